Context: an optimization exercise on an open-source flow, tuned for small area. The choices shown serve that exercise and are no tape-out recipe.
Where RTL was checked, it was by simulation tests only, not by an equivalence proof against the original.
Runs are listed by start time; runs that overlapped did not see each other's results, and the first one shown may already differ from the original design.
Some runs may be left out. An edit can pass the tests and still lose a function that they never use.
Only the layout flow was run in runs 10, 11 and 14 to 17; the RTL was not checked for function there.

$ cat design.v
module jt34070(
    input            rst,
    input            clk,
    input            cen,
    output reg       cen2d,      
    input            mode,
    input            dataen,
    input            dump,       
    output reg       xat,
    input      [3:0] din_a,      
    input      [3:0] din_b,      
    output reg [3:0] red,
    output reg [3:0] green,
    output reg [3:0] blue
);
reg  [13:0] pal[0:15];  
reg  [ 4:0] rdcnt;
reg  [ 7:0] dlatch;
wire [ 3:0] amux;
wire [13:0] pxl_mux;
reg         rdokl, phase;
wire        rdok;
integer     aux;
assign rdok    = !mode && !dataen;
assign amux    = phase ? dlatch[7:4] : dlatch[3:0];
assign pxl_mux = pal[ amux ];
always @(posedge clk) begin
    cen2d <= ~phase & cen;
end
always @(posedge clk) begin
    if( rst ) begin
        for( aux=0; aux<16; aux=aux+1 ) pal[aux] <= 0;
        rdcnt <= 0;
        dlatch <= 0;
        rdokl <= 0;
        phase <= 0;
        red   <= 0;
        green <= 0;
        blue  <= 0;
        xat   <= 0;
    end else if(cen) begin
        rdokl <= rdok;
        phase <= ~phase;
        if( rdok ) begin
            rdcnt <= !rdokl ? 1 : rdcnt+5'd1;
        end
        if( rdok ) begin  
            if( !rdcnt[0] )
                pal[ rdcnt[4:1] ][13:8] <= { din_a[2:1], din_b };
            else
                pal[ rdcnt[4:1] ][ 7:0] <= { din_a, din_b };
        end
        if( phase ) dlatch <= { din_a, din_b };
        if( dataen ) begin
            xat <= pxl_mux[13];
            if( !pxl_mux[12] ) begin  
                { red, green, blue } <= pxl_mux[11:0];
            end
        end else begin
            { red, green, blue } <= 0;
        end
    end
end
endmodule
$ cat run.sh
#!/bin/bash
# synth_recipe.tcl (not shown) runs the flow's synth.tcl, then flattens the netlist and writes it again
# the make line also repeats each setting of config.mk as NAME=value (left out here)
make -C /OpenROAD-flow-scripts/flow DESIGN_CONFIG=/design/flow/config.mk WORK_HOME=/design/flow/orfs CLKGATE_MAP_FILE= SYNTH_SCRIPT=/design/flow/synth_recipe.tcl finish
$ cat config.mk
export PLATFORM = sky130hd
export DESIGN_NAME = jt34070
export DESIGN_NICKNAME = jt34070
export VERILOG_FILES = /design/flow/design.v
export SDC_FILE = /design/flow/constraint.sdc
export NUM_CORES = 4
export LEC_CHECK = 0
export CAP_MARGIN = 20
export CORE_MARGIN = 2
export CORE_UTILIZATION = 40
export SLEW_MARGIN = 20
$ cat constraint.sdc
create_clock -name core_clock -period 5.0 [get_ports {clk}]
set_input_delay 1.0000 -clock core_clock [delete_from_list [all_inputs] [get_ports {clk}]]
set_output_delay 1.0000 -clock core_clock [all_outputs]
set_load 0.01 [all_outputs]
==> results.py, run 1 <==
metrics = {
    "outcome": {
        "status": "complete, no violations",
    },
    "critical_path": {
        "crit_path_end_kind": "flip-flop",
        "crit_chain": "buf_4 -> mux2i_2 -> o21ai_0 -> a31oi_1 -> a41o_1 -> mux2i_1",
        "r2r_cells": 6,
        "r2r_end": "blue[0]",
        "path_buf_inv": 1,
        "cp.required_ns": 5.45,
        "max_stage_delay_ns": 0.77,
        "r2r-start": "phase",
        "startpoint_type": "flip-flop",
        "cp_max_fo": 17,
        "worstSetupPathType": "reg2reg",
        "crit_path_top_delay_cell": "a41o_1",
        "worst_ep_arrival_time_ns": 3.71,
        "crit_family": "compound AO/OA/AOI/OAI gates",
        "r2r_slack_ns": 1.74,
    },
    "clock_network": {
        "hold_buffers": 0,
        "numClockSinks": 253,
        "path_clk_slew_ns": 0.07,
        "cts_buffer_depth": 3,
        "post_cts_buffers": 0,
        "cts_made_buffers": 26,
        "cts-root-buf": "clkbuf_16",
        "cts_tree": "yes",
        "htreeDepth": 1,
        "insertion_delay_ns": 0.53,
        "post_cts_resized": 0,
    },
    "synth": {
        "synth_top_area_cell": "edfxtp_1",
        "synth-seq-cells": 253,
        "synth_top_family_by_area": "simple AND/OR/NAND/NOR gates",
        "synthFlopType": "edfxtp_1",
        "synth_edf_count": 224,
        "synth_compound_area_frac": 0.04628,
        "ys_top_cells_by_area": "edfxtp_1 (57%), and2_1 (12%), mux4_2 (9.4%)",
        "postSynthNetCount": 867,
        "ys_types": 36,
        "async_flop_share": 0,
        "syn-cell-area_mm2": 0.01171,
        "synth_top_area_frac": 0.5746,
        "synth_xor_area_frac": 0.0007482,
        "synth_fa_ha_area_frac": 0.001069,
        "synth_seq_area_share": 0.6242,
        "synthSimpleGateAreaFrac": 0.1854,
        "synthMuxAreaShare": 0.1191,
        "syn_avg_cell_area_um2": 13.74,
        "synth_cells": 852,
        "synth_warnings": 1,
    },
    "route": {
        "via_count": 6742,
        "wl_mm": 27.24,
        "drc": 0,
        "postRouteAntennaNets": 0,
        "first_pass_iters": 5,
        "drtIter0Drc": 571,
        "wl_per_cell_um": 21.27,
        "vias_per_cell": 5.263,
    },
    "finish": {
        "synthToLayoutAreaGrowth_pct": 13.18,
        "fillers": 2525,
        "multiInputGateArea_mm2": 0.004141,
        "drive_above_1_share": 0.1695,
        "final_net_count": 892,
        "mostFrequentLayoutCells": "and2_1 (224), edfxtp_1 (224), mux4_2 (49)",
        "regArea_mm2": 0.007307,
        "diodes": 0,
    },
    "place": {
        "gp_congestion": 0.8142,
        "portBuffers": 26,
        "hpwl_mm": 16.81,
    },
    "die": {
        "die_x_um": 175.1,
        "rows": 62,
        "dieHeight_um": 175.1,
        "start_util": 0.4067,
        "die_area_mm2": 0.03065,
        "ioPinCount": 28,
        "core_area_mm2": 0.02878,
    },
    "sta": {
        "fin_skew_ns": 0.009547,
        "drv_slew": 0,
        "rsz0062_at_grt": "false",
        "tightest_slew_ns": 0.8609,
        "tns_ns": 0,
        "relSlewSlack": 0.4261,
        "max_freq_mhz": 307.0,
        "min_period_over_period": 0.6514,
        "fin_crit_ns": 3.257,
        "hold_violations": 0,
        "setup_violations": 0,
    },
    "hold_path": {
        "min_to": "dlatch[7]",
        "hold_class": "reg2reg",
        "min_from": "dlatch[7]",
        "hold_path_depth": 2,
    },
    "global_routing": {
        "grt.overflow.total": 0,
        "grt.total_usage": 0.1830,
        "grt_pass1_wl_mm": 42.39,
        "grt_max_degree": 62,
        "first_global_vias": 6995,
        "antenna_found_initial": 0,
    },
    "job": {
        "maxCapViolations": 0,
    },
}
[worst max path at each step]
| stage | from | end | slack, ns | cells after the start |
|---|---|---|---|---|
| after floorplan | dataen | pal[4][10] | 2.48 | 5 |
| after global placement | dataen | pal[5][6] | 1.49 | 6 |
| after detailed placement | dataen | pal[5][1] | 1.46 | 6 |
| after CTS | phase | green[3] | 1.72 | 6 |
| after global routing | phase | green[3] | 1.57 | 6 |
| final | phase | blue[0] | 1.74 | 6 |
[layout make-up]
class                   count  area share
clock inverters            13    0.009349
clock buffers              35     0.05477
multi-input cells         541      0.3126
repair buffers             51     0.03438
well taps                 384     0.03626
flip-flops and latches    253      0.5515
inverters                   4    0.001133
[cell usage after synthesis (all sizes together), types with 4 or more instances]
cell	n
dfxtp	29
buf	18
a22oi	5
nand2	21
mux2i	26
nor3	12
or2	33
edfxtp	224
o22ai	8
nand3	18
a21oi	12
nand2b	19
a22o	24
clkbuf	36
inv	4
mux4	49
nor2	47
and2	224
o21ai	27
[through the flow]
step | instance area (µm²) | setup slack [ns] | utilization | cells | hold WS, ns
final | 13250 | 1.743 | 0.4604 | 1281 | 0.4649
after global routing | 13250 | 1.570 | 0.4604 | 1281 | 0.4994
after CTS | 13240 | 1.719 | 0.4600 | 1281 | 0.4664
after detailed placement | 12390 | 1.457 | 0.4304 | 1233 | 0.4574
after global placement | 12390 | 1.486 | 0.4304 | 1233 | 0.4546
after floorplan | 11710 | 2.477 | - | 852 | 0.4443
[sequential cells by signal, summed over array words and instances (netlist names), 4 cells and up]
register	count
green	4
rdcnt	5
dlatch	8
red	4
pal	224
blue	4
[cells by family (layout without fill, tap and decap cells)]
kind of cell	Yosys count	count (layout)
AND/OR/NAND/NOR	380	380
flip-flops	253	253
AO/OA/AOI/OAI	82	82
multiplexers	77	77
buffers and inverters	58	103
adder cells (fa/ha/maj)	1	1
XOR/XNOR	1	1
[routing by layer]
metal | up-vias | wire length (µm) | GRT usage
met5 | - | 0 | 0
met4 | 0 | 431 | 0.03958
met3 | 33 | 1430 | 0.02567
met2 | 173 | 12950 | 0.3015
met1 | 3380 | 12430 | 0.2595
li1 | 3156 | - | -
[tightest hold or removal path: stages (launching register included)]
cell     delay [ns]
dfxtp_1        0.32
nand2_1        0.05
a21oi_1        0.05
Power of run 1 is not shown: the default activity estimate is doubtful for this run.
==> inputs of run 2 (changes only) <==
==> design.v (replaced) <==
module jt34070_aoi222(
    input  a0, b0, a1, b1, a2, b2,
    output y
);
assign y = ~((a0 & b0) | (a1 & b1) | (a2 & b2));
endmodule
module jt34070(
    input            rst,
    input            clk,
    input            cen,
    output reg       cen2d,      
    input            mode,
    input            dataen,
    input            dump,       
    output reg       xat,
    input      [3:0] din_a,      
    input      [3:0] din_b,      
    output reg [3:0] red,
    output reg [3:0] green,
    output reg [3:0] blue
);
reg  [13:0] pal[0:15];
reg  [ 4:0] rdcnt;
reg  [ 7:0] dlatch;
wire [ 3:0] amux;
reg  [13:0] pxl_mux;
reg         rdokl, phase;
wire        rdok;
wire        wr;
wire [ 7:0] wdata;
reg  [15:0] asel;
reg  [31:0] wen;
integer     k;
assign rdok  = !mode && !dataen;
assign amux  = phase ? dlatch[7:4] : dlatch[3:0];
assign wr    = cen & rdok;
assign wdata = { din_a, din_b } & {8{~rst}};
always @* begin
    for( k=0; k<32; k=k+1 )
        wen[k] = rst | ( wr && rdcnt==k );
end
always @* begin
    for( k=0; k<16; k=k+1 )
        asel[k] = amux==k;
end
genvar gb, gk;
generate
    for( gb=0; gb<14; gb=gb+1 ) begin : rd_bit
        wire [5:0] n;  
        for( gk=0; gk<5; gk=gk+1 ) begin : rd_grp
            jt34070_aoi222 u_aoi(
                .a0( asel[3*gk  ] ), .b0( pal[3*gk  ][gb] ),
                .a1( asel[3*gk+1] ), .b1( pal[3*gk+1][gb] ),
                .a2( asel[3*gk+2] ), .b2( pal[3*gk+2][gb] ),
                .y ( n[gk] )
            );
        end
        assign n[5] = ~( asel[15] & pal[15][gb] );
        always @* pxl_mux[gb] = ~&n;
    end
endgenerate
always @(posedge clk) begin
    for( k=0; k<16; k=k+1 ) begin
        if( wen[2*k] )   pal[k][13:8] <= { wdata[6:5], wdata[3:0] };
        if( wen[2*k+1] ) pal[k][ 7:0] <= wdata;
    end
end
always @(posedge clk) begin
    cen2d <= ~phase & cen;
end
always @(posedge clk) begin
    if( rst ) begin
        rdcnt <= 0;
        dlatch <= 0;
        rdokl <= 0;
        phase <= 0;
        red   <= 0;
        green <= 0;
        blue  <= 0;
        xat   <= 0;
    end else if(cen) begin
        rdokl <= rdok;
        phase <= ~phase;
        if( rdok ) begin
            rdcnt <= !rdokl ? 5'd1 : rdcnt+5'd1;
        end
        if( phase ) dlatch <= { din_a, din_b };
        if( dataen ) begin
            xat <= pxl_mux[13];
            if( !pxl_mux[12] ) begin  
                { red, green, blue } <= pxl_mux[11:0];
            end
        end else begin
            { red, green, blue } <= 0;
        end
    end
end
endmodule
--- a/config.mk
+++ b/config.mk
@@ -9,3 +9,4 @@
 export CORE_MARGIN = 2
 export CORE_UTILIZATION = 40
 export SLEW_MARGIN = 20
+export SYNTH_HIERARCHICAL = 1
==> results.py, run 2 <==
metrics = {
    "route": {
        "postRouteAntennaNets": 0,
        "drtIter0Drc": 777,
        "first_pass_iters": 5,
        "drc": 0,
        "via_count": 5599,
        "wl_per_cell_um": 22.98,
        "wl_mm": 22.00,
        "vias_per_cell": 5.851,
    },
    "synth": {
        "synth-seq-cells": 253,
        "synth_cells": 566,
        "ys_types": 41,
        "synth_top_area_cell": "edfxtp_1",
        "synth_top_area_frac": 0.7120,
        "syn_avg_cell_area_um2": 16.69,
        "synth_warnings": 9,
        "ys_top_cells_by_area": "edfxtp_1 (71%), a222oi_1 (7.4%), dfxtp_1 (6.1%)",
        "yosys-top-cells-count": "edfxtp_1 (224), a222oi_1 (70), a21oi_1 (30), o21bai_1 (30), dfxtp_1 (29)",
        "syn-cell-area_mm2": 0.009448,
        "synthFlopType": "edfxtp_1",
        "postSynthNetCount": 586,
        "async_flop_share": 0,
        "synth_seq_area_share": 0.7734,
        "synth_edf_count": 224,
        "synth.most_common_cell": "edfxtp_1",
    },
    "die": {
        "core_area_mm2": 0.02333,
        "dieHeight_um": 157.7,
        "start_util": 0.4049,
        "die_area_mm2": 0.02486,
        "rows": 56,
        "ioPinCount": 28,
        "die_x_um": 157.7,
    },
    "place": {
        "hpwl_mm": 13.66,
        "gp_congestion": 0.8178,
        "portBuffers": 26,
    },
    "sta": {
        "hold_violations": 0,
        "rsz0062_at_grt": "false",
        "max_freq_mhz": 279.5,
        "fin_crit_ns": 3.578,
        "relSlewSlack": 0.2447,
        "drv_slew": 0,
        "fin_skew_ns": 0.01208,
        "hold_ws_ns": 0.4599,
        "setup_violations": 0,
        "tightest_slew_ns": 1.133,
        "min_period_over_period": 0.7156,
        "tns_ns": 0,
    },
    "clock_network": {
        "hold_buffers": 0,
        "path_clk_slew_ns": 0.06,
        "post_cts_resized": 0,
        "insertion_delay_ns": 0.51,
        "cts_buffer_depth": 3,
        "cts_tree": "yes",
        "cts_made_buffers": 25,
        "cts-root-buf": "clkbuf_16",
        "htreeDepth": 1,
        "numClockSinks": 253,
        "post_cts_buffers": 0,
    },
    "critical_path": {
        "worst_ep_arrival_time_ns": 3.93,
        "crit_chain": "nor3b_1 -> a31oi_1 -> nor2_2 -> a222oi_1 -> nand4_1 -> o32a_1 -> a32oi_1 -> nor2_1",
        "max_stage_delay_ns": 0.79,
        "r2r_cells": 8,
        "crit_path_top_delay_cell": "dfxtp_1",
        "worstSetupPathType": "reg2reg",
        "cp.required_ns": 5.36,
        "crit_path_end_kind": "flip-flop",
        "cp_max_fo": 22,
        "startpoint_type": "flip-flop",
    },
    "finish": {
        "final_net_count": 641,
        "fin_util": 0.4681,
        "fillers": 1983,
        "synthToLayoutAreaGrowth_pct": 15.61,
        "mostFrequentLayoutCells": "edfxtp_1 (224), a222oi_1 (70), a21oi_1 (30), o21bai_1 (30), dfxtp_1 (29)",
        "largestRegisters": "pal: 224 flops, dlatch: 8 flops, rdcnt: 5 flops",
        "drive_above_1_share": 0.1097,
        "largest_reg_flops": 224,
        "diodes": 0,
        "largest_register": "pal",
        "final_common_cell": "edfxtp_1",
    },
    "global_routing": {
        "grt_pass1_wl_mm": 32.91,
        "met3_usage": 0.02874,
        "grt_busiest_layer": "met2",
        "grt_util_met1": 0.2389,
        "first_global_vias": 5435,
        "met2_usage": 0.3064,
        "antenna_found_initial": 0,
        "grt_max_degree": 62,
        "grt.overflow.total": 0,
        "grt.total_usage": 0.1783,
    },
    "hold_path": {
        "hold_path_depth": 2,
        "hold_class": "reg2reg",
    },
    "job": {
        "maxCapViolations": 0,
    },
    "outcome": {
        "status": "complete, no violations",
    },
}
run 2: area by class of cell:
type | instances | area, µm² | area share
flip-flops and latches | 253 | 7307 | 0.6690
repair buffers | 47 | 416.7 | 0.03814
well taps | 319 | 399.1 | 0.03654
inverters | 8 | 30.03 | 0.002749
clock inverters | 9 | 40.04 | 0.003666
clock buffers | 35 | 683.2 | 0.06254
multi-input cells | 286 | 2047 | 0.1874
run 2: path summary, 6_finish.rpt:
| check | startpoint | endpoint | slack [ns] |
|---|---|---|---|
| worst min register to register | blue[3] | blue[3] | 0.46 |
| worst max register to register | phase | blue[0] | 1.42 |
| worst min-delay path | blue[3] | blue[3] | 0.46 |
| worst max-delay path | phase | blue[0] | 1.42 |
run 2: routing by layer:
| layer | part of all wire | up-vias |
|---|---|---|
| li1 | - | 2496 |
| met1 | 0.41 | 2841 |
| met2 | 0.51 | 233 |
| met3 | 0.073 | 29 |
| met4 | 0.015 | 0 |
| met5 | 0 | - |
run 2: metrics by stage:
stage	instances	setup slack (ns)	cell area, µm²
6_report	957	1.422	10920
5_1_grt	957	1.241	10920
4_1_cts	957	1.379	10920
3_5_place_dp	913	1.270	10190
3_3_place_gp	911	1.338	10170
2_1_floorplan	566	2.370	9448
run 2: logic make-up after synthesis:
family	share of synthesized area
AOI/OAI and AO/OA	0.1357
xor gates and xnor gates	0.0009272
and+or+nand+nor	0.06913
adders and majority gates	0.007946
DFF	0.7734
buffers and inverters	0.01285
run 2: per-module statistics from Yosys (local to each module, per instance):
| module | cells inside | copies in the design | area (µm²) | flops+latches |
|---|---|---|---|---|
| jt34070_aoi222 | 1 | 70 | 10.01 | 0 |
| jt34070 | 496 | 1 | 8747 | 253 |
run 2: critical path: cells and delay by family, from the launching register on:
kind,cells,cell delay [ns]
and+or+nand+nor,4,0.82
AOI/OAI and AO/OA,4,1.80
DFF,1,0.79
Power of run 2 is not shown: the default activity estimate is doubtful for this run.
==> inputs of run 3 (changes only) <==
==> design.v (replaced) <==
module jt34070_aoi222(
    input  a0, b0, a1, b1, a2, b2,
    output y
);
assign y = ~((a0 & b0) | (a1 & b1) | (a2 & b2));
endmodule
module jt34070_aoi31(
    input  a, b, c, rst,
    output y
);
assign y = ~((a & b & c) | rst);
endmodule
module jt34070_nor2(
    input  a, b,
    output y
);
assign y = ~(a | b);
endmodule
module jt34070_nand2(
    input  a, b,
    output y
);
assign y = ~(a & b);
endmodule
module jt34070_rdout(
    input  [5:0] n,
    input        g,
    output       y
);
assign y = g & ~&n;
endmodule
module jt34070(
    input            rst,
    input            clk,
    input            cen,
    output reg       cen2d,      
    input            mode,
    input            dataen,
    input            dump,       
    output reg       xat,
    input      [3:0] din_a,      
    input      [3:0] din_b,      
    output reg [3:0] red,
    output reg [3:0] green,
    output reg [3:0] blue
);
reg  [13:0] pal[0:15];
reg  [ 4:0] rdcnt;
reg  [ 7:0] dlatch;
reg         rdokl, phase;
wire        rdok, wr;
wire [ 7:0] wdata;
wire [31:0] wen;
wire [ 3:0] wlo_n;           
wire [ 7:0] whi_n;
wire [ 3:0] amux, amux_n;
wire [ 3:0] plo_n, phi_n;    
wire [15:0] asel;
wire [13:0] rd_d;            
wire        g, e12;
wire        col_en, xat_en, dl_en;
wire [ 4:0] cnt_nx;
assign rdok  = !mode && !dataen;
assign wr    = cen & rdok;
assign wdata = { din_a, din_b } & {8{~rst}};
genvar gi, gj;
generate
    for( gi=0; gi<4; gi=gi+1 ) begin : wlo
        jt34070_aoi31 u( .a(wr), .b(rdcnt[0]==gi[0]), .c(rdcnt[1]==gi[1]),
            .rst(rst), .y(wlo_n[gi]) );
    end
    for( gi=0; gi<8; gi=gi+1 ) begin : whi
        jt34070_aoi31 u( .a(rdcnt[2]==gi[0]), .b(rdcnt[3]==gi[1]), .c(rdcnt[4]==gi[2]),
            .rst(rst), .y(whi_n[gi]) );
    end
    for( gi=0; gi<32; gi=gi+1 ) begin : wdec
        jt34070_nor2 u( .a(wlo_n[gi%4]), .b(whi_n[gi/4]), .y(wen[gi]) );
    end
endgenerate
assign amux   = phase ? dlatch[7:4] : dlatch[3:0];
assign amux_n = ~amux;
generate
    for( gi=0; gi<4; gi=gi+1 ) begin : rpre
        jt34070_nand2 ulo( .a(gi[0] ? amux[0] : amux_n[0]), .b(gi[1] ? amux[1] : amux_n[1]),
            .y(plo_n[gi]) );
        jt34070_nand2 uhi( .a(gi[0] ? amux[2] : amux_n[2]), .b(gi[1] ? amux[3] : amux_n[3]),
            .y(phi_n[gi]) );
    end
    for( gi=0; gi<16; gi=gi+1 ) begin : rdec
        jt34070_nor2 u( .a(plo_n[gi%4]), .b(phi_n[gi/4]), .y(asel[gi]) );
    end
endgenerate
assign g = dataen & ~rst;
generate
    for( gi=0; gi<14; gi=gi+1 ) begin : rd_bit
        wire [5:0] n;  
        for( gj=0; gj<5; gj=gj+1 ) begin : rd_grp
            jt34070_aoi222 u_aoi(
                .a0( asel[3*gj  ] ), .b0( pal[3*gj  ][gi] ),
                .a1( asel[3*gj+1] ), .b1( pal[3*gj+1][gi] ),
                .a2( asel[3*gj+2] ), .b2( pal[3*gj+2][gi] ),
                .y ( n[gj] )
            );
        end
        jt34070_nand2 u_last( .a(asel[15]), .b(pal[15][gi]), .y(n[5]) );
        if( gi==12 ) begin : rep
            assign e12 = ~&n;
        end
        jt34070_rdout u_out( .n(n), .g(g), .y(rd_d[gi]) );
    end
endgenerate
assign col_en = rst | ( cen & ~(dataen & e12) );
assign xat_en = rst | ( cen & dataen );
assign dl_en  = rst | ( cen & phase );
assign cnt_nx = rdokl ? rdcnt+5'd1 : 5'd1;
always @(posedge clk) begin : pal_wr
    integer k;
    for( k=0; k<16; k=k+1 ) begin
        if( wen[2*k] )   pal[k][13:8] <= { wdata[6:5], wdata[3:0] };
        if( wen[2*k+1] ) pal[k][ 7:0] <= wdata;
    end
end
always @(posedge clk) begin
    cen2d <= ~phase & cen;
    if( col_en ) { red, green, blue } <= rd_d[11:0];
    if( xat_en ) xat <= rd_d[13];
    if( dl_en  ) dlatch <= wdata;
end
always @(posedge clk) begin
    if( rst ) begin
        rdcnt <= 0;
        rdokl <= 0;
        phase <= 0;
    end else if(cen) begin
        rdokl <= rdok;
        phase <= ~phase;
        if( rdok ) rdcnt <= cnt_nx;
    end
end
endmodule
--- a/config.mk
+++ b/config.mk
@@ -7,6 +7,9 @@
 export LEC_CHECK = 0
 export CAP_MARGIN = 20
 export CORE_MARGIN = 2
-export CORE_UTILIZATION = 40
+export CORE_UTILIZATION = 70
+export CTS_BUF_LIST = sky130_fd_sc_hd__clkbuf_8
+export CTS_CLUSTER_DIAMETER = 50
+export CTS_CLUSTER_SIZE = 20
 export SLEW_MARGIN = 20
 export SYNTH_HIERARCHICAL = 1
==> results.py, run 3 <==
metrics = {
    "outcome": {
        "status": "complete, no violations",
    },
    "synth": {
        "synthFlopType": "edfxtp_1",
        "yosys-top-cells-count": "edfxtp_1 (245), a222oi_1 (70), nor2_1 (50)",
        "synth_seq_area_share": 0.8249,
        "ys_types": 25,
        "ys_top_cells_by_area": "edfxtp_1 (81%), a222oi_1 (7.7%), nor2_1 (2.1%)",
        "synth_cells": 500,
        "syn-cell-area_mm2": 0.009112,
        "postSynthNetCount": 515,
        "synth.most_common_cell": "edfxtp_1",
        "syn_avg_cell_area_um2": 18.22,
        "synth-seq-cells": 253,
        "synth_warnings": 9,
        "async_flop_share": 0,
        "synth_top_area_cell": "edfxtp_1",
        "synth_top_area_frac": 0.8074,
        "synth_edf_count": 245,
    },
    "clock_network": {
        "htreeDepth": 1,
        "cts_buffer_depth": 3,
        "post_cts_resized": 0,
        "cts_tree": "yes",
        "hold_buffers": 0,
        "numClockSinks": 253,
        "path_clk_slew_ns": 0.11,
        "post_cts_buffers": 0,
        "cts_made_buffers": 17,
        "insertion_delay_ns": 0.50,
        "cts-root-buf": "clkbuf_8",
    },
    "sta": {
        "fin_crit_ns": 3.371,
        "max_freq_mhz": 296.7,
        "fin_skew_ns": 0.02060,
        "min_period_over_period": 0.6742,
        "relSlewSlack": 0.2842,
        "tightest_slew_ns": 1.069,
        "drv_slew": 0,
        "setup_violations": 0,
        "tns_ns": 0,
        "hold_violations": 0,
        "rsz0062_at_grt": "false",
    },
    "route": {
        "wl_mm": 18.89,
        "drtIter0Drc": 898,
        "postRouteAntennaNets": 0,
        "drc": 0,
        "vias_per_cell": 6.957,
        "first_pass_iters": 6,
        "wl_per_cell_um": 25.46,
        "via_count": 5162,
    },
    "critical_path": {
        "cp_max_fo": 9,
        "crit_chain": "clkdlybuf4s50_1 -> or3b_1 -> inv_1 -> a31oi_1 -> nor2_1",
        "crit_path_end_kind": "flip-flop",
        "cp.required_ns": 5.14,
        "crit_family": "simple AND/OR/NAND/NOR gates",
        "worstSetupPathType": "in2reg",
        "startpoint_type": "input port",
        "r2r_slack_ns": 2.05,
        "path_buf_inv": 2,
        "max_stage_delay_ns": 0.75,
        "worst_ep_arrival_time_ns": 3.51,
        "crit_path_top_delay_cell": "nor2_1",
    },
    "finish": {
        "largest_reg_flops": 224,
        "final_common_cell": "edfxtp_1",
        "mostFrequentLayoutCells": "edfxtp_1 (245), a222oi_1 (70), nor2_1 (46)",
        "drive_above_1_share": 0.09649,
        "largestRegisters": "pal: 224 flops, dlatch: 8 flops, rdcnt: 5 flops",
        "largest_register": "pal",
        "diodes": 0,
        "final_net_count": 579,
        "synthToLayoutAreaGrowth_pct": 10.50,
    },
    "die": {
        "ioPinCount": 28,
        "dieHeight_um": 118.1,
        "die_x_um": 118.1,
        "start_util": 0.7192,
        "die_area_mm2": 0.01395,
        "core_area_mm2": 0.01267,
        "rows": 41,
    },
    "global_routing": {
        "grt.total_usage": 0.2778,
        "antenna_found_initial": 0,
        "grt_pass1_wl_mm": 28.80,
        "grt.overflow.total": 0,
        "grt_busiest_layer": "met2",
        "grt_util_met1": 0.4050,
        "grt_max_degree": 22,
        "first_global_vias": 5083,
        "met2_usage": 0.4411,
        "met3_usage": 0.04215,
    },
    "hold_path": {
        "hold_class": "reg2reg",
    },
    "place": {
        "hpwl_mm": 12.48,
        "portBuffers": 26,
        "gp_congestion": 0.8010,
    },
    "job": {
        "maxCapViolations": 0,
    },
}
## run 3: cell types whose count changed in the layout (fill, tap and decap cells not counted), sizes merged, moves of 21 or more
cell    previous run  this run
o21bai            30         1
nor2              26        50
a21oi             30         7
dfxtp             29         8
edfxtp           224       245
## run 3: cell type report
class	count	area [µm²]
clock inverter	6	40.04
clock buffer	19	261.5
inverter	10	37.54
fill	690	2601
timing repair buffer	48	425.4
sequential	253	7517
multi-input combinational	234	1573
tap	172	215.2
## run 3: per-layer routing
| layer | vias up | share of wire |
|---|---|---|
| li1 | 2240 | - |
| met1 | 2555 | 0.38 |
| met3 | 46 | 0.11 |
| met2 | 321 | 0.47 |
| met4 | 0 | 0.033 |
| met5 | - | 0 |
## run 3: worst paths after layout
check	cells past startpoint	from	endpoint
worst max-delay path	5	cen	pal[11][3]
worst min-delay path	2	rdokl	rdokl
worst max register to register	10	phase	blue[3]
worst min register to register	2	rdokl	rdokl
## run 3: cells by family after synthesis
logic type | count (synthesis) | synth area share
compound gates | 109 | 0.1050
mux | 4 | 0.004394
xor+xnor | 1 | 0.0009613
fa+ha+maj | 1 | 0.001373
flops | 253 | 0.8249
simple gates | 119 | 0.05781
buf+inv | 13 | 0.005492
## run 3: worst min-delay path, cell delays in order (launching register included)
cell      delay [ns]
dfxtp_1         0.34
nand2b_1        0.07
a21oi_1         0.06
## run 3: through the flow
| stage | setup slack, ns | hold slack [ns] | instance area [µm²] | util | cells |
|---|---|---|---|---|---|
| after floorplan | 2.129 | 0.4630 | 9112 | - | 500 |
| after global placement | 1.215 | 0.4832 | 9748 | 0.7693 | 716 |
| after detailed placement | 1.159 | 0.4835 | 9748 | 0.7693 | 716 |
| after CTS | 1.699 | 0.5003 | 10050 | 0.7931 | 741 |
| after global routing | 1.516 | 0.5371 | 10070 | 0.7947 | 742 |
| final | 1.629 | 0.4986 | 10070 | 0.7947 | 742 |
## run 3: modules after synthesis (local to each module, per instance)
module,cells,cell area [µm²],copies in the design,flops+latches
jt34070,309,7846,1,253
jt34070_aoi222,1,10.01,70,0
jt34070_aoi31,1,6.256,12,0
jt34070_nand2,1,3.754,22,0
jt34070_nor2,1,3.754,48,0
jt34070_rdout,3,17.52,13,0
Power of run 3 is not shown: the default activity estimate is doubtful for this run.
==> inputs of run 4 (changes only) <==
--- a/config.mk
+++ b/config.mk
@@ -8,8 +8,8 @@
 export CAP_MARGIN = 20
 export CORE_MARGIN = 2
 export CORE_UTILIZATION = 70
-export CTS_BUF_LIST = sky130_fd_sc_hd__clkbuf_8
-export CTS_CLUSTER_DIAMETER = 50
-export CTS_CLUSTER_SIZE = 20
+export CTS_BUF_LIST = sky130_fd_sc_hd__clkbuf_16
+export CTS_CLUSTER_DIAMETER = 60
+export CTS_CLUSTER_SIZE = 30
 export SLEW_MARGIN = 20
 export SYNTH_HIERARCHICAL = 1
==> results.py, run 4 <==
metrics = {
    "outcome": {
        "status": "complete, no violations",
    },
    "die": {
        "core_area_mm2": 0.01267,
        "dieHeight_um": 118.1,
        "ioPinCount": 28,
        "die_area_mm2": 0.01395,
        "rows": 41,
        "start_util": 0.7192,
        "die_x_um": 118.1,
    },
    "synth": {
        "ys_top_cells_by_area": "edfxtp_1 (81%), a222oi_1 (7.7%), nor2_1 (2.1%)",
        "synth_warnings": 9,
        "synth_top_area_cell": "edfxtp_1",
        "synth_cells": 500,
        "synth_seq_area_share": 0.8249,
        "synth-seq-cells": 253,
        "ys_types": 25,
        "async_flop_share": 0,
        "postSynthNetCount": 515,
        "syn_avg_cell_area_um2": 18.22,
        "synth_top_area_frac": 0.8074,
        "syn-cell-area_mm2": 0.009112,
        "synth_edf_count": 245,
        "synth.most_common_cell": "edfxtp_1",
        "synthFlopType": "edfxtp_1",
        "yosys-top-cells-count": "edfxtp_1 (245), a222oi_1 (70), nor2_1 (50)",
    },
    "clock_network": {
        "cts_buffer_depth": 3,
        "cts_made_buffers": 13,
        "path_clk_slew_ns": 0.10,
        "cts_tree": "yes",
        "post_cts_buffers": 0,
        "numClockSinks": 253,
        "post_cts_resized": 0,
        "insertion_delay_ns": 0.47,
        "cts-root-buf": "clkbuf_16",
        "hold_buffers": 0,
        "htreeDepth": 1,
    },
    "sta": {
        "min_period_over_period": 0.6861,
        "tns_ns": 0,
        "rsz0062_at_grt": "false",
        "fin_crit_ns": 3.430,
        "fin_skew_ns": 0.01512,
        "hold_violations": 0,
        "setup_violations": 0,
        "relSlewSlack": 0.1993,
        "drv_slew": 0,
        "max_freq_mhz": 291.5,
        "tightest_slew_ns": 1.195,
    },
    "route": {
        "via_count": 5142,
        "wl_per_cell_um": 26.23,
        "drc": 0,
        "postRouteAntennaNets": 0,
        "first_pass_iters": 6,
        "vias_per_cell": 6.996,
        "wl_mm": 19.28,
        "drtIter0Drc": 936,
    },
    "finish": {
        "final_net_count": 574,
        "synthToLayoutAreaGrowth_pct": 11.41,
        "largestRegisters": "pal: 224 flops, dlatch: 8 flops, rdcnt: 5 flops",
        "final_common_cell": "edfxtp_1",
        "regArea_mm2": 0.007517,
        "diodes": 0,
        "mostFrequentLayoutCells": "edfxtp_1 (245), a222oi_1 (70), nor2_1 (45)",
        "fillers": 676,
        "drive_above_1_share": 0.09414,
        "largest_register": "pal",
        "multiInputGateArea_mm2": 0.001575,
        "largest_reg_flops": 224,
    },
    "critical_path": {
        "cp_max_fo": 9,
        "worst_ep_arrival_time_ns": 3.54,
        "crit_path_end_kind": "flip-flop",
        "worstSetupPathType": "in2reg",
        "startpoint_type": "input port",
        "cp.required_ns": 5.11,
    },
    "global_routing": {
        "grt.overflow.total": 0,
        "grt_pass1_wl_mm": 28.97,
        "grt_max_degree": 31,
        "grt.total_usage": 0.2802,
        "antenna_found_initial": 0,
        "first_global_vias": 5033,
    },
    "job": {
        "maxCapViolations": 0,
    },
    "place": {
        "gp_congestion": 0.8010,
        "portBuffers": 26,
        "hpwl_mm": 12.48,
    },
    "hold_path": {
        "hold_class": "reg2reg",
    },
}
run 4: per-module statistics from Yosys (local to each module, per instance):
| module | cell area (µm²) | flip-flops and latches |
|---|---|---|
| jt34070 | 7846 | 253 |
| jt34070_aoi222 | 10.01 | 0 |
| jt34070_aoi31 | 6.256 | 0 |
| jt34070_nand2 | 3.754 | 0 |
| jt34070_nor2 | 3.754 | 0 |
| jt34070_rdout | 17.52 | 0 |
run 4: layer usage:
metal | vias up | share of wire | global-route usage
met5 | - | 0 | 0
met3 | 37 | 0.11 | 0.03828
met1 | 2534 | 0.38 | 0.4070
met2 | 334 | 0.48 | 0.4505
li1 | 2237 | - | -
met4 | 0 | 0.028 | 0.09187
run 4: final cells by class:
class | count | area share
repair buffers | 47 | 0.04116
multi-input cells | 234 | 0.1552
inverters | 10 | 0.003697
clock inverters | 6 | 0.006285
clock buffers | 13 | 0.03204
flip-flops and latches | 253 | 0.7405
well taps | 172 | 0.02120
run 4: path summary, 6_finish.rpt:
kind,endpoint,depth (start not counted),from,slack (ns)
min,rdokl,2,rdokl,0.50
max reg2reg,red[2],10,phase,2.05
min reg2reg,rdokl,2,rdokl,0.50
max,pal[4][1],5,cen,1.57
run 4: logic make-up after synthesis:
group                      count (synthesis)  share of synthesized area
muxes                                      4                   0.004394
AOI/OAI and AO/OA                        109                     0.1050
DFF                                      253                     0.8249
buffers and inverters                     13                   0.005492
adders and majority gates                  1                   0.001373
and+or+nand+nor                          119                    0.05781
xor gates and xnor gates                   1                  0.0009613
run 4: per-stage QoR:
stage	setup slack, ns	util	instances	area, µm²	hold WS [ns]
2_1_floorplan	2.129	-	500	9112	0.4630
3_3_place_gp	1.215	0.7693	716	9748	0.4832
3_5_place_dp	1.159	0.7693	716	9748	0.4835
4_1_cts	1.643	0.8000	735	10140	0.4987
5_1_grt	1.463	0.8012	735	10150	0.5355
6_report	1.570	0.8012	735	10150	0.4977
run 4: critical path: stages:
cell	delay [ns]
clkdlybuf4s50_1	0.60
or3b_1	0.50
inv_1	0.24
a31oi_1	0.45
nor2_1	0.74
Power of run 4 is not shown: the default activity estimate is doubtful for this run.
==> inputs of run 5 (changes only) <==
==> config.mk (replaced) <==
export PLATFORM = sky130hd
export DESIGN_NAME = jt34070
export DESIGN_NICKNAME = jt34070
export VERILOG_FILES = /design/flow/design.v
export SDC_FILE = /design/flow/constraint.sdc
export NUM_CORES = 4
export LEC_CHECK = 0
export CAP_MARGIN = 0
export CORE_MARGIN = 2
export CORE_UTILIZATION = 80
export CTS_BUF_LIST = sky130_fd_sc_hd__clkbuf_8
export CTS_CLUSTER_DIAMETER = 50
export CTS_CLUSTER_SIZE = 20
export GPL_TIMING_DRIVEN = 0
export SLEW_MARGIN = 0
export SYNTH_HIERARCHICAL = 1
==> results.py, run 5 <==
metrics = {
    "outcome": {
        "status": "complete, no violations",
    },
    "critical_path": {
        "crit_family": "compound AO/OA/AOI/OAI gates",
        "r2r_end": "green[0]",
        "max_stage_delay_ns": 1.15,
        "path_buf_inv": 2,
        "crit_path_end_kind": "flip-flop",
        "cp.required_ns": 5.12,
        "worstSetupPathType": "reg2reg",
        "crit_path_top_delay_cell": "a21oi_1",
        "startpoint_type": "flip-flop",
        "r2r_slack_ns": 0.72,
        "worst_ep_arrival_time_ns": 4.41,
        "r2r_cells": 9,
        "r2r-start": "phase",
        "crit_chain": "clkbuf_1 -> mux2i_1 -> inv_1 -> nand2_1 -> nor2_1 -> a222oi_1 -> and4_1 -> nand3_1 -> a21oi_1",
        "cp_max_fo": 14,
    },
    "global_routing": {
        "first_global_vias": 5378,
        "grt.total_usage": 0.3523,
        "grt.overflow.total": 0,
        "grt_pass1_wl_mm": 32.06,
        "grt_max_degree": 22,
        "antenna_found_initial": 0,
    },
    "sta": {
        "tns_ns": 0,
        "relSlewSlack": 0.03338,
        "fin_crit_ns": 4.284,
        "setup_violations": 0,
        "min_period_over_period": 0.8567,
        "hold_violations": 0,
        "max_freq_mhz": 233.4,
        "fin_skew_ns": 0.01587,
        "rsz0062_at_grt": "false",
        "drv_slew": 0,
        "tightest_slew_ns": 1.450,
    },
    "synth": {
        "syn_avg_cell_area_um2": 18.22,
        "syn-cell-area_mm2": 0.009112,
        "synth.most_common_cell": "edfxtp_1",
        "ys_types": 25,
        "synth_top_area_cell": "edfxtp_1",
        "synth_top_area_frac": 0.8074,
        "yosys-top-cells-count": "edfxtp_1 (245), a222oi_1 (70), nor2_1 (50)",
        "async_flop_share": 0,
        "postSynthNetCount": 515,
        "synth_warnings": 9,
        "synth_edf_count": 245,
        "synth_cells": 500,
        "synth_seq_area_share": 0.8249,
        "synthFlopType": "edfxtp_1",
        "ys_top_cells_by_area": "edfxtp_1 (81%), a222oi_1 (7.7%), nor2_1 (2.1%)",
        "synth-seq-cells": 253,
    },
    "finish": {
        "fillers": 349,
        "synthToLayoutAreaGrowth_pct": 9.227,
        "final_common_cell": "edfxtp_1",
        "regArea_mm2": 0.007517,
        "diodes": 0,
        "mostFrequentLayoutCells": "edfxtp_1 (245), a222oi_1 (70), nor2_1 (50)",
        "largest_reg_flops": 224,
        "final_net_count": 565,
        "largest_register": "pal",
        "drive_above_1_share": 0.05925,
        "multiInputGateArea_mm2": 0.001560,
        "largestRegisters": "pal: 224 flops, dlatch: 8 flops, rdcnt: 5 flops",
    },
    "hold_path": {
        "min_to": "rdokl",
        "hold_path_depth": 2,
        "hold_class": "reg2reg",
        "min_from": "rdokl",
    },
    "route": {
        "drc": 0,
        "postRouteAntennaNets": 0,
        "wl_mm": 21.03,
        "first_pass_iters": 10,
        "via_count": 5494,
        "drtIter0Drc": 1374,
        "wl_per_cell_um": 30.17,
        "vias_per_cell": 7.882,
    },
    "place": {
        "gp_congestion": 0.8477,
        "portBuffers": 26,
        "hpwl_mm": 13.20,
    },
    "clock_network": {
        "cts-root-buf": "clkbuf_8",
        "htreeDepth": 1,
        "cts_tree": "yes",
        "post_cts_buffers": 0,
        "post_cts_resized": 0,
        "insertion_delay_ns": 0.52,
        "numClockSinks": 253,
        "cts_made_buffers": 16,
        "cts_buffer_depth": 3,
        "path_clk_slew_ns": 0.11,
        "hold_buffers": 0,
    },
    "die": {
        "dieHeight_um": 110.7,
        "ioPinCount": 28,
        "start_util": 0.8297,
        "die_area_mm2": 0.01226,
        "rows": 38,
        "die_x_um": 110.7,
        "core_area_mm2": 0.01098,
    },
    "job": {
        "maxCapViolations": 0,
    },
}
## run 5: changes by cell type in the layout (fill, tap and decap cells not counted), sizes merged
cell and change:
buf -14, clkbuf +6, clkinv -2, inv +4
## run 5: metal layers
layer  vias up  routed length [µm]  global-route usage
met4         0                 957              0.1367
met3        79                2991             0.05577
li1       2229                   -                   -
met5         -                   0                   0
met2       590               10370              0.5685
met1      2596                6713              0.5027
## run 5: how the worst max path moves through the flow
stage               start         end  slack (ns)  cells past startpoint
CTS                 phase     blue[0]        0.90                      9
global placement      rst  pal[15][3]        0.63                      3
detailed placement    rst     blue[3]        0.89                      3
finish              phase    green[0]        0.72                      9
floorplan           phase     blue[0]        2.13                      9
global route        phase    green[0]        0.69                      9
## run 5: area by class of cell
cell class | count | area share
Buffer | 3 | 0.001257
Clock buffer | 17 | 0.02351
Clock inverter | 8 | 0.003268
Inverter | 10 | 0.003771
Multi-Input combinational cell | 234 | 0.1568
Sequential cell | 253 | 0.7552
Tap cell | 140 | 0.01760
Timing Repair Buffer | 32 | 0.03859
## run 5: logic make-up (layout without fill, tap and decap cells)
logic type,Yosys count,after routing,share of synthesized area
AOI/OAI and AO/OA,109,109,0.1050
xor gates and xnor gates,1,1,0.0009613
adders and majority gates,1,1,0.001373
buffers and inverters,13,70,0.005492
DFF,253,253,0.8249
muxes,4,4,0.004394
and+or+nand+nor,119,119,0.05781
## run 5: worst min-delay path, delay by kind of cell, from the launching register on
kind | cells | cell delay (ns)
AO/OA/AOI/OAI | 1 | 0.06
AND/OR/NAND/NOR | 1 | 0.08
flip-flops | 1 | 0.35
## run 5: modules after synthesis, one instance, submodules excluded
module | cells inside | area, µm²
jt34070 | 309 | 7846
jt34070_rdout | 3 | 17.52
jt34070_aoi222 | 1 | 10.01
jt34070_aoi31 | 1 | 6.256
jt34070_nand2 | 1 | 3.754
jt34070_nor2 | 1 | 3.754
## run 5: metrics by stage
stage | instances | setup slack, ns | util | instance area (µm²) | hold WS, ns
finish | 697 | 0.7163 | 0.9062 | 9953 | 0.5273
global route | 697 | 0.6950 | 0.9062 | 9953 | 0.5634
floorplan | 500 | 2.129 | - | 9112 | 0.4630
global placement | 666 | 0.6285 | 0.8693 | 9548 | 0.4806
detailed placement | 672 | 0.8880 | 0.8820 | 9687 | 0.5063
CTS | 697 | 0.9038 | 0.9062 | 9953 | 0.5198
Power of run 5 is not shown: the default activity estimate is doubtful for this run.
==> inputs of run 6 (changes only) <==
==> config.mk (replaced) <==
export PLATFORM = sky130hd
export DESIGN_NAME = jt34070
export DESIGN_NICKNAME = jt34070
export VERILOG_FILES = /design/flow/design.v
export SDC_FILE = /design/flow/constraint.sdc
export NUM_CORES = 4
export LEC_CHECK = 0
export CAP_MARGIN = 20
export CORE_MARGIN = 2
export CORE_UTILIZATION = 70
export CTS_BUF_LIST = sky130_fd_sc_hd__clkbuf_8
export CTS_CLUSTER_DIAMETER = 50
export CTS_CLUSTER_SIZE = 20
export GPL_TIMING_DRIVEN = 0
export SLEW_MARGIN = 20
export SYNTH_HIERARCHICAL = 1
==> results.py, run 6 <==
metrics = {
    "global_routing": {
        "grt_util_met1": 0.3994,
        "met3_usage": 0.03440,
        "antenna_found_initial": 0,
        "grt_max_degree": 34,
        "grt.total_usage": 0.2728,
        "grt_busiest_layer": "met2",
        "grt.overflow.total": 0,
        "grt_pass1_wl_mm": 28.12,
        "first_global_vias": 4780,
        "met2_usage": 0.4444,
    },
    "sta": {
        "fin_crit_ns": 3.502,
        "max_freq_mhz": 285.6,
        "fin_skew_ns": 0.01568,
        "min_period_over_period": 0.7004,
        "drv_slew": 0,
        "tns_ns": 0,
        "relSlewSlack": 0.2299,
        "hold_violations": 0,
        "rsz0062_at_grt": "false",
        "setup_violations": 0,
        "tightest_slew_ns": 1.150,
    },
    "outcome": {
        "status": "complete, no violations",
    },
    "critical_path": {
        "r2r_cells": 9,
        "crit_family": "compound AO/OA/AOI/OAI gates",
        "critPathCapture": "blue[3]",
        "crit_chain": "clkbuf_1 -> mux2i_1 -> inv_1 -> nand2_1 -> nor2_1 -> a222oi_1 -> and4_1 -> nand3_1 -> a21oi_2",
        "crit_path_top_delay_cell": "a21oi_2",
        "r2r_slack_ns": 1.50,
        "max_stage_delay_ns": 0.64,
        "cp_max_fo": 14,
        "worst-path-stages": 9,
        "path_buf_inv": 2,
        "cp.required_ns": 5.14,
        "crit_path_end_kind": "flip-flop",
        "r2r-start": "phase",
        "worst_ep_arrival_time_ns": 3.64,
        "r2r_end": "blue[3]",
        "startpoint_type": "flip-flop",
        "critPathLaunch": "phase",
        "worstSetupPathType": "reg2reg",
    },
    "synth": {
        "synth.most_common_cell": "edfxtp_1",
        "syn-cell-area_mm2": 0.009112,
        "synth_cells": 500,
        "async_flop_share": 0,
        "synth_top_area_frac": 0.8074,
        "synth_edf_count": 245,
        "syn_avg_cell_area_um2": 18.22,
        "synth_top_area_cell": "edfxtp_1",
        "synth-seq-cells": 253,
        "ys_top_cells_by_area": "edfxtp_1 (81%), a222oi_1 (7.7%), nor2_1 (2.1%)",
        "synth_seq_area_share": 0.8249,
        "postSynthNetCount": 515,
        "synth_warnings": 9,
        "synthFlopType": "edfxtp_1",
        "ys_types": 25,
        "yosys-top-cells-count": "edfxtp_1 (245), a222oi_1 (70), nor2_1 (50)",
    },
    "route": {
        "drtIter0Drc": 923,
        "first_pass_iters": 9,
        "vias_per_cell": 7.008,
        "wl_mm": 18.76,
        "drc": 0,
        "wl_per_cell_um": 25.80,
        "postRouteAntennaNets": 0,
        "via_count": 5095,
    },
    "die": {
        "ioPinCount": 28,
        "core_area_mm2": 0.01267,
        "die_x_um": 118.1,
        "dieHeight_um": 118.1,
        "die_area_mm2": 0.01395,
        "rows": 41,
        "start_util": 0.7192,
    },
    "clock_network": {
        "cts_made_buffers": 17,
        "cts_buffer_depth": 3,
        "numClockSinks": 253,
        "htreeDepth": 1,
        "cts_tree": "yes",
        "cts-root-buf": "clkbuf_8",
        "path_clk_slew_ns": 0.11,
        "insertion_delay_ns": 0.50,
        "post_cts_resized": 0,
        "hold_buffers": 0,
        "post_cts_buffers": 0,
    },
    "finish": {
        "final_net_count": 564,
        "largest_reg_flops": 224,
        "fillers": 698,
        "drive_above_1_share": 0.08829,
        "largest_register": "pal",
        "synthToLayoutAreaGrowth_pct": 10.37,
        "mostFrequentLayoutCells": "edfxtp_1 (245), a222oi_1 (70), nor2_1 (40)",
        "final_common_cell": "edfxtp_1",
        "largestRegisters": "pal: 224 flops, dlatch: 8 flops, rdcnt: 5 flops",
        "diodes": 0,
    },
    "place": {
        "hpwl_mm": 11.89,
        "gp_congestion": 0.8120,
        "portBuffers": 26,
    },
    "hold_path": {
        "hold_class": "reg2reg",
        "hold_path_depth": 2,
    },
    "job": {
        "maxCapViolations": 0,
    },
}
## run 6: cell counts after synthesis
No cell type changed its count.
## run 6: per-module statistics from Yosys, one instance, submodules excluded
module,area (µm²),flops+latches
jt34070,7846,253
jt34070_rdout,17.52,0
jt34070_aoi222,10.01,0
jt34070_aoi31,6.256,0
jt34070_nand2,3.754,0
jt34070_nor2,3.754,0
## run 6: cell families after synthesis
logic type / count (synthesis) / synth area share
flip-flops: 253 / 0.8249
AND/OR/NAND/NOR: 119 / 0.05781
AO/OA/AOI/OAI: 109 / 0.1050
buffers and inverters: 13 / 0.005492
multiplexers: 4 / 0.004394
XOR/XNOR: 1 / 0.0009613
adder cells (fa/ha/maj): 1 / 0.001373
## run 6: final cells by class
class                   count  area (µm²)  share of cell area
flip-flops and latches    253        7517              0.7475
well taps                 172       215.2             0.02140
clock buffers              17       234.0             0.02326
plain buffers               3       12.51            0.001244
clock inverters             8       93.84            0.009331
multi-input cells         234        1622              0.1612
inverters                  10       37.54            0.003732
repair buffers             30       325.3             0.03235
## run 6: metrics by stage
step	cell area, µm²	utilization	setup slack, ns	hold WS [ns]	instances
3_3_place_gp	9588	0.7567	0.6834	0.4837	698
5_1_grt	10060	0.7937	1.249	0.5444	727
4_1_cts	10030	0.7914	1.587	0.5131	727
3_5_place_dp	9699	0.7655	1.140	0.4968	702
6_report	10060	0.7937	1.498	0.5304	727
2_1_floorplan	9112	-	2.129	0.4630	500
## run 6: worst min-delay path by stage
stage / from / endpoint
floorplan: rdokl / rdokl
global placement: rdokl / rdokl
detailed placement: rdokl / rdokl
CTS: rdokl / rdokl
global route: rdokl / rdokl
finish: rdokl / rdokl
## run 6: routing by layer
layer | wire length [µm] | up-vias
li1 | - | 2218
met1 | 7193 | 2557
met2 | 9316 | 286
met3 | 1804 | 34
met4 | 446 | 0
met5 | 0 | -
## run 6: worst reg2reg max path: stages (launching register included)
cell and delay [ns]:
dfxtp_1 0.33, clkbuf_1 0.40, mux2i_1 0.35, inv_1 0.10, nand2_1 0.16, nor2_1 0.26
a222oi_1 0.54, and4_1 0.26, nand3_1 0.10, a21oi_2 0.64
Power of run 6 is not shown: the default activity estimate is doubtful for this run.
==> inputs of run 7 (changes only) <==
==> flow/run.sh (new file) <==
#!/bin/bash
set -euo pipefail
export BUFFER_PORTS_ARGS="-buffer_cell sky130_fd_sc_hd__buf_1"
export CTS_ARGS="-sink_clustering_enable -repair_clock_nets -sink_clustering_size 20 -sink_clustering_max_diameter 50 -buf_list sky130_fd_sc_hd__clkbuf_8 -dont_use_dummy_load"
bash standard.sh finish > make_finish.log 2>&1
==> standard.sh (new file) <==
#!/bin/bash
# synth_recipe.tcl (not shown) runs the flow's synth.tcl, then flattens the netlist and writes it again
# the make line also repeats each setting of config.mk as NAME=value (left out here)
make -C /OpenROAD-flow-scripts/flow DESIGN_CONFIG=/design/flow/config.mk WORK_HOME=/design/flow/orfs CLKGATE_MAP_FILE= SYNTH_SCRIPT=/design/flow/synth_recipe.tcl "${@:-finish}"
removed: run.sh
==> results.py, run 7 <==
metrics = {
    "sta": {
        "setup_violations": 0,
        "max_freq_mhz": 281.4,
        "fin_crit_ns": 3.553,
        "fin_skew_ns": 0.04012,
        "hold_violations": 0,
        "min_period_over_period": 0.7106,
        "tns_ns": 0,
        "tightest_slew_ns": 1.139,
        "drv_slew": 0,
        "relSlewSlack": 0.2374,
        "rsz0062_at_grt": "false",
    },
    "critical_path": {
        "cp.required_ns": 5.14,
        "crit_chain": "clkbuf_1 -> mux2i_1 -> inv_1 -> nand2_1 -> nor2_1 -> buf_4 -> a222oi_1 -> and4_1 -> nand3_1 -> a21oi_2",
        "cp_max_fo": 12,
        "worstSetupPathType": "reg2reg",
        "r2r-start": "phase",
        "critPathLaunch": "phase",
        "crit_path_top_delay_cell": "a21oi_2",
        "worst_ep_arrival_time_ns": 3.69,
        "startpoint_type": "flip-flop",
        "crit_path_end_kind": "flip-flop",
        "max_stage_delay_ns": 0.63,
    },
    "route": {
        "drtIter0Drc": 880,
        "vias_per_cell": 7.131,
        "wl_mm": 19.25,
        "drc": 0,
        "via_count": 5120,
        "first_pass_iters": 6,
        "postRouteAntennaNets": 0,
        "wl_per_cell_um": 26.81,
    },
    "outcome": {
        "status": "complete, no violations",
    },
    "finish": {
        "largestRegisters": "pal: 224 flops, dlatch: 8 flops, rdcnt: 5 flops",
        "largest_reg_flops": 224,
        "mostFrequentLayoutCells": "edfxtp_1 (245), a222oi_1 (70), nor2_1 (39)",
        "synthToLayoutAreaGrowth_pct": 7.675,
        "final_net_count": 563,
        "final_common_cell": "edfxtp_1",
        "drive_above_1_share": 0.08059,
        "diodes": 0,
        "fin_util": 0.7744,
        "largest_register": "pal",
    },
    "synth": {
        "synth_top_area_frac": 0.8074,
        "synth_edf_count": 245,
        "yosys-top-cells-count": "edfxtp_1 (245), a222oi_1 (70), nor2_1 (50)",
        "synthFlopType": "edfxtp_1",
        "postSynthNetCount": 515,
        "async_flop_share": 0,
        "synth.most_common_cell": "edfxtp_1",
        "ys_top_cells_by_area": "edfxtp_1 (81%), a222oi_1 (7.7%), nor2_1 (2.1%)",
        "synth_cells": 500,
        "synth-seq-cells": 253,
        "syn-cell-area_mm2": 0.009112,
        "syn_avg_cell_area_um2": 18.22,
        "synth_warnings": 9,
        "synth_seq_area_share": 0.8249,
        "ys_types": 25,
        "synth_top_area_cell": "edfxtp_1",
    },
    "clock_network": {
        "cts_tree": "yes",
        "htreeDepth": 1,
        "cts_buffer_depth": 3,
        "numClockSinks": 253,
        "insertion_delay_ns": 0.50,
        "post_cts_resized": 0,
        "cts_made_buffers": 17,
        "post_cts_buffers": 0,
        "path_clk_slew_ns": 0.11,
        "hold_buffers": 0,
        "cts-root-buf": "clkbuf_8",
    },
    "hold_path": {
        "min_from": "rdokl",
        "hold_class": "reg2reg",
    },
    "global_routing": {
        "antenna_found_initial": 0,
        "grt.total_usage": 0.2813,
        "grt_pass1_wl_mm": 29.02,
        "grt.overflow.total": 0,
        "first_global_vias": 4941,
        "grt_max_degree": 34,
    },
    "die": {
        "die_area_mm2": 0.01395,
        "start_util": 0.7192,
        "die_x_um": 118.1,
        "rows": 41,
        "ioPinCount": 28,
        "dieHeight_um": 118.1,
        "core_area_mm2": 0.01267,
    },
    "place": {
        "hpwl_mm": 12.29,
        "portBuffers": 26,
        "gp_congestion": 0.7551,
    },
    "job": {
        "maxCapViolations": 0,
    },
}
[run 7: layout make-up]
cell class / count / area [µm²]
clock buffers: 17 / 234.0
inverters: 10 / 37.54
fillers: 719 / 2859
multi-input cells: 234 / 1635
flip-flops and latches: 253 / 7517
well taps: 172 / 215.2
plain buffers: 3 / 12.51
repair buffers: 29 / 160.2
[run 7: through the flow]
| stage | instance area [µm²] | worst slack (ns) | instances | hold slack, ns |
|---|---|---|---|---|
| finish | 9812 | 1.447 | 718 | 0.5280 |
| global route | 9812 | 1.265 | 718 | 0.5410 |
| CTS | 9768 | 1.477 | 717 | 0.5299 |
| detailed placement | 9534 | 1.419 | 700 | 0.5133 |
| global placement | 9425 | 1.181 | 698 | 0.4848 |
| floorplan | 9112 | 2.129 | 500 | 0.4630 |
[run 7: worst max-delay path: cells and delay by family (launching register included)]
kind                   cells  cell delay (ns)
muxes                      1             0.36
AOI/OAI and AO/OA          2             1.07
buffers and inverters      3             0.73
and+or+nand+nor            4             0.70
DFF                        1             0.33
[run 7: cells by family (layout without fill, tap and decap cells)]
kind of cell / count (synthesis) / after routing / share of synthesized area
buffers and inverters: 13 / 59 / 0.005492
adders and majority gates: 1 / 1 / 0.001373
muxes: 4 / 4 / 0.004394
and+or+nand+nor: 119 / 119 / 0.05781
DFF: 253 / 253 / 0.8249
xor gates and xnor gates: 1 / 1 / 0.0009613
AOI/OAI and AO/OA: 109 / 109 / 0.1050
[run 7: path summary, 6_finish.rpt]
path | endpoint | slack, ns | cells after the start
setup / recovery | red[0] | 1.45 | 10
hold / removal | rdokl | 0.53 | 2
setup reg to reg | red[0] | 1.45 | 10
hold reg to reg | rdokl | 0.53 | 2
[run 7: layer usage]
layer | part of all wire | wire length, µm | track usage | up-vias
li1 | - | - | - | 2203
met1 | 0.39 | 7506 | 0.4176 | 2561
met2 | 0.49 | 9496 | 0.4632 | 328
met3 | 0.10 | 1950 | 0.03973 | 28
met4 | 0.015 | 292 | 0.04970 | 0
met5 | 0 | 0 | 0 | -
[run 7: modules after synthesis (local to each module, per instance)]
module / area (µm²) / cells / flip-flops and latches / times used
jt34070: 7846 / 309 / 253 / 1
jt34070_rdout: 17.52 / 3 / 0 / 13
jt34070_aoi222: 10.01 / 1 / 0 / 70
jt34070_aoi31: 6.256 / 1 / 0 / 12
jt34070_nand2: 3.754 / 1 / 0 / 22
jt34070_nor2: 3.754 / 1 / 0 / 48
Power of run 7 is not shown: the default activity estimate is doubtful for this run.
==> inputs of run 8 (changes only) <==
--- a/design.v
+++ b/design.v
@@ -21,6 +21,12 @@
     output y
 );
 assign y = ~(a & b);
+endmodule
+module jt34070_gate(
+    input  a, rst,
+    output y
+);
+assign y = a & ~rst;
 endmodule
 module jt34070_rdout(
     input  [5:0] n,
@@ -49,7 +55,8 @@
 reg  [ 7:0] dlatch;
 reg         rdokl, phase;
 wire        rdok, wr;
-wire [ 7:0] wdata;
+wire [ 7:0] wdata;           
+wire [ 5:0] wdath;           
 wire [31:0] wen;
 wire [ 3:0] wlo_n;           
 wire [ 7:0] whi_n;
@@ -62,8 +69,15 @@
 wire [ 4:0] cnt_nx;
 assign rdok  = !mode && !dataen;
 assign wr    = cen & rdok;
-assign wdata = { din_a, din_b } & {8{~rst}};
 genvar gi, gj;
+generate
+    for( gi=0; gi<8; gi=gi+1 ) begin : wdl
+        jt34070_gate u( .a( gi<4 ? din_b[gi%4] : din_a[gi%4] ), .rst(rst), .y(wdata[gi]) );
+    end
+    for( gi=0; gi<6; gi=gi+1 ) begin : wdh
+        jt34070_gate u( .a( gi<4 ? din_b[gi%4] : din_a[gi-3] ), .rst(rst), .y(wdath[gi]) );
+    end
+endgenerate
 generate
     for( gi=0; gi<4; gi=gi+1 ) begin : wlo
         jt34070_aoi31 u( .a(wr), .b(rdcnt[0]==gi[0]), .c(rdcnt[1]==gi[1]),
@@ -116,7 +130,7 @@
 always @(posedge clk) begin : pal_wr
     integer k;
     for( k=0; k<16; k=k+1 ) begin
-        if( wen[2*k] )   pal[k][13:8] <= { wdata[6:5], wdata[3:0] };
+        if( wen[2*k] )   pal[k][13:8] <= wdath;
         if( wen[2*k+1] ) pal[k][ 7:0] <= wdata;
     end
 end
==> config.mk (replaced) <==
export PLATFORM = sky130hd
export DESIGN_NAME = jt34070
export DESIGN_NICKNAME = jt34070
export VERILOG_FILES = /design/flow/design.v
export SDC_FILE = /design/flow/constraint.sdc
export NUM_CORES = 4
export LEC_CHECK = 0
export CAP_MARGIN = 0
export CORE_MARGIN = 2
export CORE_UTILIZATION = 80
export CTS_BUF_LIST = sky130_fd_sc_hd__clkbuf_8
export CTS_CLUSTER_DIAMETER = 50
export CTS_CLUSTER_SIZE = 20
export GPL_TIMING_DRIVEN = 0
export SLEW_MARGIN = 0
export SYNTH_HIERARCHICAL = 1
==> results.py, run 8 <==
metrics = {
    "place": {
        "pre_cts_slack_ns": 1.129,
        "hpwl_mm": 12.43,
        "gp_congestion": 0.8843,
        "portBuffers": 26,
        "dp_cells": 674,
    },
    "clock_network": {
        "path_clk_slew_ns": 0.12,
        "cts_tree": "yes",
        "htreeDepth": 1,
        "cts_made_buffers": 16,
        "numClockSinks": 253,
        "post_cts_buffers": 0,
        "insertion_delay_ns": 0.52,
        "hold_buffers": 0,
        "cts-root-buf": "clkbuf_8",
        "cts_buffer_depth": 3,
        "post_cts_resized": 0,
    },
    "synth": {
        "postSynthNetCount": 520,
        "syn_avg_cell_area_um2": 18.32,
        "synth.most_common_cell": "edfxtp_1",
        "synth_edf_count": 245,
        "async_flop_share": 0,
        "synth_warnings": 9,
        "yosys-top-cells-count": "edfxtp_1 (245), a222oi_1 (70), nor2_1 (50)",
        "ys_types": 26,
        "synth_cells": 505,
        "synth_top_area_frac": 0.7952,
        "syn-cell-area_mm2": 0.009251,
        "ys_top_cells_by_area": "edfxtp_1 (80%), a222oi_1 (7.6%), nor2b_4 (2.1%)",
        "synthFlopType": "edfxtp_1",
        "synth_seq_area_share": 0.8126,
        "synth-seq-cells": 253,
        "synth_top_area_cell": "edfxtp_1",
    },
    "route": {
        "via_count": 5357,
        "drc": 0,
        "wl_mm": 19.57,
        "first_pass_iters": 9,
        "wl_per_cell_um": 28.36,
        "drtIter0Drc": 1061,
        "vias_per_cell": 7.764,
        "postRouteAntennaNets": 0,
    },
    "sta": {
        "finalWorstSetupSlack_ns": 1.047,
        "min_period_over_period": 0.7905,
        "fin_skew_ns": 0.03192,
        "drv_slew": 0,
        "relSlewSlack": 0.03864,
        "max_freq_mhz": 253.0,
        "fin_crit_ns": 3.953,
        "tightest_slew_ns": 1.442,
        "setup_violations": 0,
        "hold_violations": 0,
        "rsz0062_at_grt": "false",
        "tns_ns": 0,
    },
    "critical_path": {
        "r2r_end": "green[1]",
        "cp_max_fo": 14,
        "critPathLaunch": "phase",
        "worstSetupPathType": "reg2reg",
        "r2r_cells": 9,
        "worst_ep_arrival_time_ns": 4.07,
        "critPathCapture": "green[1]",
        "startpoint_type": "flip-flop",
        "crit_path_end_kind": "flip-flop",
        "r2r_slack_ns": 1.05,
        "cp.required_ns": 5.12,
        "r2r-start": "phase",
    },
    "finish": {
        "mostFrequentLayoutCells": "edfxtp_1 (245), a222oi_1 (70), nor2_1 (50)",
        "drive_above_1_share": 0.06033,
        "largest_register": "pal",
        "largestRegisters": "pal: 224 flops, dlatch: 8 flops, rdcnt: 5 flops",
        "largest_reg_flops": 224,
        "final_cells": 690,
        "diodes": 0,
        "final_common_cell": "edfxtp_1",
        "final_net_count": 564,
        "synthToLayoutAreaGrowth_pct": 5.383,
    },
    "die": {
        "start_util": 0.8137,
        "die_x_um": 111.5,
        "die_area_mm2": 0.01244,
        "core_area_mm2": 0.01137,
        "ioPinCount": 28,
        "rows": 39,
        "dieHeight_um": 111.5,
    },
    "global_routing": {
        "met3_usage": 0.04845,
        "grt_util_met1": 0.4552,
        "grt.overflow.total": 0,
        "grt_busiest_layer": "met2",
        "first_global_vias": 5321,
        "grt_max_degree": 35,
        "grt.total_usage": 0.3277,
        "met2_usage": 0.5455,
        "grt_pass1_wl_mm": 30.33,
        "antenna_found_initial": 0,
    },
    "job": {
        "maxCapViolations": 0,
    },
    "outcome": {
        "status": "complete, no violations",
    },
    "hold_path": {
        "min_from": "rdokl",
        "hold_class": "reg2reg",
    },
}
[run 8: cell type report]
cell class / instances / area (µm²)
fillers: 462 / 1620
flip-flops and latches: 253 / 7517
inverters: 10 / 37.54
clock buffers: 16 / 220.2
plain buffers: 2 / 8.758
well taps: 143 / 178.9
repair buffers: 26 / 98.84
multi-input cells: 240 / 1688
[run 8: critical path: stages, from the launching register on]
cell	delay, ns
dfxtp_1	0.33
clkbuf_1	0.40
mux2i_1	0.35
inv_1	0.11
nand2_1	0.17
nor2_1	0.26
a222oi_1	0.48
and4_1	0.24
nand3_1	0.08
a21oi_1	1.13
[run 8: worst min path at each step]
stage	end	cells after the start	slack (ns)
floorplan	rdokl	2	0.46
global placement	rdokl	2	0.48
detailed placement	rdokl	2	0.50
CTS	rdokl	2	0.51
global route	rdokl	2	0.54
finish	rdokl	2	0.52
[run 8: per-module statistics from Yosys, one instance, submodules excluded]
module	cells inside	area [µm²]	times used
jt34070	300	7792	1
jt34070_aoi222	1	10.01	70
jt34070_aoi31	1	6.256	12
jt34070_gate	1	13.76	14
jt34070_nand2	1	3.754	22
jt34070_nor2	1	3.754	48
jt34070_rdout	3	17.52	13
[run 8: cell families after synthesis]
| group | after synthesis | synth area share |
|---|---|---|
| AOI/OAI and AO/OA | 109 | 0.1035 |
| xor gates and xnor gates | 1 | 0.0009469 |
| adders and majority gates | 1 | 0.001352 |
| buffers and inverters | 12 | 0.005004 |
| DFF | 253 | 0.8126 |
| muxes | 4 | 0.004328 |
| and+or+nand+nor | 125 | 0.07236 |
[run 8: per-stage QoR]
step           utilization  hold slack (ns)  instance area [µm²]
2_1_floorplan            -           0.4569                 9251
3_3_place_gp        0.8380           0.4753                 9528
3_5_place_dp        0.8381           0.4951                 9529
4_1_cts             0.8575           0.5147                 9749
5_1_grt             0.8575           0.5432                 9749
6_report            0.8575           0.5167                 9749
[run 8: per-layer routing]
layer	part of all wire	wire length, µm
met1	0.34	6681
met2	0.49	9569
met3	0.13	2496
met4	0.042	822
met5	0	0
Power of run 8 is not shown: the default activity estimate is doubtful for this run.
==> inputs of run 9 (changes only) <==
==> flow/run.sh (replaced) <==
#!/bin/bash
set -euo pipefail
export BUFFER_PORTS_ARGS="-buffer_cell sky130_fd_sc_hd__buf_1"
export CTS_ARGS="-sink_clustering_enable -repair_clock_nets -sink_clustering_size 20 -sink_clustering_max_diameter 50 -buf_list sky130_fd_sc_hd__clkbuf_8 -dont_use_dummy_load"
RES=orfs/results/${FLOW_PLATFORM}/jt34070/base
bash standard.sh synth > make_synth.log 2>&1
cp $RES/1_2_yosys.v $RES/1_2_yosys.orig.v
python3 flow/downsize.py ${FLOW_HOME}/platforms/${FLOW_PLATFORM}/lib/sky130_fd_sc_hd__tt_025C_1v80.lib $RES/1_2_yosys.v > downsize.log 2>&1
touch $RES/1_2_yosys.v
bash standard.sh finish > make_finish.log 2>&1
==> flow/downsize.py (new file) <==
#!/usr/bin/env python3
"""Swap each combinational cell of a synthesized netlist for the smallest-area
cell of the same family (same function and pins, other drive strength).
Registers and clock cells are left as synthesis made them.
usage: downsize.py LIBERTY NETLIST"""
import re
import sys

lib_path, net_path = sys.argv[1], sys.argv[2]
lib = open(lib_path).read()
cells = {}
for m in re.finditer(r'\n\s*cell\s*\(\s*"?(\w+)"?\s*\)\s*\{', lib):
    name = m.group(1)
    end = lib.find('\n    cell (', m.end())
    body = lib[m.end():end if end > 0 else len(lib)]
    area = float(re.search(r'area\s*:\s*([\d.]+)', body).group(1))
    pins = tuple(sorted(set(re.findall(r'\bpin\s*\(\s*"?(\w+)"?\s*\)', body))))
    seq = ' ff ' in body or 'ff (' in body or 'latch (' in body or 'statetable' in body
    cells[name] = (area, pins, seq)

keep = re.compile(r'__(clk|dly|tap|fill|decap|conb|probe|lpflow|diode|mux2i)')
fam = {}
for name, (area, pins, seq) in cells.items():
    m = re.match(r'(sky130_fd_sc_hd__\w+?)_(\d+)$', name)
    if m and not seq and not keep.search(name):
        fam.setdefault((m.group(1), pins), []).append((area, name))

def best(name):
    if name not in cells:
        return name
    area, pins, seq = cells[name]
    m = re.match(r'(sky130_fd_sc_hd__\w+?)_(\d+)$', name)
    if seq or not m or keep.search(name):
        return name
    cands = fam.get((m.group(1), pins), [])
    a, n = min(cands, default=(area, name))
    return n if a < area else name

net = open(net_path).read()
count = 0
def sub(m):
    global count
    new = best(m.group(2))
    if new != m.group(2):
        count += 1
    return m.group(1) + new + m.group(3)
net = re.sub(r'(^\s*)(sky130_fd_sc_hd__\w+)(\s)', sub, net, flags=re.M)
open(net_path, 'w').write(net)
print(f"downsized {count} cells")
==> results.py, run 9 <==
metrics = {
    "global_routing": {
        "first_global_vias": 5157,
        "grt_max_degree": 35,
        "grt.total_usage": 0.3194,
        "grt.overflow.total": 0,
        "grt_pass1_wl_mm": 29.41,
        "antenna_found_initial": 0,
    },
    "sta": {
        "hold_ws_ns": 0.5351,
        "finalWorstSetupSlack_ns": 1.063,
        "tns_ns": 0,
        "rsz0062_at_grt": "false",
        "drv_slew": 0,
        "tightest_slew_ns": 1.364,
        "setup_violations": 0,
        "relSlewSlack": 0.08723,
        "hold_violations": 0,
        "fin_crit_ns": 3.937,
        "fin_skew_ns": 0.03215,
        "min_period_over_period": 0.7874,
        "max_freq_mhz": 254.0,
    },
    "synth": {
        "synth_warnings": 9,
        "syn-cell-area_mm2": 0.009145,
        "postSynthNetCount": 520,
        "syn_avg_cell_area_um2": 18.11,
        "synth_cells": 505,
    },
    "route": {
        "drc": 0,
        "wl_per_cell_um": 27.84,
        "postRouteAntennaNets": 0,
        "drtIter0Drc": 1069,
        "vias_per_cell": 7.634,
        "wl_mm": 19.24,
        "first_pass_iters": 6,
        "via_count": 5275,
    },
    "critical_path": {
        "startpoint_type": "flip-flop",
        "r2r-start": "phase",
        "max_stage_delay_ns": 1.02,
        "cp_max_fo": 14,
        "crit_chain": "clkbuf_1 -> mux2i_1 -> inv_1 -> nand2_1 -> nor2_1 -> a222oi_1 -> and4_1 -> nand3_1 -> a21oi_1",
        "r2r_slack_ns": 1.06,
        "crit_path_top_delay_cell": "a21oi_1",
        "r2r_cells": 9,
        "path_buf_inv": 2,
        "crit_path_end_kind": "flip-flop",
        "r2r_end": "blue[0]",
        "crit_family": "compound AO/OA/AOI/OAI gates",
        "cp.required_ns": 5.09,
        "worst_ep_arrival_time_ns": 4.03,
        "worstSetupPathType": "reg2reg",
    },
    "finish": {
        "largestRegisters": "pal: 224 flops, dlatch: 8 flops, rdcnt: 5 flops",
        "final_net_count": 565,
        "final_common_cell": "edfxtp_1",
        "diodes": 0,
        "mostFrequentLayoutCells": "edfxtp_1 (245), a222oi_1 (70), nor2_1 (50)",
        "synthToLayoutAreaGrowth_pct": 5.664,
        "largest_register": "pal",
        "drive_above_1_share": 0.03832,
        "final_cells": 691,
        "largest_reg_flops": 224,
    },
    "die": {
        "rows": 39,
        "die_area_mm2": 0.01230,
        "start_util": 0.8113,
        "core_area_mm2": 0.01127,
        "ioPinCount": 28,
        "die_x_um": 110.9,
        "dieHeight_um": 110.9,
    },
    "outcome": {
        "status": "complete, no violations",
    },
    "place": {
        "gp_congestion": 0.8407,
        "dp_cells": 674,
        "portBuffers": 26,
        "pre_cts_slack_ns": 1.041,
        "hpwl_mm": 12.11,
    },
    "hold_path": {
        "min_to": "rdcnt[1]",
        "min_from": "rdcnt[1]",
        "hold_class": "reg2reg",
        "hold_path_depth": 2,
    },
    "clock_network": {
        "cts_buffer_depth": 3,
        "hold_buffers": 0,
        "htreeDepth": 1,
        "post_cts_resized": 0,
        "cts_made_buffers": 17,
        "post_cts_buffers": 0,
        "cts_tree": "yes",
        "cts-root-buf": "clkbuf_8",
        "insertion_delay_ns": 0.50,
        "numClockSinks": 253,
        "path_clk_slew_ns": 0.12,
    },
    "job": {
        "maxCapViolations": 0,
    },
}
[run 9: stage by stage]
| stage | utilization | instance area, µm² |
|---|---|---|
| 3_3_place_gp | 0.8358 | 9422 |
| 5_1_grt | 0.8573 | 9663 |
| 2_1_floorplan | - | 9145 |
| 6_report | 0.8573 | 9663 |
| 4_1_cts | 0.8566 | 9656 |
| 3_5_place_dp | 0.8358 | 9422 |
[run 9: final cells by class]
cell class	instances	area, µm²
buffer	2	7.507
clock buffer	17	234.0
fill	471	1609
inverter	10	37.54
multi-input combinational	240	1590
sequential	253	7517
tap	143	178.9
timing repair buffer	26	97.59
[run 9: worst max path at each step]
stage	from	end	slack (ns)	cells past startpoint
after floorplan	phase	blue[0]	2.13	9
after global placement	rst	green[3]	1.16	3
after detailed placement	rst	green[0]	1.04	3
after CTS	phase	blue[1]	1.18	9
after global routing	phase	blue[2]	0.95	9
final	phase	blue[0]	1.06	9
[run 9: tightest hold or removal path, delay by kind of cell (launching register included)]
kind | cells | cell delay, ns
compound gates | 1 | 0.06
flops | 1 | 0.36
simple gates | 1 | 0.07
[run 9: metal layers]
metal | wire length (µm) | track usage | up-vias
met5 | 0 | 0 | -
met4 | 649 | 0.1375 | 0
met3 | 2199 | 0.03663 | 52
met2 | 9763 | 0.5231 | 472
met1 | 6625 | 0.4517 | 2534
li1 | - | - | 2217
Power of run 9 is not shown: the default activity estimate is doubtful for this run.
==> inputs of run 10 (changes only) <==
==> design.v (replaced) <==
module jt34070_aoi222(
    input  a0, b0, a1, b1, a2, b2,
    output y
);
assign y = ~((a0 & b0) | (a1 & b1) | (a2 & b2));
endmodule
module jt34070_nand3(
    input  a, b, c,
    output y
);
assign y = ~(a & b & c);
endmodule
module jt34070_nor2(
    input  a, b,
    output y
);
assign y = ~(a | b);
endmodule
module jt34070_nand2(
    input  a, b,
    output y
);
assign y = ~(a & b);
endmodule
module jt34070_hold(
    input  en, hold, d, q,
    output y
);
assign y = (en & d) | (hold & q);
endmodule
module jt34070_colbit(
    input  [5:0] n,
    input        en, hold, q,
    output       y
);
assign y = (en & ~&n) | (hold & q);
endmodule
module jt34070(
    input            rst,
    input            clk,
    input            cen,
    output reg       cen2d,      
    input            mode,
    input            dataen,
    input            dump,       
    output reg       xat,
    input      [3:0] din_a,      
    input      [3:0] din_b,      
    output reg [3:0] red,
    output reg [3:0] green,
    output reg [3:0] blue
);
reg  [223:0] pal;            
reg  [ 4:0] rdcnt;
reg  [ 7:0] dlatch;
reg         rdokl, phase;
wire        rdok, wr;
wire [ 7:0] wdata;           
wire [ 5:0] wdath;           
wire [31:0] wen, whold;
wire [ 3:0] wlo_n;           
wire [ 7:0] whi_n;
wire [ 3:0] amux, amux_n;
wire [ 3:0] plo_n, phi_n;    
wire [15:0] asel;
wire [13:0] rd_n0;           
wire        e12;
wire        col_en, col_hold, xat_en, xat_hold, dl_en, dl_hold;
wire [223:0] pal_nx;
wire [ 7:0] dl_nx;
wire [11:0] col_nx;
wire        xat_nx;
wire [ 4:0] cnt_nx;
assign rdok  = !mode && !dataen;
assign wr    = cen & rdok & ~rst;
assign wdata = { din_a, din_b };
assign wdath = { din_a[2:1], din_b };
genvar gi, gj;
generate
    for( gi=0; gi<4; gi=gi+1 ) begin : wlo
        jt34070_nand3 u( .a(wr), .b(rdcnt[0]==gi[0]), .c(rdcnt[1]==gi[1]), .y(wlo_n[gi]) );
    end
    for( gi=0; gi<8; gi=gi+1 ) begin : whi
        jt34070_nand3 u( .a(rdcnt[2]==gi[0]), .b(rdcnt[3]==gi[1]), .c(rdcnt[4]==gi[2]),
            .y(whi_n[gi]) );
    end
    for( gi=0; gi<32; gi=gi+1 ) begin : wdec
        jt34070_nor2 u( .a(wlo_n[gi%4]), .b(whi_n[gi/4]), .y(wen[gi]) );
        jt34070_nor2 v( .a(wen[gi]), .b(rst), .y(whold[gi]) );
    end
endgenerate
generate
    for( gi=0; gi<16; gi=gi+1 ) begin : pent
        for( gj=0; gj<14; gj=gj+1 ) begin : pbit
            if( gj<8 ) begin : lo
                jt34070_hold u( .en(wen[2*gi+1]), .hold(whold[2*gi+1]), .d(wdata[gj]),
                    .q(pal[14*gi+gj]), .y(pal_nx[14*gi+gj]) );
            end else begin : hi
                jt34070_hold u( .en(wen[2*gi]), .hold(whold[2*gi]), .d(wdath[gj-8]),
                    .q(pal[14*gi+gj]), .y(pal_nx[14*gi+gj]) );
            end
        end
    end
endgenerate
always @(posedge clk) pal <= pal_nx;
assign amux   = phase ? dlatch[7:4] : dlatch[3:0];
assign amux_n = ~amux;
generate
    for( gi=0; gi<4; gi=gi+1 ) begin : rpre
        jt34070_nand2 ulo( .a(gi[0] ? amux[0] : amux_n[0]), .b(gi[1] ? amux[1] : amux_n[1]),
            .y(plo_n[gi]) );
        jt34070_nand2 uhi( .a(gi[0] ? amux[2] : amux_n[2]), .b(gi[1] ? amux[3] : amux_n[3]),
            .y(phi_n[gi]) );
    end
    for( gi=0; gi<16; gi=gi+1 ) begin : rdec
        jt34070_nor2 u( .a(plo_n[gi%4]), .b(phi_n[gi/4]), .y(asel[gi]) );
    end
endgenerate
assign col_en   = ~rst & cen & dataen & ~e12;
assign col_hold = ~rst & ( ~cen | (dataen & e12) );
assign xat_en   = ~rst & cen & dataen;
assign xat_hold = ~rst & ~( cen & dataen );
assign dl_en    = ~rst & cen & phase;
assign dl_hold  = ~rst & ~( cen & phase );
generate
    for( gi=0; gi<14; gi=gi+1 ) begin : rd_bit
        wire [5:0] n;  
        for( gj=0; gj<5; gj=gj+1 ) begin : rd_grp
            jt34070_aoi222 u_aoi(
                .a0( asel[3*gj  ] ), .b0( pal[14*(3*gj  )+gi] ),
                .a1( asel[3*gj+1] ), .b1( pal[14*(3*gj+1)+gi] ),
                .a2( asel[3*gj+2] ), .b2( pal[14*(3*gj+2)+gi] ),
                .y ( n[gj] )
            );
        end
        jt34070_nand2 u_last( .a(asel[15]), .b(pal[14*15+gi]), .y(n[5]) );
        if( gi<12 ) begin : col
            jt34070_colbit u( .n(n), .en(col_en), .hold(col_hold),
                .q( gi<4 ? blue[gi%4] : gi<8 ? green[gi%4] : red[gi%4] ), .y(col_nx[gi]) );
        end
        if( gi==12 ) begin : rep
            assign e12 = ~&n;
        end
        if( gi==13 ) begin : xa
            jt34070_colbit u( .n(n), .en(xat_en), .hold(xat_hold), .q(xat), .y(xat_nx) );
        end
    end
    for( gi=0; gi<8; gi=gi+1 ) begin : dl
        jt34070_hold u( .en(dl_en), .hold(dl_hold), .d(wdata[gi]), .q(dlatch[gi]), .y(dl_nx[gi]) );
    end
endgenerate
assign cnt_nx = rdokl ? rdcnt+5'd1 : 5'd1;
always @(posedge clk) begin
    cen2d <= ~phase & cen;
    { red, green, blue } <= col_nx;
    xat    <= xat_nx;
    dlatch <= dl_nx;
end
always @(posedge clk) begin
    if( rst ) begin
        rdcnt <= 0;
        rdokl <= 0;
        phase <= 0;
    end else if(cen) begin
        rdokl <= rdok;
        phase <= ~phase;
        if( rdok ) rdcnt <= cnt_nx;
    end
end
endmodule
--- a/config.mk
+++ b/config.mk
@@ -5,12 +5,12 @@
 export SDC_FILE = /design/flow/constraint.sdc
 export NUM_CORES = 4
 export LEC_CHECK = 0
-export CAP_MARGIN = 0
+export CAP_MARGIN = 20
 export CORE_MARGIN = 2
 export CORE_UTILIZATION = 80
 export CTS_BUF_LIST = sky130_fd_sc_hd__clkbuf_8
 export CTS_CLUSTER_DIAMETER = 50
 export CTS_CLUSTER_SIZE = 20
 export GPL_TIMING_DRIVEN = 0
-export SLEW_MARGIN = 0
+export SLEW_MARGIN = 20
 export SYNTH_HIERARCHICAL = 1
==> results.py, run 10 <==
metrics = {
    "finish": {
        "diodes": 0,
        "largestRegisters": "pal: 224 flops, dlatch: 8 flops, rdcnt: 5 flops",
        "fin_util": 0.8712,
        "mostFrequentLayoutCells": "dfxtp_1 (253), a22o_1 (232), nor2_1 (82)",
        "drive_above_1_share": 0.03663,
        "largest_reg_flops": 224,
        "largest_register": "pal",
        "final_common_cell": "dfxtp_1",
        "synthToLayoutAreaGrowth_pct": 6.250,
        "final_net_count": 836,
    },
    "global_routing": {
        "grt.overflow.total": 0,
        "grt_max_degree": 35,
        "first_global_vias": 7145,
        "grt.total_usage": 0.4094,
        "antenna_found_initial": 0,
        "grt_pass1_wl_mm": 38.05,
    },
    "job": {
        "maxCapViolations": 0,
    },
    "die": {
        "dieHeight_um": 109.4,
        "ioPinCount": 28,
        "die_x_um": 109.4,
        "start_util": 0.8199,
        "core_area_mm2": 0.01084,
        "die_area_mm2": 0.01197,
        "rows": 38,
    },
    "critical_path": {
        "max_stage_delay_ns": 0.84,
        "cp.required_ns": 5.42,
        "crit_path_end_kind": "flip-flop",
        "startpoint_type": "flip-flop",
        "r2r_slack_ns": 1.13,
        "r2r-start": "phase",
        "worstSetupPathType": "reg2reg",
        "crit_chain": "clkbuf_1 -> mux2i_1 -> nand2_1 -> nor2_1 -> a222oi_1 -> nand4_1 -> o21ai_0 -> a21oi_2 -> buf_8 -> a21oi_1 -> a41oi_1",
        "crit_path_top_delay_cell": "nor2_1",
        "cp_max_fo": 16,
        "worst_ep_arrival_time_ns": 4.29,
        "r2r_cells": 11,
        "r2r_end": "blue[1]",
    },
    "clock_network": {
        "hold_buffers": 0,
        "post_cts_buffers": 0,
        "post_cts_resized": 0,
        "htreeDepth": 1,
        "cts_made_buffers": 17,
        "cts_tree": "yes",
        "numClockSinks": 253,
        "insertion_delay_ns": 0.51,
        "cts-root-buf": "clkbuf_8",
        "path_clk_slew_ns": 0.11,
        "cts_buffer_depth": 3,
    },
    "sta": {
        "tightest_slew_ns": 1.153,
        "max_freq_mhz": 258.3,
        "min_period_over_period": 0.7743,
        "relSlewSlack": 0.2283,
        "tns_ns": 0,
        "fin_crit_ns": 3.871,
        "fin_skew_ns": 0.06787,
        "setup_violations": 0,
        "rsz0062_at_grt": "false",
        "hold_violations": 0,
        "drv_slew": 0,
    },
    "route": {
        "first_pass_iters": 7,
        "via_count": 7738,
        "postRouteAntennaNets": 0,
        "drtIter0Drc": 1504,
        "vias_per_cell": 8.069,
        "wl_per_cell_um": 26.29,
        "wl_mm": 25.21,
        "drc": 0,
    },
    "hold_path": {
        "min_from": "pal[100]",
        "hold_path_depth": 1,
        "hold_class": "reg2reg",
        "min_to": "pal[100]",
    },
    "synth": {
        "synth_warnings": 7,
        "postSynthNetCount": 789,
        "syn_avg_cell_area_um2": 11.48,
        "synth_cells": 774,
        "syn-cell-area_mm2": 0.008889,
    },
    "place": {
        "hpwl_mm": 16.12,
        "gp_congestion": 0.8782,
        "portBuffers": 25,
    },
    "outcome": {
        "status": "complete, no violations",
    },
}
-- run 10: cell types whose count changed in the layout (fill, tap and decap cells not counted), sizes merged, moves of 12 or more --
cell    previous run  this run
nand4             13         1
a22o               0       232
a21oi              7        22
nor2b             16         1
nor2              50        83
a41oi              0        13
dfxtp              8       253
edfxtp           245         0
and4               1        13
a31oi             12         0
o21a              13         0
-- run 10: per-layer routing --
metal | track usage | wire (µm)
met4 | 0.1600 | 919
met3 | 0.06995 | 3235
met2 | 0.6459 | 11440
met1 | 0.5655 | 9619
met5 | 0 | 0
-- run 10: worst max-delay path by stage --
stage | from | end | slack [ns]
after floorplan | phase | blue[0] | 1.78
after global placement | phase | green[0] | 0.50
after detailed placement | cen | pal[84] | 1.07
after CTS | phase | green[0] | 1.31
after global routing | phase | green[0] | 0.92
final | phase | blue[1] | 1.13
-- run 10: cell type report --
type                    count  area [µm²]
plain buffers               4       15.01
clock buffers              17       234.0
fillers                   546        1396
inverters                   9       33.78
multi-input cells         508        3781
flip-flops and latches    253        5065
well taps                 140       175.2
repair buffers             28       140.1
-- run 10: critical path, delay by kind of cell (launching register included) --
kind                   cells  cell delay, ns
multiplexers               1            0.33
AO/OA/AOI/OAI              5            1.28
flip-flops                 1            0.32
buffers and inverters      2            0.62
AND/OR/NAND/NOR            3            1.22
-- run 10: stage by stage --
stage	hold WS [ns]	cells	cell area (µm²)	setup WS [ns]
global route	0.4988	959	9444	0.9166
CTS	0.4821	959	9442	1.313
detailed placement	0.4522	942	9208	1.072
floorplan	0.4383	774	8889	1.782
finish	0.4826	959	9444	1.129
global placement	0.4507	939	9158	0.4970
Power of run 10 is not shown: the default activity estimate is doubtful for this run.
==> inputs of run 11 (changes only) <==
==> design.v (replaced) <==
module jt34070_aoi222(
    input  a0, b0, a1, b1, a2, b2,
    output y
);
assign y = ~((a0 & b0) | (a1 & b1) | (a2 & b2));
endmodule
module jt34070_aoi31(
    input  a, b, c, rst,
    output y
);
assign y = ~((a & b & c) | rst);
endmodule
module jt34070_nor2(
    input  a, b,
    output y
);
assign y = ~(a | b);
endmodule
module jt34070_nand2(
    input  a, b,
    output y
);
assign y = ~(a & b);
endmodule
module jt34070_inv(
    input  a,
    output y
);
assign y = ~a;
endmodule
module jt34070_gate(
    input  a, rst,
    output y
);
assign y = a & ~rst;
endmodule
module jt34070_hold(
    input  en, en_n, d, q,
    output y
);
assign y = (en & d) | (en_n & q);
endmodule
module jt34070_rdout(
    input  [5:0] n,
    input        g,
    output       y
);
assign y = g & ~&n;
endmodule
module jt34070(
    input            rst,
    input            clk,
    input            cen,
    output reg       cen2d,      
    input            mode,
    input            dataen,
    input            dump,       
    output reg       xat,
    input      [3:0] din_a,      
    input      [3:0] din_b,      
    output reg [3:0] red,
    output reg [3:0] green,
    output reg [3:0] blue
);
reg  [223:0] pal;            
reg  [ 4:0] rdcnt;
reg  [ 7:0] dlatch;
reg         rdokl, phase;
wire        rdok, wr;
wire [ 7:0] wdata;           
wire [ 5:0] wdath;           
wire [31:0] wen, wen_n;
wire [ 3:0] wlo_n;           
wire [ 7:0] whi_n;
wire [ 3:0] amux, amux_n;
wire [ 3:0] plo_n, phi_n;    
wire [15:0] asel;
wire [13:0] rd_d;            
wire        g, e12;
wire        col_en, xat_en, dl_en;
wire        col_en_n, xat_en_n, dl_en_n;
wire [223:0] pal_nx;
wire [ 7:0] dl_nx;
wire [11:0] col_nx;
wire        xat_nx;
wire [ 4:0] cnt_nx;
assign rdok  = !mode && !dataen;
assign wr    = cen & rdok;
genvar gi, gj;
generate
    for( gi=0; gi<8; gi=gi+1 ) begin : wdl
        jt34070_gate u( .a( gi<4 ? din_b[gi%4] : din_a[gi%4] ), .rst(rst), .y(wdata[gi]) );
    end
    for( gi=0; gi<6; gi=gi+1 ) begin : wdh
        jt34070_gate u( .a( gi<4 ? din_b[gi%4] : din_a[gi-3] ), .rst(rst), .y(wdath[gi]) );
    end
endgenerate
generate
    for( gi=0; gi<4; gi=gi+1 ) begin : wlo
        jt34070_aoi31 u( .a(wr), .b(rdcnt[0]==gi[0]), .c(rdcnt[1]==gi[1]),
            .rst(rst), .y(wlo_n[gi]) );
    end
    for( gi=0; gi<8; gi=gi+1 ) begin : whi
        jt34070_aoi31 u( .a(rdcnt[2]==gi[0]), .b(rdcnt[3]==gi[1]), .c(rdcnt[4]==gi[2]),
            .rst(rst), .y(whi_n[gi]) );
    end
    for( gi=0; gi<32; gi=gi+1 ) begin : wdec
        jt34070_nor2 u( .a(wlo_n[gi%4]), .b(whi_n[gi/4]), .y(wen[gi]) );
        jt34070_inv  v( .a(wen[gi]), .y(wen_n[gi]) );
    end
endgenerate
generate
    for( gi=0; gi<16; gi=gi+1 ) begin : pent
        for( gj=0; gj<14; gj=gj+1 ) begin : pbit
            if( gj<8 ) begin : lo
                jt34070_hold u( .en(wen[2*gi+1]), .en_n(wen_n[2*gi+1]), .d(wdata[gj]),
                    .q(pal[14*gi+gj]), .y(pal_nx[14*gi+gj]) );
            end else begin : hi
                jt34070_hold u( .en(wen[2*gi]), .en_n(wen_n[2*gi]), .d(wdath[gj-8]),
                    .q(pal[14*gi+gj]), .y(pal_nx[14*gi+gj]) );
            end
        end
    end
endgenerate
always @(posedge clk) pal <= pal_nx;
assign amux   = phase ? dlatch[7:4] : dlatch[3:0];
assign amux_n = ~amux;
generate
    for( gi=0; gi<4; gi=gi+1 ) begin : rpre
        jt34070_nand2 ulo( .a(gi[0] ? amux[0] : amux_n[0]), .b(gi[1] ? amux[1] : amux_n[1]),
            .y(plo_n[gi]) );
        jt34070_nand2 uhi( .a(gi[0] ? amux[2] : amux_n[2]), .b(gi[1] ? amux[3] : amux_n[3]),
            .y(phi_n[gi]) );
    end
    for( gi=0; gi<16; gi=gi+1 ) begin : rdec
        jt34070_nor2 u( .a(plo_n[gi%4]), .b(phi_n[gi/4]), .y(asel[gi]) );
    end
endgenerate
assign g = dataen & ~rst;
generate
    for( gi=0; gi<14; gi=gi+1 ) begin : rd_bit
        wire [5:0] n;  
        for( gj=0; gj<5; gj=gj+1 ) begin : rd_grp
            jt34070_aoi222 u_aoi(
                .a0( asel[3*gj  ] ), .b0( pal[14*(3*gj  )+gi] ),
                .a1( asel[3*gj+1] ), .b1( pal[14*(3*gj+1)+gi] ),
                .a2( asel[3*gj+2] ), .b2( pal[14*(3*gj+2)+gi] ),
                .y ( n[gj] )
            );
        end
        jt34070_nand2 u_last( .a(asel[15]), .b(pal[14*15+gi]), .y(n[5]) );
        if( gi==12 ) begin : rep
            assign e12 = ~&n;
        end
        jt34070_rdout u_out( .n(n), .g(g), .y(rd_d[gi]) );
    end
endgenerate
assign col_en = rst | ( cen & ~(dataen & e12) );
assign xat_en = rst | ( cen & dataen );
assign dl_en  = rst | ( cen & phase );
jt34070_inv u_col_n( .a(col_en), .y(col_en_n) );
jt34070_inv u_xat_n( .a(xat_en), .y(xat_en_n) );
jt34070_inv u_dl_n ( .a(dl_en ), .y(dl_en_n ) );
generate
    for( gi=0; gi<12; gi=gi+1 ) begin : col
        jt34070_hold u( .en(col_en), .en_n(col_en_n), .d(rd_d[gi]),
            .q( gi<4 ? blue[gi%4] : gi<8 ? green[gi%4] : red[gi%4] ), .y(col_nx[gi]) );
    end
    for( gi=0; gi<8; gi=gi+1 ) begin : dl
        jt34070_hold u( .en(dl_en), .en_n(dl_en_n), .d(wdata[gi]), .q(dlatch[gi]), .y(dl_nx[gi]) );
    end
endgenerate
jt34070_hold u_xat( .en(xat_en), .en_n(xat_en_n), .d(rd_d[13]), .q(xat), .y(xat_nx) );
assign cnt_nx = rdokl ? rdcnt+5'd1 : 5'd1;
always @(posedge clk) begin
    cen2d <= ~phase & cen;
    { red, green, blue } <= col_nx;
    xat    <= xat_nx;
    dlatch <= dl_nx;
end
always @(posedge clk) begin
    if( rst ) begin
        rdcnt <= 0;
        rdokl <= 0;
        phase <= 0;
    end else if(cen) begin
        rdokl <= rdok;
        phase <= ~phase;
        if( rdok ) rdcnt <= cnt_nx;
    end
end
endmodule
==> results.py, run 11 <==
metrics = {
    "finish": {
        "fillers": 529,
        "drive_above_1_share": 0.05187,
        "mostFrequentLayoutCells": "dfxtp_1 (253), a22o_1 (245), a222oi_1 (70)",
        "final_net_count": 846,
        "fin_util": 0.8766,
        "regArea_mm2": 0.005065,
        "largestRegisters": "pal: 224 flops, dlatch: 8 flops, rdcnt: 5 flops",
        "final_cells": 969,
        "diodes": 0,
        "synthToLayoutAreaGrowth_pct": 6.403,
        "largest_register": "pal",
        "final_common_cell": "dfxtp_1",
        "largest_reg_flops": 224,
        "multiInputGateArea_mm2": 0.003787,
    },
    "clock_network": {
        "path_clk_slew_ns": 0.10,
        "insertion_delay_ns": 0.52,
        "cts_tree": "yes",
        "htreeDepth": 1,
        "post_cts_resized": 0,
        "cts-root-buf": "clkbuf_8",
        "numClockSinks": 253,
        "cts_made_buffers": 17,
        "post_cts_buffers": 0,
        "cts_buffer_depth": 3,
        "hold_buffers": 0,
    },
    "sta": {
        "max_freq_mhz": 232.2,
        "tns_ns": 0,
        "rsz0062_at_grt": "false",
        "finalWorstSetupSlack_ns": 0.6939,
        "relSlewSlack": 0.1723,
        "fin_crit_ns": 4.306,
        "setup_violations": 0,
        "drv_slew": 0,
        "hold_violations": 0,
        "fin_skew_ns": 0.03366,
        "tightest_slew_ns": 1.236,
        "min_period_over_period": 0.8612,
    },
    "die": {
        "rows": 38,
        "die_x_um": 109.9,
        "die_area_mm2": 0.01208,
        "start_util": 0.8238,
        "core_area_mm2": 0.01089,
        "dieHeight_um": 109.9,
        "ioPinCount": 28,
    },
    "global_routing": {
        "grt_pass1_wl_mm": 37.78,
        "first_global_vias": 7226,
        "grt.total_usage": 0.4060,
        "grt.overflow.total": 0,
        "grt_max_degree": 35,
        "antenna_found_initial": 0,
    },
    "route": {
        "wl_per_cell_um": 26.08,
        "via_count": 7820,
        "wl_mm": 25.27,
        "first_pass_iters": 9,
        "vias_per_cell": 8.070,
        "postRouteAntennaNets": 0,
        "drtIter0Drc": 1362,
        "drc": 0,
    },
    "place": {
        "dp_cells": 951,
        "portBuffers": 26,
        "gp_congestion": 0.9575,
        "pre_cts_slack_ns": 0.5887,
        "hpwl_mm": 16.47,
    },
    "synth": {
        "syn-cell-area_mm2": 0.008970,
        "synth_cells": 785,
        "postSynthNetCount": 800,
        "synth_warnings": 7,
        "syn_avg_cell_area_um2": 11.43,
    },
    "critical_path": {
        "r2r_cells": 11,
        "path_buf_inv": 3,
        "cp.required_ns": 5.39,
        "crit_family": "compound AO/OA/AOI/OAI gates",
        "worst_ep_arrival_time_ns": 4.69,
        "startpoint_type": "flip-flop",
        "crit_path_top_delay_cell": "a21oi_2",
        "worst-path-stages": 11,
        "crit_path_end_kind": "flip-flop",
        "crit_path_frequent_cell": "inv_1",
        "cp_max_fo": 14,
        "max_stage_delay_ns": 0.70,
        "crit_chain": "clkbuf_1 -> mux2i_1 -> inv_1 -> nand2_1 -> nor2_1 -> a222oi_1 -> and4_1 -> nand3_1 -> a21oi_2 -> inv_1 -> a22o_1",
        "worstSetupPathType": "reg2reg",
    },
    "hold_path": {
        "hold_path_depth": 1,
        "hold_class": "reg2reg",
    },
    "outcome": {
        "status": "complete, no violations",
    },
    "job": {
        "maxCapViolations": 0,
    },
}
-- run 11: area by class of cell --
| cell class | count | share of cell area |
|---|---|---|
| tap | 140 | 0.01835 |
| sequential | 253 | 0.5307 |
| inverter | 45 | 0.01770 |
| clock buffer | 17 | 0.02451 |
| timing repair buffer | 27 | 0.01114 |
| multi-input combinational | 485 | 0.3968 |
| buffer | 2 | 0.0007866 |
-- run 11: worst register-to-register path: stages (launching register included) --
cell and delay, ns:
dfxtp_1 0.32, clkbuf_1 0.33, mux2i_1 0.41, inv_1 0.12
nand2_1 0.23, nor2_1 0.30, a222oi_1 0.55, and4_1 0.28
nand3_1 0.10, a21oi_2 0.70, inv_1 0.51, a22o_1 0.34
-- run 11: metal layers --
| metal | up-vias | wire length, µm | global-route usage |
|---|---|---|---|
| li1 | 3274 | - | - |
| met1 | 3721 | 9155 | 0.5354 |
| met2 | 682 | 11550 | 0.6543 |
| met3 | 143 | 3240 | 0.06995 |
| met4 | 0 | 1328 | 0.1844 |
| met5 | - | 0 | 0 |
-- run 11: through the flow --
| step | cell area [µm²] | hold WS (ns) |
|---|---|---|
| floorplan | 8970 | 0.4383 |
| global placement | 9243 | 0.4504 |
| detailed placement | 9279 | 0.4531 |
| CTS | 9513 | 0.4776 |
| global route | 9544 | 0.4966 |
| finish | 9544 | 0.4788 |
-- run 11: path summary, 6_finish.rpt --
kind              endpoint  startpoint  slack [ns]
setup / recovery   blue[1]       phase        0.69
hold / removal    pal[108]    pal[108]        0.48
setup reg to reg   blue[1]       phase        0.69
hold reg to reg   pal[108]    pal[108]        0.48
Power of run 11 is not shown: the default activity estimate is doubtful for this run.
==> inputs of run 12 (changes only) <==
==> design.v (replaced) <==
module jt34070_aoi222(
    input  a0, b0, a1, b1, a2, b2,
    output y
);
assign y = ~((a0 & b0) | (a1 & b1) | (a2 & b2));
endmodule
module jt34070_nand3(
    input  a, b, c,
    output y
);
assign y = ~(a & b & c);
endmodule
module jt34070_nor2(
    input  a, b,
    output y
);
assign y = ~(a | b);
endmodule
module jt34070_nand2(
    input  a, b,
    output y
);
assign y = ~(a & b);
endmodule
module jt34070_hold(
    input  en, hold, d, q,
    output y
);
assign y = (en & d) | (hold & q);
endmodule
module jt34070_inv(
    input  a,
    output y
);
assign y = ~a;
endmodule
module jt34070_colbit(
    input  [5:0] n,
    input        en, hold, q,
    output       y
);
wire x0, x1, y_n;
jt34070_nand3  u_x0( .a(n[0]), .b(n[1]), .c(n[2]), .y(x0) );
jt34070_nand3  u_x1( .a(n[3]), .b(n[4]), .c(n[5]), .y(x1) );
jt34070_aoi222 u_ao( .a0(en), .b0(x0), .a1(en), .b1(x1), .a2(hold), .b2(q), .y(y_n) );
jt34070_inv    u_y ( .a(y_n), .y(y) );
endmodule
module jt34070_cnt0(
    input  one, en, f, hold, q,
    output y
);
assign y = one | (en & f) | (hold & q);
endmodule
module jt34070(
    input            rst,
    input            clk,
    input            cen,
    output reg       cen2d,      
    input            mode,
    input            dataen,
    input            dump,       
    output reg       xat,
    input      [3:0] din_a,      
    input      [3:0] din_b,      
    output reg [3:0] red,
    output reg [3:0] green,
    output reg [3:0] blue
);
reg  [223:0] pal;            
reg  [ 4:0] ldst;            
reg  [ 7:0] dlatch;
reg         rdokl, phase;
wire        rdok, wr;
wire [ 7:0] wdata;           
wire [ 5:0] wdath;           
wire [31:0] wen, whold;
wire [ 3:0] wlo_n;           
wire [ 7:0] whi_n;
wire [ 3:0] amux, amux_n;
wire [ 3:0] plo_n, phi_n;    
wire [15:0] asel;
wire [13:0] rd_n0;           
wire        e12;
wire        col_en, col_hold, xat_en, xat_hold, dl_en, dl_hold;
wire [223:0] pal_nx;
wire [ 7:0] dl_nx;
wire [11:0] col_nx;
wire        xat_nx;
wire [ 4:0] ldst_nx;
wire        ld_fb, wr_inc, wr_one, ld_hold;
assign rdok  = !mode && !dataen;
assign wr    = cen & rdok & ~rst;
assign wdata = { din_a, din_b };
assign wdath = { din_a[2:1], din_b };
function [4:0] ld_state;
    input integer k;
    integer i;
    reg [4:0] s;
    begin
        s = 5'd0;
        for( i=0; i<k; i=i+1 )
            s = { s[3:0], s[4] ^ s[2] ^ (s[3:0]==4'd0) };
        ld_state = s;
    end
endfunction
genvar gi, gj;
generate
    for( gi=0; gi<4; gi=gi+1 ) begin : wlo
        jt34070_nand3 u( .a(wr), .b(ldst[0]==gi[0]), .c(ldst[1]==gi[1]), .y(wlo_n[gi]) );
    end
    for( gi=0; gi<8; gi=gi+1 ) begin : whi
        jt34070_nand3 u( .a(ldst[2]==gi[0]), .b(ldst[3]==gi[1]), .c(ldst[4]==gi[2]),
            .y(whi_n[gi]) );
    end
    for( gi=0; gi<32; gi=gi+1 ) begin : wdec
        localparam [4:0] S = ld_state(gi);
        jt34070_nor2 u( .a(wlo_n[S[1:0]]), .b(whi_n[S[4:2]]), .y(wen[gi]) );
        jt34070_nor2 v( .a(wen[gi]), .b(rst), .y(whold[gi]) );
    end
endgenerate
generate
    for( gi=0; gi<16; gi=gi+1 ) begin : pent
        for( gj=0; gj<14; gj=gj+1 ) begin : pbit
            if( gj<8 ) begin : lo
                jt34070_hold u( .en(wen[2*gi+1]), .hold(whold[2*gi+1]), .d(wdata[gj]),
                    .q(pal[14*gi+gj]), .y(pal_nx[14*gi+gj]) );
            end else begin : hi
                jt34070_hold u( .en(wen[2*gi]), .hold(whold[2*gi]), .d(wdath[gj-8]),
                    .q(pal[14*gi+gj]), .y(pal_nx[14*gi+gj]) );
            end
        end
    end
endgenerate
always @(posedge clk) pal <= pal_nx;
assign amux   = phase ? dlatch[7:4] : dlatch[3:0];
assign amux_n = ~amux;
generate
    for( gi=0; gi<4; gi=gi+1 ) begin : rpre
        jt34070_nand2 ulo( .a(gi[0] ? amux[0] : amux_n[0]), .b(gi[1] ? amux[1] : amux_n[1]),
            .y(plo_n[gi]) );
        jt34070_nand2 uhi( .a(gi[0] ? amux[2] : amux_n[2]), .b(gi[1] ? amux[3] : amux_n[3]),
            .y(phi_n[gi]) );
    end
    for( gi=0; gi<16; gi=gi+1 ) begin : rdec
        jt34070_nor2 u( .a(plo_n[gi%4]), .b(phi_n[gi/4]), .y(asel[gi]) );
    end
endgenerate
assign col_en   = ~rst & cen & dataen & ~e12;
assign col_hold = ~rst & ( ~cen | (dataen & e12) );
assign xat_en   = ~rst & cen & dataen;
assign xat_hold = ~rst & ~( cen & dataen );
assign dl_en    = ~rst & cen & phase;
assign dl_hold  = ~rst & ~( cen & phase );
generate
    for( gi=0; gi<14; gi=gi+1 ) begin : rd_bit
        wire [5:0] n;  
        for( gj=0; gj<5; gj=gj+1 ) begin : rd_grp
            jt34070_aoi222 u_aoi(
                .a0( asel[3*gj  ] ), .b0( pal[14*(3*gj  )+gi] ),
                .a1( asel[3*gj+1] ), .b1( pal[14*(3*gj+1)+gi] ),
                .a2( asel[3*gj+2] ), .b2( pal[14*(3*gj+2)+gi] ),
                .y ( n[gj] )
            );
        end
        jt34070_nand2 u_last( .a(asel[15]), .b(pal[14*15+gi]), .y(n[5]) );
        if( gi<12 ) begin : col
            jt34070_colbit u( .n(n), .en(col_en), .hold(col_hold),
                .q( gi<4 ? blue[gi%4] : gi<8 ? green[gi%4] : red[gi%4] ), .y(col_nx[gi]) );
        end
        if( gi==12 ) begin : rep
            assign e12 = ~&n;
        end
        if( gi==13 ) begin : xa
            jt34070_colbit u( .n(n), .en(xat_en), .hold(xat_hold), .q(xat), .y(xat_nx) );
        end
    end
    for( gi=0; gi<8; gi=gi+1 ) begin : dl
        jt34070_hold u( .en(dl_en), .hold(dl_hold), .d(wdata[gi]), .q(dlatch[gi]), .y(dl_nx[gi]) );
    end
endgenerate
assign wr_inc  = wr & rdokl;
assign wr_one  = wr & ~rdokl;
assign ld_hold = ~( wr | rst );
assign ld_fb   = ldst[4] ^ ldst[2] ^ ( ldst[3:0]==4'd0 );
jt34070_cnt0 u_cnt0( .one(wr_one), .en(wr_inc), .f(ld_fb), .hold(ld_hold), .q(ldst[0]),
    .y(ldst_nx[0]) );
generate
    for( gi=1; gi<5; gi=gi+1 ) begin : cnt
        jt34070_hold u( .en(wr_inc), .hold(ld_hold), .d(ldst[gi-1]), .q(ldst[gi]),
            .y(ldst_nx[gi]) );
    end
endgenerate
always @(posedge clk) begin
    cen2d <= ~phase & cen;
    { red, green, blue } <= col_nx;
    xat    <= xat_nx;
    dlatch <= dl_nx;
    ldst   <= ldst_nx;
end
always @(posedge clk) begin
    if( rst ) begin
        rdokl <= 0;
        phase <= 0;
    end else if(cen) begin
        rdokl <= rdok;
        phase <= ~phase;
    end
end
endmodule
==> flow/run.sh (replaced) <==
#!/bin/bash
set -euo pipefail
export BUFFER_PORTS_ARGS="-buffer_cell sky130_fd_sc_hd__buf_1"
export CTS_ARGS="-sink_clustering_enable -repair_clock_nets -sink_clustering_size 36 -sink_clustering_max_diameter 60 -buf_list sky130_fd_sc_hd__clkbuf_16 -dont_use_dummy_load"
RES=orfs/results/${FLOW_PLATFORM}/jt34070/base
bash standard.sh synth > make_synth.log 2>&1
cp $RES/1_2_yosys.v $RES/1_2_yosys.orig.v
python3 flow/downsize.py ${FLOW_HOME}/platforms/${FLOW_PLATFORM}/lib/sky130_fd_sc_hd__tt_025C_1v80.lib $RES/1_2_yosys.v > downsize.log 2>&1
touch $RES/1_2_yosys.v
bash standard.sh finish > make_finish.log 2>&1
==> results.py, run 12 <==
metrics = {
    "hold_path": {
        "hold_class": "reg2reg",
        "min_from": "pal[59]",
    },
    "route": {
        "drtIter0Drc": 1470,
        "wl_per_cell_um": 26.23,
        "vias_per_cell": 8.027,
        "drc": 0,
        "wl_mm": 24.82,
        "first_pass_iters": 6,
        "postRouteAntennaNets": 0,
        "via_count": 7594,
    },
    "global_routing": {
        "grt_util_met1": 0.5438,
        "antenna_found_initial": 0,
        "grt_pass1_wl_mm": 38.05,
        "met2_usage": 0.6677,
        "met3_usage": 0.07233,
        "grt.total_usage": 0.4110,
        "grt_busiest_layer": "met2",
        "grt.overflow.total": 0,
        "grt_max_degree": 40,
        "first_global_vias": 7148,
    },
    "die": {
        "ioPinCount": 28,
        "rows": 38,
        "die_area_mm2": 0.01190,
        "start_util": 0.8182,
        "core_area_mm2": 0.01079,
        "dieHeight_um": 109.1,
        "die_x_um": 109.1,
    },
    "critical_path": {
        "startpoint_type": "flip-flop",
        "crit_path_end_kind": "flip-flop",
        "worstSetupPathType": "reg2reg",
        "crit_path_top_delay_cell": "nor2_1",
        "cp.required_ns": 5.34,
        "crit_chain": "buf_1 -> mux2i_1 -> nand2_1 -> nor2_1 -> a222oi_1 -> nand4_1 -> nor3_2 -> buf_4 -> a222oi_1 -> inv_1",
        "critPathLaunch": "phase",
        "worst_ep_arrival_time_ns": 4.02,
        "r2r-start": "phase",
        "max_stage_delay_ns": 0.89,
        "cp_max_fo": 16,
        "crit_path_frequent_cell": "a222oi_1",
    },
    "synth": {
        "ys_top_cells_by_area": "dfxtp_1 (57%), a22o_1 (23%), a222oi_1 (9.4%)",
        "synth.most_common_cell": "dfxtp_1",
        "synthFlopType": "dfxtp_1",
        "async_flop_share": 0,
        "synth_top_area_frac": 0.5724,
        "synth_edf_count": 0,
        "synth-seq-cells": 253,
        "synth_top_area_cell": "dfxtp_1",
        "synth_cells": 767,
        "ys_types": 24,
        "synth_seq_area_share": 0.5724,
        "yosysChipArea_mm2": 0.008848,
        "synth_warnings": 7,
        "syn-cell-area_mm2": 0.008831,
        "postSynthNetCount": 781,
        "syn_avg_cell_area_um2": 11.51,
        "yosys-top-cells-count": "dfxtp_1 (253), a22o_1 (236), nor2_1 (84)",
    },
    "sta": {
        "tns_ns": 0,
        "fin_skew_ns": 0.06407,
        "rsz0062_at_grt": "false",
        "drv_slew": 0,
        "hold_ws_ns": 0.4788,
        "fin_crit_ns": 3.678,
        "relSlewSlack": 0.2425,
        "min_period_over_period": 0.7356,
        "tightest_slew_ns": 1.132,
        "setup_violations": 0,
        "max_freq_mhz": 271.9,
        "hold_violations": 0,
    },
    "finish": {
        "mostFrequentLayoutCells": "dfxtp_1 (253), a22o_1 (236), nor2_1 (83), a222oi_1 (83), nand3_1 (39)",
        "drive_above_1_share": 0.03226,
        "largest_reg_flops": 224,
        "synthToLayoutAreaGrowth_pct": 7.070,
        "final_net_count": 822,
        "final_common_cell": "dfxtp_1",
        "largest_register": "pal",
        "largestRegisters": "pal: 224 flops, dlatch: 8 flops, ldst: 5 flops",
        "diodes": 0,
    },
    "place": {
        "portBuffers": 25,
        "hpwl_mm": 15.77,
        "gp_congestion": 0.9171,
    },
    "clock_network": {
        "cts_buffer_depth": 3,
        "cts-root-buf": "clkbuf_16",
        "hold_buffers": 0,
        "numClockSinks": 253,
        "htreeDepth": 1,
        "cts_made_buffers": 13,
        "post_cts_resized": 0,
        "insertion_delay_ns": 0.49,
        "cts_tree": "yes",
        "post_cts_buffers": 0,
        "path_clk_slew_ns": 0.09,
    },
    "outcome": {
        "status": "complete, no violations",
    },
    "job": {
        "maxCapViolations": 0,
    },
}
-- run 12: path summary, 6_finish.rpt --
check,to,slack [ns],depth (start not counted)
max,green[0],1.32,10
min,pal[59],0.48,1
max reg2reg,green[0],1.32,10
min reg2reg,pal[59],0.48,1
-- run 12: per-stage QoR --
stage	util	worst slack, ns	instance area [µm²]	instances
5_1_grt	0.8761	1.117	9455	946
3_5_place_dp	0.8451	0.5898	9121	933
4_1_cts	0.8753	1.070	9447	946
6_report	0.8761	1.322	9455	946
2_1_floorplan	-	1.574	8831	767
3_3_place_gp	0.8431	0.3530	9100	932
-- run 12: Yosys stat by module, one instance, submodules excluded, a selection --
module	flip-flops and latches	cells
jt34070_nand2	0	1
jt34070_inv	0	1
jt34070_nor2	0	1
jt34070	253	294
jt34070_hold	0	1
jt34070_cnt0	0	1
jt34070_nand3	0	1
jt34070_aoi222	0	1
-- run 12: cell families after synthesis --
| group | Yosys count | share of synthesized area |
|---|---|---|
| flops | 253 | 0.5724 |
| mux | 4 | 0.004525 |
| simple gates | 156 | 0.07692 |
| buf+inv | 27 | 0.01174 |
| xor+xnor | 1 | 0.0009900 |
| compound gates | 326 | 0.3334 |
-- run 12: area by class of cell --
type                    instances  area [µm²]
clock buffers                  13       325.3
plain buffers                   2       7.507
inverters                      25       93.84
repair buffers                 26       110.1
multi-input cells             487        3679
well taps                     140       175.2
fillers                       531        1338
flip-flops and latches        253        5065
-- run 12: critical path, delay by kind of cell, from the launching register on --
family | cells | cell delay (ns)
multiplexers | 1 | 0.36
flip-flops | 1 | 0.32
AND/OR/NAND/NOR | 4 | 1.45
buffers and inverters | 3 | 0.71
AO/OA/AOI/OAI | 2 | 0.70
-- run 12: routing by layer --
layer,up-vias,routed length [µm]
met2,596,11470
met4,0,1181
met1,3634,9178
met3,107,2982
met5,-,0
li1,3257,-
Power of run 12 is not shown: the default activity estimate is doubtful for this run.
==> inputs of run 13 (changes only) <==
==> flow/run.sh (replaced) <==
#!/bin/bash
set -euo pipefail
export BUFFER_PORTS_ARGS="-buffer_cell sky130_fd_sc_hd__buf_1"
export CTS_ARGS="-sink_clustering_enable -repair_clock_nets -sink_clustering_size 20 -sink_clustering_max_diameter 50 -buf_list sky130_fd_sc_hd__clkbuf_8 -dont_use_dummy_load"
RES=orfs/results/${FLOW_PLATFORM}/jt34070/base
bash standard.sh synth > make_synth.log 2>&1
cp $RES/1_2_yosys.v $RES/1_2_yosys.orig.v
python3 flow/downsize.py ${FLOW_HOME}/platforms/${FLOW_PLATFORM}/lib/sky130_fd_sc_hd__tt_025C_1v80.lib $RES/1_2_yosys.v > downsize.log 2>&1
touch $RES/1_2_yosys.v
bash standard.sh finish > make_finish.log 2>&1
==> results.py, run 13 <==
metrics = {
    "outcome": {
        "status": "complete, no violations",
    },
    "critical_path": {
        "crit_chain": "buf_2 -> nor4b_1 -> nand3_1 -> nor2_1 -> nor2_1 -> a22o_1",
        "worstSetupPathType": "in2reg",
        "crit_path_top_delay_cell": "nor4b_1",
        "crit_path_end_kind": "flip-flop",
        "startpoint_type": "input port",
        "r2r_cells": 10,
        "r2r-start": "phase",
        "crit_path_frequent_cell": "nor2_1",
        "max_stage_delay_ns": 1.05,
        "r2r_slack_ns": 1.26,
        "cp_max_fo": 39,
        "cp.required_ns": 5.43,
        "r2r_end": "blue[2]",
        "worst_ep_arrival_time_ns": 4.53,
    },
    "synth": {
        "syn-cell-area_mm2": 0.008831,
        "synth_top_area_frac": 0.5724,
        "ys_types": 24,
        "yosys-top-cells-count": "dfxtp_1 (253), a22o_1 (236), nor2_1 (84)",
        "synth.most_common_cell": "dfxtp_1",
        "synthFlopType": "dfxtp_1",
        "synth_seq_area_share": 0.5724,
        "synth_top_area_cell": "dfxtp_1",
        "postSynthNetCount": 781,
        "synth-seq-cells": 253,
        "synth_warnings": 7,
        "yosysChipArea_mm2": 0.008848,
        "ys_top_cells_by_area": "dfxtp_1 (57%), a22o_1 (23%), a222oi_1 (9.4%)",
        "synth_edf_count": 0,
        "synth_cells": 767,
        "syn_avg_cell_area_um2": 11.51,
        "async_flop_share": 0,
    },
    "clock_network": {
        "numClockSinks": 253,
        "cts_tree": "yes",
        "path_clk_slew_ns": 0.12,
        "post_cts_resized": 0,
        "cts_made_buffers": 17,
        "cts_buffer_depth": 3,
        "post_cts_buffers": 0,
        "hold_buffers": 0,
        "htreeDepth": 1,
        "insertion_delay_ns": 0.52,
        "cts-root-buf": "clkbuf_8",
    },
    "sta": {
        "fin_skew_ns": 0.03211,
        "drv_slew": 0,
        "max_freq_mhz": 243.7,
        "hold_violations": 0,
        "min_period_over_period": 0.8207,
        "tightest_slew_ns": 1.242,
        "rsz0062_at_grt": "false",
        "fin_crit_ns": 4.104,
        "setup_violations": 0,
        "relSlewSlack": 0.1686,
        "tns_ns": 0,
    },
    "global_routing": {
        "grt_busiest_layer": "met2",
        "grt_max_degree": 40,
        "grt.total_usage": 0.4114,
        "grt.overflow.total": 0,
        "met2_usage": 0.6460,
        "met3_usage": 0.07770,
        "grt_pass1_wl_mm": 37.98,
        "first_global_vias": 7274,
        "antenna_found_initial": 0,
        "grt_util_met1": 0.5486,
    },
    "place": {
        "hpwl_mm": 15.77,
        "portBuffers": 25,
        "dp_cells": 933,
        "gp_congestion": 0.9171,
    },
    "finish": {
        "largest_reg_flops": 224,
        "fillers": 571,
        "drive_above_1_share": 0.03818,
        "diodes": 0,
        "regArea_mm2": 0.005065,
        "mostFrequentLayoutCells": "dfxtp_1 (253), a22o_1 (236), nor2_1 (83), a222oi_1 (83), nand3_1 (39)",
        "final_net_count": 828,
        "final_common_cell": "dfxtp_1",
        "largest_register": "pal",
        "largestRegisters": "pal: 224 flops, dlatch: 8 flops, ldst: 5 flops",
        "synthToLayoutAreaGrowth_pct": 6.135,
        "final_cells": 952,
        "multiInputGateArea_mm2": 0.003672,
    },
    "route": {
        "via_count": 7660,
        "first_pass_iters": 9,
        "postRouteAntennaNets": 0,
        "wl_per_cell_um": 26.11,
        "wl_mm": 24.86,
        "drc": 0,
        "vias_per_cell": 8.046,
        "drtIter0Drc": 1522,
    },
    "hold_path": {
        "hold_path_depth": 1,
        "min_from": "pal[96]",
        "hold_class": "reg2reg",
        "min_to": "pal[96]",
    },
    "die": {
        "die_area_mm2": 0.01190,
        "start_util": 0.8182,
        "core_area_mm2": 0.01079,
        "die_x_um": 109.1,
        "rows": 38,
        "ioPinCount": 28,
        "dieHeight_um": 109.1,
    },
    "job": {
        "maxCapViolations": 0,
    },
}
-- run 13: cell counts after synthesis --
Identical to the previous run, type by type.
-- run 13: worst max-delay path: cells and delay by family --
kind | cells | cell delay [ns]
AO/OA/AOI/OAI | 1 | 0.30
AND/OR/NAND/NOR | 4 | 2.87
buffers and inverters | 1 | 0.35
-- run 13: final cells by class --
| type | instances | share of cell area |
|---|---|---|
| plain buffers | 2 | 0.0008010 |
| clock buffers | 17 | 0.02496 |
| inverters | 25 | 0.01001 |
| flip-flops and latches | 253 | 0.5404 |
| well taps | 140 | 0.01869 |
| multi-input cells | 487 | 0.3918 |
| repair buffers | 28 | 0.01335 |
-- run 13: worst max-delay path by stage --
stage	cells past startpoint	slack (ns)	endpoint	start
final	6	0.90	pal[126]	rst
after global routing	6	0.87	pal[130]	rst
after CTS	6	1.11	pal[160]	rst
after detailed placement	6	0.59	pal[160]	rst
after global placement	6	0.35	pal[132]	rst
after floorplan	10	1.57	blue[0]	phase
-- run 13: logic make-up (layout without fill, tap and decap cells) --
| logic type | count (synthesis) | after routing | synth area share |
|---|---|---|---|
| flip-flops | 253 | 253 | 0.5724 |
| AO/OA/AOI/OAI | 326 | 326 | 0.3334 |
| AND/OR/NAND/NOR | 156 | 156 | 0.07692 |
| XOR/XNOR | 1 | 1 | 0.0009900 |
| buffers and inverters | 27 | 72 | 0.01174 |
| multiplexers | 4 | 4 | 0.004525 |
-- run 13: per-module statistics from Yosys (local to each module, per instance), excerpt --
module | copies in the design | flops+latches | cells inside | cell area [µm²]
jt34070 | 1 | 253 | 294 | 5319
jt34070_aoi222 | 83 | 0 | 1 | 10.01
jt34070_cnt0 | 1 | 0 | 1 | 10.01
jt34070_hold | 236 | 0 | 1 | 8.758
jt34070_nand3 | 38 | 0 | 1 | 5.005
jt34070_inv | 13 | 0 | 1 | 3.754
jt34070_nand2 | 22 | 0 | 1 | 3.754
jt34070_nor2 | 80 | 0 | 1 | 3.754
-- run 13: layer usage --
metal	vias to the layer above	wire (µm)
met1	3664	9352
met2	622	11430
met3	104	2992
met5	-	0
met4	0	1079
li1	3270	-
-- run 13: metrics by stage --
stage,setup WS (ns),utilization,hold WS [ns],instance area [µm²]
after floorplan,1.574,-,0.4383,8831
after global placement,0.3530,0.8431,0.4507,9100
after detailed placement,0.5898,0.8451,0.4521,9121
after CTS,1.109,0.8668,0.4772,9355
after global routing,0.8674,0.8684,0.4940,9373
final,0.8964,0.8684,0.4807,9373
Power of run 13 is not shown: the default activity estimate is doubtful for this run.
==> inputs of run 14 (changes only) <==
--- a/design.v
+++ b/design.v
@@ -43,6 +43,14 @@
 jt34070_nand3  u_x0( .a(n[0]), .b(n[1]), .c(n[2]), .y(x0) );
 jt34070_nand3  u_x1( .a(n[3]), .b(n[4]), .c(n[5]), .y(x1) );
 jt34070_aoi222 u_ao( .a0(en), .b0(x0), .a1(en), .b1(x1), .a2(hold), .b2(q), .y(y_n) );
+jt34070_inv    u_y ( .a(y_n), .y(y) );
+endmodule
+module jt34070_hold3(
+    input  ea, a, eb, b, hold, q,
+    output y
+);
+wire y_n;
+jt34070_aoi222 u_ao( .a0(ea), .b0(a), .a1(eb), .b1(b), .a2(hold), .b2(q), .y(y_n) );
 jt34070_inv    u_y ( .a(y_n), .y(y) );
 endmodule
 module jt34070_cnt0(
@@ -68,7 +76,8 @@
 );
 reg  [223:0] pal;            
 reg  [ 4:0] ldst;            
-reg  [ 7:0] dlatch;
+reg  [ 3:0] dlhi;            
+reg  [ 3:0] amux;            
 reg         rdokl, phase;
 wire        rdok, wr;
 wire [ 7:0] wdata;           
@@ -76,14 +85,15 @@
 wire [31:0] wen, whold;
 wire [ 3:0] wlo_n;           
 wire [ 7:0] whi_n;
-wire [ 3:0] amux, amux_n;
+wire [ 3:0] amux_n;
 wire [ 3:0] plo_n, phi_n;    
 wire [15:0] asel;
 wire [13:0] rd_n0;           
 wire        e12;
 wire        col_en, col_hold, xat_en, xat_hold, dl_en, dl_hold;
+wire        am_ea, am_eb, am_hold;
 wire [223:0] pal_nx;
-wire [ 7:0] dl_nx;
+wire [ 3:0] dlhi_nx, amux_nx;
 wire [11:0] col_nx;
 wire        xat_nx;
 wire [ 4:0] ldst_nx;
@@ -132,7 +142,6 @@
     end
 endgenerate
 always @(posedge clk) pal <= pal_nx;
-assign amux   = phase ? dlatch[7:4] : dlatch[3:0];
 assign amux_n = ~amux;
 generate
     for( gi=0; gi<4; gi=gi+1 ) begin : rpre
@@ -151,6 +160,9 @@
 assign xat_hold = ~rst & ~( cen & dataen );
 assign dl_en    = ~rst & cen & phase;
 assign dl_hold  = ~rst & ~( cen & phase );
+assign am_ea    = dl_en;
+assign am_eb    = ~rst & cen & ~phase;
+assign am_hold  = ~rst & ~cen;
 generate
     for( gi=0; gi<14; gi=gi+1 ) begin : rd_bit
         wire [5:0] n;  
@@ -174,8 +186,10 @@
             jt34070_colbit u( .n(n), .en(xat_en), .hold(xat_hold), .q(xat), .y(xat_nx) );
         end
     end
-    for( gi=0; gi<8; gi=gi+1 ) begin : dl
-        jt34070_hold u( .en(dl_en), .hold(dl_hold), .d(wdata[gi]), .q(dlatch[gi]), .y(dl_nx[gi]) );
+    for( gi=0; gi<4; gi=gi+1 ) begin : dl
+        jt34070_hold u( .en(dl_en), .hold(dl_hold), .d(din_a[gi]), .q(dlhi[gi]), .y(dlhi_nx[gi]) );
+        jt34070_hold3 v( .ea(am_ea), .a(din_b[gi]), .eb(am_eb), .b(dlhi[gi]), .hold(am_hold),
+            .q(amux[gi]), .y(amux_nx[gi]) );
     end
 endgenerate
 assign wr_inc  = wr & rdokl;
@@ -194,7 +208,8 @@
     cen2d <= ~phase & cen;
     { red, green, blue } <= col_nx;
     xat    <= xat_nx;
-    dlatch <= dl_nx;
+    dlhi   <= dlhi_nx;
+    amux   <= amux_nx;
     ldst   <= ldst_nx;
 end
 always @(posedge clk) begin
==> results.py, run 14 <==
metrics = {
    "synth": {
        "synth_cells": 769,
        "synth_top_area_cell": "dfxtp_1",
        "ys_top_cells_by_area": "dfxtp_1 (57%), a22o_1 (23%), a222oi_1 (9.9%)",
        "postSynthNetCount": 783,
        "synth.most_common_cell": "dfxtp_1",
        "synth_warnings": 7,
        "syn_avg_cell_area_um2": 11.47,
        "synth_top_area_frac": 0.5730,
        "synth_seq_area_share": 0.5730,
        "yosys-top-cells-count": "dfxtp_1 (253), a22o_1 (232), a222oi_1 (87)",
        "yosysChipArea_mm2": 0.008838,
        "synthFlopType": "dfxtp_1",
        "synth_edf_count": 0,
        "synth-seq-cells": 253,
        "ys_types": 24,
        "syn-cell-area_mm2": 0.008818,
        "async_flop_share": 0,
    },
    "sta": {
        "setup_violations": 0,
        "tns_ns": 0,
        "hold_violations": 0,
        "min_period_over_period": 0.8424,
        "rsz0062_at_grt": "false",
        "fin_skew_ns": 0.03126,
        "tightest_slew_ns": 1.251,
        "drv_slew": 0,
        "relSlewSlack": 0.1626,
        "fin_crit_ns": 4.212,
        "max_freq_mhz": 237.4,
    },
    "route": {
        "first_pass_iters": 8,
        "vias_per_cell": 7.911,
        "drc": 0,
        "postRouteAntennaNets": 0,
        "drtIter0Drc": 1610,
        "wl_per_cell_um": 25.59,
        "wl_mm": 24.38,
        "via_count": 7539,
    },
    "critical_path": {
        "crit_path_frequent_cell": "nor2_1",
        "r2r_cells": 9,
        "r2r_slack_ns": 1.86,
        "crit_family": "simple AND/OR/NAND/NOR gates",
        "crit_path_end_kind": "flip-flop",
        "worst-path-stages": 7,
        "worst_ep_arrival_time_ns": 4.61,
        "path_buf_inv": 2,
        "critPathLaunch": "rst",
        "r2r_end": "green[0]",
        "cp.required_ns": 5.40,
        "max_stage_delay_ns": 0.95,
        "startpoint_type": "input port",
        "critPathCapture": "pal[113]",
        "cp_max_fo": 33,
        "crit_chain": "buf_2 -> buf_1 -> nor4b_1 -> nand3_1 -> nor2_1 -> nor2_1 -> a22o_1",
        "worstSetupPathType": "in2reg",
        "crit_path_top_delay_cell": "nor4b_1",
        "r2r-start": "amux[1]",
    },
    "clock_network": {
        "insertion_delay_ns": 0.51,
        "hold_buffers": 0,
        "numClockSinks": 253,
        "cts_buffer_depth": 3,
        "post_cts_buffers": 0,
        "cts-root-buf": "clkbuf_8",
        "htreeDepth": 1,
        "cts_tree": "yes",
        "post_cts_resized": 0,
        "cts_made_buffers": 17,
        "path_clk_slew_ns": 0.10,
    },
    "place": {
        "hpwl_mm": 15.63,
        "portBuffers": 25,
        "gp_congestion": 0.9581,
    },
    "global_routing": {
        "first_global_vias": 7101,
        "antenna_found_initial": 0,
        "grt.overflow.total": 0,
        "grt_pass1_wl_mm": 37.54,
        "grt.total_usage": 0.4050,
        "grt_max_degree": 34,
    },
    "finish": {
        "synthToLayoutAreaGrowth_pct": 6.087,
        "multiInputGateArea_mm2": 0.003647,
        "diodes": 0,
        "final_common_cell": "dfxtp_1",
        "largest_reg_flops": 224,
        "regArea_mm2": 0.005065,
        "drive_above_1_share": 0.03690,
        "mostFrequentLayoutCells": "dfxtp_1 (253), a22o_1 (232), a222oi_1 (87)",
        "fillers": 543,
        "final_net_count": 829,
        "largestRegisters": "pal: 224 flops, ldst: 5 flops",
        "largest_register": "pal",
    },
    "die": {
        "start_util": 0.8171,
        "dieHeight_um": 109.0,
        "rows": 38,
        "die_area_mm2": 0.01188,
        "ioPinCount": 28,
        "core_area_mm2": 0.01079,
        "die_x_um": 109.0,
    },
    "hold_path": {
        "min_from": "rdokl",
        "hold_class": "reg2reg",
    },
    "job": {
        "maxCapViolations": 0,
    },
    "outcome": {
        "status": "complete, no violations",
    },
}
==> run 14: changes by cell type in the layout (fill, tap and decap cells not counted) <==
cell      previous run  this run
a222oi_1            83        87
a22o_1             236       232
inv_1               25        29
mux2i_1              4         0
a21o_1               0         1
a31o_2               1         0
buf_4                3         2
nor2_2               1         2
nor3_1               0         1
==> run 14: cells by family after synthesis <==
logic type,Yosys count,share of synthesized area
AND/OR/NAND/NOR,158,0.07800
buffers and inverters,31,0.01373
XOR/XNOR,1,0.0009911
AO/OA/AOI/OAI,326,0.3342
flip-flops,253,0.5730
==> run 14: worst register-to-register path: stages, from the launching register on <==
cell	delay [ns]
dfxtp_1	0.36
inv_1	0.11
nand2_1	0.17
nor2_1	0.98
a222oi_1	0.36
nand4_1	0.26
nor3_2	0.12
buf_4	0.21
a222oi_1	0.37
inv_1	0.09
==> run 14: routing by layer <==
metal / part of all wire / wire, µm / vias up / GRT usage
met2: 0.46 / 11100 / 634 / 0.6460
met4: 0.040 / 966 / 0 / 0.1557
met1: 0.38 / 9225 / 3540 / 0.5557
met3: 0.13 / 3094 / 101 / 0.06635
met5: 0 / 0 / - / 0
li1: - / - / 3264 / -
==> run 14: Yosys stat by module, one instance, submodules excluded, excerpt <==
module          cells inside  times used  flip-flops and latches  cell area, µm²
jt34070                  292           1                     253            5289
jt34070_aoi222             1          87                       0           10.01
jt34070_cnt0               1           1                       0           10.01
jt34070_hold               1         232                       0           8.758
jt34070_nand3              1          38                       0           5.005
jt34070_inv                1          17                       0           3.754
jt34070_nand2              1          22                       0           3.754
jt34070_nor2               1          80                       0           3.754
==> run 14: how the worst min path moves through the flow <==
stage	to	slack, ns	cells after the start
floorplan	cen2d	0.43	1
global placement	rdokl	0.44	1
detailed placement	pal[141]	0.45	1
CTS	rdokl	0.48	1
global route	rdokl	0.49	1
finish	rdokl	0.48	1
==> run 14: area by class of cell <==
| cell class | instances | share of cell area |
|---|---|---|
| Multi-Input combinational cell | 485 | 0.3899 |
| Sequential cell | 253 | 0.5414 |
| Buffer | 2 | 0.0008025 |
| Timing Repair Buffer | 27 | 0.01257 |
| Tap cell | 140 | 0.01872 |
| Clock buffer | 17 | 0.02501 |
| Inverter | 29 | 0.01164 |
==> run 14: metrics by stage <==
step	util	hold slack (ns)	area, µm²	setup slack [ns]	std cells
after floorplan	-	0.4298	8818	1.833	769
after global placement	0.8420	0.4409	9087	0.3087	934
after detailed placement	0.8440	0.4528	9109	0.4821	935
after CTS	0.8656	0.4789	9343	0.9833	952
after global routing	0.8668	0.4899	9355	0.7077	953
final	0.8668	0.4791	9355	0.7881	953
Power of run 14 is not shown: the default activity estimate is doubtful for this run.
==> inputs of run 15 (changes only) <==
==> flow/run.sh (replaced) <==
#!/bin/bash
set -euo pipefail
export BUFFER_PORTS_ARGS="-buffer_cell sky130_fd_sc_hd__buf_1"
export CTS_ARGS="-sink_clustering_enable -repair_clock_nets -sink_clustering_size 20 -sink_clustering_max_diameter 50 -buf_list sky130_fd_sc_hd__clkbuf_8 -root_buf sky130_fd_sc_hd__clkbuf_4 -tree_buf sky130_fd_sc_hd__clkbuf_4 -dont_use_dummy_load"
RES=orfs/results/${FLOW_PLATFORM}/jt34070/base
bash standard.sh synth > make_synth.log 2>&1
cp $RES/1_2_yosys.v $RES/1_2_yosys.orig.v
python3 flow/downsize.py ${FLOW_HOME}/platforms/${FLOW_PLATFORM}/lib/sky130_fd_sc_hd__tt_025C_1v80.lib $RES/1_2_yosys.v > downsize.log 2>&1
touch $RES/1_2_yosys.v
bash standard.sh finish > make_finish.log 2>&1
==> results.py, run 15 <==
metrics = {
    "hold_path": {
        "hold_class": "reg2reg",
        "min_from": "pal[34]",
    },
    "clock_network": {
        "cts-root-buf": "clkbuf_4",
        "path_clk_slew_ns": 0.10,
        "hold_buffers": 0,
        "htreeDepth": 1,
        "numClockSinks": 253,
        "post_cts_resized": 0,
        "insertion_delay_ns": 0.62,
        "cts_tree": "yes",
        "post_cts_buffers": 0,
        "cts_made_buffers": 17,
        "cts_buffer_depth": 3,
    },
    "finish": {
        "fin_util": 0.8651,
        "fillers": 550,
        "final_net_count": 829,
        "largest_reg_flops": 224,
        "largest_register": "pal",
        "drive_above_1_share": 0.03690,
        "largestRegisters": "pal: 224 flops, ldst: 5 flops",
        "mostFrequentLayoutCells": "dfxtp_1 (253), a22o_1 (232), a222oi_1 (87)",
        "final_area_mm2": 0.009336,
        "final_common_cell": "dfxtp_1",
        "synthToLayoutAreaGrowth_pct": 5.874,
        "diodes": 0,
    },
    "die": {
        "dieHeight_um": 109.0,
        "rows": 38,
        "die_area_mm2": 0.01188,
        "core_area_mm2": 0.01079,
        "die_x_um": 109.0,
        "ioPinCount": 28,
        "start_util": 0.8171,
    },
    "global_routing": {
        "first_global_vias": 7078,
        "grt.total_usage": 0.4044,
        "grt.overflow.total": 0,
        "antenna_found_initial": 0,
        "grt_pass1_wl_mm": 37.47,
        "grt_max_degree": 34,
    },
    "synth": {
        "synth_top_area_cell": "dfxtp_1",
        "ys_types": 24,
        "synth-seq-cells": 253,
        "async_flop_share": 0,
        "ys_top_cells_by_area": "dfxtp_1 (57%), a22o_1 (23%), a222oi_1 (9.9%)",
        "postSynthNetCount": 783,
        "syn-cell-area_mm2": 0.008818,
        "synth_cells": 769,
        "yosys-top-cells-count": "dfxtp_1 (253), a22o_1 (232), a222oi_1 (87)",
        "synth_seq_area_share": 0.5730,
        "synthFlopType": "dfxtp_1",
        "synth_top_area_frac": 0.5730,
        "yosysChipArea_mm2": 0.008838,
        "syn_avg_cell_area_um2": 11.47,
        "synth_warnings": 7,
        "synth.most_common_cell": "dfxtp_1",
        "synth_edf_count": 0,
    },
    "critical_path": {
        "crit_path_frequent_cell": "nor2_1",
        "crit_path_end_kind": "flip-flop",
        "crit_family": "simple AND/OR/NAND/NOR gates",
        "worstSetupPathType": "in2reg",
        "max_stage_delay_ns": 0.95,
        "critPathLaunch": "rst",
        "worst_ep_arrival_time_ns": 4.60,
        "crit_chain": "buf_2 -> buf_1 -> nor4b_1 -> nand3_1 -> nor2_1 -> nor2_1 -> a22o_1",
        "cp_max_fo": 33,
        "r2r-start": "amux[1]",
        "cp.required_ns": 5.50,
        "crit_path_top_delay_cell": "nor4b_1",
        "startpoint_type": "input port",
        "path_buf_inv": 2,
    },
    "route": {
        "wl_mm": 24.32,
        "vias_per_cell": 7.954,
        "wl_per_cell_um": 25.52,
        "via_count": 7580,
        "drc": 0,
        "first_pass_iters": 9,
        "drtIter0Drc": 1629,
        "postRouteAntennaNets": 0,
    },
    "outcome": {
        "status": "complete, no violations",
    },
    "place": {
        "portBuffers": 25,
        "gp_congestion": 0.9581,
        "placed_area_mm2": 0.009109,
        "hpwl_mm": 15.63,
    },
    "sta": {
        "tightest_slew_ns": 1.240,
        "fin_crit_ns": 4.107,
        "min_period_over_period": 0.8213,
        "hold_violations": 0,
        "relSlewSlack": 0.1700,
        "max_freq_mhz": 243.5,
        "drv_slew": 0,
        "setup_violations": 0,
        "rsz0062_at_grt": "false",
        "tns_ns": 0,
        "fin_skew_ns": 0.03021,
    },
    "job": {
        "maxCapViolations": 0,
    },
}
run 15: cell count changes in the layout (fill, tap and decap cells not counted):
cell      before  now
clkbuf_8      17   14
clkbuf_4       0    3
run 15: stage by stage:
| step | instances | hold slack, ns | worst slack, ns |
|---|---|---|---|
| floorplan | 769 | 0.4298 | 1.833 |
| global placement | 934 | 0.4409 | 0.3087 |
| detailed placement | 935 | 0.4528 | 0.4821 |
| CTS | 952 | 0.4792 | 1.088 |
| global route | 953 | 0.4901 | 0.8082 |
| finish | 953 | 0.4806 | 0.8934 |
run 15: cell type report:
type                    instances  area [µm²]  share of cell area
flip-flops and latches        253        5065              0.5425
repair buffers                 27       117.6             0.01260
plain buffers                   2       7.507           0.0008041
multi-input cells             485        3647              0.3906
inverters                      29       108.9             0.01166
well taps                     140       175.2             0.01876
clock buffers                  17       215.2             0.02305
run 15: cell families (layout without fill, tap and decap cells):
logic type | count (synthesis) | count (layout) | share of synthesized area
xor gates and xnor gates | 1 | 1 | 0.0009911
and+or+nand+nor | 158 | 158 | 0.07800
buffers and inverters | 31 | 75 | 0.01373
DFF | 253 | 253 | 0.5730
AOI/OAI and AO/OA | 326 | 326 | 0.3342
run 15: per-module statistics from Yosys, one instance, submodules excluded, excerpt:
module          copies in the design  cells inside
jt34070                            1           292
jt34070_aoi222                    87             1
jt34070_cnt0                       1             1
jt34070_hold                     232             1
jt34070_inv                       17             1
jt34070_nand2                     22             1
jt34070_nand3                     38             1
jt34070_nor2                      80             1
run 15: metal layers:
layer	GRT usage	vias to the layer above	part of all wire
met2	0.6415	628	0.46
met5	0	-	0
met1	0.5534	3577	0.38
met3	0.07352	110	0.13
met4	0.1548	0	0.037
li1	-	3265	-
run 15: path summary, 6_finish.rpt:
kind         cells past startpoint       end  slack, ns
min reg2reg                      1   pal[34]       0.48
min                              1   pal[34]       0.48
max                              7  pal[113]       0.89
max reg2reg                      9  green[0]       1.89
run 15: worst register-to-register path, delay by kind of cell (launching register included):
family	cells	cell delay [ns]
AOI/OAI and AO/OA	2	0.73
buffers and inverters	3	0.41
DFF	1	0.36
and+or+nand+nor	4	1.51
Power of run 15 is not shown: the default activity estimate is doubtful for this run.
==> inputs of run 16 (changes only) <==
==> flow/run.sh (replaced) <==
#!/bin/bash
set -euo pipefail
export BUFFER_PORTS_ARGS="-buffer_cell sky130_fd_sc_hd__buf_1"
export CTS_ARGS="-sink_clustering_enable -repair_clock_nets -sink_clustering_size 22 -sink_clustering_max_diameter 40 -buf_list sky130_fd_sc_hd__clkbuf_8 -dont_use_dummy_load"
RES=orfs/results/${FLOW_PLATFORM}/jt34070/base
bash standard.sh synth > make_synth.log 2>&1
cp $RES/1_2_yosys.v $RES/1_2_yosys.orig.v
python3 flow/downsize.py ${FLOW_HOME}/platforms/${FLOW_PLATFORM}/lib/sky130_fd_sc_hd__tt_025C_1v80.lib $RES/1_2_yosys.v > downsize.log 2>&1
touch $RES/1_2_yosys.v
bash standard.sh finish > make_finish.log 2>&1
==> results.py, run 16 <==
metrics = {
    "sta": {
        "drv_slew": 0,
        "rsz0062_at_grt": "false",
        "fin_crit_ns": 4.203,
        "hold_violations": 0,
        "hold_ws_ns": 0.4720,
        "setup_violations": 0,
        "min_period_over_period": 0.8407,
        "finalWorstSetupSlack_ns": 0.7965,
        "relSlewSlack": 0.1872,
        "tightest_slew_ns": 1.215,
        "fin_skew_ns": 0.05835,
        "tns_ns": 0,
        "max_freq_mhz": 237.9,
    },
    "clock_network": {
        "post_cts_resized": 0,
        "cts_tree": "yes",
        "htreeDepth": 1,
        "numClockSinks": 253,
        "cts_buffer_depth": 3,
        "post_cts_buffers": 0,
        "cts-root-buf": "clkbuf_8",
        "hold_buffers": 0,
        "path_clk_slew_ns": 0.06,
        "cts_made_buffers": 28,
        "insertion_delay_ns": 0.56,
    },
    "critical_path": {
        "startpoint_type": "input port",
        "cp_max_fo": 33,
        "crit_family": "simple AND/OR/NAND/NOR gates",
        "worstSetupPathType": "in2reg",
        "cp.required_ns": 5.42,
        "crit_path_end_kind": "flip-flop",
        "crit_chain": "buf_2 -> buf_1 -> nor4b_1 -> nand3_1 -> nor2_1 -> nor2_1 -> a22o_1",
        "max_stage_delay_ns": 0.93,
        "path_buf_inv": 2,
        "worst_ep_arrival_time_ns": 4.62,
        "r2r_slack_ns": 2.04,
        "crit_path_frequent_cell": "nor2_1",
        "crit_path_top_delay_cell": "nor4b_1",
    },
    "synth": {
        "synth_warnings": 7,
        "syn-cell-area_mm2": 0.008818,
        "synth_cells": 769,
        "synth-seq-cells": 253,
        "postSynthNetCount": 783,
        "synth_top_area_cell": "dfxtp_1",
        "ys_top_cells_by_area": "dfxtp_1 (57%), a22o_1 (23%), a222oi_1 (9.9%)",
        "ys_types": 24,
        "synth_top_area_frac": 0.5730,
        "yosysChipArea_mm2": 0.008838,
        "synthFlopType": "dfxtp_1",
        "syn_avg_cell_area_um2": 11.47,
        "synth.most_common_cell": "dfxtp_1",
        "yosys-top-cells-count": "dfxtp_1 (253), a22o_1 (232), a222oi_1 (87)",
        "synth_edf_count": 0,
        "synth_seq_area_share": 0.5730,
        "async_flop_share": 0,
    },
    "route": {
        "postRouteAntennaNets": 0,
        "vias_per_cell": 7.977,
        "wl_mm": 25.07,
        "drc": 0,
        "wl_per_cell_um": 25.98,
        "first_pass_iters": 8,
        "via_count": 7698,
        "drtIter0Drc": 1764,
    },
    "finish": {
        "largest_register": "pal",
        "mostFrequentLayoutCells": "dfxtp_1 (253), a22o_1 (232), a222oi_1 (87)",
        "final_common_cell": "dfxtp_1",
        "largestRegisters": "pal: 224 flops, ldst: 5 flops",
        "largest_reg_flops": 224,
        "diodes": 0,
        "final_cells": 965,
        "synthToLayoutAreaGrowth_pct": 7.832,
        "drive_above_1_share": 0.04848,
        "final_net_count": 841,
    },
    "die": {
        "die_area_mm2": 0.01188,
        "ioPinCount": 28,
        "rows": 38,
        "core_area_mm2": 0.01079,
        "dieHeight_um": 109.0,
        "start_util": 0.8171,
        "die_x_um": 109.0,
    },
    "global_routing": {
        "grt_pass1_wl_mm": 38.54,
        "grt.total_usage": 0.4176,
        "first_global_vias": 7275,
        "grt.overflow.total": 0,
        "antenna_found_initial": 0,
        "grt_max_degree": 34,
    },
    "place": {
        "hpwl_mm": 15.63,
        "dp_cells": 935,
        "gp_congestion": 0.9581,
        "pre_cts_slack_ns": 0.4821,
        "portBuffers": 25,
    },
    "hold_path": {
        "hold_class": "reg2reg",
    },
    "job": {
        "maxCapViolations": 0,
    },
    "outcome": {
        "status": "complete, no violations",
    },
}
-- run 16: layout make-up --
| cell class | count | area (µm²) |
|---|---|---|
| sequential | 253 | 5065 |
| multi-input combinational | 485 | 3642 |
| fill | 512 | 1284 |
| clock buffer | 28 | 385.4 |
| tap | 140 | 175.2 |
| timing repair buffer | 28 | 125.1 |
| inverter | 29 | 108.9 |
| buffer | 2 | 7.507 |
-- run 16: metal layers --
| layer | vias to the layer above | global-route usage | wire (µm) |
|---|---|---|---|
| met1 | 3640 | 0.5569 | 9368 |
| met5 | - | 0 | 0 |
| li1 | 3284 | - | - |
| met4 | 0 | 0.1639 | 1031 |
| met2 | 667 | 0.6619 | 11340 |
| met3 | 107 | 0.09623 | 3328 |
-- run 16: worst reg2reg max path: cells and delay by family, from the launching register on --
kind,cells,cell delay (ns)
and+or+nand+nor,4,1.46
AOI/OAI and AO/OA,2,0.61
buffers and inverters,3,0.37
DFF,1,0.36
-- run 16: cell families after synthesis --
kind of cell	synth area share
AO/OA/AOI/OAI	0.3342
XOR/XNOR	0.0009911
buffers and inverters	0.01373
flip-flops	0.5730
AND/OR/NAND/NOR	0.07800
-- run 16: metrics by stage --
stage | instance area [µm²] | util
floorplan | 8818 | -
global placement | 9087 | 0.8420
detailed placement | 9109 | 0.8440
CTS | 9494 | 0.8797
global route | 9509 | 0.8811
finish | 9509 | 0.8811
-- run 16: Yosys stat by module, one instance, submodules excluded, excerpt --
module / copies in the design / area [µm²]
jt34070_aoi222: 87 / 10.01
jt34070_nand3: 38 / 5.005
jt34070_hold: 232 / 8.758
jt34070_cnt0: 1 / 10.01
jt34070_inv: 17 / 3.754
jt34070: 1 / 5289
jt34070_nor2: 80 / 3.754
jt34070_nand2: 22 / 3.754
-- run 16: final timing paths --
kind | depth (start not counted) | to | startpoint
min reg2reg | 1 | pal[141] | pal[141]
min | 1 | pal[141] | pal[141]
max | 7 | pal[146] | rst
max reg2reg | 9 | green[1] | amux[0]
Power of run 16 is not shown: the default activity estimate is doubtful for this run.
==> inputs of run 17 (changes only) <==
==> flow/run.sh (replaced) <==
#!/bin/bash
set -euo pipefail
export BUFFER_PORTS_ARGS="-buffer_cell sky130_fd_sc_hd__buf_1"
export CTS_ARGS="-sink_clustering_enable -repair_clock_nets -sink_clustering_size 20 -sink_clustering_max_diameter 70 -buf_list sky130_fd_sc_hd__clkbuf_8 -root_buf sky130_fd_sc_hd__clkbuf_4 -tree_buf sky130_fd_sc_hd__clkbuf_4 -dont_use_dummy_load"
RES=orfs/results/${FLOW_PLATFORM}/jt34070/base
bash standard.sh synth > make_synth.log 2>&1
cp $RES/1_2_yosys.v $RES/1_2_yosys.orig.v
python3 flow/downsize.py ${FLOW_HOME}/platforms/${FLOW_PLATFORM}/lib/sky130_fd_sc_hd__tt_025C_1v80.lib $RES/1_2_yosys.v > downsize.log 2>&1
touch $RES/1_2_yosys.v
bash standard.sh finish > make_finish.log 2>&1
==> results.py, run 17 <==
metrics = {
    "finish": {
        "drive_above_1_share": 0.03686,
        "diodes": 0,
        "largest_register": "pal",
        "largest_reg_flops": 224,
        "fillers": 560,
        "regArea_mm2": 0.005065,
        "largestRegisters": "pal: 224 flops, ldst: 5 flops",
        "synthToLayoutAreaGrowth_pct": 5.860,
        "final_net_count": 830,
        "mostFrequentLayoutCells": "dfxtp_1 (253), a22o_1 (232), a222oi_1 (87)",
        "multiInputGateArea_mm2": 0.003645,
        "final_common_cell": "dfxtp_1",
    },
    "route": {
        "postRouteAntennaNets": 0,
        "vias_per_cell": 7.980,
        "drtIter0Drc": 1463,
        "wl_per_cell_um": 25.77,
        "drc": 0,
        "wl_mm": 24.58,
        "first_pass_iters": 12,
        "via_count": 7613,
    },
    "hold_path": {
        "hold_class": "reg2reg",
        "hold_path_depth": 1,
        "min_from": "pal[152]",
        "min_to": "pal[152]",
    },
    "place": {
        "hpwl_mm": 15.63,
        "gp_congestion": 0.9581,
        "portBuffers": 25,
    },
    "critical_path": {
        "crit_path_end_kind": "flip-flop",
        "r2r_end": "green[0]",
        "crit_path_top_delay_cell": "nor4b_1",
        "r2r_slack_ns": 2.04,
        "crit_chain": "buf_2 -> buf_1 -> nor4b_1 -> nand3_1 -> nor2_1 -> nor2_1 -> a22o_1",
        "worstSetupPathType": "in2reg",
        "r2r-start": "amux[0]",
        "worst_ep_arrival_time_ns": 4.49,
        "crit_path_frequent_cell": "nor2_1",
        "r2r_cells": 9,
        "cp.required_ns": 5.51,
        "startpoint_type": "input port",
        "cp_max_fo": 33,
        "max_stage_delay_ns": 0.86,
    },
    "sta": {
        "fin_crit_ns": 3.977,
        "tns_ns": 0,
        "hold_ws_ns": 0.4854,
        "fin_skew_ns": 0.03172,
        "setup_violations": 0,
        "max_freq_mhz": 251.4,
        "hold_violations": 0,
        "tightest_slew_ns": 1.253,
        "drv_slew": 0,
        "rsz0062_at_grt": "false",
        "relSlewSlack": 0.1618,
        "min_period_over_period": 0.7954,
    },
    "synth": {
        "yosys-top-cells-count": "dfxtp_1 (253), a22o_1 (232), a222oi_1 (87)",
        "postSynthNetCount": 783,
        "synth_seq_area_share": 0.5730,
        "async_flop_share": 0,
        "synth_warnings": 7,
        "ys_top_cells_by_area": "dfxtp_1 (57%), a22o_1 (23%), a222oi_1 (9.9%)",
        "yosysChipArea_mm2": 0.008838,
        "ys_types": 24,
        "synth_top_area_frac": 0.5730,
        "synthFlopType": "dfxtp_1",
        "synth.most_common_cell": "dfxtp_1",
        "synth-seq-cells": 253,
        "synth_top_area_cell": "dfxtp_1",
        "syn_avg_cell_area_um2": 11.47,
        "syn-cell-area_mm2": 0.008818,
        "synth_edf_count": 0,
        "synth_cells": 769,
    },
    "die": {
        "dieHeight_um": 109.0,
        "die_x_um": 109.0,
        "rows": 38,
        "start_util": 0.8171,
        "core_area_mm2": 0.01079,
        "die_area_mm2": 0.01188,
        "ioPinCount": 28,
    },
    "clock_network": {
        "htreeDepth": 1,
        "post_cts_buffers": 0,
        "cts-root-buf": "clkbuf_4",
        "cts_made_buffers": 16,
        "cts_tree": "yes",
        "insertion_delay_ns": 0.61,
        "hold_buffers": 0,
        "post_cts_resized": 0,
        "numClockSinks": 253,
        "path_clk_slew_ns": 0.11,
        "cts_buffer_depth": 3,
    },
    "global_routing": {
        "grt.overflow.total": 0,
        "grt_pass1_wl_mm": 38.02,
        "first_global_vias": 7173,
        "grt_max_degree": 34,
        "antenna_found_initial": 0,
        "grt.total_usage": 0.4103,
    },
    "job": {
        "maxCapViolations": 0,
    },
    "outcome": {
        "status": "complete, no violations",
    },
}
==> run 17: worst max-delay path by stage <==
stage / start / to / slack, ns / cells after the start
2_1_floorplan: cen / pal[0] / 1.83 / 6
3_3_place_gp: rst / pal[126] / 0.31 / 7
3_5_place_dp: rst / pal[113] / 0.48 / 7
4_1_cts: rst / pal[113] / 1.10 / 7
5_1_grt: rst / pal[114] / 0.74 / 7
6_report: rst / pal[131] / 1.02 / 7
==> run 17: critical path, delay by kind of cell <==
family	cells	cell delay (ns)
and+or+nand+nor	4	2.59
buffers and inverters	2	0.58
AOI/OAI and AO/OA	1	0.30
==> run 17: kinds of logic after synthesis <==
| family | synth area share |
|---|---|
| compound gates | 0.3342 |
| flops | 0.5730 |
| simple gates | 0.07800 |
| buf+inv | 0.01373 |
| xor+xnor | 0.0009911 |
==> run 17: layout make-up <==
type | instances | share of cell area
sequential | 253 | 0.5426
timing repair buffer | 29 | 0.01421
clock buffer | 16 | 0.02158
multi-input combinational | 485 | 0.3904
tap | 140 | 0.01876
buffer | 2 | 0.0008042
inverter | 29 | 0.01166
==> run 17: routing by layer <==
metal  part of all wire  wire length, µm  GRT usage  vias up
met5                  0                0          0        -
met4              0.047             1144     0.1722        0
met1               0.37             9191     0.5500     3595
li1                   -                -          -     3256
met2               0.45            11010     0.6531      639
met3               0.13             3231    0.07890      123
==> run 17: per-stage QoR <==
step | cells | util | setup WS [ns] | cell area [µm²]
2_1_floorplan | 769 | - | 1.833 | 8818
3_3_place_gp | 934 | 0.8420 | 0.3087 | 9087
3_5_place_dp | 935 | 0.8440 | 0.4821 | 9109
4_1_cts | 951 | 0.8626 | 1.098 | 9310
5_1_grt | 954 | 0.8649 | 0.7431 | 9335
6_report | 954 | 0.8649 | 1.023 | 9335
==> run 17: Yosys stat by module (local to each module, per instance), excerpt <==
| module | cells | flip-flops and latches | copies in the design |
|---|---|---|---|
| jt34070 | 292 | 253 | 1 |
| jt34070_aoi222 | 1 | 0 | 87 |
| jt34070_cnt0 | 1 | 0 | 1 |
| jt34070_hold | 1 | 0 | 232 |
| jt34070_nand3 | 1 | 0 | 38 |
| jt34070_inv | 1 | 0 | 17 |
| jt34070_nand2 | 1 | 0 | 22 |
| jt34070_nor2 | 1 | 0 | 80 |
Power of run 17 is not shown: the default activity estimate is doubtful for this run.
==> inputs of run 18 (changes only) <==
--- a/design.v
+++ b/design.v
@@ -27,6 +27,12 @@
     output y
 );
 assign y = (en & d) | (hold & q);
+endmodule
+module jt34070_oai21(
+    input  a, b, c,
+    output y
+);
+assign y = ~((a | b) & c);
 endmodule
 module jt34070_inv(
     input  a,
@@ -39,11 +45,12 @@
     input        en, hold, q,
     output       y
 );
-wire x0, x1, y_n;
+wire x0, x1, ld_n, hd_n;
 jt34070_nand3  u_x0( .a(n[0]), .b(n[1]), .c(n[2]), .y(x0) );
 jt34070_nand3  u_x1( .a(n[3]), .b(n[4]), .c(n[5]), .y(x1) );
-jt34070_aoi222 u_ao( .a0(en), .b0(x0), .a1(en), .b1(x1), .a2(hold), .b2(q), .y(y_n) );
-jt34070_inv    u_y ( .a(y_n), .y(y) );
+jt34070_oai21  u_ld( .a(x0), .b(x1), .c(en), .y(ld_n) );
+jt34070_nand2  u_hd( .a(hold), .b(q), .y(hd_n) );
+jt34070_nand2  u_y ( .a(ld_n), .b(hd_n), .y(y) );
 endmodule
 module jt34070_hold3(
     input  ea, a, eb, b, hold, q,
==> flow/run.sh (replaced) <==
#!/bin/bash
set -euo pipefail
export BUFFER_PORTS_ARGS="-buffer_cell sky130_fd_sc_hd__buf_1"
export CTS_ARGS="-sink_clustering_enable -repair_clock_nets -sink_clustering_size 20 -sink_clustering_max_diameter 50 -buf_list sky130_fd_sc_hd__clkbuf_8 -root_buf sky130_fd_sc_hd__clkbuf_4 -tree_buf sky130_fd_sc_hd__clkbuf_4 -dont_use_dummy_load"
RES=orfs/results/${FLOW_PLATFORM}/jt34070/base
bash standard.sh synth > make_synth.log 2>&1
cp $RES/1_2_yosys.v $RES/1_2_yosys.orig.v
python3 flow/downsize.py ${FLOW_HOME}/platforms/${FLOW_PLATFORM}/lib/sky130_fd_sc_hd__tt_025C_1v80.lib $RES/1_2_yosys.v > downsize.log 2>&1
touch $RES/1_2_yosys.v
bash standard.sh finish > make_finish.log 2>&1
==> results.py, run 18 <==
metrics = {
    "clock_network": {
        "numClockSinks": 253,
        "cts-root-buf": "clkbuf_4",
        "post_cts_resized": 0,
        "cts_made_buffers": 17,
        "cts_tree": "yes",
        "hold_buffers": 0,
        "htreeDepth": 1,
        "insertion_delay_ns": 0.62,
        "cts_buffer_depth": 3,
        "path_clk_slew_ns": 0.10,
        "post_cts_buffers": 0,
    },
    "synth": {
        "synth.most_common_cell": "dfxtp_1",
        "yosysChipArea_mm2": 0.008822,
        "synth-seq-cells": 253,
        "ys_types": 25,
        "async_flop_share": 0,
        "yosys-top-cells-count": "dfxtp_1 (253), a22o_1 (232), nor2_1 (85)",
        "synth_top_area_frac": 0.5741,
        "ys_top_cells_by_area": "dfxtp_1 (57%), a22o_1 (23%), a222oi_1 (8.4%)",
        "synth_edf_count": 0,
        "synth_warnings": 7,
        "syn_avg_cell_area_um2": 11.26,
        "synth_cells": 782,
        "synthFlopType": "dfxtp_1",
        "postSynthNetCount": 796,
        "synth_top_area_cell": "dfxtp_1",
        "syn-cell-area_mm2": 0.008802,
        "synth_seq_area_share": 0.5741,
    },
    "sta": {
        "max_freq_mhz": 250.3,
        "setup_violations": 0,
        "tns_ns": 0,
        "rsz0062_at_grt": "false",
        "min_period_over_period": 0.7991,
        "drv_slew": 0,
        "fin_skew_ns": 0.03459,
        "tightest_slew_ns": 1.154,
        "fin_crit_ns": 3.996,
        "hold_violations": 0,
        "relSlewSlack": 0.2277,
    },
    "critical_path": {
        "path_buf_inv": 2,
        "cp.required_ns": 5.50,
        "worst_ep_arrival_time_ns": 4.50,
        "crit_path_frequent_cell": "nor2_1",
        "r2r_cells": 8,
        "crit_family": "simple AND/OR/NAND/NOR gates",
        "crit_path_end_kind": "flip-flop",
        "startpoint_type": "input port",
        "cp_max_fo": 33,
        "crit_path_top_delay_cell": "nor4b_1",
        "worst-path-stages": 7,
        "crit_chain": "buf_2 -> buf_1 -> nor4b_1 -> nand3_1 -> nor2_1 -> nor2_1 -> a22o_1",
        "max_stage_delay_ns": 0.82,
        "worstSetupPathType": "in2reg",
    },
    "finish": {
        "mostFrequentLayoutCells": "dfxtp_1 (253), a22o_1 (232), nor2_1 (85)",
        "diodes": 0,
        "largest_register": "pal",
        "largest_reg_flops": 224,
        "largestRegisters": "pal: 224 flops, ldst: 5 flops",
        "fin_util": 0.8617,
        "final_net_count": 840,
        "drive_above_1_share": 0.03155,
        "synthToLayoutAreaGrowth_pct": 5.657,
        "final_common_cell": "dfxtp_1",
        "fillers": 572,
    },
    "die": {
        "ioPinCount": 28,
        "die_area_mm2": 0.01186,
        "rows": 38,
        "dieHeight_um": 108.9,
        "die_x_um": 108.9,
        "start_util": 0.8156,
        "core_area_mm2": 0.01079,
    },
    "place": {
        "hpwl_mm": 15.67,
        "gp_congestion": 0.9527,
        "portBuffers": 25,
    },
    "route": {
        "first_pass_iters": 12,
        "postRouteAntennaNets": 0,
        "via_count": 7694,
        "drc": 0,
        "drtIter0Drc": 1193,
        "wl_per_cell_um": 25.14,
        "vias_per_cell": 7.981,
        "wl_mm": 24.23,
    },
    "global_routing": {
        "grt_max_degree": 34,
        "antenna_found_initial": 0,
        "first_global_vias": 7174,
        "grt_pass1_wl_mm": 36.89,
        "grt.total_usage": 0.3962,
        "grt.overflow.total": 0,
    },
    "hold_path": {
        "hold_path_depth": 2,
        "hold_class": "reg2reg",
    },
    "job": {
        "maxCapViolations": 0,
    },
    "outcome": {
        "status": "complete, no violations",
    },
}
-- run 18: cell count changes after synthesis --
cell,before,now
inv_1,29,16
nand2_1,23,49
a222oi_1,87,74
o21ai_1,0,13
-- run 18: per-module statistics from Yosys (local to each module, per instance), excerpt --
module | copies in the design | cells | cell area (µm²)
jt34070 | 1 | 292 | 5289
jt34070_aoi222 | 74 | 1 | 10.01
jt34070_cnt0 | 1 | 1 | 10.01
jt34070_hold | 232 | 1 | 8.758
jt34070_nand3 | 38 | 1 | 5.005
jt34070_oai21 | 13 | 1 | 5.005
jt34070_inv | 4 | 1 | 3.754
jt34070_nand2 | 48 | 1 | 3.754
jt34070_nor2 | 80 | 1 | 3.754
-- run 18: area by class of cell --
class	count	area, µm²	share of cell area
well taps	140	175.2	0.01883
plain buffers	2	7.507	0.0008072
flip-flops and latches	253	5065	0.5446
clock buffers	17	215.2	0.02314
repair buffers	25	102.6	0.01103
inverters	16	60.06	0.006458
multi-input cells	511	3675	0.3951
-- run 18: kinds of logic (layout without fill, tap and decap cells) --
| kind of cell | Yosys count | after routing | synth area share |
|---|---|---|---|
| flops | 253 | 253 | 0.5741 |
| buf+inv | 18 | 60 | 0.008226 |
| xor+xnor | 1 | 1 | 0.0009929 |
| compound gates | 326 | 326 | 0.3275 |
| simple gates | 184 | 184 | 0.08921 |
-- run 18: final timing paths --
path / slack [ns] / to / startpoint
max: 1.00 / pal[45] / rst
min: 0.44 / green[0] / green[0]
max reg2reg: 2.21 / red[3] / amux[1]
min reg2reg: 0.44 / green[0] / green[0]
-- run 18: metal layers --
layer / global-route usage / up-vias / part of all wire
met2: 0.6318 / 649 / 0.45
met5: 0 / - / 0
met3: 0.07173 / 119 / 0.12
met4: 0.1749 / 0 / 0.046
li1: - / 3286 / -
met1: 0.5289 / 3640 / 0.38
-- run 18: per-stage QoR --
step                      area, µm²  std cells  setup WS (ns)  hold WS (ns)
after CTS                      9295        964          1.186        0.4444
after detailed placement       9080        947         0.5445        0.4293
final                          9300        964          1.004        0.4408
after global routing           9300        964         0.8010        0.4617
after global placement         9071        947         0.2952        0.4246
after floorplan                8802        782          1.833        0.4298
-- run 18: worst register-to-register path, cell delays in order (launching register included) --
cell and delay (ns):
dfxtp_1 0.39, inv_1 0.08, nand2_1 0.17, nor2_1 0.28, a222oi_1 0.59, nand4_1 0.23, nor3_2 0.62, o21ai_1 0.25
nand2_1 0.12
Power of run 18 is not shown: the default activity estimate is doubtful for this run.
==> inputs of run 19 (changes only) <==
--- a/config.mk
+++ b/config.mk
@@ -7,7 +7,7 @@
 export LEC_CHECK = 0
 export CAP_MARGIN = 20
 export CORE_MARGIN = 2
-export CORE_UTILIZATION = 80
+export CORE_UTILIZATION = 88
 export CTS_BUF_LIST = sky130_fd_sc_hd__clkbuf_8
 export CTS_CLUSTER_DIAMETER = 50
 export CTS_CLUSTER_SIZE = 20
==> results.py, run 19 <==
metrics = {
    "synth": {
        "synth_edf_count": 0,
        "syn-cell-area_mm2": 0.008802,
        "synthFlopType": "dfxtp_1",
        "synth_warnings": 7,
        "ys_top_cells_by_area": "dfxtp_1 (57%), a22o_1 (23%), a222oi_1 (8.4%)",
        "yosys-top-cells-count": "dfxtp_1 (253), a22o_1 (232), nor2_1 (85)",
        "ys_types": 25,
        "synth_cells": 782,
        "synth-seq-cells": 253,
        "async_flop_share": 0,
        "synth_seq_area_share": 0.5741,
        "syn_avg_cell_area_um2": 11.26,
        "synthMuxAreaShare": 0,
        "synthSimpleGateAreaFrac": 0.08921,
        "synth.most_common_cell": "dfxtp_1",
        "synth_top_area_cell": "dfxtp_1",
        "synth_xor_area_frac": 0.0009928,
        "synth_top_area_frac": 0.5741,
        "postSynthNetCount": 796,
        "yosysChipArea_mm2": 0.008822,
        "synth_compound_area_frac": 0.3275,
        "synth_top_family_by_area": "compound AO/OA/AOI/OAI gates",
        "synth_fa_ha_area_frac": 0,
    },
    "outcome": {
        "status": "did not finish",
        "haltStage": "global placement without I/O",
        "tool.error": "[ERROR GPL-0301] Utilization 103.682 % exceeds 100%.",
    },
    "die": {
        "die_x_um": 104.0,
        "start_util": 0.9047,
        "rows": 36,
        "dieHeight_um": 104.0,
    },
}
run 19: cell counts after synthesis:
No cell type changed its count.
run 19: Yosys stat by module, one instance, submodules excluded, excerpt:
module	flops+latches	times used	cell area (µm²)	cells
jt34070_cnt0	0	1	10.01	1
jt34070_nor2	0	80	3.754	1
jt34070_nand3	0	38	5.005	1
jt34070_inv	0	4	3.754	1
jt34070_nand2	0	48	3.754	1
jt34070_aoi222	0	74	10.01	1
run 19: cells by family after synthesis:
group           after synthesis
compound gates              326
flops                       253
simple gates                184
xor+xnor                      1
buf+inv                      18
==> inputs of run 20 (changes only) <==
--- a/design.v
+++ b/design.v
@@ -51,14 +51,6 @@
 jt34070_oai21  u_ld( .a(x0), .b(x1), .c(en), .y(ld_n) );
 jt34070_nand2  u_hd( .a(hold), .b(q), .y(hd_n) );
 jt34070_nand2  u_y ( .a(ld_n), .b(hd_n), .y(y) );
-endmodule
-module jt34070_hold3(
-    input  ea, a, eb, b, hold, q,
-    output y
-);
-wire y_n;
-jt34070_aoi222 u_ao( .a0(ea), .b0(a), .a1(eb), .b1(b), .a2(hold), .b2(q), .y(y_n) );
-jt34070_inv    u_y ( .a(y_n), .y(y) );
 endmodule
 module jt34070_cnt0(
     input  one, en, f, hold, q,
@@ -84,7 +76,7 @@
 reg  [223:0] pal;            
 reg  [ 4:0] ldst;            
 reg  [ 3:0] dlhi;            
-reg  [ 3:0] amux;            
+reg  [ 3:0] amux_n;          
 reg         rdokl, phase;
 wire        rdok, wr;
 wire [ 7:0] wdata;           
@@ -92,7 +84,7 @@
 wire [31:0] wen, whold;
 wire [ 3:0] wlo_n;           
 wire [ 7:0] whi_n;
-wire [ 3:0] amux_n;
+wire [ 3:0] amux;
 wire [ 3:0] plo_n, phi_n;    
 wire [15:0] asel;
 wire [13:0] rd_n0;           
@@ -100,7 +92,7 @@
 wire        col_en, col_hold, xat_en, xat_hold, dl_en, dl_hold;
 wire        am_ea, am_eb, am_hold;
 wire [223:0] pal_nx;
-wire [ 3:0] dlhi_nx, amux_nx;
+wire [ 3:0] dlhi_nx, amux_n_nx;
 wire [11:0] col_nx;
 wire        xat_nx;
 wire [ 4:0] ldst_nx;
@@ -149,7 +141,7 @@
     end
 endgenerate
 always @(posedge clk) pal <= pal_nx;
-assign amux_n = ~amux;
+assign amux = ~amux_n;
 generate
     for( gi=0; gi<4; gi=gi+1 ) begin : rpre
         jt34070_nand2 ulo( .a(gi[0] ? amux[0] : amux_n[0]), .b(gi[1] ? amux[1] : amux_n[1]),
@@ -195,8 +187,8 @@
     end
     for( gi=0; gi<4; gi=gi+1 ) begin : dl
         jt34070_hold u( .en(dl_en), .hold(dl_hold), .d(din_a[gi]), .q(dlhi[gi]), .y(dlhi_nx[gi]) );
-        jt34070_hold3 v( .ea(am_ea), .a(din_b[gi]), .eb(am_eb), .b(dlhi[gi]), .hold(am_hold),
-            .q(amux[gi]), .y(amux_nx[gi]) );
+        jt34070_aoi222 v( .a0(am_ea), .b0(din_b[gi]), .a1(am_eb), .b1(dlhi[gi]),
+            .a2(am_hold), .b2(amux[gi]), .y(amux_n_nx[gi]) );
     end
 endgenerate
 assign wr_inc  = wr & rdokl;
@@ -216,7 +208,7 @@
     { red, green, blue } <= col_nx;
     xat    <= xat_nx;
     dlhi   <= dlhi_nx;
-    amux   <= amux_nx;
+    amux_n <= amux_n_nx;
     ldst   <= ldst_nx;
 end
 always @(posedge clk) begin
--- a/config.mk
+++ b/config.mk
@@ -7,7 +7,7 @@
 export LEC_CHECK = 0
 export CAP_MARGIN = 20
 export CORE_MARGIN = 2
-export CORE_UTILIZATION = 88
+export CORE_UTILIZATION = 80
 export CTS_BUF_LIST = sky130_fd_sc_hd__clkbuf_8
 export CTS_CLUSTER_DIAMETER = 50
 export CTS_CLUSTER_SIZE = 20
==> results.py, run 20 <==
metrics = {
    "critical_path": {
        "path_buf_inv": 2,
        "worstSetupPathType": "in2reg",
        "crit_family": "simple AND/OR/NAND/NOR gates",
        "crit_path_top_delay_cell": "nor4b_1",
        "max_stage_delay_ns": 0.86,
        "cp.required_ns": 5.46,
        "crit_chain": "buf_2 -> buf_1 -> nor4b_1 -> nand3_1 -> nor2_1 -> nor2_1 -> a22o_1",
        "crit_path_end_kind": "flip-flop",
        "cp_max_fo": 33,
        "crit_path_frequent_cell": "nor2_1",
        "worst_ep_arrival_time_ns": 4.54,
        "startpoint_type": "input port",
    },
    "synth": {
        "async_flop_share": 0,
        "ys_types": 25,
        "synth_top_area_frac": 0.5751,
        "yosys-top-cells-count": "dfxtp_1 (253), a22o_1 (232), nor2_1 (85)",
        "synth-seq-cells": 253,
        "synthFlopType": "dfxtp_1",
        "syn_avg_cell_area_um2": 11.29,
        "synth.most_common_cell": "dfxtp_1",
        "synth_seq_area_share": 0.5751,
        "postSynthNetCount": 792,
        "syn-cell-area_mm2": 0.008787,
        "synth_top_area_cell": "dfxtp_1",
        "yosysChipArea_mm2": 0.008807,
        "synth_edf_count": 0,
        "synth_warnings": 7,
        "synth_cells": 778,
        "ys_top_cells_by_area": "dfxtp_1 (58%), a22o_1 (23%), a222oi_1 (8.4%)",
    },
    "finish": {
        "synthToLayoutAreaGrowth_pct": 5.681,
        "mostFrequentLayoutCells": "dfxtp_1 (253), a22o_1 (232), nor2_1 (82)",
        "largest_reg_flops": 224,
        "largestRegisters": "pal: 224 flops, ldst: 5 flops",
        "largest_register": "pal",
        "final_net_count": 836,
        "fin_util": 0.8604,
        "drive_above_1_share": 0.03537,
        "diodes": 0,
        "final_common_cell": "dfxtp_1",
    },
    "sta": {
        "fin_crit_ns": 4.078,
        "tns_ns": 0,
        "hold_violations": 0,
        "tightest_slew_ns": 1.184,
        "min_period_over_period": 0.8156,
        "max_freq_mhz": 245.2,
        "setup_violations": 0,
        "relSlewSlack": 0.2079,
        "finalWorstSetupSlack_ns": 0.9222,
        "rsz0062_at_grt": "false",
        "drv_slew": 0,
        "fin_skew_ns": 0.05962,
    },
    "die": {
        "dieHeight_um": 108.8,
        "die_area_mm2": 0.01184,
        "core_area_mm2": 0.01079,
        "ioPinCount": 28,
        "start_util": 0.8142,
        "rows": 38,
        "die_x_um": 108.8,
    },
    "clock_network": {
        "htreeDepth": 1,
        "numClockSinks": 253,
        "cts_made_buffers": 16,
        "cts_tree": "yes",
        "post_cts_resized": 0,
        "path_clk_slew_ns": 0.11,
        "insertion_delay_ns": 0.62,
        "post_cts_buffers": 0,
        "cts-root-buf": "clkbuf_4",
        "cts_buffer_depth": 3,
        "hold_buffers": 0,
    },
    "route": {
        "drc": 0,
        "drtIter0Drc": 1402,
        "postRouteAntennaNets": 0,
        "vias_per_cell": 7.929,
        "wl_per_cell_um": 25.16,
        "via_count": 7612,
        "wl_mm": 24.15,
        "first_pass_iters": 8,
    },
    "hold_path": {
        "hold_class": "reg2reg",
    },
    "global_routing": {
        "grt_max_degree": 34,
        "first_global_vias": 6987,
        "met2_usage": 0.6451,
        "grt.overflow.total": 0,
        "antenna_found_initial": 0,
        "grt.total_usage": 0.4017,
        "grt_util_met1": 0.5560,
        "grt_busiest_layer": "met2",
        "met3_usage": 0.05559,
        "grt_pass1_wl_mm": 37.08,
    },
    "place": {
        "gp_congestion": 0.9249,
        "portBuffers": 25,
        "pre_cts_slack_ns": 0.5960,
        "hpwl_mm": 15.50,
    },
    "outcome": {
        "status": "complete, no violations",
    },
    "job": {
        "maxCapViolations": 0,
    },
}
[run 20: path summary, 6_finish.rpt]
kind	from	end	slack, ns	cells after the start
worst max-delay path	rst	pal[132]	0.92	7
worst min-delay path	dlhi[0]	amux_n[0]	0.44	1
worst min register to register	dlhi[0]	amux_n[0]	0.44	1
worst max register to register	amux_n[3]	red[2]	2.25	8
[run 20: cell families (layout without fill, tap and decap cells)]
family | after synthesis | after routing | share of synthesized area
buf+inv | 14 | 56 | 0.006534
simple gates | 184 | 184 | 0.08936
flops | 253 | 253 | 0.5751
compound gates | 326 | 326 | 0.3280
xor+xnor | 1 | 1 | 0.0009946
[run 20: Yosys stat by module (local to each module, per instance), excerpt]
module          flops+latches  copies in the design
jt34070                   253                     1
jt34070_oai21               0                    13
jt34070_nand2               0                    48
jt34070_aoi222              0                    74
jt34070_nor2                0                    80
jt34070_cnt0                0                     1
jt34070_hold                0                   232
jt34070_nand3               0                    38
[run 20: cell type report]
class,count,area [µm²]
buffer,2,7.507
tap,140,175.2
sequential,253,5065
fill,554,1506
inverter,12,45.04
timing repair buffer,26,110.1
clock buffer,16,201.4
multi-input combinational,511,3682
[run 20: metrics by stage]
step / instances / hold WS, ns / cell area, µm²
6_report: 960 / 0.4428 / 9286
5_1_grt: 960 / 0.4548 / 9286
4_1_cts: 959 / 0.4301 / 9266
3_5_place_dp: 943 / 0.4342 / 9065
3_3_place_gp: 943 / 0.4229 / 9056
2_1_floorplan: 778 / 0.4180 / 8787
[run 20: worst register-to-register path: stages, from the launching register on]
cell	delay (ns)
dfxtp_1	0.37
inv_1	0.07
nand2_1	0.18
nor2_1	0.29
a222oi_1	0.50
nand4_1	0.25
nor3_2	0.68
o21ai_1	0.22
nand2_1	0.14
[run 20: layer usage]
layer | part of all wire | vias to the layer above
li1 | - | 3268
met1 | 0.39 | 3677
met2 | 0.47 | 573
met3 | 0.11 | 94
met4 | 0.039 | 0
met5 | 0 | -
Power of run 20 is not shown: the default activity estimate is doubtful for this run.
==> inputs of run 21 (changes only) <==
--- a/design.v
+++ b/design.v
@@ -33,12 +33,6 @@
     output y
 );
 assign y = ~((a | b) & c);
-endmodule
-module jt34070_inv(
-    input  a,
-    output y
-);
-assign y = ~a;
 endmodule
 module jt34070_colbit(
     input  [5:0] n,
@@ -52,11 +46,17 @@
 jt34070_nand2  u_hd( .a(hold), .b(q), .y(hd_n) );
 jt34070_nand2  u_y ( .a(ld_n), .b(hd_n), .y(y) );
 endmodule
-module jt34070_cnt0(
+module jt34070_hold_n(
+    input  en, hold, d, q,
+    output y
+);
+assign y = ~((en & d) | (hold & q));
+endmodule
+module jt34070_cnt0_n(
     input  one, en, f, hold, q,
     output y
 );
-assign y = one | (en & f) | (hold & q);
+assign y = ~(one | (en & f) | (hold & q));
 endmodule
 module jt34070(
     input            rst,
@@ -74,7 +74,7 @@
     output reg [3:0] blue
 );
 reg  [223:0] pal;            
-reg  [ 4:0] ldst;            
+reg  [ 4:0] ldst_n;          
 reg  [ 3:0] dlhi;            
 reg  [ 3:0] amux_n;          
 reg         rdokl, phase;
@@ -95,7 +95,7 @@
 wire [ 3:0] dlhi_nx, amux_n_nx;
 wire [11:0] col_nx;
 wire        xat_nx;
-wire [ 4:0] ldst_nx;
+wire [ 4:0] ldst, ldst_n_nx;
 wire        ld_fb, wr_inc, wr_one, ld_hold;
 assign rdok  = !mode && !dataen;
 assign wr    = cen & rdok & ~rst;
@@ -195,12 +195,13 @@
 assign wr_one  = wr & ~rdokl;
 assign ld_hold = ~( wr | rst );
 assign ld_fb   = ldst[4] ^ ldst[2] ^ ( ldst[3:0]==4'd0 );
-jt34070_cnt0 u_cnt0( .one(wr_one), .en(wr_inc), .f(ld_fb), .hold(ld_hold), .q(ldst[0]),
-    .y(ldst_nx[0]) );
+assign ldst    = ~ldst_n;
+jt34070_cnt0_n u_cnt0( .one(wr_one), .en(wr_inc), .f(ld_fb), .hold(ld_hold), .q(ldst[0]),
+    .y(ldst_n_nx[0]) );
 generate
     for( gi=1; gi<5; gi=gi+1 ) begin : cnt
-        jt34070_hold u( .en(wr_inc), .hold(ld_hold), .d(ldst[gi-1]), .q(ldst[gi]),
-            .y(ldst_nx[gi]) );
+        jt34070_hold_n u( .en(wr_inc), .hold(ld_hold), .d(ldst[gi-1]), .q(ldst[gi]),
+            .y(ldst_n_nx[gi]) );
     end
 endgenerate
 always @(posedge clk) begin
@@ -209,7 +210,7 @@
     xat    <= xat_nx;
     dlhi   <= dlhi_nx;
     amux_n <= amux_n_nx;
-    ldst   <= ldst_nx;
+    ldst_n <= ldst_n_nx;
 end
 always @(posedge clk) begin
     if( rst ) begin
==> results.py, run 21 <==
metrics = {
    "critical_path": {
        "crit_chain": "buf_2 -> buf_1 -> nor4b_2 -> nand3_1 -> nor2_1 -> nor2_1 -> a22o_1",
        "max_stage_delay_ns": 0.75,
        "path_buf_inv": 2,
        "worstSetupPathType": "in2reg",
        "cp_max_fo": 33,
        "crit_family": "simple AND/OR/NAND/NOR gates",
        "crit_path_frequent_cell": "nor2_1",
        "crit_path_end_kind": "flip-flop",
        "r2r_slack_ns": 2.20,
        "startpoint_type": "input port",
        "worst_ep_arrival_time_ns": 4.24,
        "crit_path_top_delay_cell": "nor2_1",
        "cp.required_ns": 5.47,
    },
    "synth": {
        "synth.most_common_cell": "dfxtp_1",
        "synth_xor_area_frac": 0.0009909,
        "synthFlopType": "dfxtp_1",
        "synth_top_area_cell": "dfxtp_1",
        "ys_top_cells_by_area": "dfxtp_1 (57%), a22o_1 (23%), a222oi_1 (8.4%)",
        "synth_fa_ha_area_frac": 0,
        "synthMuxAreaShare": 0,
        "postSynthNetCount": 792,
        "syn_avg_cell_area_um2": 11.29,
        "ys_types": 24,
        "synthSimpleGateAreaFrac": 0.08904,
        "synth_top_area_frac": 0.5730,
        "synth_edf_count": 0,
        "synth_warnings": 7,
        "yosysChipArea_mm2": 0.008838,
        "synth-seq-cells": 253,
        "async_flop_share": 0,
        "synth_top_family_by_area": "compound AO/OA/AOI/OAI gates",
        "synth_seq_area_share": 0.5730,
        "syn-cell-area_mm2": 0.008781,
        "synth_compound_area_frac": 0.3293,
        "yosys-top-cells-count": "dfxtp_1 (253), a22o_1 (228), nor2_1 (84)",
        "synth_cells": 778,
    },
    "outcome": {
        "status": "complete, no violations",
    },
    "finish": {
        "largest_register": "pal",
        "mostFrequentLayoutCells": "dfxtp_1 (253), a22o_1 (228), nor2_1 (84)",
        "largest_reg_flops": 224,
        "drive_above_1_share": 0.03410,
        "largestRegisters": "pal: 224 flops, ldst_n: 5 flops",
        "fin_util": 0.8612,
        "final_common_cell": "dfxtp_1",
        "final_cells": 962,
        "final_net_count": 837,
        "synthToLayoutAreaGrowth_pct": 5.856,
    },
    "global_routing": {
        "grt.total_usage": 0.4061,
        "grt_pass1_wl_mm": 37.40,
        "antenna_found_initial": 1,
        "first_global_vias": 7123,
        "grt_max_degree": 34,
        "grt.overflow.total": 0,
    },
    "die": {
        "core_area_mm2": 0.01079,
        "start_util": 0.8136,
        "die_x_um": 108.8,
        "die_area_mm2": 0.01183,
        "dieHeight_um": 108.8,
        "rows": 38,
        "ioPinCount": 28,
    },
    "clock_network": {
        "cts_tree": "yes",
        "post_cts_buffers": 0,
        "htreeDepth": 1,
        "cts_made_buffers": 17,
        "path_clk_slew_ns": 0.09,
        "hold_buffers": 0,
        "insertion_delay_ns": 0.64,
        "post_cts_resized": 0,
        "cts_buffer_depth": 3,
        "numClockSinks": 253,
        "cts-root-buf": "clkbuf_4",
    },
    "route": {
        "via_count": 7656,
        "drc": 0,
        "wl_per_cell_um": 25.47,
        "vias_per_cell": 7.958,
        "wl_mm": 24.50,
        "postRouteAntennaNets": 0,
        "first_pass_iters": 9,
        "drtIter0Drc": 1317,
    },
    "hold_path": {
        "hold_class": "reg2reg",
    },
    "sta": {
        "hold_violations": 0,
        "rsz0062_at_grt": "false",
        "min_period_over_period": 0.7539,
        "tns_ns": 0,
        "setup_violations": 0,
        "drv_slew": 0,
        "max_freq_mhz": 265.3,
        "fin_crit_ns": 3.769,
        "fin_skew_ns": 0.06678,
        "tightest_slew_ns": 1.240,
        "relSlewSlack": 0.1702,
    },
    "place": {
        "gp_congestion": 0.9746,
        "portBuffers": 25,
        "dp_cells": 943,
        "hpwl_mm": 15.69,
    },
    "job": {
        "maxCapViolations": 0,
    },
}
run 21: final timing paths:
kind,depth (start not counted),start,end
setup reg to reg,8,amux_n[0],green[3]
hold / removal,2,green[1],green[1]
hold reg to reg,2,green[1],green[1]
setup / recovery,7,rst,pal[116]
run 21: modules after synthesis (local to each module, per instance), excerpt:
module / copies in the design / area [µm²]
jt34070_aoi222: 74 / 10.01
jt34070_cnt0_n: 1 / 15.01
jt34070_hold: 228 / 8.758
jt34070_hold_n: 4 / 12.51
jt34070_nor2: 80 / 3.754
jt34070_oai21: 13 / 5.005
run 21: cell type report:
type	count	area [µm²]
Tap cell	140	175.2
Fill cell	575	1498
Inverter	12	45.04
Clock buffer	17	215.2
Antenna cell	1	2.502
Buffer	2	7.507
Sequential cell	253	5065
Timing Repair Buffer	26	110.1
Multi-Input combinational cell	511	3675
run 21: routing by layer:
layer	GRT usage	vias to the layer above	wire length (µm)
met5	0	-	0
met3	0.06396	125	2977
met1	0.5487	3650	9148
met2	0.6464	618	11080
met4	0.1850	0	1296
li1	-	3263	-
run 21: cells by family (layout without fill, tap and decap cells):
group | Yosys count | count (layout)
AO/OA/AOI/OAI | 326 | 326
flip-flops | 253 | 253
AND/OR/NAND/NOR | 184 | 184
buffers and inverters | 14 | 57
XOR/XNOR | 1 | 1
other | 0 | 1
run 21: tightest hold or removal path: stages (launching register included):
cell and delay [ns]:
dfxtp_1 0.32, nand2_1 0.05, nand2_1 0.04
run 21: metrics by stage:
step | hold slack, ns | setup WS [ns] | instance area [µm²]
2_1_floorplan | 0.4180 | 1.833 | 8781
3_3_place_gp | 0.4251 | 0.3142 | 9050
3_5_place_dp | 0.4319 | 0.5396 | 9059
4_1_cts | 0.4459 | 1.052 | 9274
5_1_grt | 0.4695 | 1.260 | 9295
6_report | 0.4422 | 1.231 | 9295
Power of run 21 is not shown: the default activity estimate is doubtful for this run.
==> inputs of run 22 (changes only) <==
==> flow/run.sh (replaced) <==
#!/bin/bash
set -euo pipefail
export BUFFER_PORTS_ARGS="-buffer_cell sky130_fd_sc_hd__buf_1"
export CTS_ARGS="-sink_clustering_enable -repair_clock_nets -sink_clustering_size 20 -sink_clustering_max_diameter 50 -buf_list {sky130_fd_sc_hd__clkbuf_4 sky130_fd_sc_hd__clkbuf_8} -root_buf sky130_fd_sc_hd__clkbuf_4 -tree_buf sky130_fd_sc_hd__clkbuf_4 -dont_use_dummy_load"
RES=orfs/results/${FLOW_PLATFORM}/jt34070/base
bash standard.sh synth > make_synth.log 2>&1
cp $RES/1_2_yosys.v $RES/1_2_yosys.orig.v
python3 flow/downsize.py ${FLOW_HOME}/platforms/${FLOW_PLATFORM}/lib/sky130_fd_sc_hd__tt_025C_1v80.lib $RES/1_2_yosys.v > downsize.log 2>&1
touch $RES/1_2_yosys.v
bash standard.sh finish > make_finish.log 2>&1
==> results.py, run 22 <==
metrics = {
    "outcome": {
        "status": "complete, no violations",
    },
    "route": {
        "wl_mm": 24.50,
        "wl_per_cell_um": 25.47,
        "drc": 0,
        "first_pass_iters": 9,
        "via_count": 7656,
        "vias_per_cell": 7.958,
        "postRouteAntennaNets": 0,
        "drtIter0Drc": 1317,
    },
    "die": {
        "start_util": 0.8136,
        "dieHeight_um": 108.8,
        "die_x_um": 108.8,
        "rows": 38,
        "ioPinCount": 28,
        "core_area_mm2": 0.01079,
        "die_area_mm2": 0.01183,
    },
    "critical_path": {
        "crit_path_frequent_cell": "nor2_1",
        "max_stage_delay_ns": 0.75,
        "startpoint_type": "input port",
        "crit_chain": "buf_2 -> buf_1 -> nor4b_2 -> nand3_1 -> nor2_1 -> nor2_1 -> a22o_1",
        "crit_path_end_kind": "flip-flop",
        "crit_path_top_delay_cell": "nor2_1",
        "cp_max_fo": 33,
        "worst_ep_arrival_time_ns": 4.24,
        "worstSetupPathType": "in2reg",
        "cp.required_ns": 5.47,
    },
    "global_routing": {
        "grt_pass1_wl_mm": 37.40,
        "grt_max_degree": 34,
        "antenna_found_initial": 1,
        "grt.overflow.total": 0,
        "grt.total_usage": 0.4061,
        "first_global_vias": 7123,
    },
    "hold_path": {
        "hold_class": "reg2reg",
    },
    "synth": {
        "synth_top_area_frac": 0.5730,
        "synth_top_area_cell": "dfxtp_1",
        "async_flop_share": 0,
        "synth_cells": 778,
        "synth_warnings": 7,
        "synth_seq_area_share": 0.5730,
        "ys_top_cells_by_area": "dfxtp_1 (57%), a22o_1 (23%), a222oi_1 (8.4%)",
        "yosys-top-cells-count": "dfxtp_1 (253), a22o_1 (228), nor2_1 (84)",
        "syn_avg_cell_area_um2": 11.29,
        "synthFlopType": "dfxtp_1",
        "synth_edf_count": 0,
        "ys_types": 24,
        "postSynthNetCount": 792,
        "synth.most_common_cell": "dfxtp_1",
        "synth-seq-cells": 253,
        "syn-cell-area_mm2": 0.008781,
        "yosysChipArea_mm2": 0.008838,
    },
    "clock_network": {
        "cts-root-buf": "clkbuf_4",
        "htreeDepth": 1,
        "hold_buffers": 0,
        "cts_made_buffers": 17,
        "cts_buffer_depth": 3,
        "numClockSinks": 253,
        "post_cts_resized": 0,
        "post_cts_buffers": 0,
        "cts_tree": "yes",
        "path_clk_slew_ns": 0.09,
        "insertion_delay_ns": 0.64,
    },
    "finish": {
        "drive_above_1_share": 0.03410,
        "final_common_cell": "dfxtp_1",
        "mostFrequentLayoutCells": "dfxtp_1 (253), a22o_1 (228), nor2_1 (84)",
        "largest_reg_flops": 224,
        "largestRegisters": "pal: 224 flops, ldst_n: 5 flops",
        "synthToLayoutAreaGrowth_pct": 5.856,
        "final_net_count": 837,
        "fillers": 575,
        "largest_register": "pal",
    },
    "sta": {
        "drv_slew": 0,
        "tns_ns": 0,
        "max_freq_mhz": 265.3,
        "hold_violations": 0,
        "tightest_slew_ns": 1.240,
        "min_period_over_period": 0.7539,
        "fin_crit_ns": 3.769,
        "relSlewSlack": 0.1702,
        "fin_skew_ns": 0.06678,
        "setup_violations": 0,
        "rsz0062_at_grt": "false",
    },
    "job": {
        "maxCapViolations": 0,
    },
    "place": {
        "portBuffers": 25,
        "hpwl_mm": 15.69,
        "gp_congestion": 0.9746,
    },
}
-- run 22: cell counts after synthesis --
No cell type changed its count.
-- run 22: final timing paths --
kind / from / endpoint / slack [ns] / cells past startpoint
worst min register to register: green[1] / green[1] / 0.44 / 2
worst min-delay path: green[1] / green[1] / 0.44 / 2
worst max register to register: amux_n[0] / green[3] / 2.20 / 8
worst max-delay path: rst / pal[116] / 1.23 / 7
-- run 22: layout make-up --
class                      count  area, µm²  share of cell area
sequential                   253       5065              0.5449
tap                          140      175.2             0.01885
inverter                      12      45.04            0.004846
timing repair buffer          26      110.1             0.01185
antenna                        1      2.502           0.0002692
multi-input combinational    511       3675              0.3953
clock buffer                  17      215.2             0.02315
buffer                         2      7.507           0.0008076
-- run 22: worst max-delay path: cells and delay by family --
family / cells / cell delay (ns)
AOI/OAI and AO/OA: 1 / 0.29
buffers and inverters: 2 / 0.63
and+or+nand+nor: 4 / 2.29
-- run 22: per-stage QoR --
stage / instances / area (µm²) / worst slack, ns / util / hold slack [ns]
6_report: 962 / 9295 / 1.231 / 0.8612 / 0.4422
5_1_grt: 962 / 9295 / 1.260 / 0.8612 / 0.4695
4_1_cts: 960 / 9274 / 1.052 / 0.8593 / 0.4459
3_5_place_dp: 943 / 9059 / 0.5396 / 0.8393 / 0.4319
3_3_place_gp: 943 / 9050 / 0.3142 / 0.8385 / 0.4251
2_1_floorplan: 778 / 8781 / 1.833 / - / 0.4180
-- run 22: per-module statistics from Yosys (local to each module, per instance), excerpt --
module	cells	cell area, µm²	flops+latches
jt34070_aoi222	1	10.01	0
jt34070_hold	1	8.758	0
jt34070_nor2	1	3.754	0
jt34070_nand3	1	5.005	0
jt34070_cnt0_n	1	15.01	0
jt34070_nand2	1	3.754	0
jt34070	292	5300	253
jt34070_oai21	1	5.005	0
jt34070_hold_n	1	12.51	0
-- run 22: kinds of logic after synthesis --
group,synth area share
AND/OR/NAND/NOR,0.08904
flip-flops,0.5730
XOR/XNOR,0.0009911
AO/OA/AOI/OAI,0.3293
buffers and inverters,0.007644
-- run 22: routing by layer --
layer,up-vias,wire [µm],track usage
met1,3650,9148,0.5487
li1,3263,-,-
met4,0,1296,0.1850
met3,125,2977,0.06396
met2,618,11080,0.6464
met5,-,0,0
Power of run 22 is not shown: the default activity estimate is doubtful for this run.

port drivers added, routing unchanged:
The results above use ideal ports. As a check the final layouts listed here were re-extracted and re-timed, cells and wires unchanged. Step 1 (the two cells are an assumption about what drives the block):
set clk [get_ports {clk}]
set_driving_cell -lib_cell sky130_fd_sc_hd__clkbuf_16 $clk
set_driving_cell -lib_cell sky130_fd_sc_hd__buf_2 [delete_from_list [all_inputs] $clk]
Step 2, shift: input delay + t, output delay - t, t = (earliest + latest rising clock arrival at the registers) / 2. This alone moves slack from input paths to output paths. Slacks: ideal / step 1 / step 2; pairs: ideal / step 1.
run | shift t [ns] | setup WS [ns] | worst setup path after step 2
run 1 | 0.571 | 1.743 / 1.743 / 1.438 | input to register
run 2 | 0.552 | 1.422 / 1.422 / 1.198 | input to register
run 3 | 0.522 | 1.629 / 1.641 / 1.119 | input to register
run 4 | 0.502 | 1.570 / 1.587 / 1.085 | input to register
run 5 | 0.544 | 0.716 / 0.716 / 0.716 | register to register
run 6 | 0.533 | 1.498 / 1.498 / 1.070 | input to register
run 7 | 0.520 | 1.447 / 1.447 / 1.381 | input to register
run 8 | 0.538 | 1.047 / 1.047 / 1.047 | register to register
run 9 | 0.516 | 1.063 / 1.063 / 0.825 | input to register
run 10 | 0.512 | 1.129 / 1.129 / 0.777 | input to register
run 11 | 0.542 | 0.694 / 0.694 / 0.694 | register to register
run 12 | 0.506 | 1.322 / 1.322 / 0.879 | input to register
run 13 | 0.551 | 0.896 / 0.920 / 0.368 | input to register
run 14 | 0.533 | 0.788 / 0.802 / 0.269 | input to register
run 15 | 0.633 | 0.893 / 0.906 / 0.272 | input to register
run 16 | 0.570 | 0.797 / 0.811 / 0.241 | input to register
run 17 | 0.633 | 1.023 / 1.037 / 0.404 | input to register
run 18 | 0.638 | 1.004 / 1.019 / 0.381 | input to register
run 20 | 0.623 | 0.922 / 0.937 / 0.315 | input to register
run 21 | 0.645 | 1.231 / 1.251 / 0.606 | input to register
run 22 | 0.645 | 1.231 / 1.251 / 0.606 | input to register
After both steps every run listed still meets setup and hold.
